This design comes from an exercise in tuning for small area on the open sky130 flow, not from production work. At most, simulation tests tie the RTL to the original design; equivalence was not proved. Runs are listed by start time; runs that overlapped did not see each other's results, and the first one shown may already differ from the original design. Not every run is shown, and edits may drop behaviour that the tests do not exercise. The RTL of runs 2 to 4 was laid out without a check of its function. Power and IR drop assume default switching activity.

==> design.v <==
module Keyboard_Driver
(
	input					clk_in,				 
	input					rst_n_in,			 
	input					key_clk,			 
	input					key_data,			 
	output	reg				key_state,			 
	output	reg		[4:0]   key_ctrl
);
reg		key_clk_r0,key_clk_r1; 
reg		key_data_r0,key_data_r1;
always @ (posedge clk_in or negedge rst_n_in) begin
	if(!rst_n_in) begin
		key_clk_r0 <= 1'b1;
		key_clk_r1 <= 1'b1;
		key_data_r0 <= 1'b1;
		key_data_r1 <= 1'b1;
	end else begin
		key_clk_r0 <= key_clk;
		key_clk_r1 <= key_clk_r0;
		key_data_r0 <= key_data;
		key_data_r1 <= key_data_r0;
	end
end
wire	key_clk_neg = key_clk_r1 & (~key_clk_r0); 
reg				[3:0]	cnt; 
reg				[7:0]	temp_data;
always @ (posedge clk_in or negedge rst_n_in) begin
	if(!rst_n_in) begin
		cnt <= 4'd0;
		temp_data <= 8'd0;
	end else if(key_clk_neg) begin 
		if(cnt >= 4'd10) cnt <= 4'd0;
		else cnt <= cnt + 1'b1;
		case (cnt)
			4'd0: ;	 
			4'd1: temp_data[0] <= key_data_r1;   
			4'd2: temp_data[1] <= key_data_r1;   
			4'd3: temp_data[2] <= key_data_r1;   
			4'd4: temp_data[3] <= key_data_r1;   
			4'd5: temp_data[4] <= key_data_r1;   
			4'd6: temp_data[5] <= key_data_r1;   
			4'd7: temp_data[6] <= key_data_r1;   
			4'd8: temp_data[7] <= key_data_r1;   
			4'd9: ;	 
			4'd10:;	 
			default: ;
		endcase
	end
end
reg						key_break;   
reg				[7:0]	key_byte;
always @ (posedge clk_in or negedge rst_n_in) begin 
	if(!rst_n_in) begin
		key_break <= 1'b0;
		key_state <= 1'b0;
		key_byte <= 1'b0;
	end else if(cnt==4'd10 && key_clk_neg) begin 
		if(temp_data == 8'hf0) key_break <= 1'b1;	 
		else if(!key_break) begin 	 
			key_state <= 1'b1;
			key_byte <= temp_data; 
		end else begin				 
			key_state <= 1'b0;
			key_break <= 1'b0;
			key_byte<='b0;
		end
	end
end
always @ (posedge clk_in or negedge rst_n_in) begin
	if(!rst_n_in) key_ctrl <= 5'b00000;
	else case (key_byte)     
		8'h1d: key_ctrl <= 5'b00001; 
		8'h1c: key_ctrl <= 5'b00100; 
		8'h1b: key_ctrl <= 5'b00010; 
		8'h23: key_ctrl <= 5'b01000; 
		8'h3b: key_ctrl <= 5'b10000; 
		default: ;
	endcase
end
endmodule
`timescale 1ns / 1ns
module Game_Control (
    input wire clk,
    input wire rst,
    input wire flag_player,
    input wire [4:0]ctrl,
    output reg [9:0]  ball_x_pos,
    output reg [9:0]  ball_y_pos,
    output reg [99:0] Player_Red,
    output reg [99:0] Player_Green,
    output reg [99:0] former_ball
);
localparam cnt_max=8191;                 
reg        clk_ctrl;
reg [28:0] clk_cnt;	
wire       tick = (clk_cnt == cnt_max) && !clk_ctrl;   
wire [9:0] x_pos;
wire [9:0] y_pos;
assign    x_pos=(ball_x_pos-240)/40;
assign    y_pos=(ball_y_pos-90)/40;
always @ (posedge clk,posedge rst)  begin
  if (rst)  clk_cnt <= 'd0;
  else clk_cnt <= clk_cnt==cnt_max ? 'd0 : clk_cnt+1;
end
always @(posedge clk, posedge rst) begin
  if (rst)  clk_ctrl <= 'd0;
  else clk_ctrl <= clk_cnt==cnt_max ? ~clk_ctrl : clk_ctrl;
end
always@(posedge clk,posedge rst)
begin
  if (rst) begin
    ball_x_pos <= 10'd240 ;
    ball_y_pos <= 10'd90 ;
  end
  else if (tick) begin
    case(ctrl[3:0])
        4'b0100:begin 
            if (ball_x_pos== 10'd240) 
                  ball_x_pos<=10'd600;
            else 
                  ball_x_pos<=ball_x_pos-10'd40;
        end
        4'b1000:begin 
            if (ball_x_pos==10'd600)
                  ball_x_pos<=10'd240;
            else 
                  ball_x_pos<= ball_x_pos+10'd40;
        end 
        4'b0001: begin 
            if (ball_y_pos== 10'd90)
                  ball_y_pos<=10'd450;
            else 
                  ball_y_pos<=ball_y_pos-10'd40;                                                
        end
        4'b0010: begin
            if(ball_y_pos== 10'd450)
                  ball_y_pos<=10'd90;
            else         
                  ball_y_pos<=ball_y_pos+10'd40; 
        end       
        default: begin
                  ball_x_pos<=ball_x_pos;
                  ball_y_pos<=ball_y_pos;
        end
    endcase
  end
end
always @(posedge clk, posedge rst) begin
  if (rst) former_ball <= 'd0;
  else if (tick && ctrl[4]) former_ball[y_pos*10+x_pos] <= 1'b1;
end
always @(posedge clk, posedge rst) begin
  if (rst) Player_Red <= 'd0;
  else if (tick && ctrl[4] && ~former_ball[y_pos*10+x_pos]) Player_Red[y_pos*10+x_pos] <= flag_player;
  else Player_Red<=Player_Red;
end
always @(posedge clk, posedge rst) begin
  if (rst) Player_Green <= 'd0;
  else if (tick && ctrl[4] && ~former_ball[y_pos*10+x_pos]) Player_Green[y_pos*10+x_pos] <= ~flag_player;
  else Player_Green<=Player_Green;
end
endmodule
`timescale 1ns / 1ns
module Vga_Display (
    input wire clk,
    input wire rst,
    input wire flag_player,
    input wire [9:0]  ball_x_pos,
    input wire [9:0]  ball_y_pos,
    input wire [99:0] Player_Red,
    input wire [99:0] Player_Green,
    input wire [99:0] former_ball,
    output wire [11:0]disp_rgb,
    output wire hsync,
    output wire vsync
);
reg[11:0]    hcount;    	 
reg[11:0]    vcount;		 
reg[11:0]    data;
reg[11:0]    data_h;  			 
reg[11:0]    data_v;
reg[11:0]    data_player;
reg[11:0]    data_gameover;
reg         flag_over;				 
wire        hcount_ov;
wire        vcount_ov;
wire        dat_act;
reg         clk_vga;
reg         clk_cnt;
wire        pix = clk_cnt & ~clk_vga;   
function sel100(input [99:0] v, input [31:0] i);
  reg [127:0] p;
  begin
    p = {28'd0, v};
    sel100 = (i < 32'd100) ? p[i[6:0]] : 1'b0;
  end
endfunction
wire [9:0] x_pos;					
wire [9:0] y_pos;
wire [99:0] block;
assign x_pos=(hcount-220)/40;
assign y_pos=(vcount-70)/40;
assign block[0] = ((hcount - 240)*(hcount - 240)+(vcount - 90)*(vcount - 90))<=400;
assign block[1] = ((hcount - 280)*(hcount - 280)+(vcount - 90)*(vcount - 90))<=400;
assign block[2] = ((hcount - 320)*(hcount - 320)+(vcount - 90)*(vcount - 90))<=400;
assign block[3] = ((hcount - 360)*(hcount - 360)+(vcount - 90)*(vcount - 90))<=400;
assign block[4] = ((hcount - 400)*(hcount - 400)+(vcount - 90)*(vcount - 90))<=400;
assign block[5] = ((hcount - 440)*(hcount - 440)+(vcount - 90)*(vcount - 90))<=400;
assign block[6] = ((hcount - 480)*(hcount - 480)+(vcount - 90)*(vcount - 90))<=400;
assign block[7] = ((hcount - 520)*(hcount - 520)+(vcount - 90)*(vcount - 90))<=400;
assign block[8] = ((hcount - 560)*(hcount - 560)+(vcount - 90)*(vcount - 90))<=400;
assign block[9] = ((hcount - 600)*(hcount - 600)+(vcount - 90)*(vcount - 90))<=400;
assign block[10] = (hcount - 240)*(hcount - 240)+(vcount - 130)*(vcount - 130)<=400;
assign block[11] = (hcount - 280)*(hcount - 280)+(vcount - 130)*(vcount - 130)<=400;
assign block[12] = (hcount - 320)*(hcount - 320)+(vcount - 130)*(vcount - 130)<=400;
assign block[13] = (hcount - 360)*(hcount - 360)+(vcount - 130)*(vcount - 130)<=400;
assign block[14] = (hcount - 400)*(hcount - 400)+(vcount - 130)*(vcount - 130)<=400;
assign block[15] = (hcount - 440)*(hcount - 440)+(vcount - 130)*(vcount - 130)<=400;
assign block[16] = (hcount - 480)*(hcount - 480)+(vcount - 130)*(vcount - 130)<=400;
assign block[17] = (hcount - 520)*(hcount - 520)+(vcount - 130)*(vcount - 130)<=400;
assign block[18] = (hcount - 560)*(hcount - 560)+(vcount - 130)*(vcount - 130)<=400;
assign block[19] = (hcount - 600)*(hcount - 600)+(vcount - 130)*(vcount - 130)<=400;
assign block[20] = (hcount - 240)*(hcount - 240)+(vcount -170)*(vcount - 170)<=400;
assign block[21] = (hcount - 280)*(hcount - 280)+(vcount -170)*(vcount - 170)<=400;
assign block[22] = (hcount - 320)*(hcount - 320)+(vcount -170)*(vcount - 170)<=400;
assign block[23] = (hcount - 360)*(hcount - 360)+(vcount -170)*(vcount - 170)<=400;
assign block[24] = (hcount - 400)*(hcount - 400)+(vcount -170)*(vcount - 170)<=400;
assign block[25] = (hcount - 440)*(hcount - 440)+(vcount -170)*(vcount - 170)<=400;
assign block[26] = (hcount - 480)*(hcount - 480)+(vcount -170)*(vcount - 170)<=400;
assign block[27] = (hcount - 520)*(hcount - 520)+(vcount -170)*(vcount - 170)<=400;
assign block[28] = (hcount - 560)*(hcount - 560)+(vcount -170)*(vcount - 170)<=400;
assign block[29] = (hcount - 600)*(hcount - 600)+(vcount -170)*(vcount - 170)<=400;
assign block[30] = (hcount - 240)*(hcount - 240)+(vcount - 210)*(vcount - 210)<=400;
assign block[31] = (hcount - 280)*(hcount - 280)+(vcount - 210)*(vcount - 210)<=400;
assign block[32] = (hcount - 320)*(hcount - 320)+(vcount - 210)*(vcount - 210)<=400;
assign block[33] = (hcount - 360)*(hcount - 360)+(vcount - 210)*(vcount - 210)<=400;
assign block[34] = (hcount - 400)*(hcount - 400)+(vcount - 210)*(vcount - 210)<=400;
assign block[35] = (hcount - 440)*(hcount - 440)+(vcount - 210)*(vcount - 210)<=400;
assign block[36] = (hcount - 480)*(hcount - 480)+(vcount - 210)*(vcount - 210)<=400;
assign block[37] = (hcount - 520)*(hcount - 520)+(vcount - 210)*(vcount - 210)<=400;
assign block[38] = (hcount - 560)*(hcount - 560)+(vcount - 210)*(vcount - 210)<=400;
assign block[39] = (hcount - 600)*(hcount - 600)+(vcount - 210)*(vcount - 210)<=400;
assign block[40] = (hcount - 240)*(hcount - 240)+(vcount - 250)*(vcount - 250)<=400;
assign block[41] = (hcount - 280)*(hcount - 280)+(vcount - 250)*(vcount - 250)<=400;
assign block[42] = (hcount - 320)*(hcount - 320)+(vcount - 250)*(vcount - 250)<=400;
assign block[43] = (hcount - 360)*(hcount - 360)+(vcount - 250)*(vcount - 250)<=400;
assign block[44] = (hcount - 400)*(hcount - 400)+(vcount - 250)*(vcount - 250)<=400;
assign block[45] = (hcount - 440)*(hcount - 440)+(vcount - 250)*(vcount - 250)<=400;
assign block[46] = (hcount - 480)*(hcount - 480)+(vcount - 250)*(vcount - 250)<=400;
assign block[47] = (hcount - 520)*(hcount - 520)+(vcount - 250)*(vcount - 250)<=400;
assign block[48] = (hcount - 560)*(hcount - 560)+(vcount - 250)*(vcount - 250)<=400;
assign block[49] = (hcount - 600)*(hcount - 600)+(vcount - 250)*(vcount - 250)<=400;
assign block[50] = (hcount - 240)*(hcount - 240)+(vcount - 290)*(vcount - 290)<=400;
assign block[51] = (hcount - 280)*(hcount - 280)+(vcount - 290)*(vcount - 290)<=400;
assign block[52] = (hcount - 320)*(hcount - 320)+(vcount - 290)*(vcount - 290)<=400;
assign block[53] = (hcount - 360)*(hcount - 360)+(vcount - 290)*(vcount - 290)<=400;
assign block[54] = (hcount - 400)*(hcount - 400)+(vcount - 290)*(vcount - 290)<=400;
assign block[55] = (hcount - 440)*(hcount - 440)+(vcount - 290)*(vcount - 290)<=400;
assign block[56] = (hcount - 480)*(hcount - 480)+(vcount - 290)*(vcount - 290)<=400;
assign block[57] = (hcount - 520)*(hcount - 520)+(vcount - 290)*(vcount - 290)<=400;
assign block[58] = (hcount - 560)*(hcount - 560)+(vcount - 290)*(vcount - 290)<=400;
assign block[59] = (hcount - 600)*(hcount - 600)+(vcount - 290)*(vcount - 290)<=400;
assign block[60] = (hcount - 240)*(hcount - 240)+(vcount -330)*(vcount - 330)<=400;
assign block[61] = (hcount - 280)*(hcount - 280)+(vcount -330)*(vcount - 330)<=400;
assign block[62] = (hcount - 320)*(hcount - 320)+(vcount -330)*(vcount - 330)<=400;
assign block[63] = (hcount - 360)*(hcount - 360)+(vcount -330)*(vcount - 330)<=400;
assign block[64] = (hcount - 400)*(hcount - 400)+(vcount -330)*(vcount - 330)<=400;
assign block[65] = (hcount - 440)*(hcount - 440)+(vcount -330)*(vcount - 330)<=400;
assign block[66] = (hcount - 480)*(hcount - 480)+(vcount -330)*(vcount - 330)<=400;
assign block[67] = (hcount - 520)*(hcount - 520)+(vcount -330)*(vcount - 330)<=400;
assign block[68] = (hcount - 560)*(hcount - 560)+(vcount -330)*(vcount - 330)<=400;
assign block[69] = (hcount - 600)*(hcount - 600)+(vcount -330)*(vcount - 330)<=400;
assign block[70] = (hcount - 240)*(hcount - 240)+(vcount - 370)*(vcount - 370)<=400;
assign block[71] = (hcount - 280)*(hcount - 280)+(vcount - 370)*(vcount - 370)<=400;
assign block[72] = (hcount - 320)*(hcount - 320)+(vcount - 370)*(vcount - 370)<=400;
assign block[73] = (hcount - 360)*(hcount - 360)+(vcount - 370)*(vcount - 370)<=400;
assign block[74] = (hcount - 400)*(hcount - 400)+(vcount - 370)*(vcount - 370)<=400;
assign block[75] = (hcount - 440)*(hcount - 440)+(vcount - 370)*(vcount - 370)<=400;
assign block[76] = (hcount - 480)*(hcount - 480)+(vcount - 370)*(vcount - 370)<=400;
assign block[77] = (hcount - 520)*(hcount - 520)+(vcount - 370)*(vcount - 370)<=400;
assign block[78] = (hcount - 560)*(hcount - 560)+(vcount - 370)*(vcount - 370)<=400;
assign block[79] = (hcount - 600)*(hcount - 600)+(vcount - 370)*(vcount - 370)<=400;
assign block[80] = (hcount - 240)*(hcount - 240)+(vcount - 410)*(vcount -410)<=400;
assign block[81] = (hcount - 280)*(hcount - 280)+(vcount - 410)*(vcount -410)<=400;
assign block[82] = (hcount - 320)*(hcount - 320)+(vcount - 410)*(vcount -410)<=400;
assign block[83] = (hcount - 360)*(hcount - 360)+(vcount - 410)*(vcount -410)<=400;
assign block[84] = (hcount - 400)*(hcount - 400)+(vcount - 410)*(vcount -410)<=400;
assign block[85] = (hcount - 440)*(hcount - 440)+(vcount - 410)*(vcount -410)<=400;
assign block[86] = (hcount - 480)*(hcount - 480)+(vcount - 410)*(vcount -410)<=400;
assign block[87] = (hcount - 520)*(hcount - 520)+(vcount - 410)*(vcount -410)<=400;
assign block[88] = (hcount - 560)*(hcount - 560)+(vcount - 410)*(vcount -410)<=400;
assign block[89] = (hcount - 600)*(hcount - 600)+(vcount - 410)*(vcount -410)<=400;
assign block[90] = (hcount - 240)*(hcount - 240)+(vcount - 450)*(vcount - 450)<=400;
assign block[91] = (hcount - 280)*(hcount - 280)+(vcount - 450)*(vcount -450)<=400;
assign block[92] = (hcount - 320)*(hcount - 320)+(vcount -450)*(vcount - 450)<=400;
assign block[93] = (hcount - 360)*(hcount - 360)+(vcount - 450)*(vcount - 450)<=400;
assign block[94] = (hcount - 400)*(hcount - 400)+(vcount - 450)*(vcount - 450)<=400;
assign block[95] = (hcount - 440)*(hcount - 440)+(vcount -450)*(vcount - 450)<=400;
assign block[96] = (hcount - 480)*(hcount - 480)+(vcount - 450)*(vcount - 450)<=400;
assign block[97] = (hcount - 520)*(hcount - 520)+(vcount -450)*(vcount - 450)<=400;
assign block[98] = (hcount - 560)*(hcount - 560)+(vcount -450)*(vcount -450)<=400;
assign block[99] = (hcount - 600)*(hcount - 600)+(vcount - 450)*(vcount - 450)<=400;
parameter hsync_end = 10'd95;
parameter hdat_begin = 10'd143;
parameter hdat_end   = 10'd783;
parameter hpixel_end = 10'd799;
parameter vsync_end  = 10'd1;
parameter vdat_begin = 10'd34;
parameter vdat_end   = 10'd514;
parameter vline_end  = 10'd524; 
parameter ball_r=20;
always @(posedge clk, posedge rst) begin
  if (rst) clk_cnt <= 1'b0;
  else clk_cnt <= ~clk_cnt;
end
always@(posedge clk, posedge rst) begin
  if (rst) clk_vga <= 1'b0;
  else clk_vga <= clk_cnt ? ~clk_vga : clk_vga;
end             
always@(posedge clk, posedge rst) begin
  if (rst) hcount <= 'd0;
  else if (!pix) hcount <= hcount;
  else if(hcount_ov) hcount <= 10'd0;
  else hcount <= hcount + 10'd1;
end
assign hcount_ov = (hcount == hpixel_end);
always@(posedge clk, posedge rst) begin
  if (rst) vcount <= 'd0;
  else if (!pix) vcount <= vcount;
  else if(hcount_ov) 
  begin
    if(vcount_ov)
        vcount <= 10'd0;
    else
        vcount <= vcount + 10'd1;
  end
end
assign vcount_ov = (vcount == vline_end);
assign dat_act = ((hcount >= hdat_begin) && (hcount < hdat_end)) && ((vcount > vdat_begin) && (vcount<vdat_end));
assign hsync   = (hcount > hsync_end);                    
assign vsync   = (vcount > vsync_end);
assign disp_rgb = (dat_act)? data : 3'h000;  
always@(posedge clk, posedge rst) begin
  if (rst) data <= 'd0;
  else if (!pix) data <= data;
  else if(flag_over==0) data <= data_v&data_h&data_player;     
  else data <= data_gameover; 
end	 
always@(posedge clk, posedge rst) begin
  if (rst)  data_player <= 'd0;
  else if (!pix) data_player <= data_player;
  else if ((hcount - ball_x_pos)*(hcount - ball_x_pos)+(vcount- ball_y_pos)*(vcount - ball_y_pos)<=(ball_r * ball_r)) 
        data_player<= 12'h000; 
  else if (sel100(block, y_pos*10+x_pos)&&sel100(former_ball, y_pos*10+x_pos)&&sel100(Player_Red, y_pos*10+x_pos)) 
        data_player <= 12'hf00; 
  else if (sel100(block, y_pos*10+x_pos)&&sel100(former_ball, y_pos*10+x_pos)) 
        data_player <= 12'h0f0;       
  else data_player <= 12'hfff;             
end
always@(posedge clk, posedge rst) begin
  if (rst) data_v <= 'd0;
  else if (!pix) data_v <= data_v;
  else if(hcount<=200||hcount>=640)
	    data_v <= 12'h000; 
  else if(hcount ==240||hcount ==280||hcount ==320||hcount ==360||hcount ==400||hcount ==440||hcount ==480||hcount ==520||hcount==560||hcount==600)
      data_v <= 12'h000; 
  else 
      data_v <= 12'hfff; 
end
always@(posedge clk, posedge rst) begin
  if (rst) data_h <= 'd0;
  else if (!pix) data_h <= data_h;
  else if(vcount<=50||vcount>=490)
	    data_h <= 12'h000; 
  else if(vcount ==90||vcount ==130||vcount ==170||vcount==210 ||vcount==250||vcount ==290||vcount ==330||vcount==370 ||vcount==410||vcount==450)
      data_h <= 12'h000;
  else
      data_h <= 12'hfff;
end  
wire U_win_a;
wire U_win_b;
wire U_win_c;
wire U_win_d;
wire V_win_a;
wire V_win_b;
wire V_win_c;
wire V_win_d;
wire U_win;
wire V_win;
assign U_win_a = (x_pos<=5) && (sel100(Player_Red, y_pos*10+x_pos)&&sel100(Player_Red, y_pos*10+x_pos+1)&&sel100(Player_Red, y_pos*10+x_pos+2)&&sel100(Player_Red, y_pos*10+x_pos+3)&&sel100(Player_Red, y_pos*10+x_pos+4));
assign U_win_b = (y_pos<=5) && (sel100(Player_Red, y_pos*10+x_pos)&&sel100(Player_Red, (y_pos+1)*10+x_pos)&&sel100(Player_Red, (y_pos+2)*10+x_pos)&&sel100(Player_Red, (y_pos+3)*10+x_pos)&&sel100(Player_Red, (y_pos+4)*10+x_pos));
assign U_win_c = (x_pos<=5 && y_pos<=5) && (sel100(Player_Red, y_pos*10+x_pos)&&sel100(Player_Red, (y_pos+1)*10+x_pos+1)&&sel100(Player_Red, (y_pos+2)*10+x_pos+2)&&sel100(Player_Red, (y_pos+3)*10+x_pos+3)&&sel100(Player_Red, (y_pos+4)*10+x_pos+4));
assign U_win_d = (x_pos>=4 && x_pos<=9 && y_pos<=5) && (sel100(Player_Red, y_pos*10+x_pos)&&sel100(Player_Red, (y_pos+1)*10+x_pos-1)&&sel100(Player_Red, (y_pos+2)*10+x_pos-2)&&sel100(Player_Red, (y_pos+3)*10+x_pos-3)&&sel100(Player_Red, (y_pos+4)*10+x_pos-4));
assign U_win = U_win_a || U_win_b || U_win_c || U_win_d;
assign V_win_a = (x_pos<=5) && (sel100(Player_Green, y_pos*10+x_pos)&&sel100(Player_Green, y_pos*10+x_pos+1)&&sel100(Player_Green, y_pos*10+x_pos+2)&&sel100(Player_Green, y_pos*10+x_pos+3)&&sel100(Player_Green, y_pos*10+x_pos+4));
assign V_win_b = (y_pos<=5) && (sel100(Player_Green, y_pos*10+x_pos)&&sel100(Player_Green, (y_pos+1)*10+x_pos)&&sel100(Player_Green, (y_pos+2)*10+x_pos)&&sel100(Player_Green, (y_pos+3)*10+x_pos)&&sel100(Player_Green, (y_pos+4)*10+x_pos));
assign V_win_c = (x_pos<=5 && y_pos<=5) && (sel100(Player_Green, y_pos*10+x_pos)&&sel100(Player_Green, (y_pos+1)*10+x_pos+1)&&sel100(Player_Green, (y_pos+2)*10+x_pos+2)&&sel100(Player_Green, (y_pos+3)*10+x_pos+3)&&sel100(Player_Green, (y_pos+4)*10+x_pos+4));
assign V_win_d = (x_pos>=4 && x_pos<=9 && y_pos<=5) && (sel100(Player_Green, y_pos*10+x_pos)&&sel100(Player_Green, (y_pos+1)*10+x_pos-1)&&sel100(Player_Green, (y_pos+2)*10+x_pos-2)&&sel100(Player_Green, (y_pos+3)*10+x_pos-3)&&sel100(Player_Green, (y_pos+4)*10+x_pos-4));
assign V_win = V_win_a || V_win_b || V_win_c || V_win_d;
always@(posedge clk, posedge rst) begin
  if (rst) flag_over <= 0;
  else if (!pix) flag_over <= flag_over;
  else flag_over <= flag_over || (U_win || V_win); 
end
always@(posedge clk, posedge rst) begin
  if (rst) data_gameover <= 'd0;
  else if (!pix) data_gameover <= data_gameover;
  else begin
    if(((hcount>=240&&hcount<=260)||(hcount>=300&&hcount<=320)||(hcount>=360&&hcount<=380)||(hcount>=420&&hcount<=440)||(hcount>=480&&hcount<=500)||(hcount>=560&&hcount<=580))&&(vcount >=200&&vcount <=360))
	    data_gameover <= flag_player ? 12'hf00 : 12'h0f0; 
    else if(hcount>=260&&hcount<=380&&vcount>=340&&vcount <=360)
      data_gameover <= flag_player ? 12'hf00 : 12'h0f0;
    else if(hcount>=500&&hcount<=560&&vcount>=200&&vcount <=220)
      data_gameover <= flag_player ? 12'hf00 : 12'h0f0;
    else
     data_gameover <= 12'h000;
  end
end
endmodule
`timescale 1ns / 1ns
module Top_Module (
    input wire clk,
    input wire rst,
    input wire key_clk,
    input wire key_data,
    input wire flag_player,
    output wire [11:0]disp_rgb,
    output wire hsync,
    output wire vsync
);
    wire [99:0] Player_Red;
    wire [99:0] Player_Green;
    wire [99:0] former_ball;
    wire [9:0]  ball_x_pos;
    wire [9:0]  ball_y_pos;
    wire [4:0] ctrl;
Game_Control game_control(
    .clk                        (clk)          ,
    .rst                        (rst)          ,
    .flag_player                (flag_player)  ,
    .ctrl                       (ctrl),
    .ball_x_pos                 (ball_x_pos)   ,
    .ball_y_pos                 (ball_y_pos)   ,
    .Player_Red                 (Player_Red)   ,
    .Player_Green               (Player_Green) ,
    .former_ball                (former_ball)
);
Vga_Display vga_display(
    .clk                        (clk)          ,
    .rst                        (rst)          ,
    .flag_player                (flag_player)  ,
    .ball_x_pos                 (ball_x_pos)   ,
    .ball_y_pos                 (ball_y_pos)   ,
    .Player_Red                 (Player_Red)   ,
    .Player_Green               (Player_Green) ,
    .former_ball                (former_ball)  ,
    .disp_rgb                   (disp_rgb)     ,
    .hsync                      (hsync)        ,
    .vsync                      (vsync)
);
Keyboard_Driver keyboard_Driver(
    .clk_in(clk),				 
    .rst_n_in(~rst),			 
    .key_clk(key_clk),			 
    .key_data(key_data),			 
    .key_state(),			 
    .key_ctrl(ctrl)
);
endmodule
==> run.sh <==
#!/bin/bash
# synth_recipe.tcl (not shown) runs the flow's synth.tcl, then flattens the netlist and writes it again
# the make line also repeats each setting of config.mk as NAME=value (left out here)
make -C /OpenROAD-flow-scripts/flow DESIGN_CONFIG=/design/flow/config.mk WORK_HOME=/design/flow/orfs CLKGATE_MAP_FILE= SYNTH_SCRIPT=/design/flow/synth_recipe.tcl finish
==> config.mk <==
export PLATFORM = sky130hd
export DESIGN_NAME = Top_Module
export DESIGN_NICKNAME = Top_Module
export VERILOG_FILES = /design/flow/design.v
export SDC_FILE = /design/flow/constraint.sdc
export NUM_CORES = 8
export LEC_CHECK = 0
export ABC_AREA = 1
export CAP_MARGIN = 20
export CORE_MARGIN = 2
export CORE_UTILIZATION = 40
export SLEW_MARGIN = 20
==> constraint.sdc <==
create_clock -name core_clock -period 25.0 [get_ports {clk}]
set_input_delay 5.0000 -clock core_clock [delete_from_list [all_inputs] [get_ports {clk}]]
set_output_delay 5.0000 -clock core_clock [all_outputs]
set_load 0.01 [all_outputs]
==> out/qor.json, run 1 <==
{
  "clock_tree.root_cell": {"value": "clkbuf_16"},
  "finalSetupViolCount": {"value": 0},
  "first_pass_grt_wire_length": {"value": 2080000, "unit": "µm"},
  "critical_path_fanouts_max": {"value": 27},
  "floorplan.initialDensity": {"value": 40.2, "unit": "%"},
  "grt_setup_unrepaired": {"value": "no"},
  "timing.hold.worst_endpoint": {"value": "keyboard_Driver.key_clk_r1$_DFF_PP1_"},
  "remaining_drc_errors": {"value": 0},
  "synth.yosys.seq_area_share": {"value": 2.81, "unit": "%"},
  "r2r-end": {"value": "vga_display.data_player[10]$_DFFE_PP0P_"},
  "number_of_detailed_routing_iterations_run_before_antenna_repair": {"value": 10},
  "largest_area_contributor_in_the_netlist": {"value": "fa_1"},
  "cts_tree": {"value": "done"},
  "cap_violations": {"value": 0},
  "hold-path-cell-count": {"value": 0},
  "synthTopCellsByArea": {"value": "fa_1 (31%), ha_1 (18%), inv_1 (11%)"},
  "i_o_pins": {"value": 19},
  "crit_path_start_kind": {"value": "flop"},
  "post-route-min-period": {"value": 16.04, "unit": "ns"},
  "first_global_vias": {"value": 320000},
  "antenna_violating_nets_post_route": {"value": 0},
  "final_hold_viol_count": {"value": 0},
  "cts_hold_buf": {"value": 0},
  "run_status": {"value": "finished clean"},
  "post_route_standard_cell_area_excluding_fillers": {"value": 392000, "unit": "µm²"},
  "route.detailed.vias_per_inst": {"value": 5.48},
  "clk_path_buf_depth": {"value": 3},
  "final.period_utilization": {"value": 64.2, "unit": "%"},
  "initialDrtViolationCount": {"value": 38600},
  "grt_max_degree": {"value": 116},
  "regToRegSetupSlack": {"value": 8.96, "unit": "ns"},
  "critPathCaptureType": {"value": "flop"},
  "gr-usage-all-layers": {"value": 30.1, "unit": "%"},
  "crit_slowest_cell": {"value": "fa_1"},
  "synth_flop_cell": {"value": "dfrtp_1"},
  "p_leak": {"value": 207, "unit": "nW"},
  "regToRegStartpoint": {"value": "vga_display.hcount[4]$_DFFE_PP0P_"},
  "fin_setup_tns": {"value": 0, "unit": "ns"},
  "min_path_type": {"value": "flop to flop"},
  "rows": {"value": 351},
  "critical_path_class": {"value": "flop to flop"},
  "worst-endpoint-required": {"value": 25.60, "unit": "ns"},
  "hpwlAfterDp": {"value": 1180000, "unit": "µm"},
  "rr_worst_depth": {"value": 58},
  "cts_sinks": {"value": 412},
  "number_of_enable_type_register_cells_in_the_synthesized_netlist": {"value": 0},
  "clk_pin_slew": {"value": 0.07, "unit": "ns"},
  "num-nets-final": {"value": 59500},
  "critical_path.max_stage_delay": {"value": 1.23, "unit": "ns"},
  "wl_per_cell": {"value": 23.3, "unit": "µm"},
  "cp.buffers_inverters": {"value": 12},
  "coreArea": {"value": 914000, "unit": "µm²"},
  "num_vias": {"value": 334000},
  "path_common_cell": {"value": "nand2_1"},
  "hold_start": {"value": "keyboard_Driver.key_clk_r0$_DFF_PP1_"},
  "port-buffer-count": {"value": 18},
  "slew_headroom": {"value": 11.3, "unit": "%"},
  "yosys_warnings": {"value": 3},
  "gp_congestion": {"value": 1.07},
  "yosysTopAreaCellShare": {"value": 31.3, "unit": "%"},
  "die_footprint": {"value": 925000, "unit": "µm²"},
  "routed_wirelength": {"value": 1420000, "unit": "µm"},
  "antenna_found_initial": {"value": 142},
  "placement.cell_area": {"value": 390000, "unit": "µm²"},
  "drv_slew": {"value": 0},
  "fmaxAchievable": {"value": 0.0624, "unit": "GHz"},
  "arrival": {"value": 16.64, "unit": "ns"},
  "post_route_cells_drive_above_1_share": {"value": 4.19, "unit": "%"},
  "synth.distinct_cells": {"value": 86},
  "ctsHtreeMaxLevel": {"value": 2},
  "clk_latency": {"value": 0.73, "unit": "ns"},
  "post-cts-setup-buffer-count": {"value": 0},
  "sum_of_overflow_across_all_layers_after_global_routing": {"value": 0},
  "max-vdd-ir-drop": {"value": 0.228, "unit": "mV"},
  "areaGrowthSynthToFinish": {"value": 6.88, "unit": "%"},
  "synthesis.instances": {"value": 48300},
  "ctsResizeCount": {"value": 0},
  "power_density": {"value": 8.12, "unit": "nW/µm²"},
  "synthArstFlopShare": {"value": 100, "unit": "%"},
  "worst_clock_skew": {"value": 0.0761, "unit": "ns"},
  "worstMarginPinSlew": {"value": 1.33, "unit": "ns"},
  "category_of_cells_accounting_for_the_largest_share_of_critical_path_delay": {"value": "adder cells"},
  "die_width": {"value": 962, "unit": "µm"},
  "postSynthRegisterBits": {"value": 412},
  "synth.cell_area": {"value": 367000, "unit": "µm²"},
  "post_synth.cell_area_avg": {"value": 7.59, "unit": "µm²"},
  "die_height": {"value": 962, "unit": "µm"},
  "cts_buffers": {"value": 52}
}
cells in the final DEF, fill, tap and decap left out, drive strengths merged, types with 108 or more instances in the layout:
cell type	instances
inv	10600
nand2	6897
fa	5740
ha	5193
a21oi	4009
nor2	3744
nand3	2438
xor2	2004
o21ai	1862
xnor2	1282
buf	905
nand4	689
dfrtp	400
o21bai	315
or2	314
nor3	314
o211ai	277
a211oi	196
a31oi	184
nor4	128
a21o	111
o21a	109
o31ai	108
per-stage QoR:
| step | total power, mW | util (%) | setup WS, ns | cells | hold slack (ns) |
|---|---|---|---|---|---|
| 2_1_floorplan | 2.07 | - | 8.56 | 48400 | 0.345 |
| 6_report | 3.19 | 42.9 | 8.96 | 60900 | 0.373 |
| 4_1_cts | 3.22 | 42.9 | 9.24 | 60800 | 0.373 |
| 5_1_grt | 3.51 | 42.9 | 8.14 | 60800 | 0.376 |
| 3_3_place_gp | 2.36 | 42.7 | 8.40 | 60700 | 0.361 |
| 3_5_place_dp | 2.40 | 42.7 | 9.21 | 60700 | 0.359 |
how the worst max path moves through the flow:
stage	start	endpoint	slack (ns)	depth (start not counted)
global placement	game_control.ball_y_pos[1]$_DFFE_PP1P_	vga_display.data_player[10]$_DFFE_PP0P_	8.40	50
CTS	vga_display.hcount[4]$_DFFE_PP0P_	vga_display.data_player[10]$_DFFE_PP0P_	9.24	58
global route	vga_display.hcount[4]$_DFFE_PP0P_	vga_display.data_player[10]$_DFFE_PP0P_	8.14	58
floorplan	rst	game_control.Player_Green[0]$_DFFE_PP0P_	8.56	1
detailed placement	vga_display.hcount[4]$_DFFE_PP0P_	vga_display.data_player[10]$_DFFE_PP0P_	9.21	58
finish	vga_display.hcount[4]$_DFFE_PP0P_	vga_display.data_player[10]$_DFFE_PP0P_	8.96	58
state kept, by name (all words and copies together) (netlist names), 2 cells and up:
name and cells:
keyboard_Driver.key_ctrl 5, keyboard_Driver.key_byte 8, game_control.Player_Red 100, game_control.former_ball 100, vga_display.hcount 12, vga_display.data 3
game_control.Player_Green 100, game_control.ball_x_pos 7, keyboard_Driver.cnt 4, keyboard_Driver.temp_data 8, game_control.ball_y_pos 8, vga_display.vcount 12
vga_display.data_player 3, vga_display.data_gameover 2, game_control.clk_cnt 29
Yosys cell counts (all sizes together) (10+ instances only):
cell type,n
o22ai,43
ha,5193
mux2,12
nand4,689
o2111ai,53
nor3b,41
a21oi,4009
inv,10600
and3,20
dfstp,12
a211oi,196
nand3b,37
o31ai,108
or2,314
clkbuf,544
a22oi,10
xnor2,1282
nand3,2438
o21bai,315
o221a,10
o21a,109
xor2,2004
nor4,128
o221ai,30
o211ai,277
a21boi,77
a21o,111
clkinv,36
o311ai,17
a2111oi,54
a31oi,184
fa,5740
dfrtp,400
o21ai,1862
nor3,314
nor4b,20
a221oi,61
buf,213
nand2,6897
a311oi,10
and2,25
a22o,12
nor2,3744
layer usage:
metal  up-vias  wire (µm)  share of wire [%]  global-route usage [%]
li1     154000          -                  -                       -
met1    160000     567000                 40                    40.5
met2     16200     585000                 41                    44.3
met3      3317     170000                 12                    7.45
met4        74      96800                6.8                    16.3
met5         -        467              0.033                       0
logic make-up (layout without fill, tap and decap cells):
kind of cell | Yosys count | in the layout | synth area share (%)
AO/OA/AOI/OAI | 7604 | 7604 | 11.6
adder cells (fa/ha/maj) | 10900 | 10900 | 49.0
multiplexers | 14 | 14 | 0.0423
AND/OR/NAND/NOR | 14700 | 14700 | 17.0
other | 2 | 142 | 0.00205
flip-flops | 412 | 412 | 2.81
XOR/XNOR | 3286 | 3286 | 7.85
buffers and inverters | 11400 | 11700 | 11.7
cell type report:
type | count | area (µm²)
flip-flops and latches | 412 | 10400
repair buffers | 923 | 7030
fillers | 93500 | 522000
well taps | 12200 | 15200
multi-input cells | 36600 | 318000
clock inverters | 28 | 337
diodes | 103 | 258
clock buffers | 68 | 1440
inverters | 10700 | 40000
power by group:
| group | total [mW] | internal, mW | switching (mW) | leakage [nW] |
|---|---|---|---|---|
| logic | 1.69 | 0.687 | 1.00 | 202 |
| registers | 0.691 | 0.680 | 0.0110 | 4.77 |
| clock network | 0.808 | 0.454 | 0.354 | 0.869 |
==> inputs of run 2 (changes only) <==
==> design.v (replaced) <==
module Keyboard_Driver
(
	input					clk_in,
	input					rst_n_in,
	input					key_clk,
	input					key_data,
	output	reg		[2:0]   key_ctrl
);
reg key_clk_r0, key_clk_r1;
reg key_data_r0, key_data_r1;
always @(posedge clk_in or negedge rst_n_in) begin
	if (!rst_n_in) begin
		key_clk_r0 <= 1'b1;
		key_clk_r1 <= 1'b1;
	end else begin
		key_clk_r0 <= key_clk;
		key_clk_r1 <= key_clk_r0;
	end
end
always @(posedge clk_in) begin
	key_data_r0 <= key_data;
	key_data_r1 <= key_data_r0;
end
wire key_clk_neg = key_clk_r1 & ~key_clk_r0;
reg [3:0] cnt;
always @(posedge clk_in or negedge rst_n_in) begin
	if (!rst_n_in) cnt <= 4'd0;
	else if (cnt == 4'd11) cnt <= 4'd0;
	else if (key_clk_neg) cnt <= cnt + 4'd1;
end
reg [7:0] temp_data;
always @(posedge clk_in) begin
	if (key_clk_neg && cnt >= 4'd1 && cnt <= 4'd8)
		temp_data <= {key_data_r1, temp_data[7:1]};
end
reg key_break;
always @(posedge clk_in or negedge rst_n_in) begin
	if (!rst_n_in) begin
		key_break <= 1'b0;
		key_ctrl <= 3'd0;
	end else if (cnt == 4'd11) begin
		if (temp_data == 8'hf0) key_break <= 1'b1;
		else if (!key_break) begin
			case (temp_data)
				8'h1d: key_ctrl <= 3'd1;
				8'h1b: key_ctrl <= 3'd2;
				8'h1c: key_ctrl <= 3'd3;
				8'h23: key_ctrl <= 3'd4;
				8'h3b: key_ctrl <= 3'd5;
				default: ;
			endcase
		end else key_break <= 1'b0;
	end
end
endmodule
`timescale 1ns / 1ns
module Game_Control (
    input  wire       clk,
    input  wire       rst,
    input  wire [2:0] ctrl,
    output reg [13:0] cnt,
    output wire       tick,
    output reg  [3:0] cur_x,
    output reg  [3:0] cur_y
);
always @(posedge clk, posedge rst) begin
  if (rst) cnt <= 14'd18;
  else cnt <= cnt + 14'd1;
end
assign tick = (cnt == 14'd8209);
always @(posedge clk, posedge rst) begin
  if (rst) begin
    cur_x <= 4'd6;
    cur_y <= 4'd2;
  end else if (tick) begin
    case (ctrl)
      3'd1: cur_y <= (cur_y == 4'd2)  ? 4'd11 : cur_y - 4'd1;
      3'd2: cur_y <= (cur_y == 4'd11) ? 4'd2  : cur_y + 4'd1;
      3'd3: cur_x <= (cur_x == 4'd6)  ? 4'd15 : cur_x - 4'd1;
      3'd4: cur_x <= (cur_x == 4'd15) ? 4'd6  : cur_x + 4'd1;
      default: ;
    endcase
  end
end
endmodule
`timescale 1ns / 1ns
module Vga_Display (
    input  wire        clk,
    input  wire        rst,
    input  wire        flag_player,
    input  wire [2:0]  ctrl,
    input  wire [13:0] cnt,
    input  wire        tick,
    input  wire [3:0]  cur_x,
    input  wire [3:0]  cur_y,
    output wire [11:0] disp_rgb,
    output wire        hsync,
    output wire        vsync
);
function hge(input [4:0] q_, input [5:0] r_, input [9:0] c);
  hge = (q_ > c / 40) || (q_ == c / 40 && r_ >= c % 40);
endfunction
function vge(input [3:0] q_, input [5:0] r_, input [9:0] c);
  vge = (q_ > c / 40) || (q_ == c / 40 && r_ >= c % 40);
endfunction
wire       pix = (cnt[1:0] == 2'b11);
wire [2:0] b   = cnt[4:2];
reg  [2:0] a;
reg  [4:0] q;
reg  [5:0] rv;
reg  [3:0] qv;
wire [5:0] r = {a, b};
wire line_end = pix && q == 5'd20 && a == 3'd2 && b == 3'd3;    
wire seg_end  = pix && ((b == 3'd7 && a == 3'd4) || line_end);   
always @(posedge clk, posedge rst) begin
  if (rst) begin
    a <= 3'd2;
    q <= 5'd0;
  end else if (line_end) q <= 5'd0;
  else if (pix && b == 3'd7) begin
    if (a == 3'd4) begin
      a <= 3'd0;
      q <= q + 5'd1;
    end else a <= a + 3'd1;
  end
end
always @(posedge clk, posedge rst) begin
  if (rst) begin
    qv <= 4'd0;
    rv <= 6'd10;
  end else if (line_end) begin
    if (qv == 4'd13 && rv == 6'd14) begin
      qv <= 4'd0;
      rv <= 6'd10;
    end else if (rv == 6'd39) begin
      rv <= 6'd0;
      qv <= qv + 4'd1;
    end else rv <= rv + 6'd1;
  end
end
reg [99:0] ring_r, ring_g;
reg [3:0]  ph_x, ph_y;
reg        clearing, pend, pc, pocc;
always @(posedge clk, posedge rst) begin
  if (rst) begin
    ph_x <= 4'd6;
    ph_y <= 4'd2;
  end else if (ph_x == 4'd15) begin
    ph_x <= 4'd6;
    ph_y <= (ph_y == 4'd11) ? 4'd2 : ph_y + 4'd1;
  end else ph_x <= ph_x + 4'd1;
end
wire [3:0] dx = cur_x - ph_x;
wire [3:0] dy = cur_y - ph_y;
wire eq0 = (dx == 4'd0) && (dy == 4'd0);
wire y0 = ~pocc && dy == 4'd0;
wire y1 = ~pocc && dy == 4'd1;
wire y2 = ~pocc && dy == 4'd2;
wire y3 = ~pocc && dy == 4'd3;
wire y4 = ~pocc && dy == 4'd4;
wire x0 = dx == 4'd0;
wire x1 = dx == 4'd1;
wire x2 = dx == 4'd2;
wire x3 = dx == 4'd3;
wire x4 = dx == 4'd4;
wire xm1 = dx == 4'd15;
wire xm2 = dx == 4'd14;
wire xm3 = dx == 4'd13;
wire xm4 = dx == 4'd12;
wire h0 = y0 & x0;
wire ha1 = y0 & x1, ha2 = y0 & x2, ha3 = y0 & x3, ha4 = y0 & x4;
wire hb1 = y1 & x0, hb2 = y2 & x0, hb3 = y3 & x0, hb4 = y4 & x0;
wire hc1 = y1 & x1, hc2 = y2 & x2, hc3 = y3 & x3, hc4 = y4 & x4;
wire hd1 = y1 & xm1, hd2 = y2 & xm2, hd3 = y3 & xm3, hd4 = y4 & xm4;
always @(posedge clk) begin
  ring_r <= {~clearing & (ring_r[0] | (pend & h0 & pc)),  ring_r[99:1]};
  ring_g <= {~clearing & (ring_g[0] | (pend & h0 & ~pc)), ring_g[99:1]};
end
wire is_move = (ctrl != 3'd0) && (ctrl != 3'd5);
wire place   = tick && ctrl == 3'd5 && !pocc;
always @(posedge clk, posedge rst) begin
  if (rst) begin
    clearing <= 1'b1;
    pend <= 1'b0;
    pocc <= 1'b1;
  end else begin
    clearing <= clearing & ~cnt[7];
    if (place) pend <= 1'b1;
    else if (h0) pend <= 1'b0;
    if (tick && is_move) pocc <= 1'b1;
    else if (eq0) pocc <= ring_r[0] | ring_g[0] | pend;
  end
end
always @(posedge clk) begin
  if (place) pc <= flag_player;
end
wire r0 = ring_r[0] | h0;
wire g0 = ring_g[0] | h0;
wire lr_a = r0 & (ring_r[1]|ha1) & (ring_r[2]|ha2) & (ring_r[3]|ha3) & (ring_r[4]|ha4);
wire lg_a = g0 & (ring_g[1]|ha1) & (ring_g[2]|ha2) & (ring_g[3]|ha3) & (ring_g[4]|ha4);
wire lr_b = r0 & (ring_r[10]|hb1) & (ring_r[20]|hb2) & (ring_r[30]|hb3) & (ring_r[40]|hb4);
wire lg_b = g0 & (ring_g[10]|hb1) & (ring_g[20]|hb2) & (ring_g[30]|hb3) & (ring_g[40]|hb4);
wire lr_c = r0 & (ring_r[11]|hc1) & (ring_r[22]|hc2) & (ring_r[33]|hc3) & (ring_r[44]|hc4);
wire lg_c = g0 & (ring_g[11]|hc1) & (ring_g[22]|hc2) & (ring_g[33]|hc3) & (ring_g[44]|hc4);
wire lr_d = r0 & (ring_r[9]|hd1) & (ring_r[18]|hd2) & (ring_r[27]|hd3) & (ring_r[36]|hd4);
wire lg_d = g0 & (ring_g[9]|hd1) & (ring_g[18]|hd2) & (ring_g[27]|hd3) & (ring_g[36]|hd4);
wire in_a = h0 | ha1 | ha2 | ha3 | ha4;
wire in_b = h0 | hb1 | hb2 | hb3 | hb4;
wire in_c = h0 | hc1 | hc2 | hc3 | hc4;
wire in_d = h0 | hd1 | hd2 | hd3 | hd4;
wire       tw    = (q >= 5'd15);
wire [4:0] q1    = q + 5'd1;
wire [4:0] q9    = q - 5'd9;
wire [3:0] cap_x = tw ? q9[3:0] : q1[3:0];
wire [3:0] cap_y = tw ? qv + 4'd1 : qv;
wire       cap   = (ph_x == cap_x) && (ph_y == cap_y);
wire ga = (ph_x <= 4'd11) & ~tw;                
wire gb = (ph_y <= 4'd7);                       
wire gc = ga & gb;
wire gd = (ph_x >= 4'd10) & gb & ~tw;           
wire w_red = (ga & (lr_a | (lg_a & ~in_a))) | (gb & (lr_b | (lg_b & ~in_b)))
           | (gc & (lr_c | (lg_c & ~in_c))) | (gd & (lr_d | (lg_d & ~in_d)));
wire w_grn = (ga & ((lr_a & ~in_a) | lg_a)) | (gb & ((lr_b & ~in_b) | lg_b))
           | (gc & ((lr_c & ~in_c) | lg_c)) | (gd & ((lr_d & ~in_d) | lg_d));
wire w_non = (ga & (lr_a | lg_a) & ~in_a) | (gb & (lr_b | lg_b) & ~in_b)
           | (gc & (lr_c | lg_c) & ~in_c) | (gd & (lr_d | lg_d) & ~in_d);
wire c_w  = pend ? (pc ? w_red : w_grn) : w_non;
wire c_r  = ring_r[0] | (pend & h0 & pc);
wire c_g  = ring_g[0] | (pend & h0 & ~pc);
reg n_w, n_wr, n_wg, n_r, n_g, n_p;
reg u_w, u_wr, u_wg, u_r, u_g, u_p;
wire s_w  = cap ? c_w   : n_w;
wire s_wr = cap ? w_red : n_wr;
wire s_wg = cap ? w_grn : n_wg;
wire s_r  = cap ? c_r   : n_r;
wire s_g  = cap ? c_g   : n_g;
wire s_p  = cap ? h0    : n_p;
wire t_w  = seg_end ? n_w  : u_w;
wire t_wr = seg_end ? n_wr : u_wr;
wire t_wg = seg_end ? n_wg : u_wg;
wire t_r  = seg_end ? n_r  : u_r;
wire t_g  = seg_end ? n_g  : u_g;
wire t_p  = seg_end ? n_p  : u_p;
always @(posedge clk) begin
  n_wr <= s_wr;
  n_wg <= s_wg;
  n_p  <= s_p;
  u_wr <= t_wr;
  u_wg <= t_wg;
  u_p  <= t_p;
  if (place) begin
    n_w <= flag_player ? s_wr : s_wg;
    n_r <= s_r | (s_p & flag_player);
    n_g <= s_g | (s_p & ~flag_player);
    u_w <= flag_player ? t_wr : t_wg;
    u_r <= t_r | (t_p & flag_player);
    u_g <= t_g | (t_p & ~flag_player);
  end else begin
    n_w <= s_w;
    n_r <= s_r;
    n_g <= s_g;
    u_w <= t_w;
    u_r <= t_r;
    u_g <= t_g;
  end
end
wire normal  = (q >= 5'd6) && (q <= 5'd15) && (qv >= 4'd2) && (qv <= 4'd11);
wire weirdok = (q >= 5'd16) && (qv >= 4'd2) && (qv <= 4'd7);
wire wscan   = (normal | weirdok) & u_w;
reg flag_over;
wire fo_new = flag_over | wscan;
wire signed [7:0] ex = $signed({2'b00, r}) - 8'sd20;
wire signed [7:0] ey = $signed({2'b00, rv}) - 8'sd20;
wire [15:0] e2 = ex * ex + ey * ey;
wire incirc = (e2 <= 16'd400);
wire [4:0] cur_x1 = {1'b0, cur_x} + 5'd1;
wire cursor = (qv == cur_y && q == {1'b0, cur_x} && incirc)
            | (qv == cur_y && q == cur_x1 && r == 6'd0 && rv == 6'd20)
            | (qv == cur_y + 4'd1 && q == {1'b0, cur_x} && r == 6'd20 && rv == 6'd0);
wire stone = normal & incirc & (u_r | u_g);
wire line_v = ~hge(q, r, 221) | hge(q, r, 660) | (r == 6'd20 && q >= 5'd6 && q <= 5'd15);
wire line_h = ~vge(qv, rv, 61) | vge(qv, rv, 500) | (rv == 6'd20 && qv >= 4'd2 && qv <= 4'd11);
wire white  = ~line_v & ~line_h & ~cursor;
wire b_r = white & (~stone | u_r);
wire b_g = white & (~stone | u_g);
wire go = (((hge(q, r, 260) && !hge(q, r, (280) + 1)) || (hge(q, r, 320) && !hge(q, r, (340) + 1)) || (hge(q, r, 380) && !hge(q, r, (400) + 1)) || (hge(q, r, 440) && !hge(q, r, (460) + 1))
            || (hge(q, r, 500) && !hge(q, r, (520) + 1)) || (hge(q, r, 580) && !hge(q, r, (600) + 1))) && (vge(qv, rv, 210) && !vge(qv, rv, (370) + 1)))
       || ((hge(q, r, 280) && !hge(q, r, (400) + 1)) && (vge(qv, rv, 350) && !vge(qv, rv, (370) + 1)))
       || ((hge(q, r, 520) && !hge(q, r, (580) + 1)) && (vge(qv, rv, 210) && !vge(qv, rv, (230) + 1)));
reg s1_r, s1_g, d_r, d_g;
always @(posedge clk, posedge rst) begin
  if (rst) flag_over <= 1'b0;
  else if (pix) flag_over <= fo_new;
end
always @(posedge clk) begin
  if (pix) begin
    s1_r <= fo_new ? (go & flag_player)  : b_r;
    s1_g <= fo_new ? (go & ~flag_player) : b_g;
    d_r  <= s1_r;
    d_g  <= s1_g;
  end
end
wire act = (hge(q, r, 163) && !hge(q, r, (802) + 1)) && (vge(qv, rv, 45) && !vge(qv, rv, (523) + 1));
assign disp_rgb = act ? {{4{d_r}}, {4{d_g}}, {4{d_r & d_g}}} : 12'd0;
assign hsync = hge(q, r, 116);
assign vsync = vge(qv, rv, 12);
endmodule
`timescale 1ns / 1ns
module Top_Module (
    input wire clk,
    input wire rst,
    input wire key_clk,
    input wire key_data,
    input wire flag_player,
    output wire [11:0]disp_rgb,
    output wire hsync,
    output wire vsync
);
wire [2:0]  ctrl;
wire [13:0] cnt;
wire        tick;
wire [3:0]  cur_x, cur_y;
Keyboard_Driver keyboard_Driver(
    .clk_in   (clk),
    .rst_n_in (~rst),
    .key_clk  (key_clk),
    .key_data (key_data),
    .key_ctrl (ctrl)
);
Game_Control game_control(
    .clk   (clk),
    .rst   (rst),
    .ctrl  (ctrl),
    .cnt   (cnt),
    .tick  (tick),
    .cur_x (cur_x),
    .cur_y (cur_y)
);
Vga_Display vga_display(
    .clk         (clk),
    .rst         (rst),
    .flag_player (flag_player),
    .ctrl        (ctrl),
    .cnt         (cnt),
    .tick        (tick),
    .cur_x       (cur_x),
    .cur_y       (cur_y),
    .disp_rgb    (disp_rgb),
    .hsync       (hsync),
    .vsync       (vsync)
);
endmodule
==> out/qor.json, run 2 <==
{
  "run_status": {"value": "finished clean"},
  "synth.cell_area": {"value": 15000, "unit": "µm²"},
  "final.period_utilization": {"value": 36.5, "unit": "%"},
  "register_area": {"value": 6260, "unit": "µm²"},
  "power.combinational.fraction": {"value": 2.1, "unit": "%"},
  "final_hold_viol_count": {"value": 0},
  "grt_setup_unrepaired": {"value": "no"},
  "coreArea": {"value": 36700, "unit": "µm²"},
  "worst-endpoint-required": {"value": 20.00, "unit": "ns"},
  "finalSetupViolCount": {"value": 0},
  "fmaxAchievable": {"value": 0.110, "unit": "GHz"},
  "die_footprint": {"value": 39000, "unit": "µm²"},
  "cellInternalPower": {"value": 0.698, "unit": "mW"},
  "ctsHtreeMaxLevel": {"value": 1},
  "filler_cell_count": {"value": 3537},
  "port-buffer-count": {"value": 18},
  "netSwitchingFraction": {"value": 21.5, "unit": "%"},
  "post-route-min-period": {"value": 9.12, "unit": "ns"},
  "largest_area_contributor_in_the_netlist": {"value": "dfxtp_1"},
  "number_of_enable_type_register_cells_in_the_synthesized_netlist": {"value": 15},
  "multi_input_area": {"value": 7290, "unit": "µm²"},
  "rr_worst_depth": {"value": 27},
  "areaGrowthSynthToFinish": {"value": 9.78, "unit": "%"},
  "synthArstFlopShare": {"value": 21.5, "unit": "%"},
  "die_width": {"value": 197, "unit": "µm"},
  "p_leak": {"value": 7.60, "unit": "nW"},
  "synth_flop_cell": {"value": "dfxtp_1"},
  "critPathCaptureType": {"value": "primary output"},
  "post_route_cells_drive_above_1_share": {"value": 6.03, "unit": "%"},
  "proportion_of_power_drawn_by_the_clock_network": {"value": 44.3, "unit": "%"},
  "critical_path_class": {"value": "flop to primary output"},
  "first_global_vias": {"value": 10200},
  "routed_wirelength": {"value": 30800, "unit": "µm"},
  "most-common-layout-cells": {"value": "inv_1 (311), nand2_1 (253), dfxtp_1 (212), nor2_1 (173)"},
  "postSynthRegisterBits": {"value": 289},
  "layout_commonest_cell": {"value": "inv_1"},
  "gp_congestion": {"value": 0.916},
  "antenna_violating_nets_post_route": {"value": 0},
  "hold-path-cell-count": {"value": 0},
  "arrival": {"value": 4.12, "unit": "ns"},
  "rows": {"value": 70},
  "clk_path_buf_depth": {"value": 3},
  "drv_slew": {"value": 0},
  "cts_buffers": {"value": 27},
  "yosysTopAreaCellShare": {"value": 28.4, "unit": "%"},
  "num_vias": {"value": 10400},
  "final_cells": {"value": 2176},
  "wl_per_cell": {"value": 14.1, "unit": "µm"},
  "synthTopCellsByArea": {"value": "dfxtp_1 (28%), fa_1 (13%), dfrtp_1 (7.9%)"},
  "placement.cell_area": {"value": 15600, "unit": "µm²"},
  "yosys.cell_count.top_type": {"value": "inv_1"},
  "number_of_detailed_routing_iterations_run_before_antenna_repair": {"value": 5},
  "yosys_warnings": {"value": 3},
  "max-vdd-ir-drop": {"value": 0.0633, "unit": "mV"},
  "grt_max_degree": {"value": 63},
  "post-cts-setup-buffer-count": {"value": 0},
  "use_met2": {"value": 26.1, "unit": "%"},
  "gr-max-usage-layer": {"value": "met2"},
  "post_synth.cell_area_avg": {"value": 8.96, "unit": "µm²"},
  "post_route_standard_cell_area_excluding_fillers": {"value": 16400, "unit": "µm²"},
  "cts_hold_buf": {"value": 0},
  "gr-usage-all-layers": {"value": 16.4, "unit": "%"},
  "synth.distinct_cells": {"value": 61},
  "power.sequential.fraction": {"value": 53.6, "unit": "%"},
  "worstMarginPinSlew": {"value": 0.989, "unit": "ns"},
  "cts_tree": {"value": "done"},
  "clk_pin_slew": {"value": 0.07, "unit": "ns"},
  "grt.met3_usage": {"value": 2.58, "unit": "%"},
  "fin_setup_tns": {"value": 0, "unit": "ns"},
  "ctsResizeCount": {"value": 0},
  "initialDrtViolationCount": {"value": 660},
  "yosys-top-cells-count": {"value": "inv_1 (312), nand2_1 (253), dfxtp_1 (212)"},
  "slew_headroom": {"value": 33.5, "unit": "%"},
  "cts_sinks": {"value": 289},
  "num-nets-final": {"value": 1883},
  "synth.yosys.seq_area_share": {"value": 41.9, "unit": "%"},
  "route.detailed.vias_per_inst": {"value": 4.78},
  "cap_violations": {"value": 0},
  "first_pass_grt_wire_length": {"value": 51500, "unit": "µm"},
  "place.detailed.instances": {"value": 2129},
  "die_height": {"value": 197, "unit": "µm"},
  "synthesis.instances": {"value": 1670},
  "hpwlAfterDp": {"value": 24100, "unit": "µm"},
  "netSwitchingPower": {"value": 0.191, "unit": "mW"},
  "min_path_type": {"value": "flop to flop"},
  "sum_of_overflow_across_all_layers_after_global_routing": {"value": 0},
  "i_o_pins": {"value": 19},
  "floorplan.initialDensity": {"value": 40.8, "unit": "%"},
  "critical_path_fanouts_max": {"value": 15},
  "globalRouteMet1Util": {"value": 23.6, "unit": "%"},
  "power_density": {"value": 54.2, "unit": "nW/µm²"},
  "num_antenna_cells": {"value": 0},
  "remaining_drc_errors": {"value": 0},
  "crit_path_start_kind": {"value": "flop"},
  "worst_clock_skew": {"value": 0.0156, "unit": "ns"},
  "reg_top3": {"value": "vga_display.ring_g x100, vga_display.ring_r x100, game_control.cnt x14"},
  "clock_tree.root_cell": {"value": "clkbuf_16"},
  "antenna_found_initial": {"value": 0},
  "power": {"value": 0.890, "unit": "mW"},
  "clk_latency": {"value": 0.54, "unit": "ns"}
}
## run 2: through the flow
stage	hold WS, ns	setup slack [ns]	util [%]
floorplan	0.310	17.49	-
global placement	0.311	16.63	42.4
detailed placement	0.312	16.45	42.4
CTS	0.319	15.85	44.7
global route	0.327	15.55	44.8
finish	0.315	15.88	44.8
## run 2: logic make-up (layout without fill, tap and decap cells)
group | count (synthesis) | in the layout | synth area share, %
XOR/XNOR | 62 | 62 | 3.81
flip-flops | 289 | 289 | 41.9
AND/OR/NAND/NOR | 593 | 593 | 17.1
adder cells (fa/ha/maj) | 188 | 188 | 20.4
AO/OA/AOI/OAI | 180 | 180 | 7.25
buffers and inverters | 356 | 394 | 9.42
multiplexers | 2 | 2 | 0.142
## run 2: final timing paths
kind                                                start                                end  slack, ns
setup reg to reg            vga_display.rv[2]$_DFFE_PP0P_         vga_display.s1_g$_DFFE_PP_      17.04
max in group asynchronous                             rst  game_control.cur_y[0]$_DFFE_PP0P_      19.39
setup / recovery            game_control.cnt[4]$_DFF_PP1_                        disp_rgb[3]      15.88
hold / removal             vga_display.ring_g[49]$_DFF_P_     vga_display.ring_g[48]$_DFF_P_       0.31
hold reg to reg            vga_display.ring_g[49]$_DFF_P_     vga_display.ring_g[48]$_DFF_P_       0.31
min in group asynchronous                             rst      vga_display.rv[0]$_DFFE_PP0P_       5.04
## run 2: worst max-delay path: stages, from the launching register on
cell and delay [ns]:
dfstp_2 0.74, clkinv_1 0.36, ha_1 0.33, nor2_1 0.14, nor2_1 0.08, inv_1 0.30
nor2_1 0.17, o21ai_0 0.16, o221ai_1 0.31, nor3_1 0.38, clkdlybuf4s50_1 0.62
## run 2: final cells by class
type | count | share of cell area, %
clock buffer | 36 | 4.70
clock inverter | 11 | 0.510
inverter | 326 | 7.45
multi-input combinational | 1025 | 44.4
sequential | 289 | 38.1
tap | 468 | 3.57
timing repair buffer | 21 | 1.23
## run 2: power by group through the flow
stage                     clock (mW)  sequential, mW  combinational, mW
final                          0.394           0.477             0.0188
after global routing           0.425           0.477             0.0226
after CTS                      0.406           0.477             0.0185
after detailed placement           0           0.487             0.0184
after global placement             0           0.487             0.0177
after floorplan                    0           0.486             0.0139
## run 2: layer usage
layer	up-vias	routed length, µm
met4	0	535
met2	231	13800
met5	-	0
met3	34	1390
met1	4876	15000
li1	5252	-
==> inputs of run 3 (changes only) <==
--- a/design.v
+++ b/design.v
@@ -270,8 +270,34 @@
 reg flag_over;
 wire fo_new = flag_over | wscan;
-wire signed [7:0] ex = $signed({2'b00, r}) - 8'sd20;
-wire signed [7:0] ey = $signed({2'b00, rv}) - 8'sd20;
-wire [15:0] e2 = ex * ex + ey * ey;
-wire incirc = (e2 <= 16'd400);
+wire [5:0] adx = (r  >= 6'd20) ? r  - 6'd20 : 6'd20 - r;
+wire [5:0] ady = (rv >= 6'd20) ? rv - 6'd20 : 6'd20 - rv;
+reg  [4:0] lim;
+always @* begin
+  case (ady[4:0])
+    5'd0: lim = 5'd20;
+    5'd1: lim = 5'd19;
+    5'd2: lim = 5'd19;
+    5'd3: lim = 5'd19;
+    5'd4: lim = 5'd19;
+    5'd5: lim = 5'd19;
+    5'd6: lim = 5'd19;
+    5'd7: lim = 5'd18;
+    5'd8: lim = 5'd18;
+    5'd9: lim = 5'd17;
+    5'd10: lim = 5'd17;
+    5'd11: lim = 5'd16;
+    5'd12: lim = 5'd16;
+    5'd13: lim = 5'd15;
+    5'd14: lim = 5'd14;
+    5'd15: lim = 5'd13;
+    5'd16: lim = 5'd12;
+    5'd17: lim = 5'd10;
+    5'd18: lim = 5'd8;
+    5'd19: lim = 5'd6;
+    5'd20: lim = 5'd0;
+    default: lim = 5'd0;
+  endcase
+end
+wire incirc = (adx <= {1'b0, lim});
 wire [4:0] cur_x1 = {1'b0, cur_x} + 5'd1;
 wire cursor = (qv == cur_y && q == {1'b0, cur_x} && incirc)
--- a/config.mk
+++ b/config.mk
@@ -10,3 +10,4 @@
 export CORE_MARGIN = 2
 export CORE_UTILIZATION = 40
+export CTS_BUF_LIST = sky130_fd_sc_hd__clkbuf_4
 export SLEW_MARGIN = 20
==> out/qor.json, run 3 <==
{
  "dp_worst_setup_slack": {"value": 16.95, "unit": "ns"},
  "port-buffer-count": {"value": 18},
  "die_footprint": {"value": 30200, "unit": "µm²"},
  "run_status": {"value": "finished clean"},
  "cp.buffers_inverters": {"value": 2},
  "p_leak": {"value": 5.71, "unit": "nW"},
  "post_synth.cell_area_avg": {"value": 9.12, "unit": "µm²"},
  "synth.cell_area": {"value": 11500, "unit": "µm²"},
  "cts_sinks": {"value": 289},
  "category_of_cells_accounting_for_the_largest_share_of_critical_path_delay": {"value": "simple AND/OR/NAND/NOR gates"},
  "clk_latency": {"value": 0.68, "unit": "ns"},
  "initialDrtViolationCount": {"value": 683},
  "worst_clock_skew": {"value": 0.0406, "unit": "ns"},
  "cts_hold_buf": {"value": 0},
  "critical_path.max_stage_delay": {"value": 0.67, "unit": "ns"},
  "clk_pin_slew": {"value": 0.06, "unit": "ns"},
  "ctsResizeCount": {"value": 0},
  "cp_cell_sequence": {"value": "inv_1, nor2_1, nand3_1, a2111oi_0, nand4_1, nor3_1, clkdlybuf4s50_1"},
  "power": {"value": 0.894, "unit": "mW"},
  "regToRegSetupSlack": {"value": 20.13, "unit": "ns"},
  "synthesis.instances": {"value": 1265},
  "routed_wirelength": {"value": 24300, "unit": "µm"},
  "number_of_detailed_routing_iterations_run_before_antenna_repair": {"value": 5},
  "first_pass_grt_wire_length": {"value": 40900, "unit": "µm"},
  "antenna_violating_nets_post_route": {"value": 0},
  "hold-path-cell-count": {"value": 0},
  "first_global_vias": {"value": 8460},
  "hold-worst-slack": {"value": 0.310, "unit": "ns"},
  "antenna_found_initial": {"value": 1},
  "arrival": {"value": 3.74, "unit": "ns"},
  "synthTopCellsByArea": {"value": "dfxtp_1 (37%), dfrtp_1 (10%), nand2_1 (6.5%)"},
  "coreArea": {"value": 28500, "unit": "µm²"},
  "critical_path_class": {"value": "flop to primary output"},
  "worst-endpoint-required": {"value": 20.00, "unit": "ns"},
  "synth.yosys.seq_area_share": {"value": 54.3, "unit": "%"},
  "ctsHtreeMaxLevel": {"value": 3},
  "post-route-worst-setup-slack": {"value": 16.26, "unit": "ns"},
  "floorplan.initialDensity": {"value": 40.4, "unit": "%"},
  "finalSetupViolCount": {"value": 0},
  "crit_slowest_cell": {"value": "dfrtp_1"},
  "reg_top3": {"value": "vga_display.ring_g x100, vga_display.ring_r x100, game_control.cnt x14"},
  "r2r-end": {"value": "vga_display.s1_g$_DFFE_PP_"},
  "cts_tree": {"value": "done"},
  "i_o_pins": {"value": 19},
  "num-nets-final": {"value": 1398},
  "rows": {"value": 62},
  "post-cts-setup-buffer-count": {"value": 0},
  "grt_max_degree": {"value": 63},
  "min_path_type": {"value": "flop to flop"},
  "rr_worst_depth": {"value": 22},
  "placement.cell_area": {"value": 12100, "unit": "µm²"},
  "yosysTopAreaCellShare": {"value": 36.8, "unit": "%"},
  "remaining_drc_errors": {"value": 0},
  "clk_path_buf_depth": {"value": 3},
  "post-route-min-period": {"value": 8.74, "unit": "ns"},
  "synth.distinct_cells": {"value": 61},
  "fin_setup_tns": {"value": 0, "unit": "ns"},
  "number_of_enable_type_register_cells_in_the_synthesized_netlist": {"value": 15},
  "yosys_warnings": {"value": 3},
  "grt_setup_unrepaired": {"value": "no"},
  "layout_commonest_cell": {"value": "dfxtp_1"},
  "areaGrowthSynthToFinish": {"value": 12.7, "unit": "%"},
  "wl_per_cell": {"value": 13.7, "unit": "µm"},
  "sum_of_overflow_across_all_layers_after_global_routing": {"value": 0},
  "clock_tree.root_cell": {"value": "clkbuf_4"},
  "hpwlAfterDp": {"value": 17000, "unit": "µm"},
  "post_route_standard_cell_area_excluding_fillers": {"value": 13000, "unit": "µm²"},
  "route.detailed.vias_per_inst": {"value": 4.80},
  "cts_buffers": {"value": 73},
  "slew_headroom": {"value": 38.2, "unit": "%"},
  "critPathCaptureType": {"value": "primary output"},
  "largest_area_contributor_in_the_netlist": {"value": "dfxtp_1"},
  "postSynthRegisterBits": {"value": 289},
  "worstMarginPinSlew": {"value": 0.923, "unit": "ns"},
  "die_width": {"value": 174, "unit": "µm"},
  "fmaxAchievable": {"value": 0.114, "unit": "GHz"},
  "max-vdd-ir-drop": {"value": 0.0495, "unit": "mV"},
  "power_density": {"value": 68.7, "unit": "nW/µm²"},
  "yosys-top-cells-count": {"value": "dfxtp_1 (212), nand2_1 (199), inv_1 (163)"},
  "die_height": {"value": 174, "unit": "µm"},
  "hold_start": {"value": "vga_display.ring_g[43]$_DFF_P_"},
  "final.period_utilization": {"value": 35.0, "unit": "%"},
  "num_vias": {"value": 8504},
  "most-common-layout-cells": {"value": "dfxtp_1 (212), nand2_1 (199), inv_1 (162), nor2_1 (120), clkbuf_4 (102)"},
  "synth_flop_cell": {"value": "dfxtp_1"},
  "regToRegStartpoint": {"value": "vga_display.rv[0]$_DFFE_PP0P_"},
  "critical_path_fanouts_max": {"value": 12},
  "yosys.cell_count.top_type": {"value": "dfxtp_1"},
  "gp_congestion": {"value": 0.894},
  "crit_path_start_kind": {"value": "flop"},
  "cap_violations": {"value": 0},
  "final_hold_viol_count": {"value": 0},
  "gr-usage-all-layers": {"value": 16.6, "unit": "%"},
  "drv_slew": {"value": 0},
  "post_route_cells_drive_above_1_share": {"value": 12.0, "unit": "%"},
  "synthArstFlopShare": {"value": 21.5, "unit": "%"},
  "timing.hold.worst_endpoint": {"value": "vga_display.ring_g[42]$_DFF_P_"}
}
## run 3: changes by cell type after synthesis, sizes merged, moves of 4 or more
cell / before / now
inv: 319 / 170
fa: 94 / 2
nor2: 185 / 126
nand2: 258 / 206
ha: 94 / 55
a21oi: 58 / 42
o21bai: 2 / 13
xor2: 46 / 35
nand4: 16 / 22
nor3: 24 / 30
o22ai: 1 / 7
clkbuf: 11 / 6
a31oi: 5 / 9
o211ai: 8 / 4
## run 3: final cells by class
type                       count  area [µm²]
fill                        2847       15500
tap                          384         480
clock buffer                 102         766
antenna                        1        2.50
sequential                   289        6260
multi-input combinational    778        4470
timing repair buffer          19         188
clock inverter                23         168
inverter                     175         661
## run 3: worst max-delay path by stage
| stage | startpoint | endpoint | slack [ns] | cells past startpoint |
|---|---|---|---|---|
| 3_5_place_dp | vga_display.q[2]$_DFFE_PP0P_ | disp_rgb[2] | 16.95 | 7 |
| 6_report | vga_display.q[2]$_DFFE_PP0P_ | disp_rgb[2] | 16.26 | 7 |
| 4_1_cts | vga_display.q[2]$_DFFE_PP0P_ | disp_rgb[2] | 16.23 | 7 |
| 2_1_floorplan | vga_display.qv[1]$_DFFE_PP0P_ | disp_rgb[1] | 17.90 | 9 |
| 5_1_grt | vga_display.q[2]$_DFFE_PP0P_ | disp_rgb[2] | 15.93 | 7 |
| 3_3_place_gp | vga_display.q[2]$_DFFE_PP0P_ | disp_rgb[0] | 17.02 | 7 |
## run 3: per-stage QoR
stage	util [%]	cells
finish	45.5	1771
global route	45.5	1771
detailed placement	42.3	1645
global placement	42.3	1645
CTS	45.5	1770
floorplan	-	1265
## run 3: report_power, final
part           switching (mW)  internal (mW)
sequential            0.00496          0.472
combinational          0.0129        0.00605
clock                   0.185          0.212
## run 3: logic make-up after synthesis
logic type      Yosys count  synth area share (%)
xor+xnor                 48                  3.71
fa+ha+maj                57                  6.31
mux                       2                 0.174
simple gates            492                  19.2
flops                   289                  54.3
compound gates          179                  9.30
buf+inv                 198                  6.96
## run 3: per-layer routing
| layer | track usage, % | share of wire [%] | vias up |
|---|---|---|---|
| li1 | - | - | 4323 |
| met4 | 7.21 | 2.0 | 0 |
| met1 | 22.3 | 49 | 3970 |
| met5 | 0 | 0 | - |
| met2 | 25.2 | 44 | 169 |
| met3 | 4.43 | 4.9 | 42 |
==> inputs of run 4 (changes only) <==
==> flow/run.sh (new file) <==
#!/bin/bash
# Layout flow: the standard synthesis, its combinational logic re-mapped for
# area by ABC (flip-flops untouched), then the standard layout steps.
set -euo pipefail
W=$(pwd)
R=$W/orfs/results/$FLOW_PLATFORM/Top_Module/base
LIB=$FLOW_HOME/platforms/$FLOW_PLATFORM/lib/sky130_fd_sc_hd__tt_025C_1v80.lib

bash standard.sh synth > $W/std_synth.log 2>&1
cp $R/1_2_yosys.v $W/std_1_2_yosys.v
sed -e "s#@IN@#$W/std_1_2_yosys.v#" -e "s#@OUT@#$W/reopt_1_2_yosys.v#" \
    -e "s#@LIB@#$LIB#g" -e "s#@TOP@#$FLOW_TOP#" $W/flow/reopt.ys > $W/reopt_run.ys
yosys -s $W/reopt_run.ys > $W/reopt.log 2>&1
cp $W/reopt_1_2_yosys.v $R/1_2_yosys.v
touch $R/1_2_yosys.v
bash standard.sh finish > $W/std_layout.log 2>&1
==> flow/reopt.ys (new file) <==
# Re-map the combinational logic of the standard synthesis for area.
# The flip-flops of the standard synthesis are kept as they are (same
# instances, names and cell types); only the gates between them change.
read_liberty -ignore_miss_func @LIB@
blackbox sky130_fd_sc_hd__df* sky130_fd_sc_hd__edf* sky130_fd_sc_hd__sdf* sky130_fd_sc_hd__dl* sky130_fd_sc_hd__sedf* sky130_fd_sc_hd__lpflow_inputisolatch_1
read_verilog @IN@
hierarchy -top @TOP@
flatten
delete t:$scopeinfo
opt_clean
opt -full
abc -liberty @LIB@ -dont_use *lpflow* -dont_use *probe* -script "+strash;&get -n;&deepsyn -T 120;&put;dch;map -a;topo"
opt_clean -purge
setundef -zero
hilomap -singleton -hicell sky130_fd_sc_hd__conb_1 HI -locell sky130_fd_sc_hd__conb_1 LO
splitnets
opt_clean -purge
stat -liberty @LIB@
write_verilog -noattr -nohex -nodec @OUT@
==> standard.sh (new file) <==
#!/bin/bash
# synth_recipe.tcl (not shown) runs the flow's synth.tcl, then flattens the netlist and writes it again
# the make line also repeats each setting of config.mk as NAME=value (left out here)
make -C /OpenROAD-flow-scripts/flow DESIGN_CONFIG=/design/flow/config.mk WORK_HOME=/design/flow/orfs CLKGATE_MAP_FILE= SYNTH_SCRIPT=/design/flow/synth_recipe.tcl "${@:-finish}"
removed: run.sh
==> out/qor.json, run 4 <==
{
  "regToRegStartpoint": {"value": "game_control.cur_y[3]$_DFFE_PP0P_"},
  "num_vias": {"value": 6885},
  "critical_path_fanouts_max": {"value": 11},
  "areaGrowthSynthToFinish": {"value": 17.1, "unit": "%"},
  "coreArea": {"value": 23300, "unit": "µm²"},
  "cp.buffers_inverters": {"value": 3},
  "hold_start": {"value": "vga_display.ring_r[66]$_DFF_P_"},
  "grt.met3_usage": {"value": 4.35, "unit": "%"},
  "num-nets-final": {"value": 1057},
  "p_leak": {"value": 4.35, "unit": "nW"},
  "fin_setup_tns": {"value": 0, "unit": "ns"},
  "drv_slew": {"value": 0},
  "sum_of_overflow_across_all_layers_after_global_routing": {"value": 0},
  "cts_hold_buf": {"value": 0},
  "number_of_detailed_routing_iterations_run_before_antenna_repair": {"value": 5},
  "worstMarginPinSlew": {"value": 1.01, "unit": "ns"},
  "critical_path.max_stage_delay": {"value": 0.62, "unit": "ns"},
  "reg_top3": {"value": "vga_display.ring_g x100, vga_display.ring_r x100, game_control.cnt x14"},
  "min_path_type": {"value": "flop to flop"},
  "multi_input_area": {"value": 2690, "unit": "µm²"},
  "antenna_violating_nets_post_route": {"value": 0},
  "floorplan.initialDensity": {"value": 40.5, "unit": "%"},
  "category_of_cells_accounting_for_the_largest_share_of_critical_path_delay": {"value": "buffers and inverters"},
  "cap_violations": {"value": 0},
  "die_width": {"value": 157, "unit": "µm"},
  "post_route_cells_drive_above_1_share": {"value": 12.3, "unit": "%"},
  "cts_tree": {"value": "done"},
  "ctsResizeCount": {"value": 0},
  "power": {"value": 0.911, "unit": "mW"},
  "slew_headroom": {"value": 32.5, "unit": "%"},
  "clk_latency": {"value": 0.68, "unit": "ns"},
  "route.detailed.vias_per_inst": {"value": 4.80},
  "netSwitchingPower": {"value": 0.197, "unit": "mW"},
  "globalRouteMet1Util": {"value": 23.2, "unit": "%"},
  "max-vdd-ir-drop": {"value": 0.0381, "unit": "mV"},
  "cellInternalPower": {"value": 0.714, "unit": "mW"},
  "fmaxAchievable": {"value": 0.121, "unit": "GHz"},
  "die_footprint": {"value": 24800, "unit": "µm²"},
  "wl_per_cell": {"value": 13.6, "unit": "µm"},
  "arrival": {"value": 3.28, "unit": "ns"},
  "i_o_pins": {"value": 19},
  "gr-max-usage-layer": {"value": "met2"},
  "initialDrtViolationCount": {"value": 574},
  "first_pass_grt_wire_length": {"value": 32400, "unit": "µm"},
  "worst-endpoint-required": {"value": 20.00, "unit": "ns"},
  "layout_commonest_cell": {"value": "dfxtp_1"},
  "worst_clock_skew": {"value": 0.0390, "unit": "ns"},
  "power.sequential.fraction": {"value": 52.4, "unit": "%"},
  "die_height": {"value": 157, "unit": "µm"},
  "first_global_vias": {"value": 6666},
  "most-common-layout-cells": {"value": "dfxtp_1 (212), nor2_1 (185), clkinv_1 (142), clkbuf_4 (104), nand2_1 (89)"},
  "clk_path_buf_depth": {"value": 3},
  "proportion_of_power_drawn_by_the_clock_network": {"value": 45.9, "unit": "%"},
  "ctsHtreeMaxLevel": {"value": 3},
  "gp_congestion": {"value": 0.923},
  "grt_setup_unrepaired": {"value": "no"},
  "path_common_cell": {"value": "nor3_1"},
  "synth.cell_area": {"value": 9420, "unit": "µm²"},
  "register_area": {"value": 6260, "unit": "µm²"},
  "run_status": {"value": "finished clean"},
  "use_met2": {"value": 24.1, "unit": "%"},
  "critical_path_class": {"value": "flop to primary output"},
  "remaining_drc_errors": {"value": 0},
  "clk_pin_slew": {"value": 0.06, "unit": "ns"},
  "netSwitchingFraction": {"value": 21.7, "unit": "%"},
  "rows": {"value": 56},
  "gr-usage-all-layers": {"value": 16.6, "unit": "%"},
  "finalSetupViolCount": {"value": 0},
  "clock_tree.root_cell": {"value": "clkbuf_4"},
  "antenna_found_initial": {"value": 1},
  "routed_wirelength": {"value": 19400, "unit": "µm"},
  "power_density": {"value": 82.5, "unit": "nW/µm²"},
  "post-cts-setup-buffer-count": {"value": 0},
  "cts_buffers": {"value": 72},
  "critPathCaptureType": {"value": "primary output"},
  "crit_slowest_cell": {"value": "clkdlybuf4s50_1"},
  "setup.worst_path.start": {"value": "vga_display.rv[5]$_DFFE_PP0P_"},
  "final.period_utilization": {"value": 33.1, "unit": "%"},
  "final_util": {"value": 47.4, "unit": "%"},
  "grt_max_degree": {"value": 63},
  "power.combinational.fraction": {"value": 1.6, "unit": "%"},
  "hpwlAfterDp": {"value": 13600, "unit": "µm"},
  "filler_cell_count": {"value": 2254},
  "final_hold_viol_count": {"value": 0},
  "cts_sinks": {"value": 289},
  "crit_path_start_kind": {"value": "flop"},
  "post_synth.cell_area_avg": {"value": 9.82, "unit": "µm²"},
  "synthesis.instances": {"value": 959},
  "cp_cell_sequence": {"value": "clkinv_1, a31oi_1, clkinv_1, nor3_1, nor3_1, o311ai_0, nand2_1, nor3_1, clkdlybuf4s50_1"},
  "yosys_warnings": {"value": 3},
  "post-route-min-period": {"value": 8.28, "unit": "ns"},
  "port-buffer-count": {"value": 18}
}
[run 4: cell type report]
cell class	count	area share (%)
flip-flops and latches	289	56.8
multi-input cells	545	24.4
clock buffers	104	7.08
inverters	125	4.25
well taps	319	3.62
clock inverters	28	2.11
repair buffers	19	1.70
diodes	5	0.113
[run 4: power groups by stage]
stage          registers, mW  clock network, mW  logic, mW
2_1_floorplan          0.486                  0     0.0115
6_report               0.478              0.418     0.0149
3_5_place_dp           0.487                  0     0.0154
5_1_grt                0.478              0.462     0.0175
4_1_cts                0.478              0.435     0.0154
3_3_place_gp           0.487                  0     0.0148
[run 4: stage by stage]
step | setup WS, ns | cell area [µm²] | cells | hold slack, ns
floorplan | 17.86 | 9420 | 959 | 0.310
global placement | 17.49 | 10000 | 1297 | 0.310
detailed placement | 17.42 | 10000 | 1297 | 0.312
CTS | 16.71 | 11000 | 1429 | 0.308
global route | 16.41 | 11000 | 1434 | 0.315
finish | 16.72 | 11000 | 1434 | 0.309
[run 4: per-layer routing]
metal	vias up	routed length [µm]
met1	3193	9310
li1	3450	-
met5	-	0
met4	0	488
met2	192	8450
met3	50	1200
[run 4: final timing paths]
path / slack [ns] / endpoint / cells past startpoint
worst max-delay path: 16.72 / disp_rgb[1] / 9
worst min-delay path: 0.31 / vga_display.ring_r[65]$_DFF_P_ / 0
worst max register to register: 20.97 / vga_display.n_w$_DFFE_PP_ / 16
worst min register to register: 0.31 / vga_display.ring_r[65]$_DFF_P_ / 0
max in group asynchronous: 19.56 / game_control.cur_x[3]$_DFFE_PP0P_ / 3
min in group asynchronous: 4.88 / game_control.cnt[10]$_DFF_PP0_ / 3
==> inputs of run 5 (changes only) <==
--- a/design.v
+++ b/design.v
@@ -151,29 +151,10 @@
   end else ph_x <= ph_x + 4'd1;
 end
-wire [3:0] dx = cur_x - ph_x;
-wire [3:0] dy = cur_y - ph_y;
-wire eq0 = (dx == 4'd0) && (dy == 4'd0);
-wire y0 = ~pocc && dy == 4'd0;
-wire y1 = ~pocc && dy == 4'd1;
-wire y2 = ~pocc && dy == 4'd2;
-wire y3 = ~pocc && dy == 4'd3;
-wire y4 = ~pocc && dy == 4'd4;
-wire x0 = dx == 4'd0;
-wire x1 = dx == 4'd1;
-wire x2 = dx == 4'd2;
-wire x3 = dx == 4'd3;
-wire x4 = dx == 4'd4;
-wire xm1 = dx == 4'd15;
-wire xm2 = dx == 4'd14;
-wire xm3 = dx == 4'd13;
-wire xm4 = dx == 4'd12;
-wire h0 = y0 & x0;
-wire ha1 = y0 & x1, ha2 = y0 & x2, ha3 = y0 & x3, ha4 = y0 & x4;
-wire hb1 = y1 & x0, hb2 = y2 & x0, hb3 = y3 & x0, hb4 = y4 & x0;
-wire hc1 = y1 & x1, hc2 = y2 & x2, hc3 = y3 & x3, hc4 = y4 & x4;
-wire hd1 = y1 & xm1, hd2 = y2 & xm2, hd3 = y3 & xm3, hd4 = y4 & xm4;
+wire at_cur = (ph_x == cur_x) && (ph_y == cur_y);    
+wire r0 = ring_r[0];
+wire g0 = ring_g[0];
 always @(posedge clk) begin
-  ring_r <= {~clearing & (ring_r[0] | (pend & h0 & pc)),  ring_r[99:1]};
-  ring_g <= {~clearing & (ring_g[0] | (pend & h0 & ~pc)), ring_g[99:1]};
+  ring_r <= {~clearing & (at_cur ? (pend ? pc  : (r0 | ~g0)) : (r0 & ~g0)), ring_r[99:1]};
+  ring_g <= {~clearing & (at_cur ? (pend ? ~pc : (g0 | ~r0)) : (g0 & ~r0)), ring_g[99:1]};
 end
 wire is_move = (ctrl != 3'd0) && (ctrl != 3'd5);
@@ -187,7 +168,7 @@
     clearing <= clearing & ~cnt[7];
     if (place) pend <= 1'b1;
-    else if (h0) pend <= 1'b0;
+    else if (at_cur) pend <= 1'b0;
     if (tick && is_move) pocc <= 1'b1;
-    else if (eq0) pocc <= ring_r[0] | ring_g[0] | pend;
+    else if (at_cur) pocc <= (r0 ^ g0) | pend;
   end
 end
@@ -195,18 +176,12 @@
   if (place) pc <= flag_player;
 end
-wire r0 = ring_r[0] | h0;
-wire g0 = ring_g[0] | h0;
-wire lr_a = r0 & (ring_r[1]|ha1) & (ring_r[2]|ha2) & (ring_r[3]|ha3) & (ring_r[4]|ha4);
-wire lg_a = g0 & (ring_g[1]|ha1) & (ring_g[2]|ha2) & (ring_g[3]|ha3) & (ring_g[4]|ha4);
-wire lr_b = r0 & (ring_r[10]|hb1) & (ring_r[20]|hb2) & (ring_r[30]|hb3) & (ring_r[40]|hb4);
-wire lg_b = g0 & (ring_g[10]|hb1) & (ring_g[20]|hb2) & (ring_g[30]|hb3) & (ring_g[40]|hb4);
-wire lr_c = r0 & (ring_r[11]|hc1) & (ring_r[22]|hc2) & (ring_r[33]|hc3) & (ring_r[44]|hc4);
-wire lg_c = g0 & (ring_g[11]|hc1) & (ring_g[22]|hc2) & (ring_g[33]|hc3) & (ring_g[44]|hc4);
-wire lr_d = r0 & (ring_r[9]|hd1) & (ring_r[18]|hd2) & (ring_r[27]|hd3) & (ring_r[36]|hd4);
-wire lg_d = g0 & (ring_g[9]|hd1) & (ring_g[18]|hd2) & (ring_g[27]|hd3) & (ring_g[36]|hd4);
-wire in_a = h0 | ha1 | ha2 | ha3 | ha4;
-wire in_b = h0 | hb1 | hb2 | hb3 | hb4;
-wire in_c = h0 | hc1 | hc2 | hc3 | hc4;
-wire in_d = h0 | hd1 | hd2 | hd3 | hd4;
+wire ar_a = (ring_r[0] & ring_r[1] & ring_r[2] & ring_r[3] & ring_r[4]),     ag_a = (ring_g[0] & ring_g[1] & ring_g[2] & ring_g[3] & ring_g[4]);
+wire nr_a = ~(ring_r[0] | ring_r[1] | ring_r[2] | ring_r[3] | ring_r[4]),     ng_a = ~(ring_g[0] | ring_g[1] | ring_g[2] | ring_g[3] | ring_g[4]);
+wire ar_b = (ring_r[0] & ring_r[10] & ring_r[20] & ring_r[30] & ring_r[40]), ag_b = (ring_g[0] & ring_g[10] & ring_g[20] & ring_g[30] & ring_g[40]);
+wire nr_b = ~(ring_r[0] | ring_r[10] | ring_r[20] | ring_r[30] | ring_r[40]), ng_b = ~(ring_g[0] | ring_g[10] | ring_g[20] | ring_g[30] | ring_g[40]);
+wire ar_c = (ring_r[0] & ring_r[11] & ring_r[22] & ring_r[33] & ring_r[44]), ag_c = (ring_g[0] & ring_g[11] & ring_g[22] & ring_g[33] & ring_g[44]);
+wire nr_c = ~(ring_r[0] | ring_r[11] | ring_r[22] | ring_r[33] | ring_r[44]), ng_c = ~(ring_g[0] | ring_g[11] | ring_g[22] | ring_g[33] | ring_g[44]);
+wire ar_d = (ring_r[0] & ring_r[9] & ring_r[18] & ring_r[27] & ring_r[36]),  ag_d = (ring_g[0] & ring_g[9] & ring_g[18] & ring_g[27] & ring_g[36]);
+wire nr_d = ~(ring_r[0] | ring_r[9] | ring_r[18] | ring_r[27] | ring_r[36]),  ng_d = ~(ring_g[0] | ring_g[9] | ring_g[18] | ring_g[27] | ring_g[36]);
 wire       tw    = (q >= 5'd15);
 wire [4:0] q1    = q + 5'd1;
@@ -219,13 +194,15 @@
 wire gc = ga & gb;
 wire gd = (ph_x >= 4'd10) & gb & ~tw;           
-wire w_red = (ga & (lr_a | (lg_a & ~in_a))) | (gb & (lr_b | (lg_b & ~in_b)))
-           | (gc & (lr_c | (lg_c & ~in_c))) | (gd & (lr_d | (lg_d & ~in_d)));
-wire w_grn = (ga & ((lr_a & ~in_a) | lg_a)) | (gb & ((lr_b & ~in_b) | lg_b))
-           | (gc & ((lr_c & ~in_c) | lg_c)) | (gd & ((lr_d & ~in_d) | lg_d));
-wire w_non = (ga & (lr_a | lg_a) & ~in_a) | (gb & (lr_b | lg_b) & ~in_b)
-           | (gc & (lr_c | lg_c) & ~in_c) | (gd & (lr_d | lg_d) & ~in_d);
+wire pr_a = ar_a & ng_a, pg_a = ag_a & nr_a;
+wire pr_b = ar_b & ng_b, pg_b = ag_b & nr_b;
+wire pr_c = ar_c & ng_c, pg_c = ag_c & nr_c;
+wire pr_d = ar_d & ng_d, pg_d = ag_d & nr_d;
+wire w_red = (ga & (ar_a | pg_a)) | (gb & (ar_b | pg_b)) | (gc & (ar_c | pg_c)) | (gd & (ar_d | pg_d));
+wire w_grn = (ga & (pr_a | ag_a)) | (gb & (pr_b | ag_b)) | (gc & (pr_c | ag_c)) | (gd & (pr_d | ag_d));
+wire w_non = (ga & (pr_a | pg_a)) | (gb & (pr_b | pg_b)) | (gc & (pr_c | pg_c)) | (gd & (pr_d | pg_d));
+wire mark = r0 & g0;
 wire c_w  = pend ? (pc ? w_red : w_grn) : w_non;
-wire c_r  = ring_r[0] | (pend & h0 & pc);
-wire c_g  = ring_g[0] | (pend & h0 & ~pc);
+wire c_r  = (r0 & ~g0) | (pend & mark & pc);
+wire c_g  = (g0 & ~r0) | (pend & mark & ~pc);
 reg n_w, n_wr, n_wg, n_r, n_g, n_p;
 reg u_w, u_wr, u_wg, u_r, u_g, u_p;
@@ -235,5 +212,5 @@
 wire s_r  = cap ? c_r   : n_r;
 wire s_g  = cap ? c_g   : n_g;
-wire s_p  = cap ? h0    : n_p;
+wire s_p  = cap ? mark  : n_p;
 wire t_w  = seg_end ? n_w  : u_w;
 wire t_wr = seg_end ? n_wr : u_wr;
--- a/flow/run.sh
+++ b/flow/run.sh
@@ -14,3 +14,7 @@
 cp $W/reopt_1_2_yosys.v $R/1_2_yosys.v
 touch $R/1_2_yosys.v
+# clock tree: clusters of at most 10 flip-flops on sky130 clkbuf_4, no dummy
+# loads; ports buffered with the smallest buffer
+export CTS_ARGS="-sink_clustering_enable -repair_clock_nets -buf_list sky130_fd_sc_hd__clkbuf_4 -sink_clustering_size 10 -sink_clustering_max_diameter 40 -dont_use_dummy_load"
+export BUFFER_PORTS_ARGS="-buffer_cell sky130_fd_sc_hd__buf_1"
 bash standard.sh finish > $W/std_layout.log 2>&1
==> out/qor.json, run 5 <==
{
  "run_status": {"value": "finished clean"},
  "filler_cell_count": {"value": 2156},
  "cts_sinks": {"value": 289},
  "power.sequential.fraction": {"value": 68.1, "unit": "%"},
  "hold_start": {"value": "vga_display.ring_g[89]$_DFF_P_"},
  "power_density": {"value": 71.0, "unit": "nW/µm²"},
  "cellInternalPower": {"value": 0.550, "unit": "mW"},
  "clk_pin_slew": {"value": 0.10, "unit": "ns"},
  "route.detailed.vias_per_inst": {"value": 4.93},
  "routed_wirelength": {"value": 16700, "unit": "µm"},
  "hold-path-cell-count": {"value": 0},
  "cts_buffers": {"value": 40},
  "power": {"value": 0.701, "unit": "mW"},
  "post_synth.cell_area_avg": {"value": 10.2, "unit": "µm²"},
  "synthesis.instances": {"value": 891},
  "die_footprint": {"value": 24100, "unit": "µm²"},
  "remaining_drc_errors": {"value": 0},
  "first_global_vias": {"value": 5791},
  "netSwitchingPower": {"value": 0.151, "unit": "mW"},
  "critical_path_fanouts_max": {"value": 8},
  "reg_top3": {"value": "vga_display.ring_g x100, vga_display.ring_r x100, game_control.cnt x14"},
  "clock_tree.root_cell": {"value": "clkbuf_4"},
  "regToRegStartpoint": {"value": "vga_display.a[1]$_DFFE_PP1P_"},
  "gp_congestion": {"value": 0.892},
  "synth.cell_area": {"value": 9130, "unit": "µm²"},
  "post-cts-setup-buffer-count": {"value": 0},
  "regToRegSetupSlack": {"value": 21.74, "unit": "ns"},
  "finalSetupViolCount": {"value": 0},
  "port-buffer-count": {"value": 18},
  "max-vdd-ir-drop": {"value": 0.0457, "unit": "mV"},
  "cts_tree": {"value": "done"},
  "worst_clock_skew": {"value": 0.0881, "unit": "ns"},
  "power.combinational.fraction": {"value": 2.0, "unit": "%"},
  "hpwlAfterDp": {"value": 11600, "unit": "µm"},
  "clk_path_buf_depth": {"value": 3},
  "most-common-layout-cells": {"value": "dfxtp_1 (212), nor2_1 (137), clkinv_1 (122), nand2_1 (81), o21ai_0 (49)"},
  "die_height": {"value": 155, "unit": "µm"},
  "post_route_cells_drive_above_1_share": {"value": 6.73, "unit": "%"},
  "antenna_violating_nets_post_route": {"value": 0},
  "critPathCaptureType": {"value": "primary output"},
  "arrival": {"value": 2.92, "unit": "ns"},
  "ctsHtreeMaxLevel": {"value": 2},
  "rr_worst_depth": {"value": 13},
  "clk_latency": {"value": 0.65, "unit": "ns"},
  "r2r-end": {"value": "vga_display.u_g$_DFF_P_"},
  "fin_setup_tns": {"value": 0, "unit": "ns"},
  "grt_setup_unrepaired": {"value": "no"},
  "slew_headroom": {"value": 46.7, "unit": "%"},
  "grt_max_degree": {"value": 63},
  "layout_commonest_cell": {"value": "dfxtp_1"},
  "fmaxAchievable": {"value": 0.126, "unit": "GHz"},
  "initialDrtViolationCount": {"value": 355},
  "num_vias": {"value": 6100},
  "floorplan.initialDensity": {"value": 40.6, "unit": "%"},
  "number_of_detailed_routing_iterations_run_before_antenna_repair": {"value": 5},
  "final.period_utilization": {"value": 31.7, "unit": "%"},
  "coreArea": {"value": 22500, "unit": "µm²"},
  "antenna_found_initial": {"value": 1},
  "p_leak": {"value": 3.76, "unit": "nW"},
  "wl_per_cell": {"value": 13.5, "unit": "µm"},
  "drv_slew": {"value": 0},
  "gr-usage-all-layers": {"value": 14.5, "unit": "%"},
  "yosys_warnings": {"value": 3},
  "num-nets-final": {"value": 958},
  "critical_path_class": {"value": "flop to primary output"},
  "proportion_of_power_drawn_by_the_clock_network": {"value": 29.9, "unit": "%"},
  "setup.worst_path.start": {"value": "vga_display.a[1]$_DFFE_PP1P_"},
  "ctsResizeCount": {"value": 0},
  "critical_path.endpoint": {"value": "disp_rgb[2]"},
  "i_o_pins": {"value": 19},
  "cts_hold_buf": {"value": 0},
  "worstMarginPinSlew": {"value": 0.800, "unit": "ns"},
  "die_width": {"value": 155, "unit": "µm"},
  "rows": {"value": 55},
  "final_hold_viol_count": {"value": 0},
  "worst-endpoint-required": {"value": 20.00, "unit": "ns"},
  "post-route-min-period": {"value": 7.92, "unit": "ns"},
  "cap_violations": {"value": 0},
  "netSwitchingFraction": {"value": 21.5, "unit": "%"},
  "min_path_type": {"value": "flop to flop"},
  "sum_of_overflow_across_all_layers_after_global_routing": {"value": 0},
  "areaGrowthSynthToFinish": {"value": 8.12, "unit": "%"},
  "first_pass_grt_wire_length": {"value": 28300, "unit": "µm"},
  "crit_path_start_kind": {"value": "flop"}
}
==> run 5: per-layer routing <==
metal | vias to the layer above | track usage [%] | wire, µm
met3 | 54 | 3.73 | 931
met1 | 2783 | 20.6 | 8270
met5 | - | 0 | 0
met4 | 0 | 6.83 | 646
met2 | 153 | 20.7 | 6890
li1 | 3110 | - | -
==> run 5: cell type report <==
type / count / area [µm²] / area share (%)
Multi-Input combinational cell: 479 / 2410 / 24.4
Clock buffer: 40 / 300 / 3.04
Inverter: 123 / 462 / 4.68
Tap cell: 285 / 357 / 3.61
Timing Repair Buffer: 20 / 82.6 / 0.836
Sequential cell: 289 / 6260 / 63.4
Antenna cell: 1 / 2.50 / 0.0253
==> run 5: metrics by stage <==
step / cells / cell area (µm²) / setup slack (ns) / util (%) / hold slack (ns)
floorplan: 891 / 9130 / 17.62 / - / 0.310
global placement: 1196 / 9570 / 17.78 / 42.5 / 0.310
detailed placement: 1196 / 9570 / 17.74 / 42.5 / 0.312
CTS: 1236 / 9870 / 17.06 / 43.9 / 0.254
global route: 1237 / 9870 / 16.77 / 43.9 / 0.281
finish: 1237 / 9870 / 17.08 / 43.9 / 0.275
==> run 5: how the worst min path moves through the flow <==
stage,to,slack (ns)
floorplan,keyboard_Driver.key_data_r1$_DFF_P_,0.31
global placement,vga_display.ring_r[18]$_DFF_P_,0.31
detailed placement,vga_display.ring_g[77]$_DFF_P_,0.31
CTS,vga_display.ring_g[88]$_DFF_P_,0.25
global route,vga_display.ring_g[88]$_DFF_P_,0.28
finish,vga_display.ring_g[88]$_DFF_P_,0.27
==> run 5: worst max-delay path, cell delays in order (launching register included) <==
cell      delay [ns]
dfstp_2         0.62
clkinv_1        0.12
nor2_1          0.21
clkinv_1        0.10
nand2_1         0.12
clkinv_1        0.07
nand2_1         0.11
o21ai_0         0.11
xor2_1          0.18
o211ai_1        0.18
nor3_1          0.31
buf_1           0.19
==> run 5: power by group through the flow <==
stage | clock network, mW | registers [mW] | logic [mW]
2_1_floorplan | 0 | 0.486 | 0.0116
3_3_place_gp | 0 | 0.487 | 0.0143
3_5_place_dp | 0 | 0.487 | 0.0149
4_1_cts | 0.223 | 0.477 | 0.0148
5_1_grt | 0.241 | 0.478 | 0.0167
6_report | 0.210 | 0.477 | 0.0144
==> inputs of run 6 (changes only) <==
--- a/design.v
+++ b/design.v
@@ -200,48 +200,43 @@
 wire w_red = (ga & (ar_a | pg_a)) | (gb & (ar_b | pg_b)) | (gc & (ar_c | pg_c)) | (gd & (ar_d | pg_d));
 wire w_grn = (ga & (pr_a | ag_a)) | (gb & (pr_b | ag_b)) | (gc & (pr_c | ag_c)) | (gd & (pr_d | ag_d));
-wire w_non = (ga & (pr_a | pg_a)) | (gb & (pr_b | pg_b)) | (gc & (pr_c | pg_c)) | (gd & (pr_d | pg_d));
 wire mark = r0 & g0;
-wire c_w  = pend ? (pc ? w_red : w_grn) : w_non;
-wire c_r  = (r0 & ~g0) | (pend & mark & pc);
-wire c_g  = (g0 & ~r0) | (pend & mark & ~pc);
-reg n_w, n_wr, n_wg, n_r, n_g, n_p;
-reg u_w, u_wr, u_wg, u_r, u_g, u_p;
-wire s_w  = cap ? c_w   : n_w;
-wire s_wr = cap ? w_red : n_wr;
-wire s_wg = cap ? w_grn : n_wg;
-wire s_r  = cap ? c_r   : n_r;
-wire s_g  = cap ? c_g   : n_g;
-wire s_p  = cap ? mark  : n_p;
-wire t_w  = seg_end ? n_w  : u_w;
+wire c_wr = (pend & ~pc) ? w_grn : w_red;
+wire c_wg = (pend & pc)  ? w_red : w_grn;
+wire c_r  = (pend & mark) ? pc  : r0;
+wire c_g  = (pend & mark) ? ~pc : g0;
+reg n_wr, n_wg, n_r, n_g;
+reg u_wr, u_wg, u_r, u_g;
+wire s_wr = cap ? c_wr : n_wr;
+wire s_wg = cap ? c_wg : n_wg;
+wire s_r  = cap ? c_r  : n_r;
+wire s_g  = cap ? c_g  : n_g;
 wire t_wr = seg_end ? n_wr : u_wr;
 wire t_wg = seg_end ? n_wg : u_wg;
 wire t_r  = seg_end ? n_r  : u_r;
 wire t_g  = seg_end ? n_g  : u_g;
-wire t_p  = seg_end ? n_p  : u_p;
 always @(posedge clk) begin
-  n_wr <= s_wr;
-  n_wg <= s_wg;
-  n_p  <= s_p;
-  u_wr <= t_wr;
-  u_wg <= t_wg;
-  u_p  <= t_p;
   if (place) begin
-    n_w <= flag_player ? s_wr : s_wg;
-    n_r <= s_r | (s_p & flag_player);
-    n_g <= s_g | (s_p & ~flag_player);
-    u_w <= flag_player ? t_wr : t_wg;
-    u_r <= t_r | (t_p & flag_player);
-    u_g <= t_g | (t_p & ~flag_player);
+    n_wr <= flag_player ? s_wr : s_wg;
+    n_wg <= flag_player ? s_wr : s_wg;
+    n_r  <= (s_r & s_g) ? flag_player  : s_r;
+    n_g  <= (s_r & s_g) ? ~flag_player : s_g;
+    u_wr <= flag_player ? t_wr : t_wg;
+    u_wg <= flag_player ? t_wr : t_wg;
+    u_r  <= (t_r & t_g) ? flag_player  : t_r;
+    u_g  <= (t_r & t_g) ? ~flag_player : t_g;
   end else begin
-    n_w <= s_w;
-    n_r <= s_r;
-    n_g <= s_g;
-    u_w <= t_w;
-    u_r <= t_r;
-    u_g <= t_g;
+    n_wr <= s_wr;
+    n_wg <= s_wg;
+    n_r  <= s_r;
+    n_g  <= s_g;
+    u_wr <= t_wr;
+    u_wg <= t_wg;
+    u_r  <= t_r;
+    u_g  <= t_g;
   end
 end
 wire normal  = (q >= 5'd6) && (q <= 5'd15) && (qv >= 4'd2) && (qv <= 4'd11);
 wire weirdok = (q >= 5'd16) && (qv >= 4'd2) && (qv <= 4'd7);
+wire u_w     = u_wr & u_wg & ~(u_r & u_g);
 wire wscan   = (normal | weirdok) & u_w;
 reg flag_over;
@@ -281,10 +276,10 @@
             | (qv == cur_y && q == cur_x1 && r == 6'd0 && rv == 6'd20)
             | (qv == cur_y + 4'd1 && q == {1'b0, cur_x} && r == 6'd20 && rv == 6'd0);
-wire stone = normal & incirc & (u_r | u_g);
+wire stone = normal & incirc & (u_r ^ u_g);
 wire line_v = ~hge(q, r, 221) | hge(q, r, 660) | (r == 6'd20 && q >= 5'd6 && q <= 5'd15);
 wire line_h = ~vge(qv, rv, 61) | vge(qv, rv, 500) | (rv == 6'd20 && qv >= 4'd2 && qv <= 4'd11);
 wire white  = ~line_v & ~line_h & ~cursor;
-wire b_r = white & (~stone | u_r);
-wire b_g = white & (~stone | u_g);
+wire b_r = white & (~stone | ~u_g);
+wire b_g = white & (~stone | ~u_r);
 wire go = (((hge(q, r, 260) && !hge(q, r, (280) + 1)) || (hge(q, r, 320) && !hge(q, r, (340) + 1)) || (hge(q, r, 380) && !hge(q, r, (400) + 1)) || (hge(q, r, 440) && !hge(q, r, (460) + 1))
             || (hge(q, r, 500) && !hge(q, r, (520) + 1)) || (hge(q, r, 580) && !hge(q, r, (600) + 1))) && (vge(qv, rv, 210) && !vge(qv, rv, (370) + 1)))
==> flow/run.sh (replaced) <==
#!/bin/bash
# Layout flow: the standard synthesis, its combinational logic re-mapped for
# area by ABC (flip-flops untouched; several random seeds, the smallest
# result kept), then the standard layout steps with a smaller clock tree.
set -euo pipefail
W=$(pwd)
R=$W/orfs/results/$FLOW_PLATFORM/Top_Module/base
LIB=$FLOW_HOME/platforms/$FLOW_PLATFORM/lib/sky130_fd_sc_hd__tt_025C_1v80.lib

bash standard.sh synth > $W/std_synth.log 2>&1
cp $R/1_2_yosys.v $W/std_1_2_yosys.v

best=""
best_area=""
for seed in 1 3 5 7; do
  sed -e "s#@IN@#$W/std_1_2_yosys.v#" -e "s#@OUT@#$W/reopt_$seed.v#" \
      -e "s#@LIB@#$LIB#g" -e "s#@TOP@#$FLOW_TOP#" -e "s#@SEED@#$seed#" \
      $W/flow/reopt.ys > $W/reopt_$seed.ys
  yosys -s $W/reopt_$seed.ys > $W/reopt_$seed.log 2>&1 &
done
wait
for seed in 1 3 5 7; do
  a=$(grep "Chip area" $W/reopt_$seed.log | tail -1 | awk '{print $NF}')
  if [ -n "$a" ] && { [ -z "$best_area" ] || awk "BEGIN{exit !($a < $best_area)}"; }; then
    best=$seed
    best_area=$a
  fi
done
echo "kept seed $best, area $best_area" > $W/reopt_choice.log
cp $W/reopt_$best.v $R/1_2_yosys.v
touch $R/1_2_yosys.v

# clock tree: clusters of at most 10 flip-flops on clkbuf_4, no dummy loads;
# ports buffered with the smallest buffer
export CTS_ARGS="-sink_clustering_enable -repair_clock_nets -buf_list sky130_fd_sc_hd__clkbuf_4 -sink_clustering_size 10 -sink_clustering_max_diameter 40 -dont_use_dummy_load"
export BUFFER_PORTS_ARGS="-buffer_cell sky130_fd_sc_hd__buf_1"
bash standard.sh finish > $W/std_layout.log 2>&1
--- a/flow/reopt.ys
+++ b/flow/reopt.ys
@@ -10,5 +10,5 @@
 opt_clean
 opt -full
-abc -liberty @LIB@ -dont_use *lpflow* -dont_use *probe* -script "+strash;&get -n;&deepsyn -T 120;&put;dch;map -a;topo"
+abc -liberty @LIB@ -dont_use *lpflow* -dont_use *probe* -script "+strash;&get -n;&deepsyn -T 90 -S @SEED@;&put;dch -f;amap;topo"
 opt_clean -purge
 setundef -zero
==> out/qor.json, run 6 <==
{
  "run_status": {"value": "finished clean"},
  "grt_max_degree": {"value": 63},
  "regToRegStartpoint": {"value": "vga_display.a[1]$_DFFE_PP1P_"},
  "number_of_detailed_routing_iterations_run_before_antenna_repair": {"value": 8},
  "placement.cell_area": {"value": 9270, "unit": "µm²"},
  "critical_path_class": {"value": "flop to primary output"},
  "synthesis.instances": {"value": 809},
  "clk_pin_slew": {"value": 0.10, "unit": "ns"},
  "gr-usage-all-layers": {"value": 13.9, "unit": "%"},
  "reg_top3": {"value": "vga_display.ring_g x100, vga_display.ring_r x100, game_control.cnt x14"},
  "max-vdd-ir-drop": {"value": 0.0367, "unit": "mV"},
  "areaGrowthSynthToFinish": {"value": 8.18, "unit": "%"},
  "critPathCaptureType": {"value": "primary output"},
  "p_leak": {"value": 3.72, "unit": "nW"},
  "cts_hold_buf": {"value": 0},
  "port-buffer-count": {"value": 18},
  "final.period_utilization": {"value": 32.3, "unit": "%"},
  "place.detailed.instances": {"value": 1108},
  "worstMarginPinSlew": {"value": 0.798, "unit": "ns"},
  "first_pass_grt_wire_length": {"value": 27100, "unit": "µm"},
  "worst_clock_skew": {"value": 0.0984, "unit": "ns"},
  "most-common-layout-cells": {"value": "dfxtp_1 (210), nor2_1 (113), clkinv_1 (95), dfrtp_1 (47), nand2_1 (45)"},
  "finalSetupViolCount": {"value": 0},
  "die_height": {"value": 153, "unit": "µm"},
  "i_o_pins": {"value": 19},
  "floorplan.initialDensity": {"value": 40.6, "unit": "%"},
  "min_path_type": {"value": "flop to flop"},
  "final_hold_viol_count": {"value": 0},
  "post-route-min-period": {"value": 8.07, "unit": "ns"},
  "rr_worst_depth": {"value": 12},
  "num_antenna_cells": {"value": 0},
  "post_synth.cell_area_avg": {"value": 10.9, "unit": "µm²"},
  "r2r-end": {"value": "vga_display.s1_r$_DFFE_PP_"},
  "routed_wirelength": {"value": 15900, "unit": "µm"},
  "clk_latency": {"value": 0.64, "unit": "ns"},
  "antenna_violating_nets_post_route": {"value": 0},
  "slew_headroom": {"value": 46.8, "unit": "%"},
  "layout_commonest_cell": {"value": "dfxtp_1"},
  "rows": {"value": 54},
  "clock_tree.root_cell": {"value": "clkbuf_4"},
  "first_global_vias": {"value": 5631},
  "cap_violations": {"value": 0},
  "critical_path.endpoint": {"value": "disp_rgb[2]"},
  "die_footprint": {"value": 23300, "unit": "µm²"},
  "initialDrtViolationCount": {"value": 354},
  "yosys_warnings": {"value": 3},
  "clk_path_buf_depth": {"value": 3},
  "ctsHtreeMaxLevel": {"value": 2},
  "num_vias": {"value": 5902},
  "crit_path_start_kind": {"value": "flop"},
  "wl_per_cell": {"value": 13.9, "unit": "µm"},
  "arrival": {"value": 3.07, "unit": "ns"},
  "ctsResizeCount": {"value": 0},
  "power_density": {"value": 72.0, "unit": "nW/µm²"},
  "gp_congestion": {"value": 0.923},
  "regToRegSetupSlack": {"value": 21.02, "unit": "ns"},
  "post_route_standard_cell_area_excluding_fillers": {"value": 9560, "unit": "µm²"},
  "drv_slew": {"value": 0},
  "setup.worst_path.start": {"value": "vga_display.q[3]$_DFFE_PP0P_"},
  "remaining_drc_errors": {"value": 0},
  "synth.cell_area": {"value": 8840, "unit": "µm²"},
  "final_util": {"value": 44.0, "unit": "%"},
  "cts_buffers": {"value": 39},
  "sum_of_overflow_across_all_layers_after_global_routing": {"value": 0},
  "num-nets-final": {"value": 874},
  "final_cells": {"value": 1147},
  "coreArea": {"value": 21800, "unit": "µm²"},
  "die_width": {"value": 153, "unit": "µm"},
  "worst-endpoint-required": {"value": 20.00, "unit": "ns"},
  "post-cts-setup-buffer-count": {"value": 0},
  "post_route_cells_drive_above_1_share": {"value": 6.57, "unit": "%"},
  "filler_cell_count": {"value": 2060},
  "hpwlAfterDp": {"value": 11000, "unit": "µm"},
  "cts_tree": {"value": "done"},
  "antenna_found_initial": {"value": 0},
  "fin_setup_tns": {"value": 0, "unit": "ns"},
  "critical_path_fanouts_max": {"value": 8},
  "route.detailed.vias_per_inst": {"value": 5.15},
  "fmaxAchievable": {"value": 0.124, "unit": "GHz"},
  "grt_setup_unrepaired": {"value": "no"},
  "cts_sinks": {"value": 285}
}
[run 6: cell count changes in the layout (fill, tap and decap cells not counted), sizes merged, moves of 6 or more]
cell | previous run | this run
nand2 | 81 | 45
clkinv | 122 | 95
nor2 | 137 | 113
o22ai | 12 | 30
o21ai | 49 | 35
nor3 | 34 | 22
o21a | 4 | 14
or3 | 0 | 10
xor2 | 9 | 0
nor4 | 10 | 2
or4 | 0 | 8
xnor2 | 7 | 0
nand3 | 22 | 16
[run 6: worst min-delay path by stage]
stage                                   startpoint                                   to  slack [ns]  cells past startpoint
2_1_floorplan  keyboard_Driver.key_data_r0$_DFF_P_  keyboard_Driver.key_data_r1$_DFF_P_        0.31                      0
3_3_place_gp        vga_display.ring_g[21]$_DFF_P_       vga_display.ring_g[20]$_DFF_P_        0.31                      0
3_5_place_dp        vga_display.ring_g[28]$_DFF_P_       vga_display.ring_g[27]$_DFF_P_        0.31                      0
4_1_cts              vga_display.ring_r[7]$_DFF_P_        vga_display.ring_r[6]$_DFF_P_        0.27                      0
5_1_grt             vga_display.ring_r[65]$_DFF_P_       vga_display.ring_r[64]$_DFF_P_        0.29                      0
6_report             vga_display.ring_r[7]$_DFF_P_        vga_display.ring_r[6]$_DFF_P_        0.28                      0
[run 6: cell type report]
| class | count | area (µm²) | area share, % |
|---|---|---|---|
| timing repair buffer | 19 | 75.1 | 0.785 |
| multi-input combinational | 428 | 2320 | 24.3 |
| inverter | 96 | 360 | 3.77 |
| sequential | 285 | 6160 | 64.5 |
| clock buffer | 39 | 293 | 3.06 |
| tap | 280 | 350 | 3.66 |
[run 6: per-layer routing]
metal | part of all wire [%] | global-route usage (%) | up-vias
met2 | 44 | 20.9 | 156
li1 | - | - | 2952
met5 | 0 | 0 | -
met3 | 5.2 | 3.30 | 39
met4 | 2.3 | 4.94 | 0
met1 | 49 | 19.6 | 2755
[run 6: metrics by stage]
stage,power [mW],setup WS [ns],hold WS [ns]
global route,0.723,16.50,0.286
floorplan,0.491,17.16,0.310
global placement,0.495,17.58,0.310
finish,0.689,16.93,0.283
CTS,0.702,16.91,0.275
detailed placement,0.495,17.54,0.312
[run 6: report_power, final]
| part | total, mW | internal (mW) | switching [mW] |
|---|---|---|---|
| combinational | 0.0152 | 0.00489 | 0.0103 |
| sequential | 0.470 | 0.465 | 0.00481 |
| clock | 0.203 | 0.0719 | 0.131 |
[run 6: worst max-delay path, cell delays in order (launching register included)]
cell and delay, ns:
dfrtp_1 0.46, nor2_1 0.26, clkinv_1 0.12, nor2_1 0.19, nand2_1 0.07, o41ai_1 0.34, a21oi_1 0.11, or2_0 0.26
nor2b_1 0.25, nor2b_1 0.25, buf_1 0.18
==> inputs of run 7 (changes only) <==
--- a/design.v
+++ b/design.v
@@ -7,30 +7,22 @@
 	output	reg		[2:0]   key_ctrl
 );
-reg key_clk_r0, key_clk_r1;
-reg key_data_r0, key_data_r1;
+reg key_clk_r0;
+reg key_data_r0;
 always @(posedge clk_in or negedge rst_n_in) begin
-	if (!rst_n_in) begin
-		key_clk_r0 <= 1'b1;
-		key_clk_r1 <= 1'b1;
-	end else begin
-		key_clk_r0 <= key_clk;
-		key_clk_r1 <= key_clk_r0;
-	end
+	if (!rst_n_in) key_clk_r0 <= 1'b1;
+	else key_clk_r0 <= key_clk;
 end
-always @(posedge clk_in) begin
-	key_data_r0 <= key_data;
-	key_data_r1 <= key_data_r0;
-end
-wire key_clk_neg = key_clk_r1 & ~key_clk_r0;
+always @(posedge clk_in) key_data_r0 <= key_data;
+wire key_clk_neg = key_clk_r0 & ~key_clk;
 reg [3:0] cnt;
 always @(posedge clk_in or negedge rst_n_in) begin
 	if (!rst_n_in) cnt <= 4'd0;
-	else if (cnt == 4'd11) cnt <= 4'd0;
-	else if (key_clk_neg) cnt <= cnt + 4'd1;
+	else if (cnt == 4'd12) cnt <= key_clk_neg ? 4'd1 : 4'd0;
+	else if (cnt == 4'd11 || key_clk_neg) cnt <= cnt + 4'd1;
 end
 reg [7:0] temp_data;
 always @(posedge clk_in) begin
 	if (key_clk_neg && cnt >= 4'd1 && cnt <= 4'd8)
-		temp_data <= {key_data_r1, temp_data[7:1]};
+		temp_data <= {key_data_r0, temp_data[7:1]};
 end
 reg key_break;
@@ -39,5 +31,5 @@
 		key_break <= 1'b0;
 		key_ctrl <= 3'd0;
-	end else if (cnt == 4'd11) begin
+	end else if (cnt == 4'd12) begin
 		if (temp_data == 8'hf0) key_break <= 1'b1;
 		else if (!key_break) begin
@@ -142,9 +134,6 @@
 reg [3:0]  ph_x, ph_y;
 reg        clearing, pend, pc, pocc;
-always @(posedge clk, posedge rst) begin
-  if (rst) begin
-    ph_x <= 4'd6;
-    ph_y <= 4'd2;
-  end else if (ph_x == 4'd15) begin
+always @(posedge clk) begin
+  if (ph_x == 4'd15) begin
     ph_x <= 4'd6;
     ph_y <= (ph_y == 4'd11) ? 4'd2 : ph_y + 4'd1;
@@ -164,14 +153,15 @@
     clearing <= 1'b1;
     pend <= 1'b0;
-    pocc <= 1'b1;
   end else begin
     clearing <= clearing & ~cnt[7];
     if (place) pend <= 1'b1;
     else if (at_cur) pend <= 1'b0;
-    if (tick && is_move) pocc <= 1'b1;
-    else if (at_cur) pocc <= (r0 ^ g0) | pend;
   end
 end
 always @(posedge clk) begin
+  if (tick && is_move) pocc <= 1'b1;
+  else if (at_cur) pocc <= (r0 ^ g0) | pend;
+end
+always @(posedge clk) begin
   if (place) pc <= flag_player;
 end
--- a/flow/run.sh
+++ b/flow/run.sh
@@ -31,7 +31,16 @@
 touch $R/1_2_yosys.v
 
-# clock tree: clusters of at most 10 flip-flops on clkbuf_4, no dummy loads;
-# ports buffered with the smallest buffer
-export CTS_ARGS="-sink_clustering_enable -repair_clock_nets -buf_list sky130_fd_sc_hd__clkbuf_4 -sink_clustering_size 10 -sink_clustering_max_diameter 40 -dont_use_dummy_load"
 export BUFFER_PORTS_ARGS="-buffer_cell sky130_fd_sc_hd__buf_1"
-bash standard.sh finish > $W/std_layout.log 2>&1
+bash standard.sh place > $W/std_place.log 2>&1
+n=0
+for cfg in "12 60" "11 60" "11 50" "10 50" "10 40" "8 30" "6 20"; do
+  set -- $cfg
+  n=$((n + 1))
+  export CTS_ARGS="-sink_clustering_enable -repair_clock_nets -buf_list sky130_fd_sc_hd__clkbuf_4 -sink_clustering_size $1 -sink_clustering_max_diameter $2 -dont_use_dummy_load"
+  rm -f $R/4_* $R/5_* $R/6_* $W/out/final.def
+  bash standard.sh finish > $W/std_layout_$n.log 2>&1
+  LIBF=$LIB RDIR=$R openroad -no_init -exit $W/flow/clkslew.tcl > $W/clkslew_$n.log 2>&1
+  slew=$(grep CLKSLEW $W/clkslew_$n.log | awk '{print $2}')
+  echo "try $n: cluster $1, diameter $2: clock-pin slew $slew ps" >> $W/cts_tries.log
+  if awk "BEGIN{exit !($slew <= 118)}"; then break; fi
+done
==> flow/clkslew.tcl (new file) <==
read_liberty $::env(LIBF)
read_db $::env(RDIR)/6_final.odb
read_sdc $::env(RDIR)/6_final.sdc
read_spef $::env(RDIR)/6_final.spef
set_propagated_clock [all_clocks]
set mx 0
foreach pin [all_registers -clock_pins -edge_triggered] {
  foreach edge {rise fall} {
    foreach analysis {min max} {
      set s [get_property $pin slew_${analysis}_$edge]
      set ps [expr {[sta::time_ui_sta $s] * 1e12}]
      if {$ps > $mx} {set mx $ps}
    }
  }
}
puts "CLKSLEW $mx"
==> out/qor.json, run 7 <==
{
  "areaGrowthSynthToFinish": {"value": 8.25, "unit": "%"},
  "gp_congestion": {"value": 0.861},
  "hpwlAfterDp": {"value": 10900, "unit": "µm"},
  "post-route-min-period": {"value": 7.99, "unit": "ns"},
  "run_status": {"value": "finished clean"},
  "critical_path_fanouts_max": {"value": 6},
  "critPathCaptureType": {"value": "primary output"},
  "synthesis.instances": {"value": 798},
  "clk_pin_slew": {"value": 0.09, "unit": "ns"},
  "clk_path_buf_depth": {"value": 3},
  "worstMarginPinSlew": {"value": 0.827, "unit": "ns"},
  "synth.cell_area": {"value": 8740, "unit": "µm²"},
  "number_of_detailed_routing_iterations_run_before_antenna_repair": {"value": 5},
  "worst-endpoint-required": {"value": 20.00, "unit": "ns"},
  "num-nets-final": {"value": 863},
  "finalSetupViolCount": {"value": 0},
  "final_cells": {"value": 1137},
  "cellInternalPower": {"value": 0.543, "unit": "mW"},
  "initialDrtViolationCount": {"value": 465},
  "num_vias": {"value": 5810},
  "antenna_found_initial": {"value": 1},
  "first_pass_grt_wire_length": {"value": 26800, "unit": "µm"},
  "floorplan.initialDensity": {"value": 40.4, "unit": "%"},
  "post-cts-setup-buffer-count": {"value": 0},
  "gr-usage-all-layers": {"value": 14.0, "unit": "%"},
  "crit_path_start_kind": {"value": "flop"},
  "cts_hold_buf": {"value": 0},
  "routed_wirelength": {"value": 16000, "unit": "µm"},
  "layout_commonest_cell": {"value": "dfxtp_1"},
  "post_route_cells_drive_above_1_share": {"value": 5.96, "unit": "%"},
  "cts_tree": {"value": "done"},
  "rows": {"value": 54},
  "route.detailed.vias_per_inst": {"value": 5.11},
  "hold-worst-slack": {"value": 0.316, "unit": "ns"},
  "i_o_pins": {"value": 19},
  "wl_per_cell": {"value": 14.1, "unit": "µm"},
  "clk_latency": {"value": 0.62, "unit": "ns"},
  "power.sequential.fraction": {"value": 67.7, "unit": "%"},
  "first_global_vias": {"value": 5405},
  "cts_sinks": {"value": 283},
  "cp.buffers_inverters": {"value": 1},
  "grt_setup_unrepaired": {"value": "no"},
  "post_synth.cell_area_avg": {"value": 11.0, "unit": "µm²"},
  "arrival": {"value": 2.99, "unit": "ns"},
  "die_width": {"value": 152, "unit": "µm"},
  "ctsResizeCount": {"value": 0},
  "die_height": {"value": 152, "unit": "µm"},
  "min_path_type": {"value": "flop to flop"},
  "grt_max_degree": {"value": 53},
  "netSwitchingPower": {"value": 0.152, "unit": "mW"},
  "slew_headroom": {"value": 44.4, "unit": "%"},
  "category_of_cells_accounting_for_the_largest_share_of_critical_path_delay": {"value": "simple AND/OR/NAND/NOR gates"},
  "netSwitchingFraction": {"value": 21.9, "unit": "%"},
  "power_density": {"value": 73.4, "unit": "nW/µm²"},
  "die_footprint": {"value": 23100, "unit": "µm²"},
  "yosys_warnings": {"value": 3},
  "worst_clock_skew": {"value": 0.0551, "unit": "ns"},
  "power.combinational.fraction": {"value": 3.2, "unit": "%"},
  "p_leak": {"value": 3.55, "unit": "nW"},
  "sum_of_overflow_across_all_layers_after_global_routing": {"value": 0},
  "critical_path.max_stage_delay": {"value": 0.59, "unit": "ns"},
  "most-common-layout-cells": {"value": "dfxtp_1 (214), nor2_1 (125), clkinv_1 (88), dfrtp_1 (42), nand2_1 (39)"},
  "cts_buffers": {"value": 38},
  "filler_cell_count": {"value": 2049},
  "fin_setup_tns": {"value": 0, "unit": "ns"},
  "register_area": {"value": 6110, "unit": "µm²"},
  "ctsHtreeMaxLevel": {"value": 2},
  "fmaxAchievable": {"value": 0.125, "unit": "GHz"},
  "antenna_violating_nets_post_route": {"value": 0},
  "remaining_drc_errors": {"value": 0},
  "final_hold_viol_count": {"value": 0},
  "coreArea": {"value": 21600, "unit": "µm²"},
  "port-buffer-count": {"value": 18},
  "cap_violations": {"value": 0},
  "reg_top3": {"value": "vga_display.ring_g x100, vga_display.ring_r x100, game_control.cnt x14"},
  "max-vdd-ir-drop": {"value": 0.0437, "unit": "mV"},
  "drv_slew": {"value": 0},
  "place.detailed.instances": {"value": 1098},
  "cp_cell_sequence": {"value": "nor2_1, nand2_1, nand2_1, nor3_1, a31oi_1, a211o_1, nor2b_1, nor2b_1, buf_1"},
  "final.period_utilization": {"value": 32.0, "unit": "%"},
  "multi_input_area": {"value": 2300, "unit": "µm²"},
  "critical_path_class": {"value": "flop to primary output"},
  "crit_slowest_cell": {"value": "dfstp_2"},
  "clock_tree.root_cell": {"value": "clkbuf_4"},
  "proportion_of_power_drawn_by_the_clock_network": {"value": 29.1, "unit": "%"}
}
-- run 7: path summary, 6_finish.rpt --
path                                          startpoint                           endpoint  slack (ns)  cells past startpoint
setup reg to reg           game_control.cnt[4]$_DFF_PP1_  game_control.cur_y[3]$_DFFE_PP0P_       21.58                     12
hold / removal             vga_display.ring_g[5]$_DFF_P_      vga_display.ring_g[4]$_DFF_P_        0.32                      0
min in group asynchronous                            rst  game_control.cur_y[2]$_DFFE_PP0P_        4.57                      3
hold reg to reg            vga_display.ring_g[5]$_DFF_P_      vga_display.ring_g[4]$_DFF_P_        0.32                      0
setup / recovery            vga_display.a[1]$_DFFE_PP1P_                        disp_rgb[0]       17.01                      9
max in group asynchronous                            rst      vga_display.qv[3]$_DFFE_PP0P_       19.93                      3
-- run 7: through the flow --
| stage | area [µm²] | setup slack [ns] | util, % | total power [mW] |
|---|---|---|---|---|
| after floorplan | 8740 | 17.26 | - | 0.497 |
| after global placement | 9170 | 17.68 | 42.4 | 0.502 |
| after detailed placement | 9170 | 17.61 | 42.4 | 0.503 |
| after CTS | 9460 | 16.98 | 43.8 | 0.707 |
| after global routing | 9460 | 16.76 | 43.8 | 0.728 |
| final | 9460 | 17.01 | 43.8 | 0.695 |
-- run 7: cell type report --
| class | count | share of cell area (%) |
|---|---|---|
| antenna | 1 | 0.0264 |
| clock buffer | 38 | 3.02 |
| inverter | 89 | 3.53 |
| multi-input combinational | 426 | 24.3 |
| sequential | 283 | 64.6 |
| tap | 280 | 3.70 |
| timing repair buffer | 20 | 0.873 |
-- run 7: routing by layer --
| metal | up-vias | GRT usage (%) | share of wire, % |
|---|---|---|---|
| li1 | 2908 | - | - |
| met3 | 36 | 3.31 | 6.4 |
| met4 | 0 | 4.90 | 2.4 |
| met5 | - | 0 | 0 |
| met2 | 160 | 20.2 | 42 |
| met1 | 2706 | 20.8 | 50 |
-- run 7: power groups by stage --
stage / clock, mW / sequential [mW] / combinational (mW)
2_1_floorplan: 0 / 0.479 / 0.0181
5_1_grt: 0.231 / 0.472 / 0.0256
6_report: 0.202 / 0.470 / 0.0220
3_5_place_dp: 0 / 0.480 / 0.0223
3_3_place_gp: 0 / 0.480 / 0.0218
4_1_cts: 0.214 / 0.471 / 0.0221
==> inputs of run 8 (changes only) <==
--- a/design.v
+++ b/design.v
@@ -232,34 +232,5 @@
 reg flag_over;
 wire fo_new = flag_over | wscan;
-wire [5:0] adx = (r  >= 6'd20) ? r  - 6'd20 : 6'd20 - r;
-wire [5:0] ady = (rv >= 6'd20) ? rv - 6'd20 : 6'd20 - rv;
-reg  [4:0] lim;
-always @* begin
-  case (ady[4:0])
-    5'd0: lim = 5'd20;
-    5'd1: lim = 5'd19;
-    5'd2: lim = 5'd19;
-    5'd3: lim = 5'd19;
-    5'd4: lim = 5'd19;
-    5'd5: lim = 5'd19;
-    5'd6: lim = 5'd19;
-    5'd7: lim = 5'd18;
-    5'd8: lim = 5'd18;
-    5'd9: lim = 5'd17;
-    5'd10: lim = 5'd17;
-    5'd11: lim = 5'd16;
-    5'd12: lim = 5'd16;
-    5'd13: lim = 5'd15;
-    5'd14: lim = 5'd14;
-    5'd15: lim = 5'd13;
-    5'd16: lim = 5'd12;
-    5'd17: lim = 5'd10;
-    5'd18: lim = 5'd8;
-    5'd19: lim = 5'd6;
-    5'd20: lim = 5'd0;
-    default: lim = 5'd0;
-  endcase
-end
-wire incirc = (adx <= {1'b0, lim});
+wire incirc = (r[3] & rv[4]) | (r[4] & rv[3]) | (r[3] & rv[2] & ~rv[5]) | (~r[3] & r[4] & rv[2]) | (r[2] & ~r[5] & rv[4]) | (r[5] & ~rv[3] & rv[4]) | (r[3] & ~rv[2] & rv[5]) | (~r[2] & r[5] & rv[3]) | (r[2] & ~r[5] & rv[3]) | (~r[3] & r[4] & rv[0]) | (~r[3] & r[4] & rv[1]) | (r[1] & ~rv[3] & rv[4]) | (r[3] & rv[3]) | (r[3] & ~rv[0] & ~rv[1] & rv[2]) | (~r[0] & ~r[1] & r[2] & rv[3]) | (r[0] & ~rv[1] & ~rv[2] & rv[4]) | (~r[3] & r[4] & rv[5]) | (~r[0] & r[1] & ~rv[2] & rv[4]) | (~r[0] & ~r[2] & r[4] & rv[0]) | (~r[2] & r[4] & ~rv[0] & rv[1]) | (r[1] & ~r[2] & rv[2] & rv[3] & ~rv[4]) | (~r[1] & ~r[2] & r[5] & ~rv[2] & rv[5]) | (r[1] & r[2] & r[3] & ~r[4] & rv[1]) | (r[0] & ~rv[3] & rv[4]) | (r[2] & rv[1] & rv[2] & rv[3] & ~rv[4]) | (~r[1] & ~r[2] & r[4] & rv[0]) | (r[0] & ~rv[0] & ~rv[2] & rv[4]) | (~r[1] & r[2] & r[3] & ~rv[1] & rv[5]) | (~r[1] & r[2] & ~rv[1] & rv[2] & rv[3]) | (~r[2] & r[5] & ~rv[1] & ~rv[2] & rv[5]) | (r[1] & r[2] & r[3] & ~r[4] & rv[0]) | (r[2] & r[3] & ~r[4] & rv[1] & ~rv[5]) | (r[2] & ~r[5] & ~rv[0] & ~rv[1] & ~rv[2] & rv[5]) | (~r[2] & r[5] & rv[0] & rv[1] & rv[2] & ~rv[5]) | (r[1] & r[2] & ~r[5] & rv[1] & rv[2] & ~rv[5]) | (r[1] & ~r[2] & r[3] & ~rv[1] & rv[5]) | (~r[1] & r[5] & rv[1] & ~rv[2] & rv[3]) | (r[0] & r[1] & ~r[2] & rv[1] & ~rv[2] & rv[3]) | (~r[0] & ~r[1] & ~r[2] & r[5] & rv[2] & ~rv[5]) | (r[1] & ~r[2] & r[3] & rv[0] & rv[1] & ~rv[2]) | (r[0] & r[1] & r[2] & ~r[5] & ~rv[2] & rv[5]) | (~r[0] & r[1] & ~rv[0] & ~rv[1] & rv[2] & rv[3]) | (~r[0] & ~r[1] & r[2] & r[3] & ~rv[0] & rv[1]) | (~r[1] & r[4] & rv[0] & rv[1] & ~rv[2]) | (r[0] & r[1] & ~r[2] & ~rv[1] & rv[4]) | (r[0] & rv[1] & rv[2] & rv[3] & ~rv[4]) | (r[4] & rv[4]) | (~r[0] & r[4] & ~rv[1] & rv[2]) | (~r[1] & r[2] & ~rv[0] & rv[4]) | (~r[0] & r[5] & rv[2] & rv[3] & ~rv[4]) | (~rv[0] & ~rv[1] & rv[2] & ~rv[3] & rv[4]) | (r[0] & r[1] & ~r[2] & ~rv[0] & rv[4]) | (~r[0] & ~r[1] & r[2] & ~r[3] & r[4]) | (r[2] & r[3] & ~r[4] & ~rv[0] & rv[2]) | (~r[0] & r[4] & rv[0] & rv[1] & ~rv[5]) | (~r[0] & ~r[2] & r[5] & rv[1] & rv[2] & ~rv[5]) | (~r[1] & ~r[2] & r[5] & rv[0] & rv[2] & ~rv[5]) | (~r[0] & ~r[2] & r[5] & ~rv[0] & ~rv[2] & rv[5]) | (r[0] & r[2] & ~r[5] & ~rv[1] & ~rv[2] & rv[5]) | (~r[1] & ~r[2] & r[5] & rv[1] & rv[2] & ~rv[5]) | (r[1] & r[2] & ~r[5] & ~rv[1] & ~rv[2] & rv[5]) | (r[1] & r[2] & ~r[5] & ~rv[0] & ~rv[2] & rv[5]) | (~r[0] & ~r[1] & r[5] & ~rv[0] & ~rv[1] & ~rv[2] & rv[5]) | (~r[0] & ~r[1] & ~r[2] & r[5] & ~rv[0] & ~rv[1] & rv[2]) | (r[0] & r[1] & r[2] & ~r[5] & rv[0] & rv[2] & ~rv[5]) | (r[0] & r[2] & ~r[5] & rv[0] & rv[1] & rv[2] & ~rv[5]);
 wire [4:0] cur_x1 = {1'b0, cur_x} + 5'd1;
 wire cursor = (qv == cur_y && q == {1'b0, cur_x} && incirc)
--- a/flow/run.sh
+++ b/flow/run.sh
@@ -1,5 +1,5 @@
 #!/bin/bash
 # Layout flow: the standard synthesis, its combinational logic re-mapped for
-# area by ABC (flip-flops untouched; several random seeds, the smallest
+# area by ABC (flip-flops untouched; eight random seeds, the smallest
 # result kept), then the standard layout steps with a smaller clock tree.
 set -euo pipefail
@@ -13,5 +13,5 @@
 best=""
 best_area=""
-for seed in 1 3 5 7; do
+for seed in 1 3 5 7 9 11 13 15; do
   sed -e "s#@IN@#$W/std_1_2_yosys.v#" -e "s#@OUT@#$W/reopt_$seed.v#" \
       -e "s#@LIB@#$LIB#g" -e "s#@TOP@#$FLOW_TOP#" -e "s#@SEED@#$seed#" \
@@ -20,5 +20,5 @@
 done
 wait
-for seed in 1 3 5 7; do
+for seed in 1 3 5 7 9 11 13 15; do
   a=$(grep "Chip area" $W/reopt_$seed.log | tail -1 | awk '{print $NF}')
   if [ -n "$a" ] && { [ -z "$best_area" ] || awk "BEGIN{exit !($a < $best_area)}"; }; then
--- a/flow/reopt.ys
+++ b/flow/reopt.ys
@@ -10,5 +10,5 @@
 opt_clean
 opt -full
-abc -liberty @LIB@ -dont_use *lpflow* -dont_use *probe* -script "+strash;&get -n;&deepsyn -T 90 -S @SEED@;&put;dch -f;amap;topo"
+abc -liberty @LIB@ -dont_use *lpflow* -dont_use *probe* -script "+strash;&get -n;&deepsyn -T 60 -S @SEED@;&put;dch -f;amap;topo"
 opt_clean -purge
 setundef -zero
==> out/qor.json, run 8 <==
{
  "run_status": {"value": "finished clean"},
  "clk_path_buf_depth": {"value": 3},
  "post_synth.cell_area_avg": {"value": 10.8, "unit": "µm²"},
  "routed_wirelength": {"value": 15600, "unit": "µm"},
  "detailed_route_wire_length_on_metal_1": {"value": 7930, "unit": "µm"},
  "ctsHtreeMaxLevel": {"value": 1},
  "wl_per_cell": {"value": 13.8, "unit": "µm"},
  "sum_of_overflow_across_all_layers_after_global_routing": {"value": 0},
  "cap_violations": {"value": 0},
  "reg_top3": {"value": "vga_display.ring_g x100, vga_display.ring_r x100, game_control.cnt x14"},
  "most-common-layout-cells": {"value": "dfxtp_1 (214), nor2_1 (135), clkinv_1 (97), dfrtp_1 (42), a21oi_1 (35)"},
  "final_hold_viol_count": {"value": 0},
  "max-vdd-ir-drop": {"value": 0.0455, "unit": "mV"},
  "rows": {"value": 53},
  "remaining_drc_errors": {"value": 0},
  "port-buffer-count": {"value": 18},
  "post_route_cells_drive_above_1_share": {"value": 4.92, "unit": "%"},
  "cts_buffers": {"value": 30},
  "clk_pin_slew": {"value": 0.11, "unit": "ns"},
  "path_common_cell": {"value": "clkinv_1"},
  "floorplan.initialDensity": {"value": 41.1, "unit": "%"},
  "cts_hold_buf": {"value": 0},
  "worst-endpoint-required": {"value": 20.00, "unit": "ns"},
  "grt_max_degree": {"value": 53},
  "hpwlAfterDp": {"value": 10800, "unit": "µm"},
  "fin_setup_tns": {"value": 0, "unit": "ns"},
  "ctsResizeCount": {"value": 0},
  "cts_sinks": {"value": 283},
  "critical_path.max_stage_delay": {"value": 0.50, "unit": "ns"},
  "die_footprint": {"value": 22900, "unit": "µm²"},
  "netSwitchingPower": {"value": 0.146, "unit": "mW"},
  "antenna_violating_nets_post_route": {"value": 0},
  "grt_setup_unrepaired": {"value": "no"},
  "critical_path_class": {"value": "flop to primary output"},
  "post-route-min-period": {"value": 8.06, "unit": "ns"},
  "power_density": {"value": 72.0, "unit": "nW/µm²"},
  "number_of_detailed_routing_iterations_run_before_antenna_repair": {"value": 8},
  "areaGrowthSynthToFinish": {"value": 7.44, "unit": "%"},
  "clock_tree.root_cell": {"value": "clkbuf_4"},
  "hold_start": {"value": "vga_display.ring_r[23]$_DFF_P_"},
  "drv_slew": {"value": 0},
  "hold-worst-slack": {"value": 0.321, "unit": "ns"},
  "proportion_of_power_drawn_by_the_clock_network": {"value": 27.2, "unit": "%"},
  "num-nets-final": {"value": 861},
  "die_height": {"value": 151, "unit": "µm"},
  "wl_met3": {"value": 724, "unit": "µm"},
  "setup.worst_path.start": {"value": "vga_display.qv[1]$_DFFE_PP0P_"},
  "power.sequential.fraction": {"value": 70.4, "unit": "%"},
  "routed-wl-met2": {"value": 6490, "unit": "µm"},
  "register_area": {"value": 6110, "unit": "µm²"},
  "min_path_type": {"value": "flop to flop"},
  "synthesis.instances": {"value": 805},
  "worstMarginPinSlew": {"value": 0.716, "unit": "ns"},
  "cts_tree": {"value": "done"},
  "num_vias": {"value": 5683},
  "layout_commonest_cell": {"value": "dfxtp_1"},
  "p_leak": {"value": 3.50, "unit": "nW"},
  "fmaxAchievable": {"value": 0.124, "unit": "GHz"},
  "yosys_warnings": {"value": 3},
  "crit_path_start_kind": {"value": "flop"},
  "power.combinational.fraction": {"value": 2.4, "unit": "%"},
  "crit_slowest_cell": {"value": "dfrtp_1"},
  "arrival": {"value": 3.06, "unit": "ns"},
  "regToRegSetupSlack": {"value": 21.40, "unit": "ns"},
  "worst_clock_skew": {"value": 0.0255, "unit": "ns"},
  "highest-signal-layer": {"value": "met4"},
  "initialDrtViolationCount": {"value": 349},
  "post-cts-setup-buffer-count": {"value": 0},
  "synth.cell_area": {"value": 8690, "unit": "µm²"},
  "route.detailed.vias_per_inst": {"value": 5.03},
  "netSwitchingFraction": {"value": 21.7, "unit": "%"},
  "cellInternalPower": {"value": 0.526, "unit": "mW"},
  "gr-usage-all-layers": {"value": 14.1, "unit": "%"},
  "first_global_vias": {"value": 5247},
  "clk_latency": {"value": 0.66, "unit": "ns"},
  "regToRegStartpoint": {"value": "game_control.cnt[2]$_DFF_PP0_"},
  "i_o_pins": {"value": 19},
  "critical_path_fanouts_max": {"value": 10},
  "die_width": {"value": 151, "unit": "µm"},
  "coreArea": {"value": 21200, "unit": "µm²"},
  "finalSetupViolCount": {"value": 0},
  "gp_congestion": {"value": 0.920},
  "first_pass_grt_wire_length": {"value": 26000, "unit": "µm"},
  "cp_cell_sequence": {"value": "nor3_1, clkinv_1, o22ai_1, clkinv_1, o21a_1, a31oi_1, o21ai_0, a21oi_1, clkinv_1, nor2_1, buf_1"},
  "multi_input_area": {"value": 2210, "unit": "µm²"},
  "antenna_found_initial": {"value": 1},
  "slew_headroom": {"value": 52.2, "unit": "%"},
  "filler_cell_count": {"value": 1968},
  "critPathCaptureType": {"value": "primary output"},
  "final.period_utilization": {"value": 32.3, "unit": "%"}
}
run 8: power groups by stage:
| stage | Clock [mW] | Combinational [mW] | Sequential (mW) |
|---|---|---|---|
| finish | 0.183 | 0.0163 | 0.473 |
| global route | 0.210 | 0.0189 | 0.475 |
| floorplan | 0 | 0.0134 | 0.481 |
| detailed placement | 0 | 0.0167 | 0.483 |
| global placement | 0 | 0.0164 | 0.483 |
| CTS | 0.193 | 0.0167 | 0.473 |
run 8: path summary, 6_finish.rpt:
| check | to | depth (start not counted) |
|---|---|---|
| max | disp_rgb[7] | 11 |
| min | vga_display.ring_r[22]$_DFF_P_ | 0 |
| max reg2reg | vga_display.qv[3]$_DFFE_PP0P_ | 15 |
| min reg2reg | vga_display.ring_r[22]$_DFF_P_ | 0 |
| max in group asynchronous | vga_display.qv[0]$_DFFE_PP0P_ | 3 |
| min in group asynchronous | keyboard_Driver.cnt[0]$_DFFE_PP0P_ | 3 |
run 8: layer usage:
layer	track usage, %	vias up
met4	5.70	0
met2	20.0	138
met3	2.95	37
met1	20.9	2605
met5	0	-
li1	-	2903
run 8: worst max-delay path: cells and delay by family, from the launching register on:
kind                   cells  cell delay (ns)
AO/OA/AOI/OAI              5             0.85
buffers and inverters      4             0.59
AND/OR/NAND/NOR            2             0.48
flip-flops                 1             0.50
run 8: layout make-up:
| cell class | instances | share of cell area, % |
|---|---|---|
| multi-input cells | 424 | 23.7 |
| repair buffers | 19 | 0.804 |
| diodes | 1 | 0.0268 |
| flip-flops and latches | 283 | 65.4 |
| well taps | 275 | 3.68 |
| clock buffers | 30 | 2.41 |
| inverters | 98 | 3.94 |
run 8: through the flow:
stage	total power, mW	instances	utilization (%)	setup WS (ns)	cell area (µm²)
2_1_floorplan	0.494	805	-	17.70	8690
3_3_place_gp	0.499	1099	43.1	17.65	9110
3_5_place_dp	0.500	1099	43.1	17.63	9110
4_1_cts	0.683	1129	44.1	16.89	9340
5_1_grt	0.705	1130	44.1	16.46	9340
6_report	0.672	1130	44.1	16.94	9340
==> inputs of run 9 (changes only) <==
--- a/design.v
+++ b/design.v
@@ -133,5 +133,5 @@
 reg [99:0] ring_r, ring_g;
 reg [3:0]  ph_x, ph_y;
-reg        clearing, pend, pc, pocc;
+reg        clearing, pend, pc;
 always @(posedge clk) begin
   if (ph_x == 4'd15) begin
@@ -143,10 +143,10 @@
 wire r0 = ring_r[0];
 wire g0 = ring_g[0];
+wire taken = r0 ^ g0;
 always @(posedge clk) begin
-  ring_r <= {~clearing & (at_cur ? (pend ? pc  : (r0 | ~g0)) : (r0 & ~g0)), ring_r[99:1]};
-  ring_g <= {~clearing & (at_cur ? (pend ? ~pc : (g0 | ~r0)) : (g0 & ~r0)), ring_g[99:1]};
+  ring_r <= {~clearing & (at_cur ? (taken ? r0 : (pend ? pc  : 1'b1)) : (r0 & ~g0)), ring_r[99:1]};
+  ring_g <= {~clearing & (at_cur ? (taken ? g0 : (pend ? ~pc : 1'b1)) : (g0 & ~r0)), ring_g[99:1]};
 end
-wire is_move = (ctrl != 3'd0) && (ctrl != 3'd5);
-wire place   = tick && ctrl == 3'd5 && !pocc;
+wire place = tick && ctrl == 3'd5;
 always @(posedge clk, posedge rst) begin
   if (rst) begin
@@ -160,8 +160,4 @@
 end
 always @(posedge clk) begin
-  if (tick && is_move) pocc <= 1'b1;
-  else if (at_cur) pocc <= (r0 ^ g0) | pend;
-end
-always @(posedge clk) begin
   if (place) pc <= flag_player;
 end
==> flow/run.sh (replaced) <==
#!/bin/bash
# Layout flow: the standard synthesis, its combinational logic re-mapped for
# area by ABC (flip-flops untouched; sixteen random seeds, the smallest
# result kept), then the standard layout steps with a smaller clock tree.
set -euo pipefail
W=$(pwd)
R=$W/orfs/results/$FLOW_PLATFORM/Top_Module/base
LIB=$FLOW_HOME/platforms/$FLOW_PLATFORM/lib/sky130_fd_sc_hd__tt_025C_1v80.lib

bash standard.sh synth > $W/std_synth.log 2>&1
cp $R/1_2_yosys.v $W/std_1_2_yosys.v

best=""
best_area=""
for batch in "1 3 5 7 9 11 13 15" "2 4 6 8 10 12 14 16"; do
  for seed in $batch; do
    sed -e "s#@IN@#$W/std_1_2_yosys.v#" -e "s#@OUT@#$W/reopt_$seed.v#" \
        -e "s#@LIB@#$LIB#g" -e "s#@TOP@#$FLOW_TOP#" -e "s#@SEED@#$seed#" \
        $W/flow/reopt.ys > $W/reopt_$seed.ys
    yosys -s $W/reopt_$seed.ys > $W/reopt_$seed.log 2>&1 &
  done
  wait
done
for seed in 1 2 3 4 5 6 7 8 9 10 11 12 13 14 15 16; do
  a=$( (grep "Chip area" $W/reopt_$seed.log || true) | tail -1 | awk '{print $NF}')
  if [ -n "$a" ] && { [ -z "$best_area" ] || awk "BEGIN{exit !($a < $best_area)}"; }; then
    best=$seed
    best_area=$a
  fi
done
echo "kept seed $best, area $best_area" > $W/reopt_choice.log
cp $W/reopt_$best.v $R/1_2_yosys.v
touch $R/1_2_yosys.v

export BUFFER_PORTS_ARGS="-buffer_cell sky130_fd_sc_hd__buf_1"
bash standard.sh place > $W/std_place.log 2>&1
n=0
for cfg in "12 60" "11 60" "11 50" "10 50" "10 40" "8 30" "6 20"; do
  set -- $cfg
  n=$((n + 1))
  export CTS_ARGS="-sink_clustering_enable -repair_clock_nets -buf_list sky130_fd_sc_hd__clkbuf_4 -sink_clustering_size $1 -sink_clustering_max_diameter $2 -dont_use_dummy_load"
  rm -f $R/4_* $R/5_* $R/6_* $W/out/final.def
  if ! bash standard.sh finish > $W/std_layout_$n.log 2>&1; then
    echo "try $n: cluster $1, diameter $2: layout failed" >> $W/cts_tries.log
    continue
  fi
  LIBF=$LIB RDIR=$R openroad -no_init -exit $W/flow/clkslew.tcl > $W/clkslew_$n.log 2>&1 || true
  slew=$( (grep CLKSLEW $W/clkslew_$n.log || true) | awk '{print $2}')
  echo "try $n: cluster $1, diameter $2: clock-pin slew $slew ps" >> $W/cts_tries.log
  if [ -n "$slew" ] && awk "BEGIN{exit !($slew <= 118)}"; then break; fi
done
==> out/qor.json, run 9 <==
{
  "hold_start": {"value": "vga_display.ring_g[51]$_DFF_P_"},
  "clk_pin_slew": {"value": 0.11, "unit": "ns"},
  "r2r-end": {"value": "vga_display.u_r$_DFF_P_"},
  "timing.hold.worst_endpoint": {"value": "vga_display.ring_g[50]$_DFF_P_"},
  "clk_path_buf_depth": {"value": 3},
  "post_synth.cell_area_avg": {"value": 10.9, "unit": "µm²"},
  "fin_setup_tns": {"value": 0, "unit": "ns"},
  "clk_latency": {"value": 0.68, "unit": "ns"},
  "critical_path_fanouts_max": {"value": 7},
  "clock_tree.root_cell": {"value": "clkbuf_4"},
  "cts_hold_buf": {"value": 0},
  "grt_max_degree": {"value": 53},
  "arrival": {"value": 3.14, "unit": "ns"},
  "gr-max-usage-layer": {"value": "met2"},
  "worst-endpoint-required": {"value": 20.00, "unit": "ns"},
  "post_route_cells_drive_above_1_share": {"value": 5.23, "unit": "%"},
  "slew_headroom": {"value": 40.2, "unit": "%"},
  "use_met2": {"value": 20.7, "unit": "%"},
  "hold-worst-slack": {"value": 0.290, "unit": "ns"},
  "num_vias": {"value": 5638},
  "antenna_violating_nets_post_route": {"value": 0},
  "finalSetupViolCount": {"value": 0},
  "most-common-layout-cells": {"value": "dfxtp_1 (213), nor2_1 (142), clkinv_1 (93), dfrtp_1 (42), a21oi_1 (41)"},
  "number_of_detailed_routing_iterations_run_before_antenna_repair": {"value": 5},
  "final.period_utilization": {"value": 32.6, "unit": "%"},
  "final_hold_viol_count": {"value": 0},
  "rr_worst_depth": {"value": 9},
  "reg_top3": {"value": "vga_display.ring_g x100, vga_display.ring_r x100, game_control.cnt x14"},
  "yosys_warnings": {"value": 3},
  "post-cts-setup-buffer-count": {"value": 0},
  "run_status": {"value": "finished clean"},
  "route.detailed.vias_per_inst": {"value": 5.04},
  "die_footprint": {"value": 22700, "unit": "µm²"},
  "ctsResizeCount": {"value": 0},
  "wl_per_cell": {"value": 13.7, "unit": "µm"},
  "drv_slew": {"value": 0},
  "first_pass_grt_wire_length": {"value": 25700, "unit": "µm"},
  "layout_commonest_cell": {"value": "dfxtp_1"},
  "grt_setup_unrepaired": {"value": "no"},
  "die_height": {"value": 151, "unit": "µm"},
  "i_o_pins": {"value": 19},
  "critPathCaptureType": {"value": "primary output"},
  "cap_violations": {"value": 0},
  "p_leak": {"value": 3.48, "unit": "nW"},
  "cts_buffers": {"value": 30},
  "worstMarginPinSlew": {"value": 0.888, "unit": "ns"},
  "worst_clock_skew": {"value": 0.0751, "unit": "ns"},
  "regToRegStartpoint": {"value": "game_control.cnt[9]$_DFF_PP0_"},
  "synthesis.instances": {"value": 791},
  "grt.met3_usage": {"value": 2.95, "unit": "%"},
  "num-nets-final": {"value": 848},
  "rows": {"value": 53},
  "areaGrowthSynthToFinish": {"value": 7.68, "unit": "%"},
  "post_route_standard_cell_area_excluding_fillers": {"value": 9280, "unit": "µm²"},
  "antenna_found_initial": {"value": 3},
  "cts_sinks": {"value": 282},
  "gp_congestion": {"value": 0.916},
  "remaining_drc_errors": {"value": 0},
  "placement.cell_area": {"value": 9050, "unit": "µm²"},
  "critical_path_class": {"value": "flop to primary output"},
  "floorplan.initialDensity": {"value": 40.9, "unit": "%"},
  "final_util": {"value": 44.0, "unit": "%"},
  "first_global_vias": {"value": 5345},
  "power_density": {"value": 72.0, "unit": "nW/µm²"},
  "coreArea": {"value": 21100, "unit": "µm²"},
  "fmaxAchievable": {"value": 0.123, "unit": "GHz"},
  "min_path_type": {"value": "flop to flop"},
  "cts_tree": {"value": "done"},
  "max-vdd-ir-drop": {"value": 0.0395, "unit": "mV"},
  "initialDrtViolationCount": {"value": 326},
  "synth.cell_area": {"value": 8620, "unit": "µm²"},
  "post-route-min-period": {"value": 8.14, "unit": "ns"},
  "crit_path_start_kind": {"value": "flop"},
  "ctsHtreeMaxLevel": {"value": 1},
  "regToRegSetupSlack": {"value": 21.48, "unit": "ns"},
  "sum_of_overflow_across_all_layers_after_global_routing": {"value": 0},
  "routed_wirelength": {"value": 15400, "unit": "µm"},
  "globalRouteMet1Util": {"value": 20.3, "unit": "%"},
  "port-buffer-count": {"value": 18},
  "gr-usage-all-layers": {"value": 13.9, "unit": "%"},
  "hpwlAfterDp": {"value": 10600, "unit": "µm"},
  "die_width": {"value": 151, "unit": "µm"},
  "hold-path-cell-count": {"value": 0}
}
run 9: changes by cell type in the layout (fill, tap and decap cells not counted), sizes merged, moves of 3 or more:
cell	previous run	this run
a2111oi	1	4
a211oi	4	8
a21oi	35	41
a22oi	9	3
a31oi	12	6
clkinv	97	93
nor2	135	142
nor3	33	23
nor4	13	10
o21ai	33	28
o22ai	29	25
o41ai	0	3
or4	6	9
run 9: where the power goes:
part           internal, mW  switching [mW]  total (mW)
Clock                0.0550           0.128       0.183
Combinational       0.00594          0.0118      0.0178
Sequential            0.462         0.00613       0.468
run 9: final cells by class:
cell class / count / area (µm²)
diodes: 2 / 5.00
clock buffers: 30 / 225
fillers: 2019 / 11800
inverters: 94 / 353
multi-input cells: 415 / 2180
flip-flops and latches: 282 / 6090
well taps: 275 / 344
repair buffers: 20 / 82.6
run 9: how the worst max path moves through the flow:
stage	cells past startpoint	from	to
after floorplan	10	vga_display.rv[2]$_DFFE_PP0P_	disp_rgb[0]
after global placement	11	vga_display.rv[2]$_DFFE_PP0P_	disp_rgb[0]
after detailed placement	11	vga_display.qv[1]$_DFFE_PP0P_	disp_rgb[1]
after CTS	11	vga_display.qv[1]$_DFFE_PP0P_	disp_rgb[1]
after global routing	11	vga_display.rv[2]$_DFFE_PP0P_	disp_rgb[3]
final	11	vga_display.qv[1]$_DFFE_PP0P_	disp_rgb[1]
run 9: per-stage QoR:
stage                     power, mW  std cells  setup WS [ns]
after floorplan               0.490        791          17.22
after global placement        0.495       1086          17.57
after detailed placement      0.495       1086          17.53
after CTS                     0.681       1116          16.76
after global routing          0.698       1117          16.44
final                         0.668       1118          16.86
run 9: per-layer routing:
metal | routed length [µm] | vias up
met5 | 0 | -
li1 | - | 2848
met1 | 7620 | 2607
met4 | 363 | 0
met3 | 952 | 30
met2 | 6420 | 153
run 9: worst max-delay path, stage by stage (launching register included):
cell and delay [ns]:
dfrtp_1 0.48, clkinv_1 0.12, nand2_1 0.08, o32ai_1 0.35
clkinv_1 0.17, o21ai_0 0.18, o41ai_1 0.13, a21oi_1 0.13
o21ai_0 0.16, nor2b_1 0.27, nor2b_1 0.25, buf_1 0.18
==> inputs of run 10 (changes only) <==
--- a/flow/run.sh
+++ b/flow/run.sh
@@ -1,6 +1,7 @@
 #!/bin/bash
 # Layout flow: the standard synthesis, its combinational logic re-mapped for
-# area by ABC (flip-flops untouched; sixteen random seeds, the smallest
-# result kept), then the standard layout steps with a smaller clock tree.
+# area by ABC (flip-flops untouched; many random seeds, in rounds that start
+# from the smallest result so far), then the standard layout steps with a
+# smaller clock tree.
 set -euo pipefail
 W=$(pwd)
@@ -11,9 +12,11 @@
 cp $R/1_2_yosys.v $W/std_1_2_yosys.v
 
-best=""
+# one batch of eight ABC runs (seeds $2..) on netlist $1; keeps the smallest
+# result so far in best.v / best_area
 best_area=""
-for batch in "1 3 5 7 9 11 13 15" "2 4 6 8 10 12 14 16"; do
-  for seed in $batch; do
-    sed -e "s#@IN@#$W/std_1_2_yosys.v#" -e "s#@OUT@#$W/reopt_$seed.v#" \
+batch() {
+  local seeds="$2" seed a
+  for seed in $seeds; do
+    sed -e "s#@IN@#$1#" -e "s#@OUT@#$W/reopt_$seed.v#" \
         -e "s#@LIB@#$LIB#g" -e "s#@TOP@#$FLOW_TOP#" -e "s#@SEED@#$seed#" \
         $W/flow/reopt.ys > $W/reopt_$seed.ys
@@ -21,14 +24,23 @@
   done
   wait
+  for seed in $seeds; do
+    a=$( (grep "Chip area" $W/reopt_$seed.log || true) | tail -1 | awk '{print $NF}')
+    echo "seed $seed on $(basename $1): ${a:-failed}" >> $W/reopt_choice.log
+    if [ -n "$a" ] && { [ -z "$best_area" ] || awk "BEGIN{exit !($a < $best_area)}"; }; then
+      cp $W/reopt_$seed.v $W/best.v
+      best_area=$a
+    fi
+  done
+}
+# sixteen seeds on the standard synthesis, then four rounds of eight more
+# seeds, each on the smallest netlist so far
+batch $W/std_1_2_yosys.v "1 3 5 7 9 11 13 15"
+batch $W/std_1_2_yosys.v "2 4 6 8 10 12 14 16"
+for round in 2 3 4 5; do
+  cp $W/best.v $W/round_$round.v
+  batch $W/round_$round.v "$((round * 10 + 1)) $((round * 10 + 2)) $((round * 10 + 3)) $((round * 10 + 4)) $((round * 10 + 5)) $((round * 10 + 6)) $((round * 10 + 7)) $((round * 10 + 8))"
 done
-for seed in 1 2 3 4 5 6 7 8 9 10 11 12 13 14 15 16; do
-  a=$( (grep "Chip area" $W/reopt_$seed.log || true) | tail -1 | awk '{print $NF}')
-  if [ -n "$a" ] && { [ -z "$best_area" ] || awk "BEGIN{exit !($a < $best_area)}"; }; then
-    best=$seed
-    best_area=$a
-  fi
-done
-echo "kept seed $best, area $best_area" > $W/reopt_choice.log
-cp $W/reopt_$best.v $R/1_2_yosys.v
+echo "kept area $best_area" >> $W/reopt_choice.log
+cp $W/best.v $R/1_2_yosys.v
 touch $R/1_2_yosys.v
 
--- a/flow/reopt.ys
+++ b/flow/reopt.ys
@@ -10,5 +10,5 @@
 opt_clean
 opt -full
-abc -liberty @LIB@ -dont_use *lpflow* -dont_use *probe* -script "+strash;&get -n;&deepsyn -T 60 -S @SEED@;&put;dch -f;amap;topo"
+abc -liberty @LIB@ -dont_use *lpflow* -dont_use *probe* -script "+strash;&get -n;&deepsyn -J 250 -T 240 -S @SEED@;&put;dch -f;amap;topo"
 opt_clean -purge
 setundef -zero
==> out/qor.json, run 10 <==
{
  "netSwitchingFraction": {"value": 21.9, "unit": "%"},
  "post_route_cells_drive_above_1_share": {"value": 5.69, "unit": "%"},
  "place.detailed.instances": {"value": 1082},
  "reg_top3": {"value": "vga_display.ring_g x100, vga_display.ring_r x100, game_control.cnt x14"},
  "final_util": {"value": 44.1, "unit": "%"},
  "clk_latency": {"value": 0.62, "unit": "ns"},
  "most-common-layout-cells": {"value": "dfxtp_1 (213), nor2_1 (146), clkinv_1 (92), dfrtp_1 (42), clkbuf_4 (36)"},
  "finalSetupViolCount": {"value": 0},
  "first_global_vias": {"value": 5332},
  "power": {"value": 0.686, "unit": "mW"},
  "proportion_of_power_drawn_by_the_clock_network": {"value": 29.1, "unit": "%"},
  "cts_sinks": {"value": 282},
  "critical_path_fanouts_max": {"value": 6},
  "die_footprint": {"value": 22700, "unit": "µm²"},
  "run_status": {"value": "finished clean"},
  "category_of_cells_accounting_for_the_largest_share_of_critical_path_delay": {"value": "simple AND/OR/NAND/NOR gates"},
  "sum_of_overflow_across_all_layers_after_global_routing": {"value": 0},
  "p_leak": {"value": 3.41, "unit": "nW"},
  "worst_clock_skew": {"value": 0.0553, "unit": "ns"},
  "cellInternalPower": {"value": 0.536, "unit": "mW"},
  "crit_path_start_kind": {"value": "flop"},
  "slew_headroom": {"value": 46.9, "unit": "%"},
  "port-buffer-count": {"value": 18},
  "grt_max_degree": {"value": 53},
  "final_cells": {"value": 1119},
  "layout_commonest_cell": {"value": "dfxtp_1"},
  "max-vdd-ir-drop": {"value": 0.0392, "unit": "mV"},
  "cp_cell_sequence": {"value": "clkinv_1, nand2_1, nor2_1, nand2_1, nor2_1, a21oi_1, o21ai_0, a31oi_1, o21ai_0, nor2b_1, nor2b_1, buf_1"},
  "antenna_found_initial": {"value": 1},
  "floorplan.initialDensity": {"value": 40.9, "unit": "%"},
  "post-route-worst-setup-slack": {"value": 16.88, "unit": "ns"},
  "crit_slowest_cell": {"value": "dfstp_2"},
  "placement.cell_area": {"value": 9010, "unit": "µm²"},
  "hold-worst-slack": {"value": 0.277, "unit": "ns"},
  "cts_buffers": {"value": 36},
  "gp_congestion": {"value": 0.910},
  "cap_violations": {"value": 0},
  "num_vias": {"value": 5600},
  "clock_tree.root_cell": {"value": "clkbuf_4"},
  "wl_per_cell": {"value": 13.9, "unit": "µm"},
  "hpwlAfterDp": {"value": 10600, "unit": "µm"},
  "route.detailed.vias_per_inst": {"value": 5.00},
  "power.combinational.fraction": {"value": 2.6, "unit": "%"},
  "cp.buffers_inverters": {"value": 2},
  "gr-usage-all-layers": {"value": 14.5, "unit": "%"},
  "drv_slew": {"value": 0},
  "first_pass_grt_wire_length": {"value": 26200, "unit": "µm"},
  "post_synth.cell_area_avg": {"value": 10.9, "unit": "µm²"},
  "post_route_standard_cell_area_excluding_fillers": {"value": 9280, "unit": "µm²"},
  "worstMarginPinSlew": {"value": 0.789, "unit": "ns"},
  "critical_path_class": {"value": "flop to primary output"},
  "num-nets-final": {"value": 850},
  "clk_path_buf_depth": {"value": 3},
  "number_of_detailed_routing_iterations_run_before_antenna_repair": {"value": 5},
  "initialDrtViolationCount": {"value": 407},
  "power.sequential.fraction": {"value": 68.3, "unit": "%"},
  "ctsHtreeMaxLevel": {"value": 2},
  "synthesis.instances": {"value": 788},
  "fin_setup_tns": {"value": 0, "unit": "ns"},
  "clk_pin_slew": {"value": 0.10, "unit": "ns"},
  "fmaxAchievable": {"value": 0.123, "unit": "GHz"},
  "remaining_drc_errors": {"value": 0},
  "arrival": {"value": 3.12, "unit": "ns"},
  "post-route-min-period": {"value": 8.12, "unit": "ns"},
  "yosys_warnings": {"value": 3},
  "cts_tree": {"value": "done"},
  "cts_hold_buf": {"value": 0},
  "power_density": {"value": 73.9, "unit": "nW/µm²"},
  "final_hold_viol_count": {"value": 0},
  "die_width": {"value": 151, "unit": "µm"},
  "i_o_pins": {"value": 19},
  "coreArea": {"value": 21000, "unit": "µm²"},
  "routed_wirelength": {"value": 15500, "unit": "µm"},
  "netSwitchingPower": {"value": 0.150, "unit": "mW"},
  "synth.cell_area": {"value": 8590, "unit": "µm²"},
  "grt_setup_unrepaired": {"value": "no"},
  "rows": {"value": 53},
  "final.period_utilization": {"value": 32.5, "unit": "%"},
  "min_path_type": {"value": "flop to flop"},
  "post-cts-setup-buffer-count": {"value": 0},
  "die_height": {"value": 151, "unit": "µm"},
  "critical_path.max_stage_delay": {"value": 0.57, "unit": "ns"},
  "antenna_violating_nets_post_route": {"value": 0},
  "areaGrowthSynthToFinish": {"value": 8.06, "unit": "%"},
  "worst-endpoint-required": {"value": 20.00, "unit": "ns"},
  "dp_worst_setup_slack": {"value": 17.56, "unit": "ns"},
  "critPathCaptureType": {"value": "primary output"},
  "ctsResizeCount": {"value": 0}
}
## run 10: final cells by class
class                   count  area, µm²
fillers                  2001      11700
clock buffers              36        270
multi-input cells         413       2150
inverters                  93        349
flip-flops and latches    282       6090
diodes                      1       2.50
well taps                 275        344
repair buffers             19       75.1
## run 10: power groups by stage
stage                     clock network [mW]  logic (mW)  registers, mW
after floorplan                            0      0.0148          0.477
after global placement                     0      0.0180          0.478
after detailed placement                   0      0.0182          0.479
after CTS                              0.210      0.0183          0.468
after global routing                   0.228      0.0206          0.470
final                                  0.200      0.0178          0.468
## run 10: worst paths after layout
check / startpoint / end / slack, ns / cells after the start
max in group asynchronous: rst / vga_display.qv[0]$_DFFE_PP0P_ / 19.98 / 3
worst max register to register: game_control.cnt[4]$_DFF_PP1_ / vga_display.u_r$_DFF_P_ / 21.47 / 9
worst min register to register: vga_display.ring_g[90]$_DFF_P_ / vga_display.ring_g[89]$_DFF_P_ / 0.28 / 0
min in group asynchronous: rst / game_control.cur_y[2]$_DFFE_PP0P_ / 4.54 / 3
worst max-delay path: vga_display.a[1]$_DFFE_PP1P_ / disp_rgb[1] / 16.88 / 12
worst min-delay path: vga_display.ring_g[90]$_DFF_P_ / vga_display.ring_g[89]$_DFF_P_ / 0.28 / 0
## run 10: worst reg2reg max path: cells and delay by family (launching register included)
family	cells	cell delay [ns]
DFF	1	0.59
and+or+nand+nor	4	1.96
AOI/OAI and AO/OA	2	0.23
buffers and inverters	3	0.63
## run 10: metal layers
metal  GRT usage, %  vias to the layer above  routed length, µm
li1               -                     2826                  -
met1           20.8                     2581               7840
met2           21.3                      161               6430
met3           3.30                       32                847
met4           5.94                        0                413
met5              0                        -                  0
==> inputs of run 11 (changes only) <==
--- a/flow/run.sh
+++ b/flow/run.sh
@@ -48,5 +48,5 @@
 bash standard.sh place > $W/std_place.log 2>&1
 n=0
-for cfg in "12 60" "11 60" "11 50" "10 50" "10 40" "8 30" "6 20"; do
+for cfg in "12 60" "11 60" "12 50" "11 50" "10 60" "10 50" "10 40" "8 30" "6 20"; do
   set -- $cfg
   n=$((n + 1))
@@ -60,4 +60,4 @@
   slew=$( (grep CLKSLEW $W/clkslew_$n.log || true) | awk '{print $2}')
   echo "try $n: cluster $1, diameter $2: clock-pin slew $slew ps" >> $W/cts_tries.log
-  if [ -n "$slew" ] && awk "BEGIN{exit !($slew <= 118)}"; then break; fi
+  if [ -n "$slew" ] && awk "BEGIN{exit !($slew <= 121)}"; then break; fi
 done
==> out/qor.json, run 11 <==
{
  "ctsResizeCount": {"value": 0},
  "num_vias": {"value": 5560},
  "crit_slowest_cell": {"value": "dfstp_2"},
  "slew_headroom": {"value": 50.2, "unit": "%"},
  "post-cts-setup-buffer-count": {"value": 0},
  "areaGrowthSynthToFinish": {"value": 7.88, "unit": "%"},
  "regToRegStartpoint": {"value": "game_control.cnt[4]$_DFF_PP1_"},
  "min_path_type": {"value": "flop to flop"},
  "clk_pin_slew": {"value": 0.10, "unit": "ns"},
  "grt_setup_unrepaired": {"value": "no"},
  "gp_congestion": {"value": 0.910},
  "arrival": {"value": 3.08, "unit": "ns"},
  "reg_top3": {"value": "vga_display.ring_g x100, vga_display.ring_r x100, game_control.cnt x14"},
  "regToRegSetupSlack": {"value": 21.55, "unit": "ns"},
  "initialDrtViolationCount": {"value": 490},
  "clk_latency": {"value": 0.62, "unit": "ns"},
  "cts_buffers": {"value": 34},
  "category_of_cells_accounting_for_the_largest_share_of_critical_path_delay": {"value": "simple AND/OR/NAND/NOR gates"},
  "wl_per_cell": {"value": 13.8, "unit": "µm"},
  "drv_slew": {"value": 0},
  "cts_sinks": {"value": 282},
  "synth.cell_area": {"value": 8590, "unit": "µm²"},
  "worst_clock_skew": {"value": 0.0584, "unit": "ns"},
  "num-nets-final": {"value": 848},
  "gr-usage-all-layers": {"value": 14.5, "unit": "%"},
  "hold_start": {"value": "vga_display.ring_g[53]$_DFF_P_"},
  "antenna_violating_nets_post_route": {"value": 0},
  "crit_path_start_kind": {"value": "flop"},
  "first_global_vias": {"value": 5315},
  "finalSetupViolCount": {"value": 0},
  "die_width": {"value": 151, "unit": "µm"},
  "number_of_detailed_routing_iterations_run_before_antenna_repair": {"value": 5},
  "cp.buffers_inverters": {"value": 2},
  "power_density": {"value": 73.5, "unit": "nW/µm²"},
  "routed_wirelength": {"value": 15400, "unit": "µm"},
  "route.detailed.vias_per_inst": {"value": 4.98},
  "fin_setup_tns": {"value": 0, "unit": "ns"},
  "rr_worst_depth": {"value": 9},
  "worst-endpoint-required": {"value": 20.00, "unit": "ns"},
  "hold-path-cell-count": {"value": 0},
  "worstMarginPinSlew": {"value": 0.747, "unit": "ns"},
  "sum_of_overflow_across_all_layers_after_global_routing": {"value": 0},
  "post-route-min-period": {"value": 8.08, "unit": "ns"},
  "antenna_found_initial": {"value": 1},
  "critical_path_class": {"value": "flop to primary output"},
  "timing.hold.worst_endpoint": {"value": "vga_display.ring_g[52]$_DFF_P_"},
  "post_route_cells_drive_above_1_share": {"value": 5.47, "unit": "%"},
  "critical_path_fanouts_max": {"value": 6},
  "cts_hold_buf": {"value": 0},
  "final_hold_viol_count": {"value": 0},
  "first_pass_grt_wire_length": {"value": 26200, "unit": "µm"},
  "critical_path.max_stage_delay": {"value": 0.57, "unit": "ns"},
  "run_status": {"value": "finished clean"},
  "yosys_warnings": {"value": 3},
  "p_leak": {"value": 3.40, "unit": "nW"},
  "critPathCaptureType": {"value": "primary output"},
  "layout_commonest_cell": {"value": "dfxtp_1"},
  "synthesis.instances": {"value": 788},
  "clk_path_buf_depth": {"value": 3},
  "cts_tree": {"value": "done"},
  "floorplan.initialDensity": {"value": 40.9, "unit": "%"},
  "port-buffer-count": {"value": 18},
  "die_height": {"value": 151, "unit": "µm"},
  "r2r-end": {"value": "vga_display.u_r$_DFF_P_"},
  "cap_violations": {"value": 0},
  "post_synth.cell_area_avg": {"value": 10.9, "unit": "µm²"},
  "rows": {"value": 53},
  "clock_tree.root_cell": {"value": "clkbuf_4"},
  "final.period_utilization": {"value": 32.3, "unit": "%"},
  "max-vdd-ir-drop": {"value": 0.0447, "unit": "mV"},
  "hold-worst-slack": {"value": 0.266, "unit": "ns"},
  "cp_cell_sequence": {"value": "clkinv_1, nand2_1, nor2_1, nand2_1, nor2_1, a21oi_1, o21ai_0, a31oi_1, o21ai_0, nor2b_1, nor2b_1, buf_1"},
  "hpwlAfterDp": {"value": 10600, "unit": "µm"},
  "ctsHtreeMaxLevel": {"value": 2},
  "coreArea": {"value": 21000, "unit": "µm²"},
  "fmaxAchievable": {"value": 0.124, "unit": "GHz"},
  "filler_cell_count": {"value": 1994},
  "grt_max_degree": {"value": 53},
  "remaining_drc_errors": {"value": 0},
  "die_footprint": {"value": 22700, "unit": "µm²"},
  "i_o_pins": {"value": 19},
  "most-common-layout-cells": {"value": "dfxtp_1 (213), nor2_1 (146), clkinv_1 (92), dfrtp_1 (42), nand2_1 (35)"}
}
run 11: final cells by class:
class / count / area (µm²) / share of cell area, %
diodes: 1 / 2.50 / 0.0270
inverters: 93 / 349 / 3.77
flip-flops and latches: 282 / 6090 / 65.7
multi-input cells: 413 / 2150 / 23.2
repair buffers: 19 / 75.1 / 0.810
clock buffers: 34 / 255 / 2.75
well taps: 275 / 344 / 3.71
run 11: how the worst max path moves through the flow:
stage                                 start     endpoint  slack, ns  cells after the start
2_1_floorplan  vga_display.a[1]$_DFFE_PP1P_  disp_rgb[0]      17.25                     11
5_1_grt        vga_display.a[1]$_DFFE_PP1P_  disp_rgb[2]      16.52                     12
4_1_cts        vga_display.a[1]$_DFFE_PP1P_  disp_rgb[1]      16.89                     12
3_3_place_gp   vga_display.a[1]$_DFFE_PP1P_  disp_rgb[0]      17.69                     12
3_5_place_dp   vga_display.a[1]$_DFFE_PP1P_  disp_rgb[1]      17.56                     12
6_report       vga_display.a[1]$_DFFE_PP1P_  disp_rgb[1]      16.92                     12
run 11: metrics by stage:
step / util [%] / std cells / area (µm²) / power, mW / setup slack [ns]
3_3_place_gp: 42.8 / 1082 / 9010 / 0.496 / 17.69
5_1_grt: 44.1 / 1117 / 9270 / 0.714 / 16.52
3_5_place_dp: 42.8 / 1082 / 9010 / 0.497 / 17.56
4_1_cts: 44.1 / 1116 / 9260 / 0.692 / 16.89
6_report: 44.1 / 1117 / 9270 / 0.681 / 16.92
2_1_floorplan: - / 788 / 8590 / 0.492 / 17.25
run 11: per-layer routing:
layer / up-vias / GRT usage, % / routed length, µm
met3: 32 / 3.94 / 998
met2: 155 / 21.0 / 6410
met1: 2549 / 20.8 / 7690
met4: 0 / 5.19 / 340
met5: - / 0 / 0
li1: 2824 / - / -
run 11: report_power, final:
| part | switching [mW] | internal, mW | leakage (nW) | total [mW] |
|---|---|---|---|---|
| clock network | 0.131 | 0.0632 | 0.156 | 0.194 |
| registers | 0.00624 | 0.462 | 2.55 | 0.468 |
| logic | 0.0110 | 0.00680 | 0.693 | 0.0178 |
==> inputs of run 12 (changes only) <==
--- a/flow/run.sh
+++ b/flow/run.sh
@@ -33,9 +33,10 @@
   done
 }
-# sixteen seeds on the standard synthesis, then four rounds of eight more
+# 24 seeds on the standard synthesis, then six rounds of eight more
 # seeds, each on the smallest netlist so far
 batch $W/std_1_2_yosys.v "1 3 5 7 9 11 13 15"
 batch $W/std_1_2_yosys.v "2 4 6 8 10 12 14 16"
-for round in 2 3 4 5; do
+batch $W/std_1_2_yosys.v "17 18 19 20 91 92 93 94"
+for round in 2 3 4 5 6 7; do
   cp $W/best.v $W/round_$round.v
   batch $W/round_$round.v "$((round * 10 + 1)) $((round * 10 + 2)) $((round * 10 + 3)) $((round * 10 + 4)) $((round * 10 + 5)) $((round * 10 + 6)) $((round * 10 + 7)) $((round * 10 + 8))"
--- a/config.mk
+++ b/config.mk
@@ -9,5 +9,6 @@
 export CAP_MARGIN = 20
 export CORE_MARGIN = 2
-export CORE_UTILIZATION = 40
+export CORE_UTILIZATION = 70
 export CTS_BUF_LIST = sky130_fd_sc_hd__clkbuf_4
+export PLACE_DENSITY = 0.85
 export SLEW_MARGIN = 20
==> out/qor.json, run 12 <==
{
  "fmaxAchievable": {"value": 0.123, "unit": "GHz"},
  "ctsHtreeMaxLevel": {"value": 2},
  "clk_pin_slew": {"value": 0.10, "unit": "ns"},
  "gp_congestion": {"value": 0.965},
  "number_of_detailed_routing_iterations_run_before_antenna_repair": {"value": 5},
  "fin_setup_tns": {"value": 0, "unit": "ns"},
  "post_route_cells_drive_above_1_share": {"value": 5.36, "unit": "%"},
  "num-nets-final": {"value": 847},
  "crit_path_start_kind": {"value": "flop"},
  "sum_of_overflow_across_all_layers_after_global_routing": {"value": 0},
  "floorplan.initialDensity": {"value": 71.5, "unit": "%"},
  "i_o_pins": {"value": 19},
  "netSwitchingPower": {"value": 0.149, "unit": "mW"},
  "die_height": {"value": 115, "unit": "µm"},
  "power.combinational.fraction": {"value": 2.8, "unit": "%"},
  "cellInternalPower": {"value": 0.532, "unit": "mW"},
  "routed-wl-met2": {"value": 8460, "unit": "µm"},
  "filler_cell_count": {"value": 792},
  "cts_hold_buf": {"value": 0},
  "post_synth.cell_area_avg": {"value": 10.9, "unit": "µm²"},
  "routed_wirelength": {"value": 17800, "unit": "µm"},
  "synthesis.instances": {"value": 788},
  "synth.cell_area": {"value": 8590, "unit": "µm²"},
  "power_density": {"value": 74.9, "unit": "nW/µm²"},
  "critical_path_fanouts_max": {"value": 6},
  "most-common-layout-cells": {"value": "dfxtp_1 (213), nor2_1 (146), clkinv_1 (92), dfrtp_1 (42), nand2_1 (35)"},
  "post-route-min-period": {"value": 8.12, "unit": "ns"},
  "clk_path_buf_depth": {"value": 3},
  "remaining_drc_errors": {"value": 0},
  "proportion_of_power_drawn_by_the_clock_network": {"value": 28.3, "unit": "%"},
  "hold-worst-slack": {"value": 0.293, "unit": "ns"},
  "clk_latency": {"value": 0.61, "unit": "ns"},
  "initialDrtViolationCount": {"value": 640},
  "antenna_found_initial": {"value": 0},
  "worst_clock_skew": {"value": 0.0370, "unit": "ns"},
  "highest-signal-layer": {"value": "met4"},
  "cap_violations": {"value": 0},
  "grt_max_degree": {"value": 53},
  "p_leak": {"value": 3.39, "unit": "nW"},
  "port-buffer-count": {"value": 18},
  "min_path_type": {"value": "flop to flop"},
  "areaGrowthSynthToFinish": {"value": 5.91, "unit": "%"},
  "dp_worst_setup_slack": {"value": 17.54, "unit": "ns"},
  "run_status": {"value": "finished clean"},
  "finalSetupViolCount": {"value": 0},
  "wl_met3": {"value": 1320, "unit": "µm"},
  "route.detailed.vias_per_inst": {"value": 6.09},
  "drv_slew": {"value": 0},
  "post-cts-setup-buffer-count": {"value": 0},
  "grt_setup_unrepaired": {"value": "no"},
  "cts_sinks": {"value": 282},
  "die_width": {"value": 115, "unit": "µm"},
  "final.period_utilization": {"value": 32.5, "unit": "%"},
  "clock_tree.root_cell": {"value": "clkbuf_4"},
  "antenna_violating_nets_post_route": {"value": 0},
  "first_pass_grt_wire_length": {"value": 29600, "unit": "µm"},
  "layout_commonest_cell": {"value": "dfxtp_1"},
  "netSwitchingFraction": {"value": 21.9, "unit": "%"},
  "num_antenna_cells": {"value": 0},
  "category_of_cells_accounting_for_the_largest_share_of_critical_path_delay": {"value": "simple AND/OR/NAND/NOR gates"},
  "wl_per_cell": {"value": 18.0, "unit": "µm"},
  "crit_slowest_cell": {"value": "dfstp_2"},
  "rows": {"value": 40},
  "die_footprint": {"value": 13200, "unit": "µm²"},
  "ctsResizeCount": {"value": 0},
  "worstMarginPinSlew": {"value": 0.916, "unit": "ns"},
  "coreArea": {"value": 12000, "unit": "µm²"},
  "cp_cell_sequence": {"value": "clkinv_1, nand2_1, nor2_1, nand2_1, nor2_1, a21oi_1, o21ai_0, a31oi_1, o21ai_0, nor2b_1, nor2b_1, buf_1"},
  "reg_top3": {"value": "vga_display.ring_g x100, vga_display.ring_r x100, game_control.cnt x14"},
  "cp.buffers_inverters": {"value": 2},
  "yosys_warnings": {"value": 3},
  "cts_buffers": {"value": 34},
  "arrival": {"value": 3.12, "unit": "ns"},
  "power.sequential.fraction": {"value": 68.9, "unit": "%"},
  "hpwlAfterDp": {"value": 12500, "unit": "µm"},
  "post-route-worst-setup-slack": {"value": 16.88, "unit": "ns"},
  "final_hold_viol_count": {"value": 0},
  "detailed_route_wire_length_on_metal_1": {"value": 7560, "unit": "µm"},
  "slew_headroom": {"value": 38.8, "unit": "%"},
  "worst-endpoint-required": {"value": 20.00, "unit": "ns"},
  "num_vias": {"value": 6013},
  "cts_tree": {"value": "done"},
  "first_global_vias": {"value": 5964},
  "gr-usage-all-layers": {"value": 28.8, "unit": "%"},
  "power": {"value": 0.681, "unit": "mW"},
  "critical_path_class": {"value": "flop to primary output"},
  "critPathCaptureType": {"value": "primary output"},
  "critical_path.max_stage_delay": {"value": 0.58, "unit": "ns"},
  "max-vdd-ir-drop": {"value": 0.0687, "unit": "mV"}
}
==> run 12: changes by cell type in the layout (fill, tap and decap cells not counted), sizes merged <==
cell,change
inv,-1
clkinv,+1
diode,-1
buf,-1
==> run 12: metal layers <==
metal / GRT usage (%) / vias to the layer above
met1: 39.2 / 2841
met3: 6.06 / 56
met2: 46.6 / 294
li1: - / 2822
met5: 0 / -
met4: 10.4 / 0
==> run 12: final timing paths <==
check | from | to | slack [ns] | cells after the start
setup / recovery | vga_display.a[1]$_DFFE_PP1P_ | disp_rgb[1] | 16.88 | 12
hold / removal | vga_display.ring_g[71]$_DFF_P_ | vga_display.ring_g[70]$_DFF_P_ | 0.29 | 0
setup reg to reg | game_control.cnt[4]$_DFF_PP1_ | vga_display.u_r$_DFF_P_ | 21.37 | 9
hold reg to reg | vga_display.ring_g[71]$_DFF_P_ | vga_display.ring_g[70]$_DFF_P_ | 0.29 | 0
max in group asynchronous | rst | vga_display.qv[2]$_DFFE_PP0P_ | 19.90 | 2
min in group asynchronous | rst | keyboard_Driver.cnt[3]$_DFFE_PP0P_ | 4.54 | 2
==> run 12: metrics by stage <==
stage / instances / util [%] / instance area [µm²]
after floorplan: 788 / - / 8590
after global placement: 953 / 73.6 / 8840
after detailed placement: 953 / 73.6 / 8840
after CTS: 987 / 75.7 / 9090
after global routing: 987 / 75.7 / 9100
final: 987 / 75.7 / 9100
==> run 12: power groups by stage <==
stage          sequential [mW]  clock [mW]  combinational [mW]
2_1_floorplan            0.477           0              0.0148
3_3_place_gp             0.478           0              0.0170
3_5_place_dp             0.479           0              0.0191
4_1_cts                  0.469       0.196              0.0192
5_1_grt                  0.470       0.217              0.0221
6_report                 0.469       0.193              0.0191
==> run 12: area by class of cell <==
type                            count  area [µm²]  area share [%]
Tap cell                          147         184            2.02
Clock buffer                       34         255            2.81
Sequential cell                   282        6090            66.9
Inverter                           93         350            3.85
Timing Repair Buffer               18        67.6           0.743
Multi-Input combinational cell    413        2150            23.6
==> inputs of run 13 (changes only) <==
--- a/flow/run.sh
+++ b/flow/run.sh
@@ -49,16 +49,16 @@
 bash standard.sh place > $W/std_place.log 2>&1
 n=0
-for cfg in "12 60" "11 60" "12 50" "11 50" "10 60" "10 50" "10 40" "8 30" "6 20"; do
+for cfg in "4 12 60" "8 22 70" "4 11 60" "8 20 60" "4 12 50" "8 18 60" "4 11 50" "4 10 60" "8 16 50" "4 10 50" "4 10 40" "4 8 30" "4 6 20"; do
   set -- $cfg
   n=$((n + 1))
-  export CTS_ARGS="-sink_clustering_enable -repair_clock_nets -buf_list sky130_fd_sc_hd__clkbuf_4 -sink_clustering_size $1 -sink_clustering_max_diameter $2 -dont_use_dummy_load"
+  export CTS_ARGS="-sink_clustering_enable -repair_clock_nets -buf_list sky130_fd_sc_hd__clkbuf_4 -sink_clustering_buffer sky130_fd_sc_hd__clkbuf_$1 -sink_clustering_size $2 -sink_clustering_max_diameter $3 -dont_use_dummy_load"
   rm -f $R/4_* $R/5_* $R/6_* $W/out/final.def
   if ! bash standard.sh finish > $W/std_layout_$n.log 2>&1; then
-    echo "try $n: cluster $1, diameter $2: layout failed" >> $W/cts_tries.log
+    echo "try $n: leaf clkbuf_$1, cluster $2, diameter $3: layout failed" >> $W/cts_tries.log
     continue
   fi
   LIBF=$LIB RDIR=$R openroad -no_init -exit $W/flow/clkslew.tcl > $W/clkslew_$n.log 2>&1 || true
   slew=$( (grep CLKSLEW $W/clkslew_$n.log || true) | awk '{print $2}')
-  echo "try $n: cluster $1, diameter $2: clock-pin slew $slew ps" >> $W/cts_tries.log
+  echo "try $n: leaf clkbuf_$1, cluster $2, diameter $3: clock-pin slew $slew ps" >> $W/cts_tries.log
   if [ -n "$slew" ] && awk "BEGIN{exit !($slew <= 121)}"; then break; fi
 done
==> out/qor.json, run 13 <==
{
  "max-vdd-ir-drop": {"value": 0.0669, "unit": "mV"},
  "clk_pin_slew": {"value": 0.11, "unit": "ns"},
  "cts_tree": {"value": "done"},
  "layout_commonest_cell": {"value": "dfxtp_1"},
  "filler_cell_count": {"value": 800},
  "ctsResizeCount": {"value": 0},
  "first_pass_grt_wire_length": {"value": 28400, "unit": "µm"},
  "gp_congestion": {"value": 0.965},
  "num-nets-final": {"value": 831},
  "die_footprint": {"value": 13200, "unit": "µm²"},
  "regToRegSetupSlack": {"value": 21.33, "unit": "ns"},
  "cap_violations": {"value": 0},
  "die_height": {"value": 115, "unit": "µm"},
  "worst-endpoint-required": {"value": 20.00, "unit": "ns"},
  "cts_sinks": {"value": 282},
  "sum_of_overflow_across_all_layers_after_global_routing": {"value": 0},
  "final_hold_viol_count": {"value": 0},
  "remaining_drc_errors": {"value": 0},
  "final.period_utilization": {"value": 32.5, "unit": "%"},
  "reg_top3": {"value": "vga_display.ring_g x100, vga_display.ring_r x100, game_control.cnt x14"},
  "worstMarginPinSlew": {"value": 0.924, "unit": "ns"},
  "cts_buffers": {"value": 18},
  "port-buffer-count": {"value": 18},
  "post_synth.cell_area_avg": {"value": 10.9, "unit": "µm²"},
  "grt_setup_unrepaired": {"value": "no"},
  "drv_slew": {"value": 0},
  "worst_clock_skew": {"value": 0.0921, "unit": "ns"},
  "areaGrowthSynthToFinish": {"value": 5.61, "unit": "%"},
  "post_route_cells_drive_above_1_share": {"value": 3.52, "unit": "%"},
  "cts_hold_buf": {"value": 0},
  "rows": {"value": 40},
  "first_global_vias": {"value": 5703},
  "num_vias": {"value": 5884},
  "yosys_warnings": {"value": 3},
  "crit_path_start_kind": {"value": "flop"},
  "slew_headroom": {"value": 38.4, "unit": "%"},
  "p_leak": {"value": 3.36, "unit": "nW"},
  "antenna_violating_nets_post_route": {"value": 0},
  "coreArea": {"value": 12000, "unit": "µm²"},
  "fmaxAchievable": {"value": 0.123, "unit": "GHz"},
  "power_density": {"value": 73.8, "unit": "nW/µm²"},
  "post-route-min-period": {"value": 8.13, "unit": "ns"},
  "floorplan.initialDensity": {"value": 71.5, "unit": "%"},
  "critical_path_fanouts_max": {"value": 6},
  "antenna_found_initial": {"value": 0},
  "arrival": {"value": 3.13, "unit": "ns"},
  "num_antenna_cells": {"value": 0},
  "post_route_standard_cell_area_excluding_fillers": {"value": 9070, "unit": "µm²"},
  "ctsHtreeMaxLevel": {"value": 1},
  "multi_input_area": {"value": 2150, "unit": "µm²"},
  "die_width": {"value": 115, "unit": "µm"},
  "synthesis.instances": {"value": 788},
  "clock_tree.root_cell": {"value": "clkbuf_4"},
  "gr-usage-all-layers": {"value": 27.3, "unit": "%"},
  "post-cts-setup-buffer-count": {"value": 0},
  "number_of_detailed_routing_iterations_run_before_antenna_repair": {"value": 5},
  "wl_per_cell": {"value": 17.8, "unit": "µm"},
  "fin_setup_tns": {"value": 0, "unit": "ns"},
  "register_area": {"value": 6090, "unit": "µm²"},
  "finalSetupViolCount": {"value": 0},
  "clk_latency": {"value": 0.66, "unit": "ns"},
  "route.detailed.vias_per_inst": {"value": 6.06},
  "grt_max_degree": {"value": 53},
  "critical_path_class": {"value": "flop to primary output"},
  "hpwlAfterDp": {"value": 12500, "unit": "µm"},
  "i_o_pins": {"value": 19},
  "placement.cell_area": {"value": 8840, "unit": "µm²"},
  "clk_path_buf_depth": {"value": 3},
  "run_status": {"value": "finished clean"},
  "routed_wirelength": {"value": 17300, "unit": "µm"},
  "synth.cell_area": {"value": 8590, "unit": "µm²"},
  "min_path_type": {"value": "flop to flop"},
  "initialDrtViolationCount": {"value": 636},
  "critPathCaptureType": {"value": "primary output"},
  "most-common-layout-cells": {"value": "dfxtp_1 (213), nor2_1 (146), clkinv_1 (92), dfrtp_1 (42), nand2_1 (35)"}
}
## run 13: worst paths after layout
check                                               start                                     to  cells past startpoint
max in group asynchronous                             rst      vga_display.flag_over$_DFFE_PP0P_                      2
max                          vga_display.a[1]$_DFFE_PP1P_                            disp_rgb[1]                     12
min in group asynchronous                             rst  keyboard_Driver.key_break$_DFFE_PP0N_                      2
min                        vga_display.ring_g[50]$_DFF_P_         vga_display.ring_g[49]$_DFF_P_                      0
min reg2reg                vga_display.ring_g[50]$_DFF_P_         vga_display.ring_g[49]$_DFF_P_                      0
max reg2reg                 game_control.cnt[4]$_DFF_PP1_                vga_display.u_r$_DFF_P_                      9
## run 13: critical path: stages, from the launching register on
cell	delay, ns
dfstp_2	0.58
clkinv_1	0.15
nand2_1	0.18
nor2_1	0.07
nand2_1	0.11
nor2_1	0.05
a21oi_1	0.17
o21ai_0	0.11
a31oi_1	0.16
o21ai_0	0.18
nor2b_1	0.29
nor2b_1	0.27
buf_1	0.18
## run 13: routing by layer
layer  GRT usage (%)  up-vias  part of all wire [%]
li1                -     2770                     -
met1            38.6     2773                    42
met2            44.1      285                    47
met3            3.85       56                   7.4
met4            9.72        0                   3.4
met5               0        -                     0
## run 13: final cells by class
class                   instances  area share (%)
clock buffers                  18            2.52
well taps                     147            2.03
flip-flops and latches        282            67.1
multi-input cells             413            23.7
repair buffers                 18           0.745
inverters                      93            3.86
## run 13: metrics by stage
stage | util [%] | cells | power [mW] | hold WS, ns | setup slack (ns)
after global routing | 75.5 | 971 | 0.693 | 0.297 | 16.51
after global placement | 73.6 | 953 | 0.495 | 0.310 | 17.67
after CTS | 75.5 | 971 | 0.673 | 0.294 | 16.84
after floorplan | - | 788 | 0.492 | 0.310 | 17.25
after detailed placement | 73.6 | 953 | 0.498 | 0.312 | 17.54
final | 75.5 | 971 | 0.670 | 0.290 | 16.87
## run 13: power by group
part / switching [mW] / total, mW / internal, mW
Sequential: 0.00688 / 0.469 / 0.462
Combinational: 0.0126 / 0.0193 / 0.00669
Clock: 0.122 / 0.182 / 0.0593
==> inputs of run 14 (changes only) <==
--- a/flow/reopt.ys
+++ b/flow/reopt.ys
@@ -10,5 +10,5 @@
 opt_clean
 opt -full
-abc -liberty @LIB@ -dont_use *lpflow* -dont_use *probe* -script "+strash;&get -n;&deepsyn -J 250 -T 240 -S @SEED@;&put;dch -f;amap;topo"
+abc -liberty @LIB@ -dont_use *lpflow* -dont_use *probe* -script "+strash;&get -n;&deepsyn -J 250 -T 240 -S @SEED@;&put;dch -f;amap -F 4 -A 8;topo"
 opt_clean -purge
 setundef -zero
==> out/qor.json, run 14 <==
{
  "arrival": {"value": 3.38, "unit": "ns"},
  "p_leak": {"value": 3.44, "unit": "nW"},
  "antenna_violating_nets_post_route": {"value": 0},
  "timing.hold.worst_endpoint": {"value": "vga_display.ring_r[13]$_DFF_P_"},
  "gp_congestion": {"value": 0.938},
  "num_vias": {"value": 5873},
  "r2r-end": {"value": "vga_display.qv[3]$_DFFE_PP0P_"},
  "drv_slew": {"value": 0},
  "placement.cell_area": {"value": 8800, "unit": "µm²"},
  "critical_path_fanouts_max": {"value": 6},
  "remaining_drc_errors": {"value": 0},
  "port-buffer-count": {"value": 18},
  "clk_latency": {"value": 0.65, "unit": "ns"},
  "i_o_pins": {"value": 19},
  "cap_violations": {"value": 0},
  "num-nets-final": {"value": 805},
  "areaGrowthSynthToFinish": {"value": 5.95, "unit": "%"},
  "rr_worst_depth": {"value": 16},
  "ctsHtreeMaxLevel": {"value": 1},
  "first_pass_grt_wire_length": {"value": 30000, "unit": "µm"},
  "post_route_standard_cell_area_excluding_fillers": {"value": 9060, "unit": "µm²"},
  "die_width": {"value": 115, "unit": "µm"},
  "cts_tree": {"value": "done"},
  "sum_of_overflow_across_all_layers_after_global_routing": {"value": 0},
  "reg_top3": {"value": "vga_display.ring_g x100, vga_display.ring_r x100, game_control.cnt x14"},
  "crit_path_start_kind": {"value": "flop"},
  "number_of_detailed_routing_iterations_run_before_antenna_repair": {"value": 6},
  "synth.cell_area": {"value": 8550, "unit": "µm²"},
  "coreArea": {"value": 12000, "unit": "µm²"},
  "power_density": {"value": 75.4, "unit": "nW/µm²"},
  "cts_hold_buf": {"value": 0},
  "critPathCaptureType": {"value": "primary output"},
  "route.detailed.vias_per_inst": {"value": 6.21},
  "run_status": {"value": "finished clean"},
  "routed_wirelength": {"value": 18300, "unit": "µm"},
  "post_synth.cell_area_avg": {"value": 11.3, "unit": "µm²"},
  "grt_setup_unrepaired": {"value": "no"},
  "post-route-min-period": {"value": 8.38, "unit": "ns"},
  "die_height": {"value": 115, "unit": "µm"},
  "cts_sinks": {"value": 282},
  "post_route_cells_drive_above_1_share": {"value": 3.88, "unit": "%"},
  "post-route-worst-setup-slack": {"value": 16.62, "unit": "ns"},
  "num_antenna_cells": {"value": 0},
  "fmaxAchievable": {"value": 0.119, "unit": "GHz"},
  "final.period_utilization": {"value": 33.5, "unit": "%"},
  "synthesis.instances": {"value": 760},
  "layout_commonest_cell": {"value": "dfxtp_1"},
  "floorplan.initialDensity": {"value": 71.5, "unit": "%"},
  "clk_pin_slew": {"value": 0.11, "unit": "ns"},
  "filler_cell_count": {"value": 717},
  "gr-usage-all-layers": {"value": 29.1, "unit": "%"},
  "first_global_vias": {"value": 5902},
  "finalSetupViolCount": {"value": 0},
  "antenna_found_initial": {"value": 0},
  "critical_path_class": {"value": "flop to primary output"},
  "hpwlAfterDp": {"value": 13100, "unit": "µm"},
  "regToRegStartpoint": {"value": "vga_display.q[0]$_DFFE_PP0P_"},
  "hold_start": {"value": "vga_display.ring_r[14]$_DFF_P_"},
  "cts_buffers": {"value": 20},
  "max-vdd-ir-drop": {"value": 0.0770, "unit": "mV"},
  "wl_per_cell": {"value": 19.3, "unit": "µm"},
  "worstMarginPinSlew": {"value": 0.918, "unit": "ns"},
  "post-cts-setup-buffer-count": {"value": 0},
  "min_path_type": {"value": "flop to flop"},
  "rows": {"value": 40},
  "fin_setup_tns": {"value": 0, "unit": "ns"},
  "yosys_warnings": {"value": 3},
  "clock_tree.root_cell": {"value": "clkbuf_4"},
  "ctsResizeCount": {"value": 0},
  "slew_headroom": {"value": 38.3, "unit": "%"},
  "initialDrtViolationCount": {"value": 533},
  "worst_clock_skew": {"value": 0.0912, "unit": "ns"},
  "most-common-layout-cells": {"value": "dfxtp_1 (213), nor2_1 (102), clkinv_1 (80), dfrtp_1 (42), a21oi_1 (37)"},
  "grt_max_degree": {"value": 53},
  "die_footprint": {"value": 13100, "unit": "µm²"},
  "regToRegSetupSlack": {"value": 20.78, "unit": "ns"},
  "hold-path-cell-count": {"value": 0},
  "dp_worst_setup_slack": {"value": 17.27, "unit": "ns"},
  "worst-endpoint-required": {"value": 20.00, "unit": "ns"},
  "final_hold_viol_count": {"value": 0},
  "clk_path_buf_depth": {"value": 3}
}
==> run 14: how the worst max path moves through the flow <==
| stage | from | to | slack, ns | depth (start not counted) |
|---|---|---|---|---|
| finish | vga_display.a[1]$_DFFE_PP1P_ | disp_rgb[2] | 16.62 | 12 |
| detailed placement | vga_display.a[1]$_DFFE_PP1P_ | disp_rgb[1] | 17.27 | 12 |
| floorplan | vga_display.a[1]$_DFFE_PP1P_ | disp_rgb[0] | 17.14 | 11 |
| global route | vga_display.a[1]$_DFFE_PP1P_ | disp_rgb[3] | 16.20 | 12 |
| global placement | vga_display.a[1]$_DFFE_PP1P_ | disp_rgb[0] | 17.46 | 12 |
| CTS | vga_display.a[1]$_DFFE_PP1P_ | disp_rgb[1] | 16.56 | 12 |
==> run 14: final cells by class <==
class | instances | area [µm²] | share of cell area [%]
Timing Repair Buffer | 18 | 67.6 | 0.746
Tap cell | 147 | 184 | 2.03
Sequential cell | 282 | 6090 | 67.2
Inverter | 81 | 305 | 3.37
Multi-Input combinational cell | 397 | 2160 | 23.8
Clock buffer | 20 | 256 | 2.83
==> run 14: routing by layer <==
| layer | routed length (µm) | GRT usage [%] | vias up |
|---|---|---|---|
| li1 | - | - | 2749 |
| met2 | 8730 | 48.5 | 270 |
| met4 | 734 | 10.7 | 0 |
| met3 | 1240 | 4.39 | 66 |
| met1 | 7570 | 38.9 | 2788 |
| met5 | 0 | 0 | - |
==> run 14: through the flow <==
step	power [mW]	util, %	std cells	hold WS (ns)
after floorplan	0.493	-	760	0.310
after global placement	0.497	73.6	925	0.310
after detailed placement	0.501	73.6	925	0.312
after CTS	0.684	75.8	945	0.289
after global routing	0.703	75.8	945	0.285
final	0.683	75.8	945	0.293
==> run 14: critical path: stages (launching register included) <==
cell      delay [ns]
dfstp_2         0.61
clkinv_1        0.13
o21ai_0         0.38
nor2_1          0.14
nand2_1         0.12
nor3_1          0.05
nor2_1          0.13
nand2_1         0.06
o21ai_0         0.09
o311ai_0        0.27
nor2b_1         0.31
nor2b_1         0.26
buf_1           0.18
==> run 14: where the power goes <==
| part | internal [mW] | switching [mW] | leakage, nW |
|---|---|---|---|
| combinational | 0.00661 | 0.0147 | 0.753 |
| sequential | 0.463 | 0.00757 | 2.55 |
| clock | 0.0660 | 0.126 | 0.136 |
==> inputs of run 15 (changes only) <==
--- a/flow/run.sh
+++ b/flow/run.sh
@@ -49,5 +49,5 @@
 bash standard.sh place > $W/std_place.log 2>&1
 n=0
-for cfg in "4 12 60" "8 22 70" "4 11 60" "8 20 60" "4 12 50" "8 18 60" "4 11 50" "4 10 60" "8 16 50" "4 10 50" "4 10 40" "4 8 30" "4 6 20"; do
+for cfg in "4 12 60" "8 22 70" "8 21 60" "4 11 60" "8 20 60" "8 20 55" "8 19 60" "8 19 55" "4 12 50" "8 18 60" "4 11 50" "4 10 60" "8 16 50" "4 10 50" "4 10 40" "4 8 30" "4 6 20"; do
   set -- $cfg
   n=$((n + 1))
==> out/qor.json, run 15 <==
{
  "post_synth.cell_area_avg": {"value": 11.3, "unit": "µm²"},
  "slew_headroom": {"value": 38.9, "unit": "%"},
  "power_density": {"value": 74.6, "unit": "nW/µm²"},
  "remaining_drc_errors": {"value": 0},
  "yosys_warnings": {"value": 3},
  "min_path_type": {"value": "flop to flop"},
  "synthesis.instances": {"value": 760},
  "initialDrtViolationCount": {"value": 557},
  "num_antenna_cells": {"value": 0},
  "first_pass_grt_wire_length": {"value": 29800, "unit": "µm"},
  "route.detailed.vias_per_inst": {"value": 6.20},
  "critPathCaptureType": {"value": "primary output"},
  "critical_path.max_stage_delay": {"value": 0.62, "unit": "ns"},
  "final_util": {"value": 75.5, "unit": "%"},
  "reg_top3": {"value": "vga_display.ring_g x100, vga_display.ring_r x100, game_control.cnt x14"},
  "number_of_detailed_routing_iterations_run_before_antenna_repair": {"value": 6},
  "final.period_utilization": {"value": 33.3, "unit": "%"},
  "coreArea": {"value": 12000, "unit": "µm²"},
  "antenna_found_initial": {"value": 0},
  "fmaxAchievable": {"value": 0.120, "unit": "GHz"},
  "cts_hold_buf": {"value": 0},
  "arrival": {"value": 3.33, "unit": "ns"},
  "die_footprint": {"value": 13100, "unit": "µm²"},
  "die_width": {"value": 115, "unit": "µm"},
  "worst_clock_skew": {"value": 0.0906, "unit": "ns"},
  "hpwlAfterDp": {"value": 13100, "unit": "µm"},
  "finalSetupViolCount": {"value": 0},
  "hold_start": {"value": "vga_display.ring_g[13]$_DFF_P_"},
  "cts_tree": {"value": "done"},
  "num_vias": {"value": 5850},
  "crit_slowest_cell": {"value": "dfstp_2"},
  "critical_path_class": {"value": "flop to primary output"},
  "place.detailed.instances": {"value": 925},
  "port-buffer-count": {"value": 18},
  "first_global_vias": {"value": 5879},
  "worstMarginPinSlew": {"value": 0.909, "unit": "ns"},
  "num-nets-final": {"value": 803},
  "clk_path_buf_depth": {"value": 3},
  "ctsHtreeMaxLevel": {"value": 1},
  "post_route_cells_drive_above_1_share": {"value": 3.64, "unit": "%"},
  "cts_buffers": {"value": 18},
  "grt_setup_unrepaired": {"value": "no"},
  "crit_path_start_kind": {"value": "flop"},
  "wl_per_cell": {"value": 19.2, "unit": "µm"},
  "floorplan.initialDensity": {"value": 71.5, "unit": "%"},
  "post-cts-setup-buffer-count": {"value": 0},
  "ctsResizeCount": {"value": 0},
  "cp_cell_sequence": {"value": "clkinv_1, o21ai_0, nor2_1, nand2_1, nor3_1, nor2_1, nand2_1, o21ai_0, o311ai_0, nor2b_1, nor2b_1, buf_1"},
  "final_hold_viol_count": {"value": 0},
  "p_leak": {"value": 3.42, "unit": "nW"},
  "grt_max_degree": {"value": 53},
  "post-route-min-period": {"value": 8.33, "unit": "ns"},
  "i_o_pins": {"value": 19},
  "worst-endpoint-required": {"value": 20.00, "unit": "ns"},
  "clk_latency": {"value": 0.64, "unit": "ns"},
  "gr-usage-all-layers": {"value": 28.8, "unit": "%"},
  "antenna_violating_nets_post_route": {"value": 0},
  "rows": {"value": 40},
  "cts_sinks": {"value": 282},
  "regToRegStartpoint": {"value": "vga_display.q[0]$_DFFE_PP0P_"},
  "gp_congestion": {"value": 0.938},
  "die_height": {"value": 115, "unit": "µm"},
  "clk_pin_slew": {"value": 0.11, "unit": "ns"},
  "fin_setup_tns": {"value": 0, "unit": "ns"},
  "sum_of_overflow_across_all_layers_after_global_routing": {"value": 0},
  "most-common-layout-cells": {"value": "dfxtp_1 (213), nor2_1 (102), clkinv_1 (80), dfrtp_1 (42), a21oi_1 (37)"},
  "areaGrowthSynthToFinish": {"value": 5.63, "unit": "%"},
  "clock_tree.root_cell": {"value": "clkbuf_4"},
  "run_status": {"value": "finished clean"},
  "final_cells": {"value": 943},
  "routed_wirelength": {"value": 18100, "unit": "µm"},
  "setup.worst_path.start": {"value": "vga_display.a[1]$_DFFE_PP1P_"},
  "hold-worst-slack": {"value": 0.276, "unit": "ns"},
  "power": {"value": 0.674, "unit": "mW"},
  "synth.cell_area": {"value": 8550, "unit": "µm²"},
  "max-vdd-ir-drop": {"value": 0.0709, "unit": "mV"},
  "layout_commonest_cell": {"value": "dfxtp_1"},
  "drv_slew": {"value": 0},
  "cap_violations": {"value": 0},
  "critical_path_fanouts_max": {"value": 6}
}
==> run 15: cell types whose count changed in the layout (fill, tap and decap cells not counted), sizes merged <==
cell,delta
clkbuf,-2
==> run 15: per-layer routing <==
layer / vias up / GRT usage, % / wire length (µm)
met3: 56 / 4.24 / 1210
met5: - / 0 / 0
met4: 0 / 9.27 / 538
met2: 281 / 47.9 / 8720
li1: 2740 / - / -
met1: 2773 / 39.3 / 7620
==> run 15: layout make-up <==
cell class              instances  area, µm²
repair buffers                 18       67.6
flip-flops and latches        282       6090
well taps                     147        184
clock buffers                  18        229
inverters                      81        305
fillers                       731       2930
multi-input cells             397       2160
==> run 15: through the flow <==
stage               instance area (µm²)  setup slack, ns
global placement                   8800            17.46
finish                             9030            16.67
global route                       9030            16.29
detailed placement                 8800            17.27
floorplan                          8550            17.14
CTS                                9030            16.66
==> run 15: path summary, 6_finish.rpt <==
check                                            endpoint  slack [ns]  depth (start not counted)
setup / recovery                              disp_rgb[2]       16.67                         12
hold / removal             vga_display.ring_g[12]$_DFF_P_        0.28                          0
setup reg to reg            vga_display.qv[3]$_DFFE_PP0P_       20.78                         16
hold reg to reg            vga_display.ring_g[12]$_DFF_P_        0.28                          0
max in group asynchronous   vga_display.rv[5]$_DFFE_PP0P_       19.85                          2
min in group asynchronous    vga_display.pend$_DFFE_PP0P_        4.51                          2
==> run 15: where the power goes <==
group / internal [mW] / switching [mW]
clock: 0.0594 / 0.123
sequential: 0.463 / 0.00755
combinational: 0.00661 / 0.0142
total: 0.529 / 0.145
==> run 15: critical path: cells and delay by family, from the launching register on <==
family                 cells  cell delay (ns)
flip-flops                 1             0.62
buffers and inverters      2             0.31
AO/OA/AOI/OAI              3             0.75
AND/OR/NAND/NOR            7             1.07

-- static timing again, ports no longer ideal --
The flow's constraints put no driver on any port. The routed layouts listed below were extracted and timed again, unchanged, in two steps. Step 1, drivers: a clkbuf_16 drives clk and a buf_2 each remaining input, both assumed. Step 2, shift: input delay + t, output delay - t, t = (earliest + latest rising clock arrival at the registers) / 2. This alone moves slack from input paths to output paths. a / b / c = no drivers / after step 1 / after step 2; a / b = the first two.
| run | t (ns) | setup WS [ns] | worst register clock-pin slew, ns |
|---|---|---|---|
| run 1 | 0.835 | 8.962 / 8.962 / 8.962 | 0.08 / 0.08 |
| run 2 | 0.584 | 15.878 / 15.827 / 16.411 | 0.07 / 0.07 |
| run 3 | 0.699 | 16.262 / 16.217 / 16.916 | 0.08 / 0.08 |
| run 4 | 0.697 | 16.719 / 16.678 / 17.375 | 0.07 / 0.07 |
| run 5 | 0.646 | 17.083 / 17.044 / 17.690 | 0.10 / 0.10 |
| run 6 | 0.633 | 16.929 / 16.890 / 17.523 | 0.10 / 0.10 |
| run 7 | 0.635 | 17.007 / 16.966 / 17.601 | 0.10 / 0.10 |
| run 8 | 0.684 | 16.936 / 16.900 / 17.584 | 0.12 / 0.12 |
| run 9 | 0.685 | 16.860 / 16.818 / 17.503 | 0.12 / 0.12 |
| run 10 | 0.629 | 16.876 / 16.840 / 17.469 | 0.11 / 0.11 |
| run 11 | 0.629 | 16.923 / 16.886 / 17.515 | 0.12 / 0.12 |
| run 12 | 0.627 | 16.884 / 16.847 / 17.474 | 0.11 / 0.11 |
| run 13 | 0.647 | 16.870 / 16.833 / 17.480 | 0.12 / 0.12 |
| run 14 | 0.639 | 16.620 / 16.584 / 17.223 | 0.11 / 0.11 |
| run 15 | 0.620 | 16.671 / 16.638 / 17.258 | 0.11 / 0.11 |
After both steps every run listed still meets setup and hold.
